What follows belongs to an exercise in optimizing a design on an open flow for small area; a production flow would make more cautious choices.
RTL that was checked went through simulation tests only; none was proved equivalent to the original.
The runs stand in the order in which they began. Some may have run side by side, so a run need not build on the results above it, and the first need not be the original design.
Not every run is shown, and edits may drop behaviour that the tests do not exercise.
For runs 1 to 7 and 15, only the layout was checked, not whether the RTL still works.
No activity file was given, so power comes from the tool's default toggle rates.

===== run.sh =====
#!/bin/bash
# synth_recipe.tcl (not shown) runs the flow's synth.tcl, then flattens the netlist and writes it again
# the make line also repeats each setting of config.mk as NAME=value (left out here)
make -C /OpenROAD-flow-scripts/flow DESIGN_CONFIG=/design/flow/config.mk WORK_HOME=/design/flow/orfs CLKGATE_MAP_FILE= SYNTH_SCRIPT=/design/flow/synth_recipe.tcl finish

===== config.mk =====
export PLATFORM = sky130hd
export DESIGN_NAME = timerWrapper
export DESIGN_NICKNAME = timerWrapper
export VERILOG_FILES = /design/flow/design.v
export SDC_FILE = /design/flow/constraint.sdc
export NUM_CORES = 4
export LEC_CHECK = 0
export CAP_MARGIN = 20
export CORE_MARGIN = 2
export CORE_UTILIZATION = 40
export SLEW_MARGIN = 20

===== design.v =====
module timerWrapper(PCLK, PENABLE, PSEL, PRESETN, PWRITE, PREADY, PSLVERR,
                    PADDR, PWDATA, PRDATA);
input PCLK, PENABLE, PSEL, PRESETN, PWRITE;
input  [31:0] PWDATA;
input  [7:0] PADDR;
output [31:0] PRDATA;
output PREADY, PSLVERR;
assign PREADY = 1'b1;
assign PSLVERR = 1'b0;
reg [31:0] overflowReg;
reg [31:0] controlReg;
reg [31:0] cnt_q;
reg        cnt_inc;        
reg        cnt_zero;       
reg        overflowReset;  
wire wr     = PSEL & PENABLE & PWRITE;
wire wr_ovf = wr & (PADDR[3:2] == 2'b00);
wire wr_cnt = wr & (PADDR[3:2] == 2'b01);
wire wr_ctl = wr & (PADDR[3:2] == 2'b10);
wire [31:0] wdata = PWDATA & {32{PRESETN}};
wire [31:0] cnt = cnt_zero ? 32'd0 : (cnt_q + {31'd0, cnt_inc});
wire        hit = (cnt == overflowReg);
always @(posedge PCLK) begin
  if (wr_ovf | ~PRESETN) overflowReg <= wdata;
  if (wr_ctl | ~PRESETN) controlReg  <= wdata;
  cnt_q <= wr_cnt ? PWDATA : cnt;
end
always @(posedge PCLK) begin
  if (~PRESETN) begin
    cnt_inc       <= 1'b0;
    cnt_zero      <= 1'b1;
    overflowReset <= 1'b0;
  end else begin
    overflowReset <= wr_ovf;
    if (overflowReset) begin
      cnt_inc  <= 1'b0;
      cnt_zero <= 1'b1;
    end else if (wr_cnt | ~controlReg[0]) begin
      cnt_inc  <= 1'b0;
      cnt_zero <= 1'b0;
    end else begin
      cnt_inc  <= ~hit;
      cnt_zero <= hit;
    end
  end
end
assign PRDATA = PADDR[3] ? controlReg : (PADDR[2] ? cnt_q : overflowReg);
endmodule

===== constraint.sdc =====
create_clock -name core_clock -period 3.0 [get_ports {PCLK}]
set_input_delay 0.6000 -clock core_clock [delete_from_list [all_inputs] [get_ports {PCLK}]]
set_output_delay 0.6000 -clock core_clock [all_outputs]
set_load 0.01 [all_outputs]

==> summary.txt, run 1 <==
The worst vdd rail ir drop is about 0.00036 V. The largest net degree at the start of global routing came out at a little under 70. The row count came out at 42. The number of cells traversed by the worst register-to-register path is 9.

The post-route netlist has 11.6% of its cells at a drive strength greater than 1. Hold is met by roughly 580 ps. The minimum setup slack in the final design came out at between 150 and 200 ps. The number of synthesized flops with an enable pin is 64. Summed over all nets, the half-perimeter wirelength after detailed placement is slightly below 10000 µm. The global-route wire length before repair came out at about 22000 µm.

The average wire length per cell after detail routing is between 15 and 20 µm. The clock-pin slew of the registers on the worst-case setup and hold paths is approximately 60 ps. The max-slew violation count is 0. The worst pin sits at a relative slew slack of a little over a third. The setup slack of the most critical reg-to-reg path came out at around 190 ps. The sequential share of the synthesized area came out at 48.6%. The via count normalized by instance count came out at roughly 5.4. The post-CTS setup buffer count is 0. Along the worst path, the maximum fanout reaches 9.

The total of buffers placed on input and output ports is 70. The sum of routed wire length over all layers is about 13000 µm. For this run, the detailed router's first-pass iteration total came to 5. STA puts the critical path data arrival time at slightly above 3000 ps. The worst setup path is launched from a register. Synthesis handed over a netlist of 534 instances. In the synthesized netlist, the cells that appear most often are nand2_1, o21ai_0, edfxtp_1. The net count after synthesis is roughly 580. A synthesized cell averages between 10 and 15 µm².

The largest total area in the synthesized netlist belongs to edfxtp_1. CTS placed an instance of clkbuf_16 at the clock tree root. Across the run, the number of max-cap violations was 0.

The later pin in the worst-skew pair is clocked with a latency of between 300 and 400 ps. The repair_antennas step left the layout with diodes totalling 0. The most used flip-flop cell after synthesis is edfxtp_1. The worst hold path was traced through 2 stages.

The number of antenna violations at the first check in global routing is 0. TritonCTS built the clock tree. The total overflow left after global routing is 0. The die boundary width is about 120 µm. The run finished with no timing, DRC or antenna violations.

The power per cell area came out at roughly 470 nW/µm². Setup repair after global routing left no endpoint under its margin. The instance count after placement with tap cells included came out at slightly below 800. From bottom edge to top edge, the die measures roughly 120 µm.

The area of the core came out at 13200 µm². The H-tree generated during clock tree synthesis spans 3 levels. No sink is reached through more buffers than the 2 on the longest clock path. The number of warning messages in the yosys log came out at 1. The largest clock skew in the final design came out at ~12 ps.

The number of nets in the finished design is between 600 and 700. For this design the top-level I/O count stands at slightly below 80. Setup violations remaining at the end of the flow were counted as 0. The startpoint-to-endpoint class of the critical path is register to register. The transition time at the pin with the least slew margin came out at 976 ps. The kind of end point of the critical path is a register. The count of endpoints failing hold in the final timing report is 0. The period utilization came out at approximately 94%.

The accumulated negative setup slack is 0 ps. The number of CTS-inserted buffers came out at 9. Counting flops and latches in the post-synthesis netlist gives about 100. The floorplan step defined a die boundary enclosing roughly 14000 µm². The path class of the tightest hold or removal check is register to register.

The clock sink total came out at ~100. Summing every instance area after synthesis gives ~5400 µm². The area growth from synthesis to layout is 24.4%.

The DRC violation total after the first TritonRoute iteration came out at between 200 and 300. The total routing resource utilization after global routing came out at about a fifth. The number of cells in the finished layout apart from fillers is ~790.

The leading cell type by number of instances after synthesis is nand2_1. In the post-synthesis netlist, the biggest area contributors are edfxtp_1, dfxtp_1, mux2i_1. The final critical delay including setup and external delays came out at 2810 ps. Static timing analysis puts the maximum clock frequency at ~360 MHz.

The number of vias after detailed routing came out at approximately 4.3k. Counting flops with an async set or reset pin after synthesis yields a share of 0%. The static leakage came out at 0.00239 µW. The worst-case setup slack after placement came out at about 180 ps. The initial core utilization is between 40 and 50%. The last weighted congestion value of the routability-driven placer is 0.881. The via count of the first global-routing pass is between 4k and 5k.

The count of unique library cells instantiated by Yosys came out at between 50 and 60. The number of buffers added to fix hold violations after cts is 0. The utilization of the core after routing came out at about half. Data on the critical path is required at its endpoint by approximately 3200 ps. The final antenna-violating net count is 0. The final routed DRC violation total is 0. The area share of the largest cell type after synthesis is a little over a third.
sequential cells by signal, summed over array words and instances, names as in the netlist:
| register | flops |
|---|---|
| cnt_inc | 1 |
| cnt_q | 32 |
| controlReg | 32 |
| cnt_zero | 1 |
| overflowReg | 32 |
| overflowReset | 1 |
critical path: stages, from the launching register on:
cell       delay, ps
dfxtp_1          420
and4_1           210
buf_4            190
nand4_2          200
or4_4            570
a21oi_2          190
xnor2_1          170
nand3_1          160
nor4_2           430
a2111oi_2        130
per-layer routing:
metal	global-route usage [%]	routed length (µm)
met3	4.43	570
met4	4.49	136
met1	26.0	6220
met5	0	0
met2	32.0	6350
what timing repair did:
item,CTS,global route
endpoints found under the setup margin,0,2
hold endpoints to repair,0,0
resized for setup,0,3
per-stage QoR:
| stage | power [µW] | cell area, µm² |
|---|---|---|
| after floorplan | 1850 | 5410 |
| after global placement | 2080 | 6440 |
| after detailed placement | 2090 | 6440 |
| after CTS | 3180 | 6710 |
| after global routing | 3280 | 6720 |
| final | 3140 | 6720 |
worst paths after layout:
check	startpoint	end
worst max-delay path	cnt_q[3]	cnt_inc
worst min-delay path	overflowReset	cnt_inc
worst max register to register	cnt_q[3]	cnt_inc
worst min register to register	overflowReset	cnt_inc
power by group:
| part | internal (µW) | switching, µW | total [µW] | leakage (µW) |
|---|---|---|---|---|
| Combinational | 230 | 214 | 444 | 0.00134 |
| Sequential | 1550 | 57.9 | 1610 | 0.000905 |
| Clock | 606 | 477 | 1080 | 0.000137 |
| Total | 2390 | 750 | 3140 | 0.00239 |
layout make-up:
| type | instances | area (µm²) |
|---|---|---|
| Clock inverter | 2 | 10.0 |
| Timing Repair Buffer | 98 | 963 |
| Multi-Input combinational cell | 393 | 2610 |
| Tap cell | 176 | 220 |
| Sequential cell | 99 | 2620 |
| Fill cell | 1211 | 6470 |
| Clock buffer | 14 | 264 |
| Inverter | 7 | 26.3 |
placed cells by master, fill, tap and decap left out, types with 4 or more instances in the layout:
cell,count
o31a_1,4
xnor2_1,17
o31ai_1,8
buf_4,23
mux2i_1,40
nor2_1,15
nand2_1,71
clkdlybuf4s50_1,68
edfxtp_1,64
inv_1,7
nor4_1,9
buf_12,5
dfxtp_1,35
or4_1,4
a21oi_1,6
nand3_1,16
o21ai_0,65
and2_1,32
o21a_1,4
and3_1,4
clkbuf_16,9
nand4_1,16
nor2b_1,7
xor2_1,16
mux2_2,6
cells by family (layout without fill, tap and decap cells):
family	after synthesis	count (layout)	share of synthesized area [%]
DFF	99	99	48.6
AOI/OAI and AO/OA	105	105	11.7
xor gates and xnor gates	33	33	5.35
buffers and inverters	42	121	3.52
muxes	47	47	8.95
other	2	2	0.139
adders and majority gates	2	2	0.463
and+or+nand+nor	204	204	21.3
==> run 2: changes to the inputs <==
--- a/config.mk
+++ b/config.mk
@@ -9,3 +9,4 @@
 export CORE_MARGIN = 2
 export CORE_UTILIZATION = 40
+export CTS_BUF_LIST = sky130_fd_sc_hd__clkbuf_4 sky130_fd_sc_hd__clkbuf_8
 export SLEW_MARGIN = 20
==> run 2 against run 1 <==
  * Combinational power about the same
  * Largest cell class unchanged
  * Utilization shrank 0.69 points
  * Critical path depth decreased by 1
  * Sequential cell count unchanged
  * Wire length is essentially flat
  * Clock skew decreased by 0.86 ps
  * Synthesized cell count is the same
  * Worst hold slack gained 2.9 ps
  * Register-to-register slack about the same
==> summary.txt, run 2 <==
The insertion delay of the later-clocked pin in the worst-skew pair is roughly 390 ps. The required time at the endpoint of the critical path is around 3300 ps. After global routing the overflow that remains totals 0. The path type of the worst min-delay path is register to register.

After synthesis, the most frequently instantiated cells are nand2_1, o21ai_0, edfxtp_1. Setup repair after global routing left no endpoint under its margin. The final antenna-violating net count came out at 0.

In this run, CTS created clock tree buffers numbering 9. The clock root buffer master is clkbuf_8. The instance count after placement with tap cells included came out at between 700 and 800. The total routing resource utilization after global routing is between 10% and 20%. The power per cell area came out at approximately 430 nW/µm². The y dimension of the die came out at between 100 and 150 µm. In this run the worst path has a maximum fanout of 6. For this run, the number of standard cells in the final layout without fillers is around 790. By area the synthesized netlist is led by edfxtp_1, dfxtp_1, mux2i_1. The worst-case setup slack after placement came out at approximately 180 ps. The global-route wire length before repair is roughly 22000 µm. The number of vias after detailed routing is between 4k and 5k.

The library cell used most frequently in the layout, excluding fill and tap cells, is nand2_1. The share of layout cells above drive strength 1 came out at about an eighth. Of the available clock period, the critical path in the final layout requires 93.8%. For the pin with the worst max-slew slack, the measured transition is approximately 960 ps. The die boundary width is around 120 µm.

The layout has about 1.2k filler cells. The final critical delay including setup and external delays came out at between 2000 and 3000 ps. The number of buffers added to fix hold violations after cts came out at 0. The count of pins on the block boundary is 79.

The most common flop cell mapped by yosys is edfxtp_1. The total buffers and inverters traversed by the critical path came out at 0. On the critical path, the stage with the largest delay is an instance of or4_4. The worst relative slew slack came out at a little over a third. The area of the die came out at 14400 µm². The routed design has roughly 13000 µm of wire. For this design the total switching power over the nets is slightly above 700 µW.

The worst setup path is launched from a register. The number of nets in the synthesized netlist is a little under 600. The total half-perimeter wirelength after legalization and detailed placement is between 9000 and 10000 µm. The worst setup path is captured at a register.

From synthesis to final layout, the design area changed by 22.7%. The top cell types in the final layout, fill and taps aside, are nand2_1, clkdlybuf4s50_1, o21ai_0. Once routing completed, OpenROAD measured the worst setup slack at roughly 190 ps. The max-slew violation count came out at 0.

CTS built an H-tree with a depth of 3. Across the VDD grid, the largest voltage drop is 0.000291 V. The setup path with the least slack is of type register to register. The clock-pin slew of the registers on the worst-case setup and hold paths is 90 ps.

The sequential share of the synthesized area is 48.6%. In the routed design, unresolved DRC markers number 0. The largest clock skew in the final design came out at between 10 and 15 ps. The flow ran to the end and the layout has no timing, DRC or antenna violations. The number of buffers on the longest clock path is 2. The share of total power dissipated in combinational logic is 15.4%. The congestion estimate from routability-driven global placement came to about 0.88. The area of the core is between 10000 and 15000 µm². The area share of the largest cell type after synthesis came out at roughly 36%. The initial core utilization came out at between 40 and 50%. The critical path's top delay family is simple AND/OR/NAND/NOR gates. The via count of the first global-routing pass came to between 4k and 5k. The number of warning messages in the yosys log came out at 1. The net switching share of the total power came out at about a quarter. In this run, flip-flops and latches consume 55.8% of the power.

The biggest area contributor in the post-synthesis netlist is edfxtp_1. Summed over all failing endpoints, the final setup total negative slack is 0 ps. Yosys instantiated no cell more often than nand2_1. The static leakage came out at 0.00235 µW.

The first routing iteration left between 200 and 300 violations. During placement, the flow inserted port buffers numbering 70. Across the run, the number of max-cap violations was 0.

The clock group share of total power is 28.7%. Buffers added to address setup during post-CTS repair amount to 0. Walking the worst path, the cells encountered are and3_1, nand4_2, or4_4, a21oi_2, xnor2_1, nand3_1, nor4_2, a2111oi_2. The number of endpoints failing setup at the final stage came out at 0. The largest registers in the layout are cnt_q x32, controlReg x32, overflowReg x32. The upper clock frequency limit is between 300 and 400 MHz.

The number of synthesized flops with an enable pin came out at 64. For this run, asynchronously set or reset flops after synthesis account for 0%. Entering global routing, the biggest net connects 69 pins. The synthesized cell area is between 5000 and 6000 µm². The internal power component is approximately 2200 µW. The count of unique library cells instantiated by Yosys came out at between 50 and 60. The row count is 42. The number of nets in the finished design came out at 655. 0 antenna diodes ended up in the layout. For this run, the slowest stage of the critical path takes 570 ps. In the final routed layout, each cell accounts on average for 16.8 µm. The number of instances in the synthesized netlist is 534. The clock sink total is 99.

Counting flops and latches in the post-synthesis netlist gives ~100. The count of endpoints failing hold in the final timing report came out at 0. TritonCTS built the clock tree.

The average size of a mapped cell is 10.1 µm². The via count normalized by instance count is 5.37. The number of antenna violations at the first check in global routing came out at 0.

At the worst endpoint, the arrival time is between 3000 and 4000 ps. The pre-antenna-repair detailed-routing pass consisted of 5 iterations.
## run 2: path summary, 6_finish.rpt
check	from	to	slack (ps)	cells past startpoint
setup / recovery	cnt_q[6]	cnt_inc	190	8
hold / removal	overflowReset	cnt_inc	580	2
setup reg to reg	cnt_q[6]	cnt_inc	190	8
hold reg to reg	overflowReset	cnt_inc	580	2
## run 2: cell families after synthesis
family	share of synthesized area, %
simple gates	21.3
compound gates	11.7
flops	48.6
mux	8.95
buf+inv	3.52
xor+xnor	5.35
fa+ha+maj	0.463
other cells	0.139
## run 2: area by class of cell
| class | count | area, µm² | area share (%) |
|---|---|---|---|
| well taps | 176 | 220 | 3.32 |
| clock buffers | 14 | 174 | 2.63 |
| multi-input cells | 393 | 2610 | 39.4 |
| clock inverters | 2 | 10.0 | 0.151 |
| flip-flops and latches | 99 | 2620 | 39.6 |
| inverters | 7 | 26.3 | 0.397 |
| repair buffers | 98 | 963 | 14.5 |
## run 2: through the flow
stage               util (%)  cell area [µm²]  hold WS [ps]  power, µW
detailed placement      48.8             6440           571       2090
global route            50.2             6630           600       3000
finish                  50.2             6630           579       2880
floorplan                  -             5410           501       1850
CTS                     50.2             6620           587       2900
global placement        48.8             6440           563       2080
## run 2: worst min-delay path, delay by kind of cell, from the launching register on
kind,cells,cell delay [ps]
flip-flops,1,310
AO/OA/AOI/OAI,1,70
AND/OR/NAND/NOR,1,160
## run 2: repair_timing
action	CTS	global route
setup endpoints to repair	0	2
endpoints found under the hold margin	0	0
resized for setup	0	2
## run 2: power groups by stage
| stage | logic [µW] | clock network (µW) | registers (µW) |
|---|---|---|---|
| final | 444 | 827 | 1610 |
| after global placement | 443 | 0 | 1640 |
| after CTS | 450 | 845 | 1610 |
| after detailed placement | 447 | 0 | 1640 |
| after floorplan | 230 | 0 | 1620 |
| after global routing | 486 | 896 | 1620 |
## run 2: routing by layer
metal | vias up | track usage, % | part of all wire [%]
met5 | - | 0 | 0
met4 | 0 | 5.81 | 1.7
met3 | 17 | 3.87 | 4.7
met2 | 91 | 32.0 | 47
met1 | 2024 | 25.7 | 46
li1 | 2103 | - | -
==> run 3: changes to the inputs <==
--- a/config.mk
+++ b/config.mk
@@ -9,4 +9,7 @@
 export CORE_MARGIN = 2
 export CORE_UTILIZATION = 40
-export CTS_BUF_LIST = sky130_fd_sc_hd__clkbuf_4 sky130_fd_sc_hd__clkbuf_8
+export CTS_BUF_LIST = sky130_fd_sc_hd__clkbuf_8
+export CTS_CLUSTER_DIAMETER = 100
+export CTS_CLUSTER_SIZE = 30
+export GPL_TIMING_DRIVEN = 0
 export SLEW_MARGIN = 20
==> run 3 against run 2 <==
  * Combinational power grew 4%
  * First-iteration DRC count grew 21%
  * Total power grew 1.4%
  * Largest cell class is now multi-input gates
==> summary.txt, run 3 <==
After filler insertion, the fill cell instance count of the layout stands at around 1.2k. Once the floorplan was initialized, standard cells occupied between 40% and 50% of the core. The largest registers in the layout are cnt_q x32, controlReg x32, overflowReg x32. The flow ran to the end and the layout has no timing, DRC or antenna violations. Leaving out fill and tap cells, the most frequent cells in the layout are nand2_1, clkdlybuf4s50_1, o21ai_0. The net count after synthesis is 581. The clock sink total is 99. The post-layout instance area came out at between 6000 and 7000 µm². The startpoint of the worst hold path is overflowReset.

Summing all placed instances gives a cell area of 6380 µm². The total of buffers placed on input and output ports came out at just under 70. The number of synthesized flops with an enable pin came out at 64. The most common flop cell mapped by yosys is edfxtp_1. The synthesized cell area came out at around 5400 µm². The number of buffers added to fix hold violations after cts came out at 0. The most common cell after layout, fill and taps aside is nand2_1. The worst relative slew slack is 57.2%. Relative to the synthesized area, the layout overhead comes to 22.9%.

In this design, the stage delay of the slowest critical-path cell is 560 ps. For this run, the number of Yosys warnings is 1. The data arrival time of the critical path is 3090 ps. The total routing resource utilization after global routing came out at 21.7%. The worst hold path terminates at cnt_inc. After detailed routing, the number of remaining DRC violations is 0. The routed design has about 15000 µm of wire. The via count normalized by instance count came out at roughly 5.5. The die boundary width came out at 120 µm. The accumulated negative setup slack is 0 ps. The sequential share of the synthesized area is ~50%. Of all cell types, the one taking the most synthesized area is edfxtp_1. The die covers ~14000 µm². The clock passes through at most 2 buffers. At the end of routability-driven placement, the weighted congestion stood at 0.893. STA classifies the critical path startpoint as a register. The global-route wire length before repair is 23700 µm. The insertion delay of the later-clocked pin in the worst-skew pair came out at ~400 ps. On the final layout, the worst clock skew is ~8.5 ps. In the post-synthesis netlist, the cell with the most instances is nand2_1. The power per cell area is 440 nW/µm². The share of layout cells above drive strength 1 is around 11%.

The worst hold path belongs to the class register to register. The minimum setup slack in the final design came out at about 180 ps. The final antenna-violating net count is 0.

The number of vias after detailed routing is around 4.4k. The worst vdd rail ir drop came out at ~0.00020 V. Clock-pin slew was measured on the worst setup and hold paths at around 90 ps.

In this run the critical register-to-register path is captured at cnt_inc. The synthesis-stage register bit count came out at 99. The number of cells on the worst hold path came out at 2. After floorplanning, the core was divided into 42 placement rows.

The largest net degree at the start of global routing came out at 20. The number of cells in the finished layout apart from fillers came out at 798. Measured in cells, the most critical reg-to-reg path has a length of 9. The startpoint-to-endpoint class of the critical path is register to register. The max-slew violation count came out at 0. The count of unique library cells instantiated by Yosys is 57. Once placement completed, the tool counted placed cells totaling roughly 780. The count of pins on the block boundary is just under 80. TritonCTS built the clock tree. The area share of the largest cell type after synthesis came out at between 30% and 40%. The count of endpoints failing hold in the final timing report came out at 0. On the critical path the largest part of the delay comes from simple AND/OR/NAND/NOR gates. The static leakage came out at ~0.0024 µW. The iteration count of the initial detailed-routing pass is 5.

The number of endpoints failing setup at the final stage came out at 0. In the finished design, the share of the clock period the worst path needs comes to a little over nine tenths. In the post-synthesis netlist, the biggest area contributors are edfxtp_1, dfxtp_1, mux2i_1. Clock tree synthesis selected as its root buffer the cell clkbuf_8. The number of instances in the synthesized netlist is 534. The y dimension of the die is 120 µm.

Setup repair after global routing left no endpoint under its margin. The H-tree depth is 3. The critical path goes through and3_1, buf_2, nand4_2, or4_4, a21oi_2, xnor2_1, nand3_1, nor4_4, a2111oi_2.

The final critical delay including setup and external delays came out at 2820 ps. The total overflow reported by the global router came out at 0. The average wire length per cell after detail routing is approximately 19 µm. OpenSTA, run right after detailed placement, puts the worst setup slack at -597 ps.

The via count of the first global-routing pass came out at ~4.3k. The upper clock frequency limit came out at ~350 MHz. The number of antenna repair diodes came out at 0. The worst setup path is captured at a register. The setup slack of the most critical reg-to-reg path came out at 180 ps.

By count the netlist is led by nand2_1, o21ai_0, edfxtp_1. The maximum fanout encountered on the critical timing path is 7. The number of antenna violations at the first check in global routing is 0. The largest individual stage delay along the critical path comes from the cell or4_4.

The transition time at the pin with the least slew margin came out at about 640 ps. The number of CTS-inserted buffers came out at 9. The share of async-settable or async-resettable flops after synthesis came out at 0%. The total buffers and inverters traversed by the critical path came out at 1. The area of the core is between 10000 and 15000 µm². The detailed router finished its first iteration with around 310 violations. The number of nets in the finished design came out at about 660.

The number of max-cap violations came out at 0. The startpoint identified for the worst register-to-register timing path is cnt_q[8]. The required time at the endpoint of the critical path came out at approximately 3300 ps. The total half-perimeter wirelength after legalization and detailed placement came out at between 10000 and 15000 µm. The average size of a mapped cell came out at just over 10 µm².
## run 3: cell counts after synthesis
Identical to the previous run, type by type.
## run 3: cell type report
type	instances	area, µm²	area share (%)
clock buffers	9	124	1.87
multi-input cells	393	2640	39.8
plain buffers	35	196	2.96
repair buffers	72	741	11.2
flip-flops and latches	99	2620	39.6
clock inverters	7	61.3	0.924
inverters	7	26.3	0.396
well taps	176	220	3.32
## run 3: worst register-to-register path, delay by kind of cell, from the launching register on
family / cells / cell delay, ps
flip-flops: 1 / 450
XOR/XNOR: 1 / 170
AND/OR/NAND/NOR: 5 / 1560
AO/OA/AOI/OAI: 2 / 300
buffers and inverters: 1 / 210
## run 3: per-stage QoR
stage	utilization (%)	hold WS (ps)	power (µW)
global route	50.3	596	3030
CTS	49.9	549	2940
finish	50.3	558	2920
floorplan	-	501	1850
detailed placement	48.3	532	2090
global placement	47.9	513	2080
## run 3: cells by family (layout without fill, tap and decap cells)
logic type	count (synthesis)	after routing	share of synthesized area (%)
other cells	2	2	0.139
flops	99	99	48.6
simple gates	204	204	21.3
fa+ha+maj	2	2	0.463
mux	47	47	8.95
xor+xnor	33	33	5.35
compound gates	105	105	11.7
buf+inv	42	130	3.52
## run 3: worst max-delay path by stage
stage / endpoint / cells past startpoint / slack, ps / startpoint
final: cnt_inc / 9 / 180 / cnt_q[8]
after floorplan: controlReg[0] / 5 / 410 / PADDR[2]
after detailed placement: PRDATA[24] / 6 / -600 / PADDR[3]
after global placement: controlReg[13] / 5 / -880 / PADDR[3]
after global routing: cnt_inc / 9 / 30 / cnt_q[11]
after CTS: PRDATA[17] / 6 / 3 / PADDR[3]
## run 3: layer usage
layer / GRT usage [%] / vias up / share of wire, % / wire length (µm)
li1: - / 2115 / - / -
met1: 30.0 / 2114 / 47 / 7030
met2: 34.2 / 127 / 47 / 6970
met3: 3.21 / 23 / 4.0 / 602
met4: 8.82 / 0 / 2.3 / 337
met5: 0 / - / 0 / 0
## run 3: power breakdown
group          switching [µW]  internal [µW]  total [µW]
sequential               57.1           1550        1610
clock                     475            376         851
combinational             234            226         460
total                     765           2150        2920
## run 3: timing repair
item	CTS	global route
buffers inserted	0	0
resized for setup	17	11
endpoints found under the setup margin	32	29
==> run 4: changes to the inputs <==
--- a/config.mk
+++ b/config.mk
@@ -9,7 +9,5 @@
 export CORE_MARGIN = 2
 export CORE_UTILIZATION = 40
-export CTS_BUF_LIST = sky130_fd_sc_hd__clkbuf_8
-export CTS_CLUSTER_DIAMETER = 100
-export CTS_CLUSTER_SIZE = 30
+export CTS_BUF_LIST = sky130_fd_sc_hd__clkbuf_4 sky130_fd_sc_hd__clkbuf_8
 export GPL_TIMING_DRIVEN = 0
 export SLEW_MARGIN = 20
==> run 4 against run 3 <==
  * Synthesized cell count stayed put
  * Highest routed layer unchanged
  * Worst hold slack worse by 0.87 ps
  * Register-to-register slack hardly changed
  * Critical endpoint unchanged
==> summary.txt, run 4 <==
The flow ran to the end and the layout has no timing, DRC or antenna violations. The transition time at the pin with the least slew margin came out at around 650 ps. After clock tree synthesis, the repair step resized 17 gates.

The synthesized netlist contains between 50 and 60 unique library cells. The H-tree depth came out at 3. The number of antenna violations at the first check in global routing is 0. Counting flops and latches in the post-synthesis netlist gives 99. The number of nets in the finished design is 664.

Once the floorplan was initialized, standard cells occupied 40.9% of the core. Counting every instance in the synthesized netlist gives 534. Along the worst path, the maximum fanout reaches 7. In this run the remaining antenna-violating nets after routing total 0. The upper clock frequency limit came out at roughly 360 MHz.

In this run, the number of DRC markers left after iteration 0 of detailed routing was 312. The area share of the largest cell type after synthesis came out at a little over a third. The y dimension of the die is approximately 120 µm. The final critical delay including setup and external delays came out at approximately 2800 ps.

The number of vias after detailed routing came out at 4377. The library cell used most frequently in the layout, excluding fill and tap cells, is nand2_1. The area of the core came out at 13200 µm². The period utilization is a little over nine tenths.

TritonCTS built the clock tree. The accumulated negative setup slack is 0 ps. The kind of end point of the critical path is a register. The static leakage came out at 0.00238 µW. The number of buffers added to fix hold violations after cts came out at 0. The post-CTS setup buffer count came out at 0. The share of layout cells above drive strength 1 is 11.4%. The first global-routing pass estimated about 24000 µm of wire. The worst setup path is launched from a register. For the worst setup path, the data arrival time is ~3000 ps.

The overall power consumption is approximately 2900 µW. Data on the critical path is required at its endpoint by approximately 3300 ps. The most common cell in the synthesized netlist is nand2_1. The insertion delay of the later-clocked pin in the worst-skew pair came out at ~400 ps. The worst setup path is of the register to register kind.

The sequential share of the synthesized area is 48.6%. The power per cell area is 441 nW/µm². The worst relative slew slack came out at ~57%. The filler cells instantiated in the layout total around 1.2k. The last weighted congestion value of the routability-driven placer came out at 0.893. In the final layout, the registers with the most flip-flops are cnt_q x32, controlReg x32, overflowReg x32.

The number of endpoints failing setup at the final stage is 0. Summed over all instances, the cell type with the most area after synthesis is edfxtp_1. The number of buffers on the longest clock path is 2. The min-delay analysis places its worst path in the category register to register.

The tree is rooted in a clkbuf_8. The top cell types in the final layout, fill and taps aside, are nand2_1, clkdlybuf4s50_1, o21ai_0. The total of buffers placed on input and output ports came out at slightly below 70. The number of warning messages in the yosys log came out at 1. The sum of routed wire length over all layers came out at approximately 15000 µm. The number of antenna diodes in the final layout is 0. The number of synthesized flops with an enable pin is 64.

By area the synthesized netlist is led by edfxtp_1, dfxtp_1, mux2i_1. The floorplan has 42 rows. The count of endpoints failing hold in the final timing report came to 0. The most used flip-flop cell after synthesis is edfxtp_1. The die boundary width is roughly 120 µm. The number of max-cap violations is 0. The instance count after placement with tap cells included came out at 782. The max-slew violation count is 0. The clock-pin slew of the registers on the worst-case setup and hold paths is around 90 ps. The area of the die is roughly 14000 µm². Of all flip-flops after synthesis, the portion carrying an async set or reset was 0%. The post-layout instance area is ~6600 µm². The largest net degree at the start of global routing came out at 20.

The iteration count of the initial detailed-routing pass is 5. The total overflow reported by the global router is 0. The clock sink total is 99. Buffers inserted during clock tree synthesis total 9. The average size of a mapped cell is ~10 µm². The utilization of the core after routing came out at between 50% and 60%. In the routed design, unresolved DRC markers number 0. Once detailed placement completed, the half-perimeter wirelength came to 11000 µm. The count of cells in the finished layout, fillers not included, comes to about 800. The cell area reported after detailed placement is between 6000 and 7000 µm². Relative to the synthesized area, the layout overhead comes to 22.9%. Pin placement for this block handled about 80 I/O pins. The largest clock skew in the final design is 7.98 ps. After detailed routing, the number of vias per cell comes to between 5 and 6. The via count of the first global-routing pass was around 4.3k. VDD sags by at most approximately 0.00020 V. The net count after synthesis came out at 581. In the synthesized netlist, the cells that appear most often are nand2_1, o21ai_0, edfxtp_1.

Global routing consumed, over all layers together, a little over a fifth of the routing resources. Setup repair after global routing left no endpoint under its margin. The synthesized cell area came out at between 5000 and 6000 µm². Dividing the detail-routed wire length by the instance count gives about 19 µm.
-- run 4: logic make-up after synthesis --
logic type | after synthesis | synth area share (%)
compound gates | 105 | 11.7
xor+xnor | 33 | 5.35
fa+ha+maj | 2 | 0.463
buf+inv | 42 | 3.52
flops | 99 | 48.6
mux | 47 | 8.95
other cells | 2 | 0.139
simple gates | 204 | 21.3
-- run 4: cell type report --
| class | count | area, µm² | area share, % |
|---|---|---|---|
| multi-input combinational | 393 | 2640 | 39.8 |
| sequential | 99 | 2620 | 39.5 |
| timing repair buffer | 72 | 741 | 11.2 |
| tap | 176 | 220 | 3.32 |
| buffer | 35 | 196 | 2.96 |
| clock buffer | 10 | 131 | 1.98 |
| clock inverter | 6 | 57.6 | 0.867 |
| inverter | 7 | 26.3 | 0.396 |
-- run 4: report_power, final --
group | switching, µW | internal, µW | total, µW
sequential | 57.0 | 1550 | 1610
clock | 474 | 389 | 863
combinational | 233 | 226 | 459
-- run 4: metrics by stage --
step                      hold slack (ps)  setup slack (ps)
after floorplan                       501               412
after global placement                513              -877
after detailed placement              532              -597
after CTS                             549              3.36
after global routing                  596              26.2
final                                 558               191
-- run 4: final timing paths --
check / from / endpoint / slack [ps] / cells after the start
max: cnt_q[8] / cnt_inc / 190 / 9
min: overflowReset / cnt_inc / 560 / 2
max reg2reg: cnt_q[8] / cnt_inc / 190 / 9
min reg2reg: overflowReset / cnt_inc / 560 / 2
-- run 4: layer usage --
metal / part of all wire, % / track usage, % / vias to the layer above
met4: 2.3 / 8.82 / 0
met5: 0 / 0 / -
met2: 47 / 34.2 / 122
li1: - / - / 2118
met3: 3.9 / 3.21 / 21
met1: 47 / 30.0 / 2116
-- run 4: worst max-delay path, cell delays in order, from the launching register on --
cell and delay, ps:
dfxtp_1 450, and3_1 200, buf_2 200, nand4_2 210, or4_4 560, a21oi_2 190, xnor2_1 170, nand3_1 210
nor4_4 380, a2111oi_2 110
==> run 5: changes to the inputs <==
--- a/design.v
+++ b/design.v
@@ -1,2 +1,21 @@
+module tm_cnt_bit(input r, input t, input d, input wr, input keep, input ovf,
+                  output y, output e);
+  wire x = r ^ t;               
+  assign y = (wr & d) | (keep & x);
+  assign e = ~(x ^ ovf);
+endmodule
+module tm_rd_bit(input o, input c, input r, input so, input sc, input sr,
+                 output y);
+  assign y = (o & so) | (r & sr) | (c & sc);
+endmodule
+module tm_carry4(input ci, input [3:0] r, output [3:0] t);
+  assign t[0] = ci;
+  assign t[1] = ci & r[0];
+  assign t[2] = ci & r[0] & r[1];
+  assign t[3] = ci & r[0] & r[1] & r[2];
+endmodule
+module tm_and4(input [3:0] a, output y);
+  assign y = &a;
+endmodule
 module timerWrapper(PCLK, PENABLE, PSEL, PRESETN, PWRITE, PREADY, PSLVERR,
                     PADDR, PWDATA, PRDATA);
@@ -15,14 +34,36 @@
 reg        overflowReset;  
 wire wr     = PSEL & PENABLE & PWRITE;
-wire wr_ovf = wr & (PADDR[3:2] == 2'b00);
-wire wr_cnt = wr & (PADDR[3:2] == 2'b01);
-wire wr_ctl = wr & (PADDR[3:2] == 2'b10);
+wire wr_ovf = wr & ~PADDR[3] & ~PADDR[2];
+wire wr_cnt = wr & ~PADDR[3] &  PADDR[2];
+wire wr_ctl = wr &  PADDR[3] & ~PADDR[2];
 wire [31:0] wdata = PWDATA & {32{PRESETN}};
-wire [31:0] cnt = cnt_zero ? 32'd0 : (cnt_q + {31'd0, cnt_inc});
-wire        hit = (cnt == overflowReg);
+wire [7:0] bp;
+wire [7:0] bc;
+wire [31:0] t;
+assign bc[0] = cnt_inc;
+genvar i;
+generate
+  for (i = 0; i < 8; i = i + 1) begin : blk
+    tm_and4   u_p(.a(cnt_q[4*i+3:4*i]), .y(bp[i]));
+    tm_carry4 u_c(.ci(bc[i]), .r(cnt_q[4*i+3:4*i]), .t(t[4*i+3:4*i]));
+    if (i < 7) begin : ch
+      assign bc[i+1] = bc[i] & bp[i];
+    end
+  end
+endgenerate
+wire        keep = ~wr_cnt & ~cnt_zero;
+wire [31:0] cnt_d;
+wire [31:0] eq;
+generate
+  for (i = 0; i < 32; i = i + 1) begin : bits
+    tm_cnt_bit u_b(.r(cnt_q[i]), .t(t[i]), .d(PWDATA[i]), .wr(wr_cnt),
+                   .keep(keep), .ovf(overflowReg[i]), .y(cnt_d[i]), .e(eq[i]));
+  end
+endgenerate
+wire hit = cnt_zero ? ~|overflowReg : &eq;
 always @(posedge PCLK) begin
   if (wr_ovf | ~PRESETN) overflowReg <= wdata;
   if (wr_ctl | ~PRESETN) controlReg  <= wdata;
-  cnt_q <= wr_cnt ? PWDATA : cnt;
+  cnt_q <= cnt_d;
 end
 always @(posedge PCLK) begin
@@ -45,4 +86,12 @@
   end
 end
-assign PRDATA = PADDR[3] ? controlReg : (PADDR[2] ? cnt_q : overflowReg);
+wire sel_ovf = ~PADDR[3] & ~PADDR[2];
+wire sel_cnt = ~PADDR[3] &  PADDR[2];
+wire sel_ctl =  PADDR[3];
+generate
+  for (i = 0; i < 32; i = i + 1) begin : rd
+    tm_rd_bit u_r(.o(overflowReg[i]), .c(controlReg[i]), .r(cnt_q[i]),
+                  .so(sel_ovf), .sc(sel_ctl), .sr(sel_cnt), .y(PRDATA[i]));
+  end
+endgenerate
 endmodule
--- a/config.mk
+++ b/config.mk
@@ -12,2 +12,3 @@
 export GPL_TIMING_DRIVEN = 0
 export SLEW_MARGIN = 20
+export SYNTH_HIERARCHICAL = 1
==> run 5 against run 4 <==
  * Now fails the layout checks on setup timing
  * Sequential power hardly changed
  * Global-route usage fell by 2.0 points
  * Clock power decreased by 7.1%
  * Critical path depth up 3
  * Cell area is 6.3% lower
  * Clock skew is essentially flat
  * Synthesized cell count fell by 28%
  * Sequential cell count unchanged
  * Die area is 11% lower
  * Highest routed layer unchanged
==> summary.txt, run 5 <==
edfxtp_1 takes more of the synthesized area than any other cell. CTS built an H-tree with a depth of 3. The last weighted congestion value of the routability-driven placer is 0.839. The data arrival time of the critical path is 3330 ps. The maximum fanout encountered on the critical timing path came out at 6. The layout filler cell count is 1018.

The path class of the tightest hold or removal check is register to register. By area the synthesized netlist is led by edfxtp_1, dfxtp_1, a222oi_1. The static leakage came out at around 0.0025 µW.

The y dimension of the die is roughly 110 µm. The largest clock skew in the final design came out at between 7 and 8 ps. The minimum setup slack in the final design is -23.0 ps. The sequential share of the synthesized area is 54.9%. The netlist uses 33 different library cells. The number of vias after detailed routing came out at 3569.

The worst vdd rail ir drop came out at 0.000193 V. The clock sink total came out at 99. The count of endpoints failing hold in the final timing report is 0. The post-layout instance area is just over 6000 µm². The total of buffers placed on input and output ports came out at 70.

The area share of the largest cell type after synthesis is ~40%. The via count normalized by instance count is around 5.6. The area of the core came out at between 10000 and 15000 µm². The DRC violation total after the first TritonRoute iteration came out at between 300 and 400. Setup repair after global routing could not meet its margin everywhere.

The most common flop cell mapped by yosys is edfxtp_1. The average wire length per cell after detail routing is just under 20 µm. The number of synthesized flops with an enable pin is between 60 and 70. The row count came out at 39. Power spread over the standard cell area amounts to around 460 nW/µm².

The area of the die is 12800 µm². The number of CTS-inserted buffers is 9. The multi-input logic area is a little over 2000 µm². The leading cell type by number of instances after synthesis is edfxtp_1.

STA classifies the critical path startpoint as a register. Timing would allow up to around 330 MHz. The insertion delay of the later-clocked pin in the worst-skew pair is 360 ps. The transition time at the pin with the least slew margin is 557 ps. The net count after synthesis came out at ~430. In this run, synthesis produced a sequential element count of 99.

Relative to the synthesized area, the layout overhead comes to 30.3%. From left edge to right edge, the die measures about 110 µm. The sum of routed wire length over all layers came out at between 10000 and 15000 µm. The worst relative slew slack is 62.9%.

The number of warning messages in the yosys log is 7. The commonest cells after synthesis are edfxtp_1, and2_1, dfxtp_1. The most numerous cell on the critical path is and3_4. The period utilization came out at 101%. STA classifies the critical path endpoint as a register. The cell area reported after detailed placement came out at just under 6000 µm². The iteration count of the initial detailed-routing pass came out at 19. Clock-pin slew was measured on the worst setup and hold paths at 90 ps. In this run the mean area of a mapped cell was between 10 and 15 µm². TritonCTS built the clock tree. The initial core utilization is between 40% and 50%. The delay of the slowest cell on the worst path came out at approximately 570 ps. The number of antenna diodes in the final layout is 0. In this run the count of I/O pins placed on the die edge is 79. The number of nets in the finished design is 529. The number of instances in the synthesized netlist came out at between 300 and 400. The number of buffers on the longest clock path is 2. The run finished, with violations left. The tool flagged a number of max-cap violations equal to 0.

The required time at the endpoint of the critical path came out at ~3300 ps. The library cells used most frequently in the layout, excluding fill and tap cells, are clkdlybuf4s50_1, edfxtp_1, and2_1. The largest net degree at the start of global routing came out at 24.

The total half-perimeter wirelength after legalization and detailed placement is 8230 µm. Once detail routing completed, the nets flagged for antenna violations numbered 0. The total overflow reported by the global router is 0. The slowest stage of the critical path is the or4_4 cell. Walking the worst path, the cells encountered are and4_4, and3_4, and3_4, and3_4, and2_4, and4_4, xor2_2, xnor2_1, nand4_1, or4_4, nor3_4, a21o_1. Across every metal layer, demand over resource in global routing totals a little under 20%. The number of hold buffers added after CTS was 0.

Of all flip-flops after synthesis, the portion carrying an async set or reset was 0%. Setup violations remaining at the end of the flow were counted as 2. In the final layout, the registers with the most flip-flops are cnt_q x32, controlReg x32, overflowReg x32. Summing all flip-flop and latch instances after layout gives 2640 µm².

The final routed DRC violation total came out at 0. The layout checks failed on setup timing. Subtracting the final worst setup slack from the clock period gives around 3000 ps.

The max-slew violation count came out at 0. The synthesized cell area came out at around 4800 µm². The critical path is of the register to register type. Hold timing on the final database bottoms out at a slack of between 500 and 600 ps. The share of layout cells above drive strength 1 is 17.8%. The tree is rooted in a clkbuf_8. The number of antenna violations at the first check in global routing was 0. The global-route wire length before repair is around 20000 µm. The via count of the first global-routing pass is about 3.7k. Leaving out fill and tap cells, the most frequent cell in the layout is clkdlybuf4s50_1. The total buffers and inverters traversed by the critical path is 0. The kind of cell with the highest combined delay along the critical path is simple AND/OR/NAND/NOR gates.
-- run 5: per-module statistics from Yosys (local to each module, per instance) --
module	cells inside	flops+latches
timerWrapper	187	99
tm_carry4	4	0
tm_cnt_bit	3	0
tm_rd_bit	2	0
tm_and4	1	0
-- run 5: metrics by stage --
stage / setup TNS, ps / setup WS, ps / total power [µW] / std cells / utilization [%]
global placement: -356820 / -3740 / 2060 / 599 / 49.1
floorplan: 0 / 6.93 / 1840 / 386 / -
finish: -35.8 / -23.0 / 2880 / 632 / 54.0
detailed placement: -7270 / -415 / 2090 / 606 / 50.9
global route: -315 / -159 / 2990 / 632 / 54.0
CTS: 0 / 2.95 / 2880 / 628 / 53.3
-- run 5: kinds of logic (layout without fill, tap and decap cells) --
logic type             count (synthesis)  in the layout  synth area share (%)
flip-flops                            99             99                  54.9
AO/OA/AOI/OAI                         68             68                  13.3
other                                  2              2                 0.157
XOR/XNOR                              64             64                  11.7
AND/OR/NAND/NOR                      108            108                  15.5
buffers and inverters                 45            148                  4.33
-- run 5: final cells by class --
class	instances	area share [%]
Tap cell	143	2.88
Inverter	32	1.93
Timing Repair Buffer	87	15.9
Sequential cell	99	42.4
Clock inverter	2	0.181
Multi-Input combinational cell	242	32.6
Clock buffer	14	2.70
Buffer	13	1.39
-- run 5: final timing paths --
path         cells after the start          start  slack, ps        to
max reg2reg                     12       cnt_q[3]        -20  cnt_zero
min                              3  overflowReset        500   cnt_inc
max                             12       cnt_q[3]        -20  cnt_zero
min reg2reg                      3  overflowReset        500   cnt_inc
-- run 5: power by group --
part / switching [µW] / total [µW] / internal [µW] / leakage [µW]
combinational: 210 / 461 / 252 / 0.00154
sequential: 65.5 / 1610 / 1550 / 0.000909
clock: 442 / 802 / 360 / 0.0000920
total: 717 / 2880 / 2160 / 0.00254
-- run 5: repair_timing --
item	in CTS	in global routing
hold endpoints to repair	0	0
buffers inserted	6	3
setup endpoints to repair	34	7
cloned	0	1
resized for setup	17	9
pin swaps	9	9
-- run 5: tightest hold or removal path: stages, from the launching register on --
cell     delay [ps]
dfxtp_1         320
nor2b_1          50
nand2_1          60
nor3_1           40
-- run 5: routing by layer --
layer / track usage, % / routed length, µm
met2: 32.3 / 5950
met5: 0 / 0
met1: 27.1 / 5700
met4: 7.24 / 207
met3: 2.20 / 591
==> run 6: changes to the inputs <==
--- a/design.v
+++ b/design.v
@@ -1,2 +1,25 @@
+module tm_and2(input a, input b, output y);
+  assign y = a & b;
+endmodule
+module tm_and3(input a, input b, input c, output y);
+  assign y = a & b & c;
+endmodule
+module tm_and4(input a, input b, input c, input d, output y);
+  assign y = a & b & c & d;
+endmodule
+module tm_nand4(input a, input b, input c, input d, output y);
+  assign y = ~(a & b & c & d);
+endmodule
+module tm_nor2(input a, input b, output y);
+  assign y = ~(a | b);
+endmodule
+module tm_nand2(input a, input b, output y);
+  assign y = ~(a & b);
+endmodule
+module tm_carry4n(input ci, input [2:0] r, output [3:1] tn);
+  assign tn[1] = ~(ci & r[0]);
+  assign tn[2] = ~(ci & r[0] & r[1]);
+  assign tn[3] = ~(ci & r[0] & r[1] & r[2]);
+endmodule
 module tm_cnt_bit(input r, input t, input d, input wr, input keep, input ovf,
                   output y, output e);
@@ -5,16 +28,13 @@
   assign e = ~(x ^ ovf);
 endmodule
+module tm_cnt_bitn(input r, input tn, input d, input wr, input keep, input ovf,
+                   output y, output e);
+  wire x = ~(r ^ tn);
+  assign y = (wr & d) | (keep & x);
+  assign e = ~(x ^ ovf);
+endmodule
 module tm_rd_bit(input o, input c, input r, input so, input sc, input sr,
                  output y);
   assign y = (o & so) | (r & sr) | (c & sc);
-endmodule
-module tm_carry4(input ci, input [3:0] r, output [3:0] t);
-  assign t[0] = ci;
-  assign t[1] = ci & r[0];
-  assign t[2] = ci & r[0] & r[1];
-  assign t[3] = ci & r[0] & r[1] & r[2];
-endmodule
-module tm_and4(input [3:0] a, output y);
-  assign y = &a;
 endmodule
 module timerWrapper(PCLK, PENABLE, PSEL, PRESETN, PWRITE, PREADY, PSLVERR,
@@ -38,28 +58,61 @@
 wire wr_ctl = wr &  PADDR[3] & ~PADDR[2];
 wire [31:0] wdata = PWDATA & {32{PRESETN}};
-wire [7:0] bp;
+wire [6:0] bp;
 wire [7:0] bc;
-wire [31:0] t;
-assign bc[0] = cnt_inc;
+wire       g03;
 genvar i;
 generate
-  for (i = 0; i < 8; i = i + 1) begin : blk
-    tm_and4   u_p(.a(cnt_q[4*i+3:4*i]), .y(bp[i]));
-    tm_carry4 u_c(.ci(bc[i]), .r(cnt_q[4*i+3:4*i]), .t(t[4*i+3:4*i]));
-    if (i < 7) begin : ch
-      assign bc[i+1] = bc[i] & bp[i];
-    end
+  for (i = 0; i < 7; i = i + 1) begin : prop
+    tm_and4 u_p(.a(cnt_q[4*i]), .b(cnt_q[4*i+1]), .c(cnt_q[4*i+2]),
+                .d(cnt_q[4*i+3]), .y(bp[i]));
   end
 endgenerate
+assign bc[0] = cnt_inc;
+tm_and2 u_bc1(.a(cnt_inc), .b(bp[0]), .y(bc[1]));
+tm_and3 u_bc2(.a(cnt_inc), .b(bp[0]), .c(bp[1]), .y(bc[2]));
+tm_and4 u_bc3(.a(cnt_inc), .b(bp[0]), .c(bp[1]), .d(bp[2]), .y(bc[3]));
+tm_and4 u_g03(.a(bp[0]), .b(bp[1]), .c(bp[2]), .d(bp[3]), .y(g03));
+tm_and2 u_bc4(.a(cnt_inc), .b(g03), .y(bc[4]));
+tm_and3 u_bc5(.a(cnt_inc), .b(g03), .c(bp[4]), .y(bc[5]));
+tm_and4 u_bc6(.a(cnt_inc), .b(g03), .c(bp[4]), .d(bp[5]), .y(bc[6]));
+tm_and4 u_bc7(.a(bc[4]), .b(bp[4]), .c(bp[5]), .d(bp[6]), .y(bc[7]));
 wire        keep = ~wr_cnt & ~cnt_zero;
 wire [31:0] cnt_d;
 wire [31:0] eq;
 generate
-  for (i = 0; i < 32; i = i + 1) begin : bits
-    tm_cnt_bit u_b(.r(cnt_q[i]), .t(t[i]), .d(PWDATA[i]), .wr(wr_cnt),
-                   .keep(keep), .ovf(overflowReg[i]), .y(cnt_d[i]), .e(eq[i]));
+  for (i = 0; i < 8; i = i + 1) begin : blk
+    wire [3:1] tn;
+    tm_carry4n u_c(.ci(bc[i]), .r(cnt_q[4*i+2:4*i]), .tn(tn));
+    tm_cnt_bit u_b0(.r(cnt_q[4*i]), .t(bc[i]), .d(PWDATA[4*i]), .wr(wr_cnt),
+                    .keep(keep), .ovf(overflowReg[4*i]), .y(cnt_d[4*i]),
+                    .e(eq[4*i]));
+    tm_cnt_bitn u_b1(.r(cnt_q[4*i+1]), .tn(tn[1]), .d(PWDATA[4*i+1]), .wr(wr_cnt),
+                     .keep(keep), .ovf(overflowReg[4*i+1]), .y(cnt_d[4*i+1]),
+                     .e(eq[4*i+1]));
+    tm_cnt_bitn u_b2(.r(cnt_q[4*i+2]), .tn(tn[2]), .d(PWDATA[4*i+2]), .wr(wr_cnt),
+                     .keep(keep), .ovf(overflowReg[4*i+2]), .y(cnt_d[4*i+2]),
+                     .e(eq[4*i+2]));
+    tm_cnt_bitn u_b3(.r(cnt_q[4*i+3]), .tn(tn[3]), .d(PWDATA[4*i+3]), .wr(wr_cnt),
+                     .keep(keep), .ovf(overflowReg[4*i+3]), .y(cnt_d[4*i+3]),
+                     .e(eq[4*i+3]));
   end
 endgenerate
-wire hit = cnt_zero ? ~|overflowReg : &eq;
+wire [7:0] eqn1;
+wire [3:0] eq2;
+wire [1:0] eqn3;
+wire       eq_all;
+generate
+  for (i = 0; i < 8; i = i + 1) begin : cmp1
+    tm_nand4 u(.a(eq[4*i]), .b(eq[4*i+1]), .c(eq[4*i+2]), .d(eq[4*i+3]), .y(eqn1[i]));
+  end
+  for (i = 0; i < 4; i = i + 1) begin : cmp2
+    tm_nor2 u(.a(eqn1[2*i]), .b(eqn1[2*i+1]), .y(eq2[i]));
+  end
+  for (i = 0; i < 2; i = i + 1) begin : cmp3
+    tm_nand2 u(.a(eq2[2*i]), .b(eq2[2*i+1]), .y(eqn3[i]));
+  end
+endgenerate
+tm_nor2 u_cmp4(.a(eqn3[0]), .b(eqn3[1]), .y(eq_all));
+wire hit = cnt_zero ? ~|overflowReg : eq_all;
 always @(posedge PCLK) begin
   if (wr_ovf | ~PRESETN) overflowReg <= wdata;
==> flow/run.sh (new file) <==
#!/bin/bash
# Standard ORFS layout (standard.sh), with the port buffers made of the
# smallest buffer cell instead of the one buffer_ports picks by default.
set -euo pipefail
export BUFFER_PORTS_ARGS="-buffer_cell sky130_fd_sc_hd__buf_1"
bash standard.sh finish > standard.log 2>&1
==> standard.sh (new file) <==
#!/bin/bash
# synth_recipe.tcl (not shown) runs the flow's synth.tcl, then flattens the netlist and writes it again
# the make line also repeats each setting of config.mk as NAME=value (left out here)
make -C /OpenROAD-flow-scripts/flow DESIGN_CONFIG=/design/flow/config.mk WORK_HOME=/design/flow/orfs CLKGATE_MAP_FILE= SYNTH_SCRIPT=/design/flow/synth_recipe.tcl "${@:-finish}"
removed: run.sh
==> run 6 against run 5 <==
  * Now clean on timing, DRC and antenna
  * Global-route usage increased by 0.057 points
  * Sequential cell count unchanged
  * Synthesized cell count decreased by 1.6%
  * Sequential power about the same
  * Via count decreased by 2.2%
  * Maximum frequency increased by 6.5%
  * Cell area decreased by 11%
  * Utilization decreased by 5.3 points
==> summary.txt, run 6 <==
The static leakage is slightly below 0.002 µW. The leading cell type by number of instances after synthesis is edfxtp_1. The final antenna-violating net count is 0. Once the floorplan was initialized, standard cells occupied approximately two fifths of the core. At the worst endpoint, the arrival time is between 3000 and 4000 ps. The layout filler cell count is 1056. The synthesized cell area came out at between 4000 and 5000 µm². The number of warning messages in the yosys log came out at 7. The number of antenna violations at the first check in global routing is 0. The transition time at the pin with the least slew margin came out at approximately 700 ps. The setup slack of the most critical reg-to-reg path came out at 160 ps. The number of nets in the finished design is just over 500.

The area of the core is 11400 µm². 79 I/O pins were placed. The period utilization is a little over nine tenths. In the post-synthesis netlist, the biggest area contributors are edfxtp_1, dfxtp_1, xnor2_1. The total overflow reported by the global router came out at 0. In the routed layout, each cell is associated on average with a via count of ~5.6. The number of synthesized flops with an enable pin came out at 64. The fraction of power consumed by sequential logic is approximately three fifths. In the global route stage, overall resource usage came out at between 15 and 20%. The cell type contributing the most total cell area after synthesis is edfxtp_1. The worst register-to-register path begins at cnt_q[6]. TritonCTS built the clock tree. The H-tree depth came out at 3. The max-slew violation count is 0. The library cell used most frequently in the layout, excluding fill and tap cells, is buf_1. The number of vias after detailed routing came out at 3490.

The repair_antennas step left the layout with diodes totalling 0. The number of buffers on the longest clock path is 2. The number of endpoints failing setup at the final stage is 0. The largest net degree at the start of global routing came out at 25. The y dimension of the die is roughly 110 µm. The sequential share of the synthesized area came out at between 50% and 60%. The kind of start point of the critical path is a register. For this run, the number of standard cells in the final layout without fillers is 619.

The number of CTS-inserted buffers is 9. For this run, design rule violations remaining after detail routing come to 0. The flow ran to the end and the layout has no timing, DRC or antenna violations. The via count of the first global-routing pass is ~3.5k.

The clock group share of total power is ~28%. The required time at the endpoint of the critical path is approximately 3300 ps. Net switching is 26.6% of the power.

The instance count after placement with tap cells included is approximately 600. The tree is rooted in a clkbuf_8. The worst setup path is of the register to register kind.

The area of the die is between 10000 and 15000 µm². The worst setup path is captured at a register. The top cell types in the final layout, fill and taps aside, are buf_1, edfxtp_1, xnor2_1. The first global-routing pass estimated 18900 µm of wire.

In this run the power density over the cells is roughly 500 nW/µm². The final critical delay including setup and external delays is ~2800 ps. The count of endpoints failing hold in the final timing report came out at 0. The area share of the largest cell type after synthesis came out at between 40% and 50%.

The share of total power dissipated in combinational logic is ~13%. The startpoint of the worst hold path is overflowReset. The sum of met2 wire segment lengths after detailed routing came out at about 5800 µm. Summed over all layers, the routed wires come to roughly 12000 µm. Setup repair after global routing left no endpoint under its margin. The iteration count of the initial detailed-routing pass is 9. After synthesis, the mean cell area works out to 12.2 µm².

The number of max-cap violations came out at 0. Clock latency on the worst-skew pair, taken at its later pin, is ~370 ps. The detailed router finished its first iteration with 263 violations. The die is around 110 µm wide. The maximum fanout encountered on the critical timing path came out at 5. The number of cells on the worst hold path is 2.

Dividing the detail-routed wire length by the instance count gives between 15 and 20 µm. The worst vdd rail ir drop came out at roughly 0.00037 V. The total met3 wirelength after detailed routing is ~600 µm.

For the final database, setup skew stands at ~8.2 ps. During placement, the flow inserted port buffers numbering 70. The highest metal layer carrying signal wires in the routed design is met4. The sequential cell area came out at 2630 µm².

The share of async-settable or async-resettable flops after synthesis is 0%. The number of instances in the synthesized netlist is 380. The total half-perimeter wirelength after legalization and detailed placement came out at roughly 8400 µm. The endpoint of the worst-slack reg-to-reg timing path is cnt_inc. The overall power consumption is about 2800 µW. The clock-pin slew of the registers on the worst-case setup and hold paths is ~90 ps. For this run, the share of the core covered by cells in the final layout is 48.7%. The most common flop cell mapped by yosys is edfxtp_1.

The share of layout cells above drive strength 1 came out at 9.45%. The row count is 39. The area growth from synthesis to layout is 19.7%. The accumulated negative setup slack is 0 ps. The worst hold path terminates at cnt_zero.

Routability-driven placement finished with a final weighted congestion of 0.854. The clock sink total is slightly below 100. In the final layout, the multi-input gates occupy between 1500 and 2000 µm². The analysis attributes to net switching a power of approximately 740 µW. The detailed router put a total of about 5500 µm of wire on met1. The count of unique library cells instantiated by Yosys came out at 27. The worst hold path belongs to the class register to register. On the final layout, the worst hold slack is 455 ps. The number of cells on the worst reg-to-reg path is 14. The synthesis-stage register bit count came out at 99. The largest registers in the layout are cnt_q x32, controlReg x32, overflowReg x32. Based on the critical path, the design can be clocked at up to between 300 and 400 MHz. The net count after synthesis is roughly 430. The worst relative slew slack is roughly 54%. By count the netlist is led by edfxtp_1, xnor2_1, dfxtp_1. The internal power component is just over 2000 µW.
-- run 6: area by class of cell --
cell class | instances | area share (%)
inverters | 33 | 2.24
repair buffers | 80 | 8.41
flip-flops and latches | 99 | 47.5
well taps | 143 | 3.23
clock buffers | 10 | 2.49
multi-input cells | 243 | 35.0
plain buffers | 5 | 0.475
clock inverters | 6 | 0.723
-- run 6: kinds of logic after synthesis --
family | synth area share, %
AOI/OAI and AO/OA | 13.6
buffers and inverters | 3.25
other | 0.162
xor gates and xnor gates | 12.1
DFF | 56.7
and+or+nand+nor | 14.2
-- run 6: power groups by stage --
| stage | registers [µW] | clock network (µW) | logic [µW] |
|---|---|---|---|
| floorplan | 1630 | 0 | 204 |
| global placement | 1650 | 0 | 320 |
| detailed placement | 1650 | 0 | 359 |
| CTS | 1620 | 805 | 361 |
| global route | 1630 | 848 | 393 |
| finish | 1620 | 788 | 358 |
-- run 6: layer usage --
| metal | track usage, % | vias to the layer above |
|---|---|---|
| li1 | - | 1650 |
| met1 | 27.0 | 1724 |
| met2 | 31.8 | 105 |
| met3 | 4.30 | 11 |
| met4 | 5.84 | 0 |
| met5 | 0 | - |
-- run 6: critical path, cell delays in order, from the launching register on --
cell	delay (ps)
dfxtp_1	410
and4_1	280
and4_4	240
and2_4	180
and4_4	260
nand4_1	160
xnor2_2	210
xnor2_1	140
nand4_1	130
nor2_1	150
nand2_1	70
nor2_1	100
inv_1	40
o32a_1	180
and4b_1	180
-- run 6: how the worst max path moves through the flow --
stage	start	end	slack [ps]	cells past startpoint
3_3_place_gp	PADDR[3]	cnt_q[25]	-2960	4
5_1_grt	cnt_q[5]	cnt_inc	10	14
4_1_cts	cnt_q[4]	cnt_inc	3	14
6_report	cnt_q[6]	cnt_inc	160	14
2_1_floorplan	PWRITE	cnt_q[0]	30	4
3_5_place_dp	cnt_q[0]	cnt_inc	-160	14
-- run 6: modules after synthesis (local to each module, per instance) --
module / flip-flops and latches / cells inside
tm_and2: 0 / 1
tm_cnt_bit: 0 / 3
tm_nand2: 0 / 1
tm_nor2: 0 / 1
tm_and3: 0 / 1
tm_rd_bit: 0 / 2
tm_and4: 0 / 1
tm_carry4n: 0 / 3
tm_cnt_bitn: 0 / 3
tm_nand4: 0 / 1
timerWrapper: 99 / 166
-- run 6: repair_timing --
action	4_1_cts	5_1_grt
hold buffers	0	0
buffers inserted	0	1
resized for setup	7	5
pin swaps	0	1
endpoints found under the setup margin	2	2
-- run 6: stage by stage --
step | cell area, µm² | setup slack [ps]
2_1_floorplan | 4640 | 28.2
3_3_place_gp | 5080 | -2960
3_5_place_dp | 5320 | -158
4_1_cts | 5510 | 3.43
5_1_grt | 5540 | 10.2
6_report | 5540 | 161
==> run 7: changes to the inputs <==
==> run.sh (new file) <==
#!/bin/bash
# synth_recipe.tcl (not shown) runs the flow's synth.tcl, then flattens the netlist and writes it again
# the make line also repeats each setting of config.mk as NAME=value (left out here)
make -C /OpenROAD-flow-scripts/flow DESIGN_CONFIG=/design/flow/config.mk WORK_HOME=/design/flow/orfs CLKGATE_MAP_FILE= SYNTH_SCRIPT=/design/flow/synth_recipe.tcl finish
removed: flow/run.sh
removed: standard.sh
==> run 7 against run 6 <==
  * Largest power group unchanged
  * Largest cell class unchanged
  * Clock power increased by about 20%
  * Combinational power is 27% higher
  * Still clean
  * Highest routed layer unchanged
  * Critical endpoint is now PRDATA[25]
  * Final cell count is 0.48% higher
==> summary.txt, run 7 <==
The flow ran to the end and the layout has no timing, DRC or antenna violations. The filler cells instantiated in the layout total 1018. The transition time at the pin with the least slew margin came out at approximately 630 ps. The total routing resource utilization after global routing came out at ~20%. The average wire length per cell after detail routing came out at 19.6 µm. The number of max-cap violations came out at 0. The final routed DRC violation total came out at 0. The count of endpoints failing hold in the final timing report came to 0. The accumulated negative setup slack came out at 0 ps. The share of async-settable or async-resettable flops after synthesis is 0%. Clock tree synthesis inserted a total of 9 buffers. The total overflow reported by the global router came out at 0. The overall power consumption is 3020 µW. The final layout contains 519 nets. The floorplan step defined a die boundary enclosing ~12000 µm². The number of antenna diodes in the final layout is 0.

The worst hold path begins at overflowReset. In the synthesized netlist the dominant register cell turns out to be edfxtp_1. Hold is met by between 400 and 500 ps. The cell area that synthesis handed to floorplanning was 4630 µm². The required time at the endpoint of the critical path came out at ~2400 ps.

For this run, the slowest stage of the critical path takes 490 ps. For this design the ratio of total power to cell area is between 400 and 500 nW/µm². For the worst setup path, the data arrival time is roughly 2300 ps. The tightest min-delay check is of the register to register type. For the worst-skew pair, the clock arrives at the later sink with an insertion delay of ~370 ps. The startpoint of the lowest-slack register-to-register path is cnt_q[0]. The pre-antenna-repair detailed-routing pass consisted of 6 iterations. The DRC violation total after the first TritonRoute iteration came out at between 300 and 400. The count of unique library cells instantiated by Yosys came out at 27. Of all nets on the critical path, the largest fanout is 24. The largest clock skew in the final design came out at about 17 ps. The number of endpoints failing setup at the final stage is 0. The last weighted congestion value of the routability-driven placer came out at 0.780. In the routed layout, each cell is associated on average with a via count of approximately 5.7.

The count of pins on the block boundary came out at between 70 and 80. The number of synthesized flops with an enable pin is between 60 and 70. The number of instances in the synthesized netlist is between 300 and 400. The number of antenna violations at the first check in global routing came out at 0.

The tree is rooted in a clkbuf_8. The net count after synthesis is 425. The first global-routing pass estimated 19000 µm of wire.

The number of cells traversed by the worst register-to-register path is 14. The number of cells in the finished layout apart from fillers is roughly 620. The most critical setup path has its endpoint at PRDATA[25]. Summing all multi-input logic gate instances after layout gives around 1900 µm². The y dimension of the die is around 110 µm. The sequential share of the synthesized area came out at 56.7%. The via count of the first global-routing pass is about 3.5k. The setup slack of the most critical reg-to-reg path is ~190 ps. The static leakage is 0.00219 µW. The total of buffers placed on input and output ports is 70. The slowest stage of the critical path belongs to the cell clkdlybuf4s50_1. The top cell types in the final layout, fill and taps aside, are clkdlybuf4s50_1, edfxtp_1, xnor2_1. The critical path goes through buf_8, buf_16, nor2_4, buf_16, a222oi_1, inv_1, clkdlybuf4s50_1. The core region is around 11000 µm². Row generation in the floorplan step produced 39 rows. The startpoint-to-endpoint class of the critical path is input pin to output pin.

The die boundary width came out at between 100 and 150 µm. The initial core utilization came out at roughly two fifths. TritonCTS built the clock tree.

After synthesis, the most frequently instantiated cells are edfxtp_1, xnor2_1, dfxtp_1. The max-slew violation count came out at 0. The kind of start point of the critical path is an input pin. The instance count after placement with tap cells included came out at approximately 600. The worst relative slew slack came out at just under 60%. Static timing analysis puts the maximum clock frequency at 348 MHz. STA classifies the critical path endpoint as an output pin. The number of warning messages in the yosys log is 7. Summed over its instances, the top area cell type makes up approximately two fifths of the synthesized netlist area. The clock passes through at most 2 buffers. The total half-perimeter wirelength after legalization and detailed placement came out at ~8600 µm.

The clock sink total is around 100. In this design, the critical path's most frequently occurring cell is buf_16. The H-tree depth is 3. edfxtp_1 is the most common cell in the netlist. In this run the mean area of a mapped cell was ~12 µm². Clock-pin slew was measured on the worst setup and hold paths at approximately 90 ps. The largest net degree at the start of global routing is 25. The worst vdd rail ir drop came out at between 0.0002 and 0.00025 V. The origin of the worst setup path is PADDR[3]. After layout, the minimum clock period comes to 2870 ps.

The post-route netlist has 12.1% of its cells at a drive strength greater than 1. The number of vias after detailed routing is 3555. The endpoint of the worst-slack reg-to-reg timing path is cnt_inc. In the final layout, the registers with the most flip-flops are cnt_q x32, controlReg x32, overflowReg x32. Summing all flip-flop and latch instances after layout gives roughly 2600 µm². The signed area change from the synthesized netlist to the final layout came out at 31.6%. The largest total area in the synthesized netlist belongs to edfxtp_1. The synthesis-stage register bit count came out at ~100.

The most common cell after layout, fill and taps aside is clkdlybuf4s50_1. In this run the remaining antenna-violating nets after routing total 0. The routed design has roughly 12000 µm of wire. The utilization of the core after routing is between 50 and 60%. In the finished design, the share of the clock period the worst path needs comes to 95.8%.

Sorting the synthesized cells by area gives the leading types as edfxtp_1, dfxtp_1, xnor2_1.
-- run 7: cell count changes in the layout (fill, tap and decap cells not counted), moves of 2 or more --
cell	change
and4_4	+2
dfxtp_1	-7
dfxtp_4	+2
dfxtp_2	+5
buf_1	-69
clkdlybuf4s50_1	+68
bufinv_16	+2
-- run 7: how the worst min path moves through the flow --
stage,endpoint,slack [ps],cells past startpoint
floorplan,cnt_zero,410,2
global placement,cnt_zero,440,2
detailed placement,cnt_zero,430,2
CTS,cnt_zero,460,2
global route,cnt_zero,480,2
finish,cnt_zero,450,2
-- run 7: timing repair --
action | in CTS | in global routing
hold buffers | 0 | 0
setup buffers | 1 | 1
setup endpoints to repair | 30 | 15
pin swaps | 0 | 2
gates resized for setup | 6 | 22
-- run 7: per-layer routing --
metal | GRT usage [%] | vias up | wire [µm]
li1 | - | 1661 | -
met1 | 28.2 | 1747 | 5370
met2 | 31.0 | 136 | 5820
met3 | 3.38 | 11 | 910
met4 | 5.51 | 0 | 103
met5 | 0 | - | 0
-- run 7: area by class of cell --
class	instances	share of cell area, %
flip-flops and latches	99	43.4
multi-input cells	243	31.9
repair buffers	83	15.7
well taps	143	2.94
clock buffers	10	2.16
inverters	33	2.04
clock inverters	6	1.48
plain buffers	5	0.432
-- run 7: report_power, final --
part	switching, µW	leakage [µW]	internal, µW
Sequential	72.4	0.000910	1550
Clock	464	0.0000982	479
Combinational	203	0.00119	249
-- run 7: per-module statistics from Yosys (local to each module, per instance), a selection --
module / flops+latches / cells inside / times used / cell area, µm²
tm_and2: 0 / 1 / 2 / 6.26
tm_and4: 0 / 1 / 11 / 8.76
tm_and3: 0 / 1 / 2 / 6.26
tm_carry4n: 0 / 3 / 8 / 15.0
tm_nand2: 0 / 1 / 2 / 3.75
tm_nand4: 0 / 1 / 8 / 6.26
tm_cnt_bit: 0 / 3 / 8 / 26.3
timerWrapper: 99 / 166 / 1 / 3030
tm_rd_bit: 0 / 2 / 32 / 13.8
-- run 7: per-stage QoR --
stage	setup WS [ps]	cell area (µm²)
floorplan	28.2	4640
global placement	-3700	5520
detailed placement	-234	5790
CTS	16.5	6030
global route	-9.68	6090
finish	127	6090
-- run 7: kinds of logic after synthesis --
logic type / Yosys count / synth area share, %
xor gates and xnor gates: 64 / 12.1
DFF: 99 / 56.7
and+or+nand+nor: 109 / 14.2
buffers and inverters: 38 / 3.25
other: 2 / 0.162
AOI/OAI and AO/OA: 68 / 13.6
-- run 7: worst max-delay path: cells and delay by family --
kind / cells / cell delay [ps]
buf+inv: 5 / 1130
compound gates: 1 / 410
simple gates: 1 / 110
==> run 8: changes to the inputs <==
==> design.v (replaced) <==
module tm_nand2(input a, input b, output y);
  assign y = ~(a & b);
endmodule
module tm_nand3(input a, input b, input c, output y);
  assign y = ~(a & b & c);
endmodule
module tm_nand4(input a, input b, input c, input d, output y);
  assign y = ~(a & b & c & d);
endmodule
module tm_nor2(input a, input b, output y);
  assign y = ~(a | b);
endmodule
module tm_nor4(input a, input b, input c, input d, output y);
  assign y = ~(a | b | c | d);
endmodule
module tm_and4(input a, input b, input c, input d, output y);
  assign y = a & b & c & d;
endmodule
module tm_or2(input a, input b, output y);
  assign y = a | b;
endmodule
module tm_carry4(input cin, input [2:0] rn, output [3:1] t);
  assign t[1] = ~(cin | rn[0]);
  assign t[2] = ~(cin | rn[0] | rn[1]);
  assign t[3] = ~(cin | rn[0] | rn[1] | rn[2]);
endmodule
module tm_cnt_bit(input rn, input t, input d, input wr, input keep, input ovfn,
                  output yn, output e);
  wire x = ~(rn ^ t);           
  assign yn = ~((wr & d) | (keep & x));
  assign e = x ^ ovfn;
endmodule
module tm_cnt_bitn(input rn, input tn, input d, input wr, input keep, input ovfn,
                   output yn, output e);
  wire x = rn ^ tn;
  assign yn = ~((wr & d) | (keep & x));
  assign e = x ^ ovfn;
endmodule
module tm_rd_bit(input on, input cn, input rn, input so, input sc, input sr,
                 output y);
  assign y = ~((on & so) | (rn & sr) | (cn & sc));
endmodule
module timerWrapper(PCLK, PENABLE, PSEL, PRESETN, PWRITE, PREADY, PSLVERR,
                    PADDR, PWDATA, PRDATA);
input PCLK, PENABLE, PSEL, PRESETN, PWRITE;
input  [31:0] PWDATA;
input  [7:0] PADDR;
output [31:0] PRDATA;
output PREADY, PSLVERR;
assign PREADY = 1'b1;
assign PSLVERR = 1'b0;
reg [31:0] ovf_n;          
reg [31:0] ctrl_n;         
reg [31:0] cnt_n;          
reg        cnt_inc;        
reg        cnt_zero;       
reg        overflowReset;  
wire wr     = PSEL & PENABLE & PWRITE;
wire wr_ovf = wr & ~PADDR[3] & ~PADDR[2];
wire wr_cnt = wr & ~PADDR[3] &  PADDR[2];
wire wr_ctl = wr &  PADDR[3] & ~PADDR[2];
wire [31:0] wdata_n;
genvar i;
generate
  for (i = 0; i < 32; i = i + 1) begin : wd
    tm_nand2 u(.a(PWDATA[i]), .b(PRESETN), .y(wdata_n[i]));
  end
endgenerate
wire [6:0] bp;
wire [7:0] bcn;
wire       g03, g46n;
generate
  for (i = 0; i < 7; i = i + 1) begin : prop
    tm_nor4 u_p(.a(cnt_n[4*i]), .b(cnt_n[4*i+1]), .c(cnt_n[4*i+2]),
                .d(cnt_n[4*i+3]), .y(bp[i]));
  end
endgenerate
assign bcn[0] = ~cnt_inc;
tm_nand2 u_bc1(.a(cnt_inc), .b(bp[0]), .y(bcn[1]));
tm_nand3 u_bc2(.a(cnt_inc), .b(bp[0]), .c(bp[1]), .y(bcn[2]));
tm_nand4 u_bc3(.a(cnt_inc), .b(bp[0]), .c(bp[1]), .d(bp[2]), .y(bcn[3]));
tm_and4  u_g03(.a(bp[0]), .b(bp[1]), .c(bp[2]), .d(bp[3]), .y(g03));
tm_nand2 u_bc4(.a(cnt_inc), .b(g03), .y(bcn[4]));
tm_nand3 u_bc5(.a(cnt_inc), .b(g03), .c(bp[4]), .y(bcn[5]));
tm_nand4 u_bc6(.a(cnt_inc), .b(g03), .c(bp[4]), .d(bp[5]), .y(bcn[6]));
tm_nand3 u_g46(.a(bp[4]), .b(bp[5]), .c(bp[6]), .y(g46n));
tm_or2   u_bc7(.a(bcn[4]), .b(g46n), .y(bcn[7]));
wire        keep = ~wr_cnt & ~cnt_zero;
wire [31:0] cnt_d_n;
wire [31:0] eq;
generate
  for (i = 0; i < 8; i = i + 1) begin : blk
    wire [3:1] t;
    tm_carry4 u_c(.cin(bcn[i]), .rn(cnt_n[4*i+2:4*i]), .t(t));
    tm_cnt_bitn u_b0(.rn(cnt_n[4*i]), .tn(bcn[i]), .d(PWDATA[4*i]), .wr(wr_cnt),
                     .keep(keep), .ovfn(ovf_n[4*i]), .yn(cnt_d_n[4*i]),
                     .e(eq[4*i]));
    tm_cnt_bit u_b1(.rn(cnt_n[4*i+1]), .t(t[1]), .d(PWDATA[4*i+1]), .wr(wr_cnt),
                    .keep(keep), .ovfn(ovf_n[4*i+1]), .yn(cnt_d_n[4*i+1]),
                    .e(eq[4*i+1]));
    tm_cnt_bit u_b2(.rn(cnt_n[4*i+2]), .t(t[2]), .d(PWDATA[4*i+2]), .wr(wr_cnt),
                    .keep(keep), .ovfn(ovf_n[4*i+2]), .yn(cnt_d_n[4*i+2]),
                    .e(eq[4*i+2]));
    tm_cnt_bit u_b3(.rn(cnt_n[4*i+3]), .t(t[3]), .d(PWDATA[4*i+3]), .wr(wr_cnt),
                    .keep(keep), .ovfn(ovf_n[4*i+3]), .yn(cnt_d_n[4*i+3]),
                    .e(eq[4*i+3]));
  end
endgenerate
wire [7:0] eqn1;
wire [3:0] eq2;
wire [1:0] eqn3;
wire       eq_all;
generate
  for (i = 0; i < 8; i = i + 1) begin : cmp1
    tm_nand4 u(.a(eq[4*i]), .b(eq[4*i+1]), .c(eq[4*i+2]), .d(eq[4*i+3]), .y(eqn1[i]));
  end
  for (i = 0; i < 4; i = i + 1) begin : cmp2
    tm_nor2 u(.a(eqn1[2*i]), .b(eqn1[2*i+1]), .y(eq2[i]));
  end
  for (i = 0; i < 2; i = i + 1) begin : cmp3
    tm_nand2 u(.a(eq2[2*i]), .b(eq2[2*i+1]), .y(eqn3[i]));
  end
endgenerate
tm_nor2 u_cmp4(.a(eqn3[0]), .b(eqn3[1]), .y(eq_all));
wire hit = cnt_zero ? &ovf_n : eq_all;
always @(posedge PCLK) begin
  if (wr_ovf | ~PRESETN) ovf_n  <= wdata_n;
  if (wr_ctl | ~PRESETN) ctrl_n <= wdata_n;
  cnt_n <= cnt_d_n;
end
always @(posedge PCLK) begin
  if (~PRESETN) begin
    cnt_inc       <= 1'b0;
    cnt_zero      <= 1'b1;
    overflowReset <= 1'b0;
  end else begin
    overflowReset <= wr_ovf;
    if (overflowReset) begin
      cnt_inc  <= 1'b0;
      cnt_zero <= 1'b1;
    end else if (wr_cnt | ctrl_n[0]) begin
      cnt_inc  <= 1'b0;
      cnt_zero <= 1'b0;
    end else begin
      cnt_inc  <= ~hit;
      cnt_zero <= hit;
    end
  end
end
wire sel_ovf = ~PADDR[3] & ~PADDR[2];
wire sel_cnt = ~PADDR[3] &  PADDR[2];
wire sel_ctl =  PADDR[3];
generate
  for (i = 0; i < 32; i = i + 1) begin : rd
    tm_rd_bit u_r(.on(ovf_n[i]), .cn(ctrl_n[i]), .rn(cnt_n[i]),
                  .so(sel_ovf), .sc(sel_ctl), .sr(sel_cnt), .y(PRDATA[i]));
  end
endgenerate
endmodule
==> run 8 against run 7 <==
  * Area after synthesis decreased by 4.0%
  * Critical path depth decreased by 2
  * Sequential cell count unchanged
  * Synthesized cell count decreased by 8.7%
  * Maximum frequency decreased by 1.5%
  * Critical path type unchanged
  * Critical endpoint is now PRDATA[0]
  * Largest cell class unchanged
  * Highest routed layer unchanged
==> summary.txt, run 8 <==
The worst setup path is of the input pin to output pin kind. The smallest clock period supported by the final layout is computed as around 2900 ps. The average size of a mapped cell is 12.8 µm².

The library cell used most frequently in the layout, excluding fill and tap cells, is clkdlybuf4s50_1. edfxtp_1 is the most common cell in the netlist. The number of antenna diodes in the final layout is 0. The iteration count of the initial detailed-routing pass is 8. The data arrival time of the critical path came out at approximately 2300 ps. Along the worst path, the maximum fanout reaches 23. The largest net degree at the start of global routing is 24. Following the worst setup path forward leads to its endpoint at PRDATA[0]. Power spread over the standard cell area amounts to 503 nW/µm². The final critical path takes up 97.2% of the cycle. For this run, the share of the core covered by cells in the final layout is 54.5%. The minimum setup slack in the final design came out at around 83 ps.

The setup slack of the most critical reg-to-reg path is 160 ps. The via count of the first global-routing pass came out at 3543. After clock tree synthesis, the clock-pin slew on the worst setup and hold paths is approximately 90 ps.

The net count after synthesis is around 390. In the final layout, the registers with the most flip-flops are cnt_n x32, ctrl_n x32, ovf_n x32. Summed over all layers, the global routing overflow is 0. After synthesis the netlist holds a flip-flop and latch count of 99.

The library cells used most frequently in the layout, excluding fill and tap cells, are clkdlybuf4s50_1, edfxtp_1, xor2_1. The global-route wire length before repair came out at between 15000 and 20000 µm. The share of async-settable or async-resettable flops after synthesis came out at 0%. In the routed layout, each cell is associated on average with a via count of between 5 and 6. The number of synthesized flops with an enable pin came out at 64. From bottom edge to top edge, the die measures roughly 110 µm.

The cell area reported after detailed placement is roughly 5600 µm². The area of the die is ~12000 µm². The synthesized cell area came out at 4440 µm². The transition time at the pin with the least slew margin is just under 600 ps.

After detailed routing, the average wire length per cell comes to 19.6 µm. The worst-case setup slack after placement came out at -270 ps. The largest clock skew in the final design is 14.7 ps.

The filler cells instantiated in the layout total approximately 960. The initial core utilization is 41.0%. The number of instances in the synthesized netlist is about 350. The worst relative slew slack came out at between 60% and 70%. The number of endpoints failing setup at the final stage is 0. The number of cells traversed by the worst register-to-register path is 13. Sorting the synthesized cells by area gives the leading types as edfxtp_1, dfxtp_1, xor2_1. The insertion delay of the later-clocked pin in the worst-skew pair is ~360 ps. The area share of the largest cell type after synthesis came out at a little over two fifths. In this run the deepest clock path goes through 2 buffers. The required time at the endpoint of the critical path is roughly 2400 ps. The number of vias after detailed routing came out at approximately 3.4k. The largest total area in the synthesized netlist belongs to edfxtp_1.

The worst setup path is captured at an output pin. The sequential cell area came out at ~2600 µm². The number of warning messages in the yosys log came out at 7. Detailed placement finished with a half-perimeter wire length of between 8000 and 9000 µm. The upper clock frequency limit is around 340 MHz. Routability-driven placement finished with a final weighted congestion of 0.763. The static leakage is around 0.0020 µW. The share of layout cells above drive strength 1 came out at 15.8%.

In this run the critical register-to-register path is captured at cnt_inc. The clock tree from TritonCTS is built. The root buffer cell chosen for the clock tree is clkbuf_8. The area of the core is ~11000 µm². The count of endpoints failing hold in the final timing report is 0. The row count is 38. The detail route stage leaves a number of antenna-violating nets equal to 0. The final routed DRC violation total is 0. The startpoint identified for the worst register-to-register timing path is cnt_n[5]. Measured along the x axis, the die boundary spans ~110 µm. The commonest cells after synthesis are edfxtp_1, xor2_1, nand2_1. The net count of the finished layout is slightly below 500. For this run, the leading register cell type out of synthesis is edfxtp_1. The clock sink total came out at ~100. The total of buffers placed on input and output ports came out at 70.

The H-tree depth came out at 3. The signed area change from the synthesized netlist to the final layout is 33.0%. The max-slew violation count came out at 0. After clock tree synthesis, the flow added hold-fix buffers numbering 0. The DRC violation total after the first TritonRoute iteration is 243. The flow ran to the end and the layout has no timing, DRC or antenna violations. The worst setup path is launched from an input pin.

The sum of routed wire length over all layers came out at around 12000 µm. In this run the count of I/O pins placed on the die edge is 79. The count of unique library cells instantiated by Yosys came out at 26. The number of CTS-inserted buffers is 9. The most critical setup path has its startpoint at PADDR[3]. The post-layout instance area came out at just under 6000 µm². The sequential share of the synthesized area is around three fifths. In this run the worst hold path is classified as register to register. The worst vdd rail ir drop came out at around 0.00034 V. The multi-input logic area is 1900 µm². The number of cells in the finished layout apart from fillers came out at 589. The number of max-cap violations is 0. The instance count after placement with tap cells included is 569.

The number of antenna violations at the first check in global routing is 0. The total routing resource utilization after global routing came out at approximately a fifth.
## run 8: cell count changes after synthesis, moves of 8 or more
| cell | previous run | this run |
|---|---|---|
| nand2_1 | 12 | 38 |
| a22o_1 | 32 | 0 |
| nor4_2 | 0 | 15 |
| and2_1 | 34 | 0 |
| nor3_1 | 1 | 9 |
| nor2_1 | 9 | 18 |
| inv_1 | 33 | 2 |
| xnor2_1 | 56 | 24 |
| xor2_1 | 8 | 40 |
| and4_1 | 11 | 1 |
| a22oi_1 | 0 | 32 |
## run 8: final cells by class
type / instances / area share, %
Sequential cell: 99 / 44.6
Multi-Input combinational cell: 244 / 32.2
Timing Repair Buffer: 86 / 16.2
Tap cell: 140 / 2.97
Clock buffer: 12 / 2.80
Clock inverter: 4 / 0.953
Buffer: 2 / 0.254
Inverter: 2 / 0.127
## run 8: power by group
| part | switching, µW | internal, µW | total [µW] | leakage, µW |
|---|---|---|---|---|
| clock network | 459 | 461 | 919 | 0.000113 |
| registers | 75.9 | 1550 | 1630 | 0.000917 |
| logic | 198 | 225 | 423 | 0.000995 |
| total | 732 | 2240 | 2970 | 0.00203 |
## run 8: logic make-up (layout without fill, tap and decap cells)
| family | after synthesis | after routing | synth area share (%) |
|---|---|---|---|
| AO/OA/AOI/OAI | 68 | 68 | 13.4 |
| XOR/XNOR | 64 | 64 | 12.6 |
| buffers and inverters | 4 | 106 | 0.507 |
| flip-flops | 99 | 99 | 59.0 |
| other | 2 | 2 | 0.169 |
| AND/OR/NAND/NOR | 110 | 110 | 14.3 |
## run 8: metal layers
metal,global-route usage [%],wire length [µm],vias to the layer above
met4,4.34,100,0
li1,-,-,1606
met1,26.7,5110,1659
met2,34.0,5630,118
met5,0,0,-
met3,3.79,687,10
## run 8: modules after synthesis, one instance, submodules excluded, a selection
module        area (µm²)  times used  flip-flops and latches
timerWrapper        2820           1                      99
tm_carry4           21.3           8                       0
tm_cnt_bit          25.0          24                       0
tm_cnt_bitn         25.0           8                       0
tm_nand4            6.26          10                       0
tm_nor2             3.75           5                       0
tm_nor4             12.5           7                       0
tm_or2              6.26           1                       0
tm_rd_bit           10.0          32                       0
## run 8: timing repair
item                       in CTS  in global routing
cloned                          0                  0
buffers inserted                2                  2
hold endpoints to repair        0                  0
pin swaps                       2                  8
setup endpoints to repair      34                 25
resized for setup               6                 13
## run 8: how the worst min path moves through the flow
stage,from,to,cells past startpoint
floorplan,overflowReset,cnt_zero,2
global placement,overflowReset,cnt_zero,2
detailed placement,overflowReset,cnt_zero,2
CTS,overflowReset,cnt_zero,2
global route,overflowReset,cnt_zero,2
finish,overflowReset,cnt_zero,2
## run 8: per-stage QoR
| stage | power, µW | hold slack (ps) | TNS, ps |
|---|---|---|---|
| floorplan | 1800 | 407 | 0 |
| global placement | 2040 | 422 | -356520 |
| detailed placement | 2080 | 427 | -6670 |
| CTS | 2980 | 446 | 0 |
| global route | 3090 | 469 | -71.6 |
| finish | 2970 | 442 | 0 |
## run 8: critical path: stages
cell and delay [ps]:
buf_4 280, nor2_4 140, buf_16 200, a222oi_1 460, clkdlybuf4s50_1 630
==> run 9: changes to the inputs <==
==> flow/run.sh (new file) <==
#!/bin/bash
# The standard layout (standard.sh), with three changes after the standard
# synthesis: port buffers use the smallest buffer cell, repair may not use the
# largest buffers, and clock tree synthesis adds no dummy loads.
set -euo pipefail
HERE=$(pwd)
bash standard.sh synth > synth.log 2>&1
export BUFFER_PORTS_ARGS="-buffer_cell sky130_fd_sc_hd__buf_1"
for s in FLOORPLAN GLOBAL_PLACE RESIZE REPAIR_TIMING_POST_PLACE CTS GLOBAL_ROUTE DETAIL_PLACE; do
  export PRE_${s}_TCL="$HERE/flow/dontuse.tcl"
done
export CTS_ARGS="-sink_clustering_enable -repair_clock_nets -dont_use_dummy_load -buf_list sky130_fd_sc_hd__clkbuf_8"
bash standard.sh finish > layout.log 2>&1
==> flow/dontuse.tcl (new file) <==
# Keep repair from picking the largest buffer cells; trees of smaller ones do.
catch {
  set_dont_use {sky130_fd_sc_hd__buf_16 sky130_fd_sc_hd__buf_12 sky130_fd_sc_hd__buf_8 sky130_fd_sc_hd__buf_6 sky130_fd_sc_hd__bufbuf_16 sky130_fd_sc_hd__bufbuf_8}
}
==> standard.sh (new file) <==
#!/bin/bash
# synth_recipe.tcl (not shown) runs the flow's synth.tcl, then flattens the netlist and writes it again
# the make line also repeats each setting of config.mk as NAME=value (left out here)
make -C /OpenROAD-flow-scripts/flow DESIGN_CONFIG=/design/flow/config.mk WORK_HOME=/design/flow/orfs CLKGATE_MAP_FILE= SYNTH_SCRIPT=/design/flow/synth_recipe.tcl "${@:-finish}"
removed: run.sh
==> run 9 against run 8 <==
  * Maximum frequency is 2.0% higher
  * Non-clock buffer count is 1 lower
  * Clock skew rose by 9.7 ps
  * Sequential power about the same
  * Combinational power decreased by 26%
  * Total power down 12%
  * Sequential cell count did not move
  * Final cell count decreased by 1.4%
==> summary.txt, run 9 <==
The first detailed-routing pass ran for 6 iterations. The multiplexer area fraction after synthesis is 0%. The biggest area contributor in the post-synthesis netlist is edfxtp_1. After detailed placement, the design holds a cell count of 567. On the final layout, the worst clock skew is 24.4 ps. The synthesis-stage register bit count came out at 99. The layout filler cell count is 1048. The number of antenna diodes in the final layout is 0. The kind of end point of the critical path is an output pin. TritonCTS built the clock tree. The largest registers in the layout are cnt_n x32, ctrl_n x32, ovf_n x32.

Counting both buffers and inverters, the worst setup path holds a total of 4. At the pin with the least slew margin, the transition time is approximately 730 ps. The final critical delay including setup and external delays came out at 2860 ps. The internal portion of the total power is about 1900 µW. The last weighted congestion value of the routability-driven placer came out at 0.840.

The most common cell in the synthesized netlist is edfxtp_1. The count of endpoints failing hold in the final timing report came out at 0. The period utilization is a little over nine tenths. Clock-pin slew was measured on the worst setup and hold paths at around 70 ps.

The share of async-settable or async-resettable flops after synthesis is 0%. Setup repair after global routing left no endpoint under its margin. In this run the worst hold path is classified as register to register. The net switching power came out at about 670 µW. The average size of a mapped cell is ~13 µm². The insertion delay of the later-clocked pin in the worst-skew pair is roughly 360 ps. The signed area change from the synthesized netlist to the final layout came out at 17.7%. The max-slew violation count is 0. The worst relative slew slack came out at 51.0%. The most used flip-flop cell after synthesis is edfxtp_1. The total overflow left after global routing is 0. The area of the die came out at between 10000 and 15000 µm². The flow ran to the end and the layout has no timing, DRC or antenna violations. In this run the worst path has a maximum fanout of 24. The overall power consumption is 2600 µW.

The final antenna-violating net count came out at 0. The synthesized-area fraction occupied by xor and xnor cells is 12.6%. Leaving out fill and tap cells, the most frequent cell in the layout is buf_1. At the placement stage, the worst setup path has a slack of -185 ps.

Summing every instance area after synthesis gives roughly 4400 µm². The initialized floorplan defines 38 standard-cell rows. The floorplan step defined a core boundary enclosing 10800 µm². The number of instances in the synthesized netlist came out at 347. The clock network is responsible for about 26% of the overall power.

In this run the horizontal extent of the chip is ~110 µm. The simple-gate portion of the synthesized area is 14.3%. Sequential elements use 59.0% of the synthesized area. The initial utilization of the core area, before any placement, comes to between 40% and 50%. The net count after synthesis came out at between 300 and 400.

The total routing resource utilization after global routing came out at 20.4%. By startpoint and endpoint, the worst setup path is classified as input pin to output pin. The minimum setup slack in the final design is roughly 140 ps. The data arrival time of the critical path came out at between 2000 and 2500 ps. The number of max-cap violations is 0. The share of layout cells above drive strength 1 came out at a little over an eighth. The delay of the slowest cell on the worst path is approximately 460 ps.

The worst vdd rail ir drop is between 0.0003 and 0.0004 V. For this block, the routed nets add up to about 12000 µm of wire. The count of pins on the block boundary is 79. The worst setup path is launched from an input pin.

The number of antenna violations at the first check in global routing came to 0. The number of endpoints failing setup at the final stage came out at 0. The root buffer cell chosen for the clock tree is clkbuf_8.

The number of buffers on the longest clock path is 2. Buffers placed on the I/O ports in this run total 70. The arithmetic-cell share of the synthesized area counting full adders, half adders and majority gates is 0%. The accumulated negative setup slack is 0 ps. The signal on the critical path passes through clkbuf_4, buf_4, nor2_4, buf_4, a222oi_1, buf_1.

The number of buffers added to fix hold violations after cts came out at 0. The library cells used most frequently in the layout, excluding fill and tap cells, are buf_1, edfxtp_1, xor2_1. The finished layout holds around 580 standard cells, fillers aside. For this run, the share of the core covered by cells in the final layout is 48.2%. The power per cell area came out at about 500 nW/µm².

The synthesized netlist contains 26 unique library cells. The static leakage is 0.00174 µW. The combinational share of power came out at between 10% and 20%. STA puts the critical path data required time at roughly 2400 ps. The cell that appears most often on the critical path is buf_4. In the routed layout, each cell is associated on average with a via count of 5.84.

Counting every sink on the clock net gives approximately 100. The area share of the largest cell type after synthesis is a little over two fifths. The combinational family with the most area after synthesis is simple AND/OR/NAND/NOR gates.

The via count of the first global-routing pass came out at 3418. The largest net degree at the start of global routing is 27. The number of synthesized flops with an enable pin came out at 64. The y dimension of the die is around 110 µm. In this run switching power makes up between 20% and 30% of total power. The first global-routing pass estimated around 18000 µm of wire. During synthesis, Yosys emitted a total of 7 warnings. The fraction of power consumed by sequential logic is 62.4%. Ranked by total cell area, the synthesized netlist is headed by edfxtp_1, dfxtp_1, xor2_1.

The number of CTS-inserted buffers is 9. The number of nets in the finished design is 488. The total half-perimeter wirelength after legalization and detailed placement is approximately 8000 µm. The DRC violation total after the first TritonRoute iteration is 319. By count the netlist is led by edfxtp_1, xor2_1, nand2_1. The upper clock frequency limit is roughly 350 MHz. In the final routed layout, each cell accounts on average for between 20 and 25 µm. The H-tree depth came out at 3. The largest individual stage delay along the critical path comes from the cell a222oi_1.

The compound-cell area share of the yosys netlist came out at a little over an eighth. The critical path's top delay family is buffers and inverters. The number of vias after detailed routing came out at about 3.4k. The final routed DRC violation total came out at 0.
## run 9: logic make-up after synthesis
| group | after synthesis |
|---|---|
| flops | 99 |
| buf+inv | 4 |
| xor+xnor | 64 |
| simple gates | 110 |
| compound gates | 68 |
| other cells | 2 |
## run 9: final timing paths
kind,from,endpoint,slack [ps],depth (start not counted)
setup / recovery,PADDR[3],PRDATA[2],140,6
hold / removal,overflowReset,cnt_zero,440,2
setup reg to reg,cnt_n[0],cnt_inc,220,13
hold reg to reg,overflowReset,cnt_zero,440,2
## run 9: power groups by stage
stage	registers, µW	logic, µW	clock network (µW)
after floorplan	1630	172	0
after global placement	1650	293	0
after detailed placement	1650	309	0
after CTS	1620	313	682
after global routing	1640	342	729
final	1630	313	665
## run 9: worst min-delay path: cells and delay by family, from the launching register on
kind | cells | cell delay [ps]
simple gates | 1 | 50
compound gates | 1 | 50
flops | 1 | 310
## run 9: metrics by stage
| stage | cell area (µm²) | hold WS, ps |
|---|---|---|
| 2_1_floorplan | 4450 | 407 |
| 3_3_place_gp | 4880 | 419 |
| 3_5_place_dp | 5010 | 423 |
| 4_1_cts | 5180 | 437 |
| 5_1_grt | 5230 | 444 |
| 6_report | 5230 | 440 |
## run 9: per-module statistics from Yosys, one instance, submodules excluded, a selection
| module | cells inside | flip-flops and latches | copies in the design |
|---|---|---|---|
| tm_cnt_bitn | 3 | 0 | 8 |
| tm_or2 | 1 | 0 | 1 |
| timerWrapper | 132 | 99 | 1 |
| tm_nor4 | 1 | 0 | 7 |
| tm_and4 | 1 | 0 | 1 |
| tm_nor2 | 1 | 0 | 5 |
| tm_cnt_bit | 3 | 0 | 24 |
## run 9: area by class of cell
cell class	count	area [µm²]	share of cell area, %
repair buffers	85	373	7.13
well taps	140	175	3.35
plain buffers	2	15.0	0.287
flip-flops and latches	99	2630	50.3
inverters	2	7.51	0.144
multi-input cells	244	1900	36.4
clock buffers	9	124	2.37
## run 9: what timing repair did
item,in CTS,in global routing
gates cloned,1,0
pin swaps,4,8
gates resized for setup,4,11
endpoints found under the setup margin,6,10
buffers inserted,3,1
## run 9: per-layer routing
| metal | vias up | wire (µm) | global-route usage, % |
|---|---|---|---|
| met3 | 9 | 747 | 3.79 |
| met4 | 0 | 112 | 5.52 |
| met5 | - | 0 | 0 |
| met2 | 116 | 5720 | 35.0 |
| li1 | 1588 | - | - |
| met1 | 1678 | 5100 | 26.6 |
==> run 10: changes to the inputs <==
--- a/flow/run.sh
+++ b/flow/run.sh
@@ -10,4 +10,5 @@
   export PRE_${s}_TCL="$HERE/flow/dontuse.tcl"
 done
-export CTS_ARGS="-sink_clustering_enable -repair_clock_nets -dont_use_dummy_load -buf_list sky130_fd_sc_hd__clkbuf_8"
+export CTS_ARGS="-sink_clustering_enable -repair_clock_nets -dont_use_dummy_load -sink_clustering_size 24 -buf_list sky130_fd_sc_hd__clkbuf_8"
+export RECOVER_POWER=100
 bash standard.sh finish > layout.log 2>&1
--- a/config.mk
+++ b/config.mk
@@ -8,5 +8,5 @@
 export CAP_MARGIN = 20
 export CORE_MARGIN = 2
-export CORE_UTILIZATION = 40
+export CORE_UTILIZATION = 60
 export CTS_BUF_LIST = sky130_fd_sc_hd__clkbuf_4 sky130_fd_sc_hd__clkbuf_8
 export GPL_TIMING_DRIVEN = 0
==> run 10 against run 9 <==
  * Critical path type unchanged
  * Still clean
  * Cell area is 2.0% lower
  * Sequential cell count did not move
  * Non-clock buffer count down 1
  * Global-route usage is 7.0 points higher
  * Total power decreased by 0.53%
  * Final cell count fell by 7.2%
  * Via count grew 2.2%
  * Worst hold slack got worse by 11 ps
  * Clock skew is 8.5 ps higher
==> summary.txt, run 10 <==
The average wire length per cell after detail routing came out at a little over 20 µm. Internal power comes to 1930 µW. The worst hold margin is ~430 ps. The startpoint of the worst hold path is overflowReset.

The fraction of power consumed by sequential logic came out at 62.8%. The required time at the endpoint of the critical path came out at between 2000 and 2500 ps. The signed area change from the synthesized netlist to the final layout came out at 15.4%.

The upper clock frequency limit came out at 344 MHz. The number of cells traversed by the worst register-to-register path came out at 13. STA puts the critical path data arrival time at between 2000 and 2500 ps. The end point of the worst hold path is cnt_zero.

The floorplan has 31 rows. The count of endpoints failing hold in the final timing report came out at 0. The total overflow reported by the global router is 0. The count of unique library cells instantiated by Yosys is 26. The period utilization is 96.9%. By startpoint and endpoint, the worst setup path is classified as input pin to output pin. In this run the mean area of a mapped cell was approximately 13 µm². The sum of routed wire length over all layers is 11000 µm. Entering global routing, the biggest net connects 23 pins. The setup slack of the most critical reg-to-reg path is between 100 and 150 ps. The number of instances in the synthesized netlist came out at 347. The net count of the finished layout is 487.

The max-slew violation count is 0. The first global-routing pass estimated between 15000 and 20000 µm of wire. The biggest area contributor in the post-synthesis netlist is edfxtp_1. The final critical delay including setup and external delays came out at around 2900 ps. The total routing resource utilization after global routing is a little over a quarter. The via count of the first global-routing pass came out at about 3.6k. The kind of end point of the critical path is an output pin.

Measured along the y axis, the die boundary spans 90.0 µm. The largest clock skew in the final design is between 30 and 40 ps. The worst-path cell with the longest stage delay is a222oi_1.

The number of buffers on the longest clock path came out at 2. The net count after synthesis is between 300 and 400. Counting both buffers and inverters, the worst setup path holds a total of 4. The endpoint of the worst-slack reg-to-reg timing path is cnt_inc. Leaving out fill and tap cells, the most frequent cell in the layout is buf_1. The H-tree depth came out at 3. The total stage count of the critical path is 6. The number of cells on the worst hold path is 2. TritonCTS built the clock tree.

The number of endpoints failing setup at the final stage came out at 0. The most common flop cell mapped by yosys is edfxtp_1. The count of pins on the block boundary came out at 79. The clock root buffer master is clkbuf_8. Yosys attributes the largest share of cell area to edfxtp_1, dfxtp_1, xor2_1.

The tightest min-delay check is of the register to register type. By count the netlist is led by edfxtp_1, xor2_1, nand2_1. The area of the die came out at roughly 8100 µm². The worst relative slew slack is 28.0%. IR analysis of the VDD net gives a maximum drop of approximately 0.00028 V. The largest registers in the layout are cnt_n x32, ctrl_n x32, ovf_n x32. Dividing total power by cell area gives a power density of approximately 500 nW/µm². The synthesis-stage register bit count came out at just under 100. In this run the remaining antenna-violating nets after routing total 0. The clock-pin slew of the registers on the worst-case setup and hold paths is around 80 ps. After routing the design area is 5120 µm². For this run, asynchronously set or reset flops after synthesis account for 0%. For the pin with the worst max-slew slack, the measured transition is 1070 ps.

The die boundary width came out at around 90 µm. The share of total power dissipated in the clock network is 25.6%. Of the synthesized area, sequential elements account for just under 60%. For this design the static power due to leakage is approximately 0.0017 µW. The total of buffers placed on input and output ports is 70.

During synthesis, Yosys emitted a total of 7 warnings. The DRC violation total after the first TritonRoute iteration came out at roughly 330. Of all nets on the critical path, the largest fanout is 21.

Summing all placed instances gives a cell area of 4960 µm². The net switching power is 657 µW. The last weighted congestion value of the routability-driven placer came out at 0.791. The count of cells in the finished layout, fillers not included, comes to around 540. The most common cell in the synthesized netlist is edfxtp_1.

Of the post-synthesis cell area, the dominant cell type holds between 40% and 50%. The worst setup path is launched from an input pin. The via count normalized by instance count came out at 6.43. In this run switching power makes up about 25% of total power. The library cells used most frequently in the layout, excluding fill and tap cells, are buf_1, edfxtp_1, xor2_1. In this run the critical register-to-register path is launched from cnt_n[1]. The number of synthesized flops with an enable pin came out at 64. The critical path's top delay family is buffers and inverters. The iteration count of the initial detailed-routing pass is 9.

Setup repair after global routing left no endpoint under its margin. The insertion delay of the later-clocked pin in the worst-skew pair came out at about 370 ps. TritonCTS created 9 clock buffers. The number of antenna violations at the first check in global routing is 0.

The clock sink total is slightly below 100. The delay of the slowest cell on the worst path is roughly 420 ps. Traced cell by cell, the critical path runs through buf_2, clkbuf_8, nor2_4, buf_4, a222oi_1, buf_1. After detailed routing, the number of remaining DRC violations is 0. The combinational share of power came out at roughly 12%. In this run, placement finished with an instance count of 526. The number of max-cap violations came out at 0. The flow ran to the end and the layout has no timing, DRC or antenna violations. The area of the core is 7210 µm². The initial utilization of the core area, before any placement, comes to about three fifths. The synthesized cell area is between 4000 and 5000 µm². The share of layout cells above drive strength 1 came out at about 12%. The routed layout has between 3k and 4k vias.

The number of antenna repair diodes is 0. Once detailed placement completed, the half-perimeter wirelength came to 7470 µm.
[run 10: cell types whose count changed in the layout (fill, tap and decap cells not counted), sizes merged]
| cell | delta |
|---|---|
| buf | -6 |
| clkbuf | +6 |
| clkdlybuf4s15 | -1 |
[run 10: cell families (layout without fill, tap and decap cells)]
logic type	Yosys count	in the layout	synth area share, %
compound gates	68	68	13.4
buf+inv	4	97	0.507
xor+xnor	64	64	12.6
other cells	2	2	0.169
flops	99	99	59.0
simple gates	110	110	14.3
[run 10: final cells by class]
class | count | area [µm²]
timing repair buffer | 84 | 352
buffer | 2 | 15.0
multi-input combinational | 244 | 1880
clock buffer | 9 | 124
inverter | 2 | 7.51
fill | 574 | 2090
tap | 99 | 124
sequential | 99 | 2630
[run 10: repair_timing]
item,4_1_cts,5_1_grt
hold buffers,0,0
endpoints found under the setup margin,2,10
pin swaps,1,6
gates resized for setup,4,8
setup buffers,1,3
cloned,0,0
[run 10: modules after synthesis, one instance, submodules excluded, a selection]
module / cells / area [µm²] / flip-flops and latches
tm_nand2: 1 / 3.75 / 0
timerWrapper: 132 / 2820 / 99
tm_nand3: 1 / 5.00 / 0
tm_and4: 1 / 8.76 / 0
tm_nor2: 1 / 3.75 / 0
tm_cnt_bitn: 3 / 25.0 / 0
[run 10: layer usage]
layer  share of wire [%]  track usage (%)
met1                  41             35.5
met2                  51             47.9
met3                 6.3             3.35
met4                 1.8             9.49
met5                   0                0
[run 10: worst register-to-register path: stages (launching register included)]
cell and delay, ps:
dfxtp_2 380, nor4_4 380, and4_4 310, nand2_2 100, or2_4 290, nor3_1 220, xnor2_1 190, xor2_1 170
nand4_1 130, nor2_1 140, nand2_1 70, nor2_1 100, a32oi_1 80, and3_2 200
[run 10: power groups by stage]
stage,clock (µW),sequential (µW),combinational [µW]
floorplan,0,1630,172
global placement,0,1650,282
detailed placement,0,1650,301
CTS,663,1620,302
global route,713,1640,328
finish,663,1630,299
[run 10: worst max path at each step]
stage / from / endpoint / slack [ps]
2_1_floorplan: PWRITE / cnt_n[0] / 100
3_3_place_gp: PADDR[3] / cnt_n[20] / -2570
3_5_place_dp: cnt_n[1] / cnt_inc / -180
4_1_cts: cnt_n[2] / cnt_inc / 10
5_1_grt: cnt_n[1] / cnt_zero / 7
6_report: PADDR[3] / PRDATA[15] / 90
[run 10: metrics by stage]
stage / util [%] / setup WS (ps) / TNS, ps / power (µW)
final: 71.0 / 92.2 / 0 / 2590
after global routing: 71.0 / 7.20 / 0 / 2680
after CTS: 70.8 / 13.8 / 0 / 2590
after detailed placement: 68.7 / -176 / -319 / 1950
after global placement: 67.0 / -2570 / -251660 / 1940
after floorplan: - / 95.2 / 0 / 1800
==> run 11: changes to the inputs <==
--- a/flow/run.sh
+++ b/flow/run.sh
@@ -10,5 +10,5 @@
   export PRE_${s}_TCL="$HERE/flow/dontuse.tcl"
 done
-export CTS_ARGS="-sink_clustering_enable -repair_clock_nets -dont_use_dummy_load -sink_clustering_size 24 -buf_list sky130_fd_sc_hd__clkbuf_8"
+export CTS_ARGS="-sink_clustering_enable -repair_clock_nets -dont_use_dummy_load -buf_list sky130_fd_sc_hd__clkbuf_8"
 export RECOVER_POWER=100
 bash standard.sh finish > layout.log 2>&1
--- a/config.mk
+++ b/config.mk
@@ -8,5 +8,5 @@
 export CAP_MARGIN = 20
 export CORE_MARGIN = 2
-export CORE_UTILIZATION = 60
+export CORE_UTILIZATION = 50
 export CTS_BUF_LIST = sky130_fd_sc_hd__clkbuf_4 sky130_fd_sc_hd__clkbuf_8
 export GPL_TIMING_DRIVEN = 0
==> run 11 against run 10 <==
  * Clock-buffer cell count is the same
  * Clock skew shrank 9.1 ps
  * Non-clock buffer count shrank 1
  * Cell area is essentially flat
  * Synthesized cell count is the same
  * Maximum frequency grew 3.1%
  * Clock power is essentially flat
  * Sequential share of layout area is essentially flat
  * Critical endpoint is now PRDATA[25]
  * Largest power group unchanged
==> summary.txt, run 11 <==
The flow ran to the end and the layout has no timing, DRC or antenna violations. The H-tree depth came out at 3. The synthesis-stage register bit count is between 90 and 100. The static leakage is roughly 0.0017 µW. For this configuration, the core starts out at a cell density of around 50%. The final routed DRC violation total came out at 0.

The via count of the first global-routing pass is about 3.5k. The synthesized netlist devotes 14.3% of its cell area to simple gates. For this block, the initial DRC count from the detailed router was between 200 and 300. The number of buffers on the longest clock path is 2. The total overflow left after global routing is 0. The maximum fanout encountered on the critical timing path is 20. The arithmetic-cell share of the synthesized area counting full adders, half adders and majority gates is 0%.

The number of endpoints failing setup at the final stage came out at 0. Among cell families on the critical path, the largest total delay comes from buffers and inverters. The final critical delay including setup and external delays is around 2800 ps. The instance count after placement with tap cells included is roughly 540. Synthesis handed over a netlist of roughly 350 instances. During synthesis, Yosys emitted a total of 7 warnings. The startpoint-to-endpoint class of the critical path is input pin to output pin. Across the run, the number of max-cap violations was 0.

Leaving out fill and tap cells, the most frequent cells in the layout are buf_1, edfxtp_1, xor2_1. Entering global routing, the biggest net connects 22 pins. The y dimension of the die came out at ~98 µm. Summing the sequential cell areas from Yosys gives 59.0% of the chip area. The number of antenna repair diodes is 0. The area of the core came out at between 8000 and 9000 µm².

The count of pins on the block boundary is about 80. The count of endpoints failing hold in the final timing report came out at 0. The net count after synthesis came out at slightly below 400. The average wire length per cell after detail routing is between 20 and 25 µm. For this run, the top clock speed supported by timing is ~350 MHz.

Traced cell by cell, the critical path runs through clkbuf_4, clkbuf_8, nor2_4, buf_4, a222oi_1, buf_1. The multiplexer area fraction after synthesis came out at 0%. The average size of a mapped cell came out at 12.8 µm². The congestion estimate from routability-driven global placement came to slightly below 0.8. The kind of start point of the critical path is an input pin. The number of nets in the finished design came out at 486. The global-route wire length before repair is ~18000 µm.

The delay of the slowest cell on the worst path is around 430 ps. The synthesized design spends more area on one cell type than any other, namely edfxtp_1. STA classifies the critical path endpoint as an output pin. For this design, the CTS-stage hold fixing added 0 buffers. The final antenna-violating net count is 0. In this run the power density over the cells is roughly 500 nW/µm². The worst relative slew slack is between 15 and 20%.

The root buffer cell chosen for the clock tree is clkbuf_8. The via count normalized by instance count came out at 6.24. The area of the die came out at just under 10000 µm². After synthesis, the share of flip-flops with an asynchronous set or reset is 0%. The synthesized-area fraction occupied by xor and xnor cells came out at 12.6%. The worst path uses 94.0% of the clock period. The max-slew violation count came out at 0. The number of synthesized flops with an enable pin is 64.

Leaving out fill and tap cells, the most frequent cell in the layout is buf_1. The number of antenna violations at the first check in global routing is 0. The total half-perimeter wirelength after legalization and detailed placement came out at a little under 8000 µm. Together, buffers and inverters on the worst path number 4. The total routing resource utilization after global routing is 24.1%. Leaving out filler cells and counting taps, the final layout contains ~550. The data arrival time of the critical path is 2220 ps. The multi-input logic area is 1870 µm². The insertion delay of the later-clocked pin in the worst-skew pair is 350 ps.

The count of unique library cells instantiated by Yosys is 26. The largest individual stage delay along the critical path comes from the cell a222oi_1. The post-route netlist has 11.6% of its cells at a drive strength greater than 1. The clock sink total came out at just under 100. The row count came out at 34. Relative to the synthesized area, the layout overhead comes to 15.4%. The pre-antenna-repair detailed-routing pass consisted of 8 iterations. The minimum setup slack in the final design is approximately 180 ps. TritonCTS created 9 clock buffers. The clock-pin slew of the registers on the worst-case setup and hold paths came out at around 90 ps. Wires add up to 11300 µm. The number of vias after detailed routing is approximately 3.4k. The most used flip-flop cell after synthesis is edfxtp_1.

The required time at the endpoint of the critical path is about 2400 ps. The synthesized cell area came out at between 4000 and 5000 µm². The combinational family with the most area after synthesis is simple AND/OR/NAND/NOR gates. TritonCTS built the clock tree. In the final layout, the registers with the most flip-flops are cnt_n x32, ctrl_n x32, ovf_n x32. The worst-case setup slack after placement came out at -165 ps.

Measured along the x axis, the die boundary spans 98.3 µm. In the final layout, flip-flops and latches occupy 2630 µm². Sorting the synthesized cells by how often they occur yields edfxtp_1, xor2_1, nand2_1.

The compound-cell area share of the yosys netlist is a little over an eighth. By area the synthesized netlist is led by edfxtp_1, dfxtp_1, xor2_1. The largest clock skew in the final design came out at between 20 and 25 ps.

The layout has 815 filler cells. In the post-synthesis netlist, the cell with the most instances is edfxtp_1. After synthesis, the largest area contributor takes up 43.3% of total cell area. The transition time at the pin with the least slew margin came out at approximately 1200 ps. The path type of the worst min-delay path is register to register. The worst vdd rail ir drop came out at 0.000269 V.

The total of buffers placed on input and output ports is 70.
-- run 11: changes by cell type in the layout (fill, tap and decap cells not counted), sizes merged --
cell    before  now
buf         79   77
clkbuf      16   17
-- run 11: kinds of logic after synthesis --
group,Yosys count
AND/OR/NAND/NOR,110
flip-flops,99
AO/OA/AOI/OAI,68
XOR/XNOR,64
buffers and inverters,4
other,2
-- run 11: power by group --
part           switching [µW]  internal [µW]
Clock                     393            270
Sequential               76.0           1550
Combinational             189            113
Total                     658           1930
-- run 11: repair_timing --
item	CTS	global route
setup endpoints to repair	2	15
gates cloned	0	0
gates resized for setup	4	7
pin swaps	1	8
setup buffers	1	2
-- run 11: final timing paths --
path	startpoint	end	slack [ps]	cells past startpoint
max reg2reg	cnt_n[2]	cnt_inc	180	13
max	PADDR[3]	PRDATA[25]	180	6
min	overflowReset	cnt_zero	460	2
min reg2reg	overflowReset	cnt_zero	460	2
-- run 11: tightest hold or removal path: stages (launching register included) --
cell     delay [ps]
dfxtp_1         330
nor2b_1          60
o31ai_2          50
-- run 11: layout make-up --
class,count,share of cell area (%)
timing repair buffer,83,6.76
buffer,2,0.293
inverter,2,0.146
clock buffer,9,2.42
sequential,99,51.2
multi-input combinational,244,36.5
tap,108,2.64
-- run 11: metrics by stage --
stage	area (µm²)	util [%]	hold WS (ps)	setup TNS, ps	total power, µW
6_report	5130	59.1	459	0	2590
5_1_grt	5130	59.1	454	-14.1	2700
3_3_place_gp	4840	55.8	430	-266310	1940
3_5_place_dp	4970	57.3	431	-283	1960
4_1_cts	5120	59.0	448	0	2610
2_1_floorplan	4450	-	407	0	1800
-- run 11: layer usage --
metal | vias up | part of all wire [%] | GRT usage, % | routed length, µm
met2 | 116 | 50 | 41.5 | 5640
li1 | 1585 | - | - | -
met4 | 0 | 1.5 | 6.53 | 167
met3 | 14 | 5.7 | 3.29 | 641
met5 | - | 0 | 0 | 0
met1 | 1698 | 43 | 32.2 | 4860
-- run 11: Yosys stat by module, one instance, submodules excluded, a selection --
module | cells | area, µm² | flops+latches | times used
timerWrapper | 132 | 2820 | 99 | 1
tm_and4 | 1 | 8.76 | 0 | 1
tm_carry4 | 3 | 21.3 | 0 | 8
tm_cnt_bit | 3 | 25.0 | 0 | 24
tm_cnt_bitn | 3 | 25.0 | 0 | 8
tm_nand2 | 1 | 3.75 | 0 | 36
tm_nand3 | 1 | 5.00 | 0 | 3
tm_nand4 | 1 | 6.26 | 0 | 10
tm_nor2 | 1 | 3.75 | 0 | 5
tm_or2 | 1 | 6.26 | 0 | 1
tm_rd_bit | 1 | 10.0 | 0 | 32
==> run 12: changes to the inputs <==
--- a/flow/run.sh
+++ b/flow/run.sh
@@ -10,5 +10,5 @@
   export PRE_${s}_TCL="$HERE/flow/dontuse.tcl"
 done
-export CTS_ARGS="-sink_clustering_enable -repair_clock_nets -dont_use_dummy_load -buf_list sky130_fd_sc_hd__clkbuf_8"
+export CTS_ARGS="-sink_clustering_enable -repair_clock_nets -dont_use_dummy_load -sink_clustering_size 10 -buf_list {sky130_fd_sc_hd__clkbuf_4 sky130_fd_sc_hd__clkbuf_8}"
 export RECOVER_POWER=100
 bash standard.sh finish > layout.log 2>&1
==> run 12 against run 11 <==
  * Still clean on timing, DRC and antenna
  * Utilization did not move
  * Register-to-register slack is essentially flat
  * Sequential power is essentially flat
  * First-iteration DRC count did not move
  * Maximum frequency is the same
  * Via count is the same
  * Total power unchanged
  * Worst setup slack unchanged
  * Critical endpoint unchanged
==> summary.txt, run 12 <==
The multi-input logic area came out at between 1500 and 2000 µm². The sequential cell area came out at ~2600 µm². The count of endpoints failing hold in the final timing report is 0. The number of warning messages in the yosys log came out at 7. The share of async-settable or async-resettable flops after synthesis came out at 0%.

The routed layout has approximately 3.4k vias. The number of antenna repair diodes is 0. The row count is 34. For the worst-skew pair, the clock arrives at the later sink with an insertion delay of approximately 350 ps. The routed design uses 641 µm of met3 wire. In this run, CTS created clock tree buffers numbering 9. After layout, the worst path uses between 90% and 100% of the clock period. The initial core utilization came out at between 50% and 60%.

The synthesis-stage register bit count is 99. Once detail routing completed, the nets flagged for antenna violations numbered 0. The synthesized cell area came out at between 4000 and 5000 µm². Clock tree synthesis selected as its root buffer the cell clkbuf_8. The number of endpoints failing setup at the final stage came out at 0. The number of cells in the finished layout apart from fillers is ~550. The die boundary width came out at 98.3 µm. Entering global routing, the biggest net connects 22 pins. The floorplan step defined a die boundary enclosing ~9700 µm². After clock tree synthesis, the clock-pin slew on the worst setup and hold paths is about 90 ps.

The count of unique library cells instantiated by Yosys came out at 26. The total half-perimeter wirelength after legalization and detailed placement came out at 7930 µm. The final critical delay including setup and external delays is around 2800 ps.

The upper clock frequency limit is 355 MHz. Measured along the y axis, the die boundary spans approximately 98 µm. The highest signal layer in the routed design is met4. Wire segments on met2 add up to around 5600 µm in the final route. Leaving out fill and tap cells, the most frequent cell in the layout is buf_1. The maximum fanout encountered on the critical timing path came out at 20.

Summing all placed instances gives a cell area of just under 5000 µm². The number of nets in the finished design came out at ~490. The post-layout instance area is 5130 µm².

Across the routed clock network, the largest skew measured is around 24 ps. The largest registers in the layout are cnt_n x32, ctrl_n x32, ovf_n x32. The average size of a mapped cell is between 10 and 15 µm². The number of synthesized flops with an enable pin is between 60 and 70. The required time at the endpoint of the critical path is about 2400 ps. After the first detailed-routing iteration, the DRC count stood at about 290. The area share of the largest cell type after synthesis is between 40% and 50%. The area of the core is ~8700 µm². The number of buffers added to fix hold violations after cts came out at 0. The final routed DRC violation total is 0. The global-route wire length before repair is between 15000 and 20000 µm. The most used flip-flop cell after synthesis is edfxtp_1. Fill cells in the final layout number between 800 and 900. The accumulated negative setup slack is 0 ps. The iteration count of the initial detailed-routing pass is 8. By count the netlist is led by edfxtp_1, xor2_1, nand2_1. The run finished with no timing, DRC or antenna violations.

In the final routing, the length of wire on met1 measures approximately 4900 µm. The number of max-cap violations is 0. The library cells used most frequently in the layout, excluding fill and tap cells, are buf_1, edfxtp_1, xor2_1.

The worst vdd rail ir drop is ~0.00027 V. The clock sink total came out at 99. The data arrival time of the critical path came out at ~2200 ps. The total overflow left after global routing is 0. The path class of the tightest hold or removal check is register to register.

The setup path with the least slack is of type input pin to output pin. The worst hold margin came out at 459 ps. In the post-synthesis netlist, the cell with the most instances is edfxtp_1. The power per cell area came out at between 500 and 600 nW/µm². The total routing resource utilization after global routing came out at about 24%. The number of antenna violations at the first check in global routing is 0. The sequential share of the synthesized area is between 50% and 60%. The post-route netlist has roughly 12% of its cells at a drive strength greater than 1.

The count of pins on the block boundary came out at between 70 and 80. The cell type contributing the most total cell area after synthesis is edfxtp_1. The last weighted congestion value of the routability-driven placer is 0.793. The signed area change from the synthesized netlist to the final layout came out at 15.4%. The average wire length per cell after detail routing is slightly above 20 µm. By area the synthesized netlist is led by edfxtp_1, dfxtp_1, xor2_1. The worst setup path is captured at an output pin.

The via count of the first global-routing pass is between 3k and 4k. Port buffering added 70 buffers. TritonCTS built the clock tree. The max-slew violation count came out at 0. The clock passes through at most 2 buffers. In this run, placement finished with an instance count of between 500 and 600. The sum of routed wire length over all layers is 11300 µm. The worst relative slew slack is about 17%. The H-tree depth came out at 3. After detailed routing, the number of vias per cell comes to roughly 6.2. The net count after synthesis came out at roughly 400. In this run the static leakage power is between 0.0015 and 0.002 µW. The worst setup path is launched from an input pin.

For the pin with the worst max-slew slack, the measured transition is between 1000 and 1500 ps. The number of instances in the synthesized netlist came out at 347.
[run 12: cell counts after synthesis]
Identical to the previous run, type by type.
[run 12: worst max-delay path, stage by stage]
cell	delay, ps
clkbuf_4	270
clkbuf_8	310
nor2_4	130
buf_4	260
a222oi_1	430
buf_1	200
[run 12: logic make-up (layout without fill, tap and decap cells)]
logic type | after synthesis | in the layout | synth area share [%]
compound gates | 68 | 68 | 13.4
flops | 99 | 99 | 59.0
simple gates | 110 | 110 | 14.3
other cells | 2 | 2 | 0.169
buf+inv | 4 | 96 | 0.507
xor+xnor | 64 | 64 | 12.6
[run 12: through the flow]
stage | power, µW | utilization, % | setup slack [ps]
3_3_place_gp | 1940 | 55.8 | -2750
5_1_grt | 2700 | 59.1 | -14.1
4_1_cts | 2610 | 59.0 | 6.67
6_report | 2590 | 59.1 | 179
3_5_place_dp | 1960 | 57.3 | -165
2_1_floorplan | 1800 | - | 95.2
[run 12: per-module statistics from Yosys, one instance, submodules excluded]
module	flip-flops and latches	times used	cell area (µm²)
tm_and4	0	1	8.76
tm_nor2	0	5	3.75
tm_nand2	0	36	3.75
tm_or2	0	1	6.26
tm_nand4	0	10	6.26
timerWrapper	99	1	2820
tm_carry4	0	8	21.3
tm_cnt_bit	0	24	25.0
tm_nor4	0	7	12.5
tm_cnt_bitn	0	8	25.0
tm_nand3	0	3	5.00
tm_rd_bit	0	32	10.0
[run 12: final cells by class]
class                      instances  area share (%)
buffer                             2           0.293
tap                              108            2.64
inverter                           2           0.146
multi-input combinational        244            36.5
clock buffer                       9            2.42
sequential                        99            51.2
timing repair buffer              83            6.76
[run 12: routing by layer]
metal | vias to the layer above | track usage (%)
met5 | - | 0
met4 | 0 | 6.53
met3 | 14 | 3.29
met2 | 116 | 41.5
met1 | 1698 | 32.2
li1 | 1585 | -
[run 12: where the power goes]
part | switching [µW] | total [µW] | internal (µW)
clock network | 393 | 663 | 270
logic | 189 | 302 | 113
registers | 76.0 | 1630 | 1550
[run 12: worst paths after layout]
path / start / endpoint / slack, ps / cells after the start
min reg2reg: overflowReset / cnt_zero / 460 / 2
max reg2reg: cnt_n[2] / cnt_inc / 180 / 13
min: overflowReset / cnt_zero / 460 / 2
max: PADDR[3] / PRDATA[25] / 180 / 6
[run 12: repair_timing]
| action | 4_1_cts | 5_1_grt |
|---|---|---|
| resized for setup | 4 | 7 |
| setup endpoints to repair | 2 | 15 |
| pin swaps | 1 | 8 |
| setup buffers | 1 | 2 |
==> run 13: changes to the inputs <==
--- a/config.mk
+++ b/config.mk
@@ -6,9 +6,8 @@
 export NUM_CORES = 4
 export LEC_CHECK = 0
-export CAP_MARGIN = 20
+export CAP_MARGIN = 5
 export CORE_MARGIN = 2
 export CORE_UTILIZATION = 50
-export CTS_BUF_LIST = sky130_fd_sc_hd__clkbuf_4 sky130_fd_sc_hd__clkbuf_8
 export GPL_TIMING_DRIVEN = 0
-export SLEW_MARGIN = 20
+export SLEW_MARGIN = 5
 export SYNTH_HIERARCHICAL = 1
==> run 13 against run 12 <==
  * Still clean
  * First-iteration DRC count fell by 10%
  * Sequential cell count did not move
  * Synthesized cell count did not move
  * Combinational power decreased by 1%
  * Non-clock buffer count decreased by 6
  * Clock skew shrank 4.5 ps
  * Sequential share of layout area rose by 0.18 points
  * Final cell count shrank 1.1%
  * Utilization is 0.20 points lower
  * Global-route usage about the same
  * Critical endpoint unchanged
  * Highest routed layer unchanged
==> summary.txt, run 13 <==
The final critical delay including setup and external delays came out at around 2800 ps. The count of endpoints failing hold in the final timing report came to 0. Counting flops and latches in the post-synthesis netlist gives ~100.

The y dimension of the die came out at 98.3 µm. The last weighted congestion value of the routability-driven placer is just under 0.8. The average size of a mapped cell is about 13 µm². The max-slew violation count came out at 0. The worst setup path is launched from an input pin.

The run finished with no timing, DRC or antenna violations. The area of the die came out at 9650 µm². The number of buffers added to fix hold violations after cts is 0.

For this design, the slowest cell found on the critical path is nor2_4. The library cells used most frequently in the layout, excluding fill and tap cells, are buf_1, edfxtp_1, xor2_1. The signed area change from the synthesized netlist to the final layout is 15.0%.

The routed design has ~11000 µm of wire. The most common cell in the synthesized netlist is edfxtp_1. The DRC violation total after the first TritonRoute iteration came out at roughly 260. Entering global routing, the biggest net connects 38 pins.

The synthesized cell area is 4440 µm². The total of buffers placed on input and output ports is 70. The kind of end point of the critical path is an output pin.

By area the synthesized netlist is led by edfxtp_1, dfxtp_1, xor2_1. The insertion delay of the later-clocked pin in the worst-skew pair is 350 ps. The via count normalized by instance count came out at about 6.3.

The clock tree from TritonCTS is built. The static leakage is 0.00168 µW. The signal on the critical path passes through buf_4, nor2_4, a222oi_1, buf_1. The first TritonRoute pass finished after 8 iterations. The data arrival time of the critical path came out at roughly 2200 ps. For this run the aggregate overflow at the end of global routing stands at 0. The number of endpoints failing setup at the final stage came out at 0. The number of nets in the finished design came out at 480. For this run, the number of Yosys warnings is 7. The layout filler cell count is between 800 and 900. Once placement finished, the instance area stood at between 4000 and 5000 µm². The worst-case setup slack after placement came out at -197 ps. The delay of the slowest cell on the worst path is slightly below 800 ps. The number of buffers on the longest clock path came out at 2. During I/O placement, the number of pins put on the boundary was 79.

The number of max-cap violations came out at 0. The share of layout cells above drive strength 1 is 11.1%. The number of synthesized flops with an enable pin came out at 64. Timing would allow up to 358 MHz. The min-delay analysis places its worst path in the category register to register.

The worst pin sits at a relative slew slack of 12.2%. The worst hold margin is about 460 ps. The sequential share of the synthesized area came out at 59.0%. For the pin with the worst max-slew slack, the measured transition is 1310 ps. The number of vias after detailed routing came out at about 3.4k.

The clock-pin slew of the registers on the worst-case setup and hold paths came out at 90 ps. The largest registers in the layout are cnt_n x32, ctrl_n x32, ovf_n x32. The most used flip-flop cell after synthesis is edfxtp_1. The final routed DRC violation total is 0. The count of unique library cells instantiated by Yosys came out at 26.

The number of cells on the worst hold path came out at 2. The die boundary width came out at a little under 100 µm. The H-tree depth is 3. STA puts the critical path data required time at between 2000 and 2500 ps. The total routing resource utilization after global routing came out at roughly a quarter. The worst vdd rail ir drop is 0.000271 V. The maximum fanout encountered on the critical timing path is 37. The number of instances in the synthesized netlist came out at 347. The number of cells traversed by the worst register-to-register path is 13. The clock root buffer master is clkbuf_8. The clock sink total came out at slightly below 100. The number of CTS-inserted buffers came out at 9. The power per cell area is approximately 500 nW/µm².

The first global-routing pass estimated between 15000 and 20000 µm of wire. The initial core utilization is between 50 and 60%. The via count of the first global-routing pass is approximately 3.5k. Leaving out fill and tap cells, the most frequent cell in the layout is buf_1.

The largest clock skew in the final design came out at about 19 ps. The final antenna-violating net count came out at 0. The number of antenna violations at the first check in global routing is 0. The average wire length per cell after detail routing came out at approximately 21 µm. The finished cells cover roughly 5100 µm². The net count after synthesis came out at 392. The row count came out at 34. The cell type contributing the most total cell area after synthesis is edfxtp_1. The minimum setup slack in the final design came out at 203 ps. The share of async-settable or async-resettable flops after synthesis is 0%.

The area share of the largest cell type after synthesis is 43.3%. The total half-perimeter wirelength after legalization and detailed placement is 7350 µm. Counting instances in the post-synthesis netlist gives the leading cell types as edfxtp_1, xor2_1, nand2_1.

The number of antenna repair diodes came out at 0. The period utilization came out at between 90 and 100%. The critical path in this run is classified as input pin to output pin. The area of the core is 8680 µm².
-- run 13: kinds of logic (layout without fill, tap and decap cells) --
logic type | after synthesis | after routing | synth area share, %
other cells | 2 | 2 | 0.169
xor+xnor | 64 | 64 | 12.6
compound gates | 68 | 68 | 13.4
flops | 99 | 99 | 59.0
simple gates | 110 | 110 | 14.3
buf+inv | 4 | 90 | 0.507
-- run 13: worst max-delay path: cells and delay by family --
kind	cells	cell delay (ps)
and+or+nand+nor	1	790
buffers and inverters	2	470
AOI/OAI and AO/OA	1	310
-- run 13: where the power goes --
part           total (µW)  switching, µW  internal, µW  leakage (µW)
registers            1630           77.1          1550      0.000919
clock network         661            391           270     0.0000647
logic                 298            189           109      0.000698
-- run 13: layout make-up --
| cell class | instances | area [µm²] | area share, % |
|---|---|---|---|
| Tap cell | 108 | 135 | 2.65 |
| Sequential cell | 99 | 2630 | 51.4 |
| Multi-Input combinational cell | 244 | 1900 | 37.2 |
| Clock buffer | 9 | 124 | 2.42 |
| Inverter | 2 | 7.51 | 0.147 |
| Timing Repair Buffer | 77 | 303 | 5.93 |
| Buffer | 2 | 15.0 | 0.294 |
-- run 13: per-module statistics from Yosys, one instance, submodules excluded --
| module | cells | area (µm²) | flip-flops and latches |
|---|---|---|---|
| tm_nor4 | 1 | 12.5 | 0 |
| tm_rd_bit | 1 | 10.0 | 0 |
| tm_nand2 | 1 | 3.75 | 0 |
| tm_nand4 | 1 | 6.26 | 0 |
| tm_nand3 | 1 | 5.00 | 0 |
| timerWrapper | 132 | 2820 | 99 |
| tm_cnt_bitn | 3 | 25.0 | 0 |
| tm_and4 | 1 | 8.76 | 0 |
| tm_or2 | 1 | 6.26 | 0 |
| tm_nor2 | 1 | 3.75 | 0 |
| tm_cnt_bit | 3 | 25.0 | 0 |
| tm_carry4 | 3 | 21.3 | 0 |
-- run 13: final timing paths --
check,startpoint,to,slack [ps]
worst max register to register,cnt_n[6],cnt_inc,250
worst min-delay path,overflowReset,cnt_zero,460
worst min register to register,overflowReset,cnt_zero,460
worst max-delay path,PADDR[3],PRDATA[25],200
-- run 13: metal layers --
metal	vias up	global-route usage, %	routed length (µm)
met3	8	3.01	769
met1	1686	32.4	4710
li1	1583	-	-
met5	-	0	0
met4	0	6.85	93
met2	127	41.3	5730
-- run 13: through the flow --
stage                     total power, µW  setup TNS, ps  utilization (%)  cells
after floorplan                      1800              0                -    347
after global placement               1940        -266310             55.8    525
after detailed placement             1960           -353             56.8    529
after CTS                            2610              0             58.5    539
after global routing                 2700        -0.0571             58.9    541
final                                2590              0             58.9    541
-- run 13: timing repair --
item / 4_1_cts / 5_1_grt
endpoints found under the setup margin: 4 / 2
pin swaps: 1 / 7
resized for setup: 5 / 7
setup buffers: 1 / 2
==> run 14: changes to the inputs <==
--- a/design.v
+++ b/design.v
@@ -11,7 +11,4 @@
   assign y = ~(a | b);
 endmodule
-module tm_nor4(input a, input b, input c, input d, output y);
-  assign y = ~(a | b | c | d);
-endmodule
 module tm_and4(input a, input b, input c, input d, output y);
   assign y = a & b & c & d;
@@ -20,8 +17,9 @@
   assign y = a | b;
 endmodule
-module tm_carry4(input cin, input [2:0] rn, output [3:1] t);
+module tm_blk(input cin, input [3:0] rn, output [3:1] t, output bp);
   assign t[1] = ~(cin | rn[0]);
   assign t[2] = ~(cin | rn[0] | rn[1]);
   assign t[3] = ~(cin | rn[0] | rn[1] | rn[2]);
+  assign bp = ~(rn[0] | rn[1] | rn[2] | rn[3]);
 endmodule
 module tm_cnt_bit(input rn, input t, input d, input wr, input keep, input ovfn,
@@ -70,10 +68,5 @@
 wire [7:0] bcn;
 wire       g03, g46n;
-generate
-  for (i = 0; i < 7; i = i + 1) begin : prop
-    tm_nor4 u_p(.a(cnt_n[4*i]), .b(cnt_n[4*i+1]), .c(cnt_n[4*i+2]),
-                .d(cnt_n[4*i+3]), .y(bp[i]));
-  end
-endgenerate
+wire       bp7;   
 assign bcn[0] = ~cnt_inc;
 tm_nand2 u_bc1(.a(cnt_inc), .b(bp[0]), .y(bcn[1]));
@@ -92,5 +85,9 @@
   for (i = 0; i < 8; i = i + 1) begin : blk
     wire [3:1] t;
-    tm_carry4 u_c(.cin(bcn[i]), .rn(cnt_n[4*i+2:4*i]), .t(t));
+    if (i < 7) begin : b
+      tm_blk u_c(.cin(bcn[i]), .rn(cnt_n[4*i+3:4*i]), .t(t), .bp(bp[i]));
+    end else begin : b
+      tm_blk u_c(.cin(bcn[i]), .rn(cnt_n[4*i+3:4*i]), .t(t), .bp(bp7));
+    end
     tm_cnt_bitn u_b0(.rn(cnt_n[4*i]), .tn(bcn[i]), .d(PWDATA[4*i]), .wr(wr_cnt),
                      .keep(keep), .ovfn(ovf_n[4*i]), .yn(cnt_d_n[4*i]),
==> run 14 against run 13 <==
  * Still clean
  * Clock power decreased by 0.9%
  * Area after synthesis decreased by 2.1%
  * Global-route usage decreased by 0.90 points
  * Synthesized cell count unchanged
  * Largest cell class unchanged
  * Largest power group unchanged
  * Highest routed layer unchanged
==> summary.txt, run 14 <==
The cell area reported after detailed placement is between 4000 and 5000 µm². The number of endpoints failing setup at the final stage came out at 0. The area of the core is around 8600 µm².

The setup slack of the most critical reg-to-reg path came out at between 150 and 200 ps. The run finished with no timing, DRC or antenna violations. The via count of the first global-routing pass is approximately 3.4k. The power per cell area came out at between 500 and 600 nW/µm².

The delay of the slowest cell on the worst path is between 800 and 900 ps. The total half-perimeter wirelength after legalization and detailed placement came out at 7020 µm. STA classifies the critical path startpoint as an input pin.

In the final layout, the share of cells above drive strength 1 is 9.17%. The iteration count of the initial detailed-routing pass is 10. The worst-case setup slack after placement came out at -407 ps. Leaving out fill and tap cells, the most frequent cell in the layout is buf_1. The number of buffers on the longest clock path came out at 2. The signal on the critical path passes through clkbuf_1, nor2b_4, a222oi_1, buf_1.

The number of instances in the synthesized netlist came out at between 300 and 400. The max-slew violation count is 0. Clock-pin slew was measured on the worst setup and hold paths at 90 ps. The average wire length per cell after detail routing came out at slightly above 20 µm.

For this configuration, the core starts out at a cell density of approximately 50%. The final critical delay including setup and external delays is approximately 2900 ps. The worst-case IR drop observed on VDD is about 0.00024 V. The clock sink total came out at ~100. The signed area change from the synthesized netlist to the final layout came out at 16.3%. The net count after synthesis came out at slightly below 400. The required time at the endpoint of the critical path is between 2000 and 2500 ps.

The last weighted congestion value of the routability-driven placer came out at a little over 0.8. 79 I/O pins were placed. After filler insertion, the fill cell instance count of the layout stands at approximately 800. The count of endpoints failing hold in the final timing report is 0. Adding up every negative setup slack in the final design gives 0 ps.

The minimum setup slack in the final design is ~120 ps. The static leakage is roughly 0.0017 µW. The data arrival time of the critical path is about 2300 ps. The tightest min-delay check is of the input pin to register type.

The cell area that synthesis handed to floorplanning was 4350 µm². The worst pin sits at a relative slew slack of between 8 and 9%. The H-tree depth is 3.

The die is between 90 and 100 µm tall. The worst hold margin is ~470 ps. The number of max-cap violations is 0. Broken down by cell family, the worst path's largest delay share belongs to simple AND/OR/NAND/NOR gates. After detailed routing, the number of vias per cell comes to around 6.2. The largest net degree at the start of global routing came out at 38.

The total routing resource utilization after global routing is 23.2%. The critical path contains buffers and inverters numbering 2 combined. The startpoint-to-endpoint class of the critical path is input pin to output pin. The highest-utilization routing layer at the global route stage is met2. The area of the die is between 9000 and 10000 µm². The routing usage on met3 came out at under 10%.

The final antenna-violating net count came out at 0. The period utilization is between 90% and 100%. The number of antenna violations at the first check in global routing is 0.

STA classifies the critical path endpoint as an output pin. Clock tree synthesis selected as its root buffer the cell clkbuf_8. Clock tree synthesis inserted a total of 9 buffers. The post-layout instance area is 5060 µm².

The number of nets in the finished design came out at 483. In the layout the commonest cells are buf_1, edfxtp_1, xor2_1. The upper clock frequency limit is between 300 and 400 MHz. The number of antenna repair diodes is 0. In the routed design, unresolved DRC markers number 0. The insertion delay of the later-clocked pin in the worst-skew pair is between 300 and 400 ps. The number of warning messages in the yosys log is 7. The number of vias after detailed routing is 3354. The met2 demand-to-capacity share in global routing came out at between 30 and 40%. The maximum fanout encountered on the critical timing path came out at 32.

The die boundary width is slightly below 100 µm. The slowest stage of the critical path belongs to the cell nor2b_4. For met1 alone, demand over resource in global routing was 30.8%.

Global routing finished with a remaining overflow of 0. The DRC violation total after the first TritonRoute iteration is 230. After detailed routing, the total wire length is about 11000 µm. Clock skew on the completed layout was measured at 25.2 ps. The overall power consumption came out at approximately 2600 µW. The global-route wire length before repair came out at roughly 17000 µm. A synthesized cell averages between 10 and 15 µm².

The row count is 34. The total of buffers placed on input and output ports came out at 70. The clock tree from TritonCTS is built. The largest registers in the layout are cnt_n x32, ctrl_n x32, ovf_n x32. The transition time at the pin with the least slew margin is around 1400 ps.
==> run 14: path summary, 6_finish.rpt <==
check	endpoint	depth (start not counted)	from
setup / recovery	PRDATA[27]	4	PADDR[2]
hold / removal	cnt_n[16]	2	PWDATA[16]
hold reg to reg	cnt_zero	2	overflowReset
setup reg to reg	cnt_inc	13	cnt_n[3]
==> run 14: report_power, final <==
part	switching (µW)	leakage [µW]	total, µW	internal, µW
Sequential	73.6	0.000919	1620	1550
Clock	385	0.0000647	655	270
Combinational	189	0.000709	298	109
==> run 14: repair_timing <==
action,CTS,global route
endpoints found under the setup margin,2,27
gates resized for setup,8,11
pin swaps,1,6
setup buffers,1,4
hold buffers,0,0
gates cloned,0,1
==> run 14: final cells by class <==
cell class              instances  area (µm²)  area share [%]
inverters                       2        7.51           0.148
clock buffers                   9         124            2.45
flip-flops and latches         99        2630            51.9
multi-input cells             245        1840            36.3
repair buffers                 79         315            6.23
plain buffers                   2        15.0           0.297
well taps                     108         135            2.67
==> run 14: per-stage QoR <==
stage	utilization (%)	cells
after floorplan	-	347
after global placement	55.3	525
after detailed placement	56.2	529
after CTS	58.3	539
after global routing	58.9	544
final	58.9	544
==> run 14: per-layer routing <==
| layer | share of wire (%) | vias up | wire (µm) |
|---|---|---|---|
| li1 | - | 1582 | - |
| met1 | 42 | 1641 | 4660 |
| met2 | 50 | 119 | 5480 |
| met3 | 6.4 | 12 | 700 |
| met4 | 1.3 | 0 | 148 |
| met5 | 0 | - | 0 |
==> run 15: changes to the inputs <==
--- a/design.v
+++ b/design.v
@@ -13,7 +13,4 @@
 module tm_and4(input a, input b, input c, input d, output y);
   assign y = a & b & c & d;
-endmodule
-module tm_or2(input a, input b, output y);
-  assign y = a | b;
 endmodule
 module tm_blk(input cin, input [3:0] rn, output [3:1] t, output bp);
@@ -67,5 +64,5 @@
 wire [6:0] bp;
 wire [7:0] bcn;
-wire       g03, g46n;
+wire       g03, h47;
 wire       bp7;   
 assign bcn[0] = ~cnt_inc;
@@ -77,6 +74,6 @@
 tm_nand3 u_bc5(.a(cnt_inc), .b(g03), .c(bp[4]), .y(bcn[5]));
 tm_nand4 u_bc6(.a(cnt_inc), .b(g03), .c(bp[4]), .d(bp[5]), .y(bcn[6]));
-tm_nand3 u_g46(.a(bp[4]), .b(bp[5]), .c(bp[6]), .y(g46n));
-tm_or2   u_bc7(.a(bcn[4]), .b(g46n), .y(bcn[7]));
+tm_and4  u_h47(.a(cnt_inc), .b(bp[4]), .c(bp[5]), .d(bp[6]), .y(h47));
+tm_nand2 u_bc7(.a(g03), .b(h47), .y(bcn[7]));
 wire        keep = ~wr_cnt & ~cnt_zero;
 wire [31:0] cnt_d_n;
==> flow/run.sh (replaced) <==
#!/bin/bash
# The standard layout (standard.sh) after the standard synthesis, with
# these changes: port buffers use the smallest buffer cell, the tie cells'
# output buffers too; repair may not use the largest buffers; clock tree
# synthesis adds no dummy loads; power recovery downsizes non-critical gates
# after global routing.
set -euo pipefail
HERE=$(pwd)
bash standard.sh synth > synth.log 2>&1
export BUFFER_PORTS_ARGS="-buffer_cell sky130_fd_sc_hd__buf_1"
for s in FLOORPLAN RESIZE REPAIR_TIMING_POST_PLACE CTS GLOBAL_ROUTE DETAIL_PLACE; do
  export PRE_${s}_TCL="$HERE/flow/dontuse.tcl"
done
export PRE_GLOBAL_PLACE_TCL="$HERE/flow/tiebuf.tcl"
export CTS_ARGS="-sink_clustering_enable -repair_clock_nets -dont_use_dummy_load -buf_list sky130_fd_sc_hd__clkbuf_8"
export RECOVER_POWER=100
bash standard.sh finish > layout.log 2>&1
==> flow/tiebuf.tcl (new file) <==
# Synthesis puts a buf_4 between each tie cell and its output port (PREADY,
# PSLVERR); the smallest buffer drives that port as well.
source [file dirname [info script]]/dontuse.tcl
set block [ord::get_db_block]
foreach inst [$block getInsts] {
  if {[[$inst getMaster] getName] ne "sky130_fd_sc_hd__buf_4"} { continue }
  set net [[$inst findITerm A] getNet]
  if {$net eq "NULL"} { continue }
  foreach it [$net getITerms] {
    if {[[[$it getInst] getMaster] getName] eq "sky130_fd_sc_hd__conb_1"} {
      replace_cell [$inst getName] sky130_fd_sc_hd__buf_1
      break
    }
  }
}
==> run 15 against run 14 <==
  * Now fails the layout checks on capacitance limit, slew limit
  * Via count decreased by 0.48%
  * Register-to-register slack better by 30 ps
  * Final cell count down 0.92%
  * Utilization down 0.70 points
  * Cell area down 1.2%
  * Maximum frequency shrank 1.0%
  * Largest cell class unchanged
  * Highest routed layer unchanged
==> summary.txt, run 15 <==
The number of CTS-inserted buffers came out at 9. The number of antenna repair diodes came out at 0. The insertion delay of the later-clocked pin in the worst-skew pair came out at around 360 ps. At the pin with the least slew margin, the transition time is 1580 ps.

The worst hold margin is 462 ps. Across every metal layer, demand over resource in global routing totals between 20% and 30%. The root buffer cell chosen for the clock tree is clkbuf_8. The sequential cell area came out at approximately 2600 µm². The library cell used most frequently in the layout, excluding fill and tap cells, is buf_1.

The share of layout cells above drive strength 1 came out at under 10%. The number of nets in the synthesized netlist is slightly below 400. After floorplanning, the core was divided into 34 placement rows.

The total of buffers placed on input and output ports came out at 70. The total buffers and inverters traversed by the critical path came out at 2. The kind of end point of the critical path is an output pin. The signal on the critical path passes through clkbuf_4, nor2_4, a222oi_1, buf_1. The sum of met2 wire segment lengths after detailed routing is between 5000 and 6000 µm. 79 I/O pins were placed. The number of antenna violations at the first check in global routing came out at 0. The data arrival time of the critical path came out at 2310 ps.

The area of the die came out at roughly 9500 µm². The iteration count of the initial detailed-routing pass is 8. Setup repair after global routing left no endpoint under its margin. The post-CTS setup buffer count is 0.

The combinational share of power came out at 11.4%. Routability-driven placement finished with a final weighted congestion of between 0.7 and 0.8. The delay of the slowest cell on the worst path is just over 800 ps. The largest clock skew in the final design came out at between 20 and 30 ps. The accumulated negative setup slack is 0 ps. The clock-pin slew of the registers on the worst-case setup and hold paths is around 100 ps.

The count of endpoints failing hold in the final timing report came out at 0. After detailed routing, the total wire length is between 10000 and 15000 µm. The power per cell area is slightly above 500 nW/µm². Summing over every cut layer, the via total after detailed routing is between 3k and 4k.

The period utilization came out at between 90% and 100%. Subtracting the final worst setup slack from the clock period gives approximately 2900 ps. The largest registers in the layout are cnt_n x32, ctrl_n x32, ovf_n x32.

The net switching share of the total power is about 25%. The clock sink total is 99. In this run the layout check failures are capacitance limit, slew limit. The number of nets in the finished design is 478. The utilization of the core after routing is about three fifths. The net switching power came out at ~650 µW. The via count normalized by instance count is 6.19. The longest clock path from root to sink contains 2 buffers.

In the synthesized netlist, the number of instances is 347. The kind of start point of the critical path is an input pin. The initial core utilization came out at between 50 and 60%. The fraction of power consumed by sequential logic is ~63%. The highest signal layer in the routed design is met4.

The run finished, with violations left. The maximum fanout encountered on the critical timing path came out at 37. Based on the critical path, the design can be clocked at up to approximately 340 MHz. Summing every instance area after synthesis gives ~4300 µm². The y dimension of the die is 97.3 µm. The total area inside the core boundary comes to between 8000 and 9000 µm². Entering global routing, the biggest net connects 38 pins. By startpoint and endpoint, the worst setup path is classified as input pin to output pin.

The layout filler cell count is ~770. The final antenna-violating net count is 0. The static leakage is around 0.0016 µW. After detailed routing, the wire length on met1 is ~4800 µm.

For this block, the initial DRC count from the detailed router was 243. The max-slew violation count was 44. The average size of a mapped cell came out at between 10 and 15 µm². The global-route wire length before repair is 16900 µm.

The number of max-cap violations came out at 2. The die boundary width is ~100 µm. The average wire length per cell after detail routing is roughly 20 µm.

The signed area change from the synthesized netlist to the final layout is 14.9%. The final routed DRC violation total is 0. In the final layout, the multi-input gates occupy about 1800 µm². The required time at the endpoint of the critical path is between 2000 and 2500 ps. In the layout the commonest cells are buf_1, edfxtp_1, xor2_1. Setup violations remaining at the end of the flow were counted as 0. The path type of the worst min-delay path is input pin to register.

The worst vdd rail ir drop came out at between 0.0002 and 0.00025 V. The total half-perimeter wirelength after legalization and detailed placement is about 7000 µm. The H-tree generated during clock tree synthesis spans 3 levels.

Of the total power, the clock network draws between 20% and 30%. The number of warning messages in the yosys log came out at 7. The total overflow reported by the global router is 0. Among all stages on the critical path, the largest delay is contributed by nor2_4.

The internal power component is roughly 1900 µW. The worst relative slew slack is -6.43%. Grouping stages by cell kind, the critical path spends the most delay in simple AND/OR/NAND/NOR gates. TritonCTS built the clock tree.

The total met3 wirelength after detailed routing came out at 566 µm. The via count of the first global-routing pass came out at about 3.3k.
run 15: worst paths after layout:
| kind | startpoint | end | depth (start not counted) | slack (ps) |
|---|---|---|---|---|
| min reg2reg | overflowReset | cnt_zero | 2 | 470 |
| max | PADDR[3] | PRDATA[27] | 4 | 90 |
| min | PWDATA[19] | cnt_n[19] | 2 | 460 |
| max reg2reg | cnt_n[2] | cnt_inc | 12 | 190 |
run 15: power by group through the flow:
stage               registers (µW)  clock network [µW]  logic, µW
floorplan                     1630                   0        171
CTS                           1620                 679        298
detailed placement            1650                   0        296
finish                        1620                 658        293
global placement              1650                   0        285
global route                  1630                 733        320
run 15: layout make-up:
cell class,count,area share (%)
clock buffer,9,2.48
multi-input combinational,244,36.0
timing repair buffer,75,6.01
buffer,2,0.150
inverter,2,0.150
tap,108,2.70
sequential,99,52.5
run 15: metal layers:
metal	up-vias	track usage (%)
li1	1567	-
met4	0	6.52
met3	13	3.31
met5	-	0
met2	116	38.2
met1	1642	30.9
run 15: per-stage QoR:
stage               std cells  area (µm²)  worst slack (ps)  total power, µW
floorplan                 347        4350              95.2             1800
global placement          525        4740             -2640             1940
detailed placement        530        4830              -224             1950
CTS                       539        4980              10.5             2600
global route              539        5000              21.5             2690
finish                    539        5000              93.7             2570
run 15: what timing repair did:
action,CTS,global route
resized for setup,3,10
hold buffers,0,0
pin swaps,0,1
setup endpoints to repair,2,14
==> run 16: changes to the inputs <==
--- a/design.v
+++ b/design.v
@@ -10,4 +10,10 @@
 module tm_nor2(input a, input b, output y);
   assign y = ~(a | b);
+endmodule
+module tm_andn(input a, input b, output y);
+  assign y = a & ~b;
+endmodule
+module tm_wr_cnt(input sel, input en, input wr, input a3, input a2, output y);
+  assign y = sel & en & wr & ~a3 & a2;
 endmodule
 module tm_and4(input a, input b, input c, input d, output y);
@@ -76,5 +82,12 @@
 tm_and4  u_h47(.a(cnt_inc), .b(bp[4]), .c(bp[5]), .d(bp[6]), .y(h47));
 tm_nand2 u_bc7(.a(g03), .b(h47), .y(bcn[7]));
-wire        keep = ~wr_cnt & ~cnt_zero;
+wire [1:0] wr_cnt_h, keep_h;
+generate
+  for (i = 0; i < 2; i = i + 1) begin : half
+    tm_wr_cnt u_w(.sel(PSEL), .en(PENABLE), .wr(PWRITE), .a3(PADDR[3]), .a2(PADDR[2]),
+                  .y(wr_cnt_h[i]));
+    tm_nor2 u_k(.a(wr_cnt_h[i]), .b(cnt_zero), .y(keep_h[i]));
+  end
+endgenerate
 wire [31:0] cnt_d_n;
 wire [31:0] eq;
@@ -87,15 +100,15 @@
       tm_blk u_c(.cin(bcn[i]), .rn(cnt_n[4*i+3:4*i]), .t(t), .bp(bp7));
     end
-    tm_cnt_bitn u_b0(.rn(cnt_n[4*i]), .tn(bcn[i]), .d(PWDATA[4*i]), .wr(wr_cnt),
-                     .keep(keep), .ovfn(ovf_n[4*i]), .yn(cnt_d_n[4*i]),
+    tm_cnt_bitn u_b0(.rn(cnt_n[4*i]), .tn(bcn[i]), .d(PWDATA[4*i]), .wr(wr_cnt_h[i/4]),
+                     .keep(keep_h[i/4]), .ovfn(ovf_n[4*i]), .yn(cnt_d_n[4*i]),
                      .e(eq[4*i]));
-    tm_cnt_bit u_b1(.rn(cnt_n[4*i+1]), .t(t[1]), .d(PWDATA[4*i+1]), .wr(wr_cnt),
-                    .keep(keep), .ovfn(ovf_n[4*i+1]), .yn(cnt_d_n[4*i+1]),
+    tm_cnt_bit u_b1(.rn(cnt_n[4*i+1]), .t(t[1]), .d(PWDATA[4*i+1]), .wr(wr_cnt_h[i/4]),
+                    .keep(keep_h[i/4]), .ovfn(ovf_n[4*i+1]), .yn(cnt_d_n[4*i+1]),
                     .e(eq[4*i+1]));
-    tm_cnt_bit u_b2(.rn(cnt_n[4*i+2]), .t(t[2]), .d(PWDATA[4*i+2]), .wr(wr_cnt),
-                    .keep(keep), .ovfn(ovf_n[4*i+2]), .yn(cnt_d_n[4*i+2]),
+    tm_cnt_bit u_b2(.rn(cnt_n[4*i+2]), .t(t[2]), .d(PWDATA[4*i+2]), .wr(wr_cnt_h[i/4]),
+                    .keep(keep_h[i/4]), .ovfn(ovf_n[4*i+2]), .yn(cnt_d_n[4*i+2]),
                     .e(eq[4*i+2]));
-    tm_cnt_bit u_b3(.rn(cnt_n[4*i+3]), .t(t[3]), .d(PWDATA[4*i+3]), .wr(wr_cnt),
-                    .keep(keep), .ovfn(ovf_n[4*i+3]), .yn(cnt_d_n[4*i+3]),
+    tm_cnt_bit u_b3(.rn(cnt_n[4*i+3]), .t(t[3]), .d(PWDATA[4*i+3]), .wr(wr_cnt_h[i/4]),
+                    .keep(keep_h[i/4]), .ovfn(ovf_n[4*i+3]), .yn(cnt_d_n[4*i+3]),
                     .e(eq[4*i+3]));
   end
@@ -142,11 +155,13 @@
   end
 end
-wire sel_ovf = ~PADDR[3] & ~PADDR[2];
-wire sel_cnt = ~PADDR[3] &  PADDR[2];
-wire sel_ctl =  PADDR[3];
+wire [1:0] sel_ovf, sel_cnt;
 generate
+  for (i = 0; i < 2; i = i + 1) begin : sel
+    tm_nor2 u_o(.a(PADDR[3]), .b(PADDR[2]), .y(sel_ovf[i]));
+    tm_andn u_c(.a(PADDR[2]), .b(PADDR[3]), .y(sel_cnt[i]));
+  end
   for (i = 0; i < 32; i = i + 1) begin : rd
     tm_rd_bit u_r(.on(ovf_n[i]), .cn(ctrl_n[i]), .rn(cnt_n[i]),
-                  .so(sel_ovf), .sc(sel_ctl), .sr(sel_cnt), .y(PRDATA[i]));
+                  .so(sel_ovf[i/16]), .sc(PADDR[3]), .sr(sel_cnt[i/16]), .y(PRDATA[i]));
   end
 endgenerate
--- a/flow/run.sh
+++ b/flow/run.sh
@@ -3,6 +3,5 @@
 # these changes: port buffers use the smallest buffer cell, the tie cells'
 # output buffers too; repair may not use the largest buffers; clock tree
-# synthesis adds no dummy loads; power recovery downsizes non-critical gates
-# after global routing.
+# synthesis adds no dummy loads.
 set -euo pipefail
 HERE=$(pwd)
@@ -14,4 +13,3 @@
 export PRE_GLOBAL_PLACE_TCL="$HERE/flow/tiebuf.tcl"
 export CTS_ARGS="-sink_clustering_enable -repair_clock_nets -dont_use_dummy_load -buf_list sky130_fd_sc_hd__clkbuf_8"
-export RECOVER_POWER=100
 bash standard.sh finish > layout.log 2>&1
--- a/config.mk
+++ b/config.mk
@@ -6,8 +6,8 @@
 export NUM_CORES = 4
 export LEC_CHECK = 0
-export CAP_MARGIN = 5
+export CAP_MARGIN = 10
 export CORE_MARGIN = 2
 export CORE_UTILIZATION = 50
 export GPL_TIMING_DRIVEN = 0
-export SLEW_MARGIN = 5
+export SLEW_MARGIN = 10
 export SYNTH_HIERARCHICAL = 1
==> run 16 against run 15 <==
  * Now clean on timing, DRC and antenna
  * Critical path depth is 1 higher
  * Utilization grew 0.37 points
  * Synthesized cell count grew 1.7%
  * Global-route usage is 0.32 points higher
  * Clock-buffer cell count unchanged
  * Clock skew shrank 1.1 ps
  * Largest cell class unchanged
  * Sequential cell count unchanged
  * First-iteration DRC count grew 14%
  * Maximum frequency is essentially flat
  * Worst setup slack got worse by 1.3 ps
==> summary.txt, run 16 <==
The accumulated negative setup slack is 0 ps. The total buffers and inverters traversed by the critical path is 3. The max-slew violation count was 0. At the later pin of the worst-skew pair, clock insertion delay measures between 300 and 400 ps. The upper clock frequency limit is 344 MHz. Max-cap violations in this run came to 0. The worst register-to-register path ends at cnt_inc. For this run, the number of Yosys warnings is 7. The net count after synthesis came out at 398.

Tracing the worst setup path back leads to its startpoint at PADDR[3]. The area of the core came out at approximately 8600 µm². Routability-driven placement finished with a final weighted congestion of a little over 0.8. STA classifies the critical path endpoint as an output pin.

Counting every sink on the clock net gives about 100. The most common cell after layout, fill and taps aside is buf_1. In this run the worst setup path terminates at PRDATA[7].

The via count of the first global-routing pass was 3387. The DRC violation total after the first TritonRoute iteration came out at around 280. The number of buffers added to fix hold violations after cts came out at 0.

The utilization of the core after routing came out at 58.5%. The critical path is of the input pin to output pin type. The total of buffers placed on input and output ports is 70.

The largest registers in the layout are cnt_n x32, ctrl_n x32, ovf_n x32. The y dimension of the die came out at a little under 100 µm. Setup repair after global routing left no endpoint under its margin. The number of antenna repair diodes came out at 0. The startpoint identified for the worst register-to-register timing path is cnt_n[3]. The largest clock skew in the final design is 28.2 ps.

The post-layout instance area came out at 5050 µm². The clock tree from TritonCTS is built. The total routing resource utilization after global routing is roughly 23%. The total overflow reported by the global router is 0. The number of buffers on the longest clock path came out at 2. The via count normalized by instance count is between 6 and 7. The number of nets in the finished design is roughly 490. The setup slack of the most critical reg-to-reg path came out at about 150 ps.

Before antenna repair, the detailed router went through 5 iterations. In this run the mean area of a mapped cell was between 10 and 15 µm². The worst-path cell with the longest stage delay is a222oi_1. The total stage count of the critical path is 5. The maximum fanout encountered on the critical timing path is 25. The die boundary width is around 100 µm. Traced cell by cell, the critical path runs through buf_2, buf_4, nor2_2, a222oi_1, buf_1. The top cell types in the final layout, fill and taps aside, are buf_1, edfxtp_1, nand2_1. The die covers 9580 µm². The worst vdd rail ir drop is about 0.00025 V.

The count of endpoints failing hold in the final timing report came out at 0. STA classifies the critical path startpoint as an input pin. The row count came out at 34.

The total half-perimeter wirelength after legalization and detailed placement is between 7000 and 8000 µm. Summing over every cut layer, the via total after detailed routing is roughly 3.4k. The root buffer cell chosen for the clock tree is clkbuf_8. The share of layout cells above drive strength 1 is between 8 and 9%. Dividing the detail-routed wire length by the instance count gives between 20 and 25 µm.

The cell area reported after detailed placement is roughly 4800 µm². The initial utilization of the core area, before any placement, comes to about 50%. The number of antenna violations at the first check in global routing came out at 0.

The instance count after placement with tap cells included is roughly 540. The number of endpoints failing setup at the final stage is 0. The data arrival time of the critical path came out at ~2300 ps. The final antenna-violating net count is 0. The worst hold path belongs to the class register to register. The delay of the slowest cell on the worst path came out at about 480 ps. The period utilization is 96.9%. The clock-pin slew of the registers on the worst-case setup and hold paths came out at 80 ps. The number of CTS-inserted buffers is 9. The synthesized cell area is ~4400 µm².

The number of instances in the synthesized netlist came out at 353. The worst relative slew slack came out at between 40% and 50%. The run finished with no timing, DRC or antenna violations.

The global-route wire length before repair came out at roughly 17000 µm. The power per cell area came out at roughly 510 nW/µm². The number of cells in the finished layout apart from fillers came out at between 500 and 600. The final routed DRC violation total came out at 0. The critical path's top delay family is buffers and inverters. The H-tree depth came out at 3. The sum of routed wire length over all layers is roughly 11000 µm. The number of cells traversed by the worst register-to-register path is 12.

For the pin with the worst max-slew slack, the measured transition is 824 ps. The count of pins on the block boundary is 79. The largest net degree at the start of global routing came out at 37. The required time at the endpoint of the critical path is 2400 ps. Relative to the synthesized area, the layout overhead comes to 14.7%. The static leakage is roughly 0.0017 µW. The final critical delay including setup and external delays came out at just under 3000 ps.
[run 16: cell types whose count changed in the layout (fill, tap and decap cells not counted), sizes merged, moves of 2 or more]
cell,previous run,this run
buf,75,80
clkbuf,11,9
nand2,39,42
and4bb,0,3
[run 16: how the worst min path moves through the flow]
| stage | startpoint | to | slack [ps] | depth (start not counted) |
|---|---|---|---|---|
| after floorplan | overflowReset | cnt_zero | 410 | 2 |
| after global placement | overflowReset | cnt_zero | 430 | 2 |
| after detailed placement | overflowReset | cnt_zero | 430 | 2 |
| after CTS | overflowReset | cnt_zero | 450 | 2 |
| after global routing | PWDATA[29] | cnt_n[29] | 460 | 2 |
| final | overflowReset | cnt_zero | 440 | 2 |
[run 16: metal layers]
metal  part of all wire (%)  global-route usage [%]  vias to the layer above
li1                       -                       -                     1603
met1                     43                    30.2                     1650
met2                     50                    39.1                       98
met3                    5.7                    3.08                       12
met4                    1.4                    8.55                        0
met5                      0                       0                        -
[run 16: worst register-to-register path: cells and delay by family, from the launching register on]
family / cells / cell delay, ps
simple gates: 9 / 1920
xor+xnor: 2 / 390
flops: 1 / 360
compound gates: 1 / 90
[run 16: metrics by stage]
step / hold slack (ps) / power, µW / setup WS [ps]
final: 444 / 2590 / 92.4
after global placement: 426 / 1940 / -1710
after detailed placement: 430 / 1950 / -236
after global routing: 461 / 2690 / 3.64
after floorplan: 407 / 1800 / 355
after CTS: 449 / 2600 / 47.6
[run 16: cell type report]
cell class                      instances  area [µm²]
Fill cell                             776        3580
Sequential cell                        99        2620
Multi-Input combinational cell        250        1850
Timing Repair Buffer                   78         312
Tap cell                              108         135
Clock buffer                            9         124
Buffer                                  2        7.51
Inverter                                2        7.51
[run 16: repair_timing]
| item | in CTS | in global routing |
|---|---|---|
| resized for setup | 5 | 7 |
| setup buffers | 0 | 3 |
| pin swaps | 0 | 3 |
| setup endpoints to repair | 20 | 2 |
[run 16: power breakdown]
part,switching [µW],internal [µW]
Sequential,72.8,1550
Combinational,188,111
Clock,401,270
Total,661,1930
==> run 17: changes to the inputs <==
--- a/flow/run.sh
+++ b/flow/run.sh
@@ -3,5 +3,6 @@
 # these changes: port buffers use the smallest buffer cell, the tie cells'
 # output buffers too; repair may not use the largest buffers; clock tree
-# synthesis adds no dummy loads.
+# synthesis adds no dummy loads; power recovery downsizes non-critical gates
+# after global routing.
 set -euo pipefail
 HERE=$(pwd)
@@ -13,3 +14,4 @@
 export PRE_GLOBAL_PLACE_TCL="$HERE/flow/tiebuf.tcl"
 export CTS_ARGS="-sink_clustering_enable -repair_clock_nets -dont_use_dummy_load -buf_list sky130_fd_sc_hd__clkbuf_8"
+export RECOVER_POWER=100
 bash standard.sh finish > layout.log 2>&1
==> run 17 against run 16 <==
  * Wire length decreased by 0.84%
  * Die area unchanged
  * Via count increased by 0.18%
  * Cell area decreased by 0.22%
  * Area after synthesis unchanged
  * Final cell count unchanged
  * Critical path type unchanged
  * Critical endpoint unchanged
==> summary.txt, run 17 <==
The run finished with no timing, DRC or antenna violations. The first routing iteration left 280 violations. The first detailed-routing pass ran for 7 iterations. The worst hold path was traced through 2 stages. No sink is reached through more buffers than the 2 on the longest clock path. The endpoint of the worst-slack reg-to-reg timing path is cnt_inc. The tightest min-delay check is of the register to register type. The number of max-cap violations is 0. The startpoint identified for the worst hold timing path is overflowReset. The average size of a mapped cell came out at ~12 µm². The setup check on the worst reg-to-reg path leaves a slack of between 150 and 200 ps. The number of warning messages in the yosys log is 7. The final antenna-violating net count came out at 0. The final route contains 3369 vias. The final layout contains routed wiring with a total length of 11000 µm. The region available for standard cell placement spans roughly 8600 µm².

The count of endpoints failing hold in the final timing report is 0. After global routing the overflow that remains totals 0. The worst vdd rail ir drop is ~0.00025 V.

The max-slew violation count came out at 0. The final routed DRC violation total came out at 0. In the final layout, the registers with the most flip-flops are cnt_n x32, ctrl_n x32, ovf_n x32.

The number of CTS-inserted buffers is 9. The instance count after placement with tap cells included came out at between 500 and 600. The number of cells traversed by the worst register-to-register path came out at 12. The clock-pin slew of the registers on the worst-case setup and hold paths came out at about 80 ps. Leaving out fill and tap cells, the most frequent cell in the layout is buf_1. TritonCTS built the clock tree. The worst hold margin is about 440 ps. The row count came out at 34. The number of antenna violations at the first check in global routing came out at 0. The critical path's top delay family is buffers and inverters.

The path with the worst hold slack has its endpoint at cnt_zero. The signal on the critical path passes through buf_2, buf_4, nor2_2, a222oi_1, buf_1. The share of layout cells above drive strength 1 came out at slightly below 7%. The floorplan step defined a die boundary enclosing about 9600 µm². The first global-routing pass estimated 17300 µm of wire. The kind of start point of the critical path is an input pin. The repair_antennas step left the layout with diodes totalling 0. The largest single stage delay on the critical path is 660 ps.

The final critical delay including setup and external delays came out at roughly 2900 ps. The number of buffers and inverters on the critical path is 3. In the layout the commonest cells are buf_1, edfxtp_1, nand2_1. The H-tree generated during clock tree synthesis spans 3 levels. For this configuration, the core starts out at a cell density of 51.0%. The average wire length per cell after detail routing is ~20 µm.

The clock root buffer master is clkbuf_8. The startpoint-to-endpoint class of the critical path is input pin to output pin. The data arrival time of the critical path came out at roughly 2300 ps. Counting every net in the synthesized netlist gives between 300 and 400.

The worst register-to-register path begins at cnt_n[3]. The total routing resource utilization after global routing is between 20% and 30%. The largest net degree at the start of global routing is 37. The total of buffers placed on input and output ports came out at 70.

The total half-perimeter wirelength after legalization and detailed placement came out at around 7500 µm. The signed area change from the synthesized netlist to the final layout is 14.4%. The period utilization is 95.8%. The static leakage came out at between 0.0015 and 0.002 µW. The worst setup path is captured at an output pin.

The number of instances in the synthesized netlist came out at 353. The synthesized cell area came out at ~4400 µm². The largest clock skew in the final design is 29.4 ps. Setup repair after global routing left no endpoint under its margin. The slowest stage of the critical path is the nor2_2 cell. Along the worst path, the maximum fanout reaches 25. In this run the horizontal extent of the chip is between 90 and 100 µm. In the final design database the tool counted 487 nets. For this run, the top clock speed supported by timing is between 300 and 400 MHz.

The via count of the first global-routing pass is 3387. The finished layout holds approximately 550 standard cells, fillers aside. The via count normalized by instance count came out at slightly above 6.

The worst relative slew slack is between 40 and 50%. The y dimension of the die is 97.9 µm. The power per cell area is roughly 500 nW/µm². The number of endpoints failing setup at the final stage is 0. The insertion delay of the later-clocked pin in the worst-skew pair is approximately 360 ps. The last weighted congestion value of the routability-driven placer came out at around 0.8. The tree built by TritonCTS fans out to 99 sinks.

During I/O placement, the number of pins put on the boundary was between 70 and 80. The transition time at the pin with the least slew margin is 853 ps. Data on the critical path is required at its endpoint by about 2400 ps.
[run 17: area by class of cell]
type	instances	area, µm²
fill	779	3590
timing repair buffer	78	303
sequential	99	2620
clock buffer	9	124
buffer	2	7.51
multi-input combinational	250	1840
inverter	2	7.51
tap	108	135
[run 17: worst max path at each step]
stage,depth (start not counted),start,slack [ps],endpoint
4_1_cts,12,cnt_n[4],50,cnt_inc
2_1_floorplan,2,PWRITE,350,ovf_n[0]
3_3_place_gp,2,PADDR[3],-1710,ovf_n[3]
3_5_place_dp,5,PADDR[3],-240,PRDATA[14]
6_report,5,PADDR[3],130,PRDATA[7]
5_1_grt,5,PADDR[3],3,PRDATA[7]
[run 17: report_power, final]
part | switching, µW | internal [µW] | total [µW]
combinational | 187 | 109 | 296
sequential | 72.9 | 1550 | 1620
clock | 397 | 270 | 667
[run 17: tightest hold or removal path: stages (launching register included)]
cell and delay [ps]:
dfxtp_1 320, nor2b_1 50, o31ai_2 50
[run 17: routing by layer]
layer / track usage (%) / share of wire (%) / vias to the layer above / wire length (µm)
met1: 30.2 / 43 / 1655 / 4690
met4: 8.55 / 1.3 / 0 / 140
li1: - / - / 1607 / -
met3: 3.08 / 5.5 / 12 / 603
met2: 39.1 / 50 / 95 / 5530
met5: 0 / 0 / - / 0
[run 17: what timing repair did]
| item | CTS | global route |
|---|---|---|
| endpoints found under the setup margin | 20 | 2 |
| hold buffers | 0 | 0 |
| gates resized for setup | 5 | 7 |
| pin swaps | 0 | 3 |
| buffers inserted | 0 | 3 |
| endpoints found under the hold margin | 0 | 0 |
[run 17: through the flow]
| stage | power, µW | worst slack, ps | setup TNS (ps) | cell area, µm² | utilization [%] |
|---|---|---|---|---|---|
| floorplan | 1800 | 355 | 0 | 4410 | - |
| global placement | 1940 | -1710 | -170340 | 4800 | 55.6 |
| detailed placement | 1950 | -236 | -6980 | 4850 | 56.2 |
| CTS | 2600 | 47.6 | 0 | 5000 | 57.9 |
| global route | 2690 | 2.95 | 0 | 5040 | 58.4 |
| finish | 2590 | 126 | 0 | 5040 | 58.4 |
==> run 18: changes to the inputs <==
--- a/design.v
+++ b/design.v
@@ -10,10 +10,4 @@
 module tm_nor2(input a, input b, output y);
   assign y = ~(a | b);
-endmodule
-module tm_andn(input a, input b, output y);
-  assign y = a & ~b;
-endmodule
-module tm_wr_cnt(input sel, input en, input wr, input a3, input a2, output y);
-  assign y = sel & en & wr & ~a3 & a2;
 endmodule
 module tm_and4(input a, input b, input c, input d, output y);
@@ -82,9 +76,10 @@
 tm_and4  u_h47(.a(cnt_inc), .b(bp[4]), .c(bp[5]), .d(bp[6]), .y(h47));
 tm_nand2 u_bc7(.a(g03), .b(h47), .y(bcn[7]));
+wire wa_n = ~(PSEL & PENABLE & PWRITE & ~PADDR[3]);
+wire a2_n = ~PADDR[2];
 wire [1:0] wr_cnt_h, keep_h;
 generate
   for (i = 0; i < 2; i = i + 1) begin : half
-    tm_wr_cnt u_w(.sel(PSEL), .en(PENABLE), .wr(PWRITE), .a3(PADDR[3]), .a2(PADDR[2]),
-                  .y(wr_cnt_h[i]));
+    tm_nor2 u_w(.a(wa_n), .b(a2_n), .y(wr_cnt_h[i]));
     tm_nor2 u_k(.a(wr_cnt_h[i]), .b(cnt_zero), .y(keep_h[i]));
   end
@@ -159,5 +154,5 @@
   for (i = 0; i < 2; i = i + 1) begin : sel
     tm_nor2 u_o(.a(PADDR[3]), .b(PADDR[2]), .y(sel_ovf[i]));
-    tm_andn u_c(.a(PADDR[2]), .b(PADDR[3]), .y(sel_cnt[i]));
+    tm_nor2 u_c(.a(PADDR[3]), .b(a2_n), .y(sel_cnt[i]));
   end
   for (i = 0; i < 32; i = i + 1) begin : rd
==> run 18 against run 17 <==
  * Still clean on timing, DRC and antenna
  * Worst hold slack improved by 21 ps
  * Sequential share of layout area rose by 0.38 points
  * Non-clock buffer count fell by 3
  * Worst setup slack got worse by 30 ps
  * Total power fell by 0.30%
  * First-iteration DRC count did not move
==> summary.txt, run 18 <==
The clock-pin slew of the registers on the worst-case setup and hold paths is approximately 70 ps. Traced cell by cell, the critical path runs through clkbuf_4, or2_2, nor2_1, nor2_1, clkbuf_4, a22oi_1. The final antenna-violating net count is 0. The max-slew violation count is 0.

The worst setup path is launched from an input pin. The share of layout cells above drive strength 1 came out at approximately 7.3%. The area of the core is roughly 8600 µm². The insertion delay of the later-clocked pin in the worst-skew pair is ~350 ps.

The accumulated negative setup slack is 0 ps. The largest net degree at the start of global routing came out at 39. The utilization of the core after routing came out at 58.3%. The die boundary width came out at between 90 and 100 µm.

The final routed DRC violation total is 0. The worst-case setup slack after placement came out at -480 ps. The clock tree from TritonCTS is built.

Hold timing on the final database bottoms out at a slack of 466 ps. The delay of the slowest cell on the worst path came out at between 900 and 1000 ps. The setup slack of the most critical reg-to-reg path came out at roughly 130 ps. After technology mapping, the gate count stands at 354. The tightest min-delay check is of the register to register type. The global-route wire length before repair is around 17000 µm. The worst vdd rail ir drop is between 0.0002 and 0.0003 V. The number of buffers on the longest clock path came out at 2. The required time at the endpoint of the critical path is 3260 ps. The largest registers in the layout are cnt_n x32, ctrl_n x32, ovf_n x32. The number of warning messages in the yosys log came out at 7.

The cell sitting at the root of the clock tree is a clkbuf_8. The final critical delay including setup and external delays is between 2000 and 3000 ps. The via count of the first global-routing pass came to roughly 3.3k. The clock sink total is ~100. During I/O placement, the number of pins put on the boundary was between 70 and 80.

Based on the critical path, the design can be clocked at up to 344 MHz. The net count after synthesis is 399. The count of endpoints failing hold in the final timing report is 0. The row count is 34. The number of vias after detailed routing came out at roughly 3.4k. The flow ran to the end and the layout has no timing, DRC or antenna violations.

Setup slack closes at roughly 96 ps. The maximum fanout encountered on the critical timing path came out at 38. The via count normalized by instance count is around 6.2.

Across the run, the number of max-cap violations was 0. Summing every instance area after synthesis gives roughly 4400 µm². After detailed routing, the average wire length per cell comes to roughly 20 µm.

The total overflow reported by the global router came out at 0. In this run, post-CTS hold repair placed 0 buffers. The floorplan step defined a die boundary enclosing roughly 9500 µm².

The number of antenna repair diodes came out at 0. The initial core utilization is 50.9%. The DRC violation total after the first TritonRoute iteration is 280. The most common cell after layout, fill and taps aside is buf_1. The startpoint-to-endpoint class of the critical path is input pin to register. The static leakage is approximately 0.0016 µW. At the end of the flow, the number of nets in the layout was between 400 and 500. The period utilization came out at a little under 100%.

The average size of a mapped cell is approximately 12 µm². The last weighted congestion value of the routability-driven placer is around 0.82. STA puts the critical path data arrival time at 3160 ps. The total routing resource utilization after global routing came out at between 20 and 25%. The signed area change from the synthesized netlist to the final layout is 14.4%. The total of buffers placed on input and output ports came out at 70. The y dimension of the die is just under 100 µm. In this run, CTS created clock tree buffers numbering 9.

The worst relative slew slack is between 10% and 20%. In the layout the commonest cells are buf_1, edfxtp_1, xor2_1. The slowest stage of the critical path is the nor2_1 cell.

The number of antenna violations at the first check in global routing is 0. Setup repair after global routing could not meet its margin everywhere. Setup violations remaining at the end of the flow were counted as 0. The worst setup path is captured at a register. The sum of routed wire length over all layers came out at roughly 11000 µm. The iteration count of the initial detailed-routing pass is 6.

The transition time at the pin with the least slew margin is roughly 1300 ps. The total half-perimeter wirelength after legalization and detailed placement is 7200 µm. The H-tree was split into 3 levels. Clock skew on the completed layout was measured at between 20 and 25 ps. The power per cell area is approximately 520 nW/µm².
-- run 18: final timing paths --
kind | startpoint | cells after the start | endpoint
setup / recovery | PADDR[3] | 6 | cnt_n[25]
hold / removal | overflowReset | 2 | cnt_zero
setup reg to reg | cnt_n[2] | 13 | cnt_zero
hold reg to reg | overflowReset | 2 | cnt_zero
-- run 18: metal layers --
layer	global-route usage [%]	routed length, µm	share of wire [%]	vias to the layer above
met5	0	0	0	-
met2	34.7	5040	46	126
li1	-	-	-	1589
met1	34.7	5190	47	1688
met3	3.09	737	6.7	8
met4	6.94	76	0.69	0
-- run 18: final cells by class --
type | instances | area [µm²]
repair buffers | 75 | 297
fillers | 766 | 3590
plain buffers | 2 | 7.51
inverters | 2 | 7.51
clock buffers | 9 | 124
multi-input cells | 251 | 1810
well taps | 108 | 135
flip-flops and latches | 99 | 2620
-- run 18: critical path: cells and delay by family --
kind	cells	cell delay [ps]
buffers and inverters	2	660
AO/OA/AOI/OAI	1	160
AND/OR/NAND/NOR	3	1720
-- run 18: where the power goes --
group | total (µW) | switching (µW) | leakage (µW) | internal [µW]
clock network | 662 | 392 | 0.0000647 | 270
registers | 1620 | 73.3 | 0.000920 | 1550
logic | 294 | 187 | 0.000653 | 106
total | 2580 | 652 | 0.00164 | 1930
-- run 18: metrics by stage --
step | cell area, µm² | power, µW | instances
finish | 5010 | 2580 | 546
global route | 5010 | 2680 | 546
CTS | 4980 | 2590 | 543
detailed placement | 4810 | 1940 | 534
global placement | 4770 | 1940 | 532
floorplan | 4380 | 1800 | 354
-- run 18: timing repair --
action | 4_1_cts | 5_1_grt
setup buffers | 0 | 2
pin swaps | 0 | 4
resized for setup | 11 | 5
endpoints found under the setup margin | 66 | 6
==> run 19: changes to the inputs <==
--- a/flow/run.sh
+++ b/flow/run.sh
@@ -13,5 +13,5 @@
 done
 export PRE_GLOBAL_PLACE_TCL="$HERE/flow/tiebuf.tcl"
-export CTS_ARGS="-sink_clustering_enable -repair_clock_nets -dont_use_dummy_load -buf_list sky130_fd_sc_hd__clkbuf_8"
+export CTS_ARGS="-sink_clustering_enable -repair_clock_nets -dont_use_dummy_load -sink_clustering_size 8 -root_buf sky130_fd_sc_hd__clkbuf_8 -buf_list sky130_fd_sc_hd__clkbuf_4"
 export RECOVER_POWER=100
 bash standard.sh finish > layout.log 2>&1
==> run 19 against run 18 <==
  * Still clean on timing, DRC and antenna
  * Worst hold slack did not move
  * Wire length did not move
  * Register-to-register slack barely moved
  * Via count did not move
  * Non-clock buffer count stayed put
  * Final cell count stayed put
  * Highest routed layer unchanged
==> summary.txt, run 19 <==
The transition time at the pin with the least slew margin is roughly 1300 ps. The data arrival time of the critical path is roughly 3200 ps. The clock-pin slew of the registers on the worst-case setup and hold paths came out at 70 ps. For this design, the CTS-stage hold fixing added 0 buffers. The area of the core is 8590 µm².

The number of antenna violations at the first check in global routing came out at 0. The clock tree from TritonCTS is built. The combinational share of power came out at 11.4%.

The critical path is of the input pin to register type. Of the total power, the share spent switching nets is approximately 25%. The fraction of power consumed by sequential logic is between 60 and 70%.

The startpoint identified for the worst hold timing path is overflowReset. The startpoint identified for the worst register-to-register timing path is cnt_n[2]. The completed layout was analyzed and its total power is around 2600 µW. The H-tree was split into 3 levels. The initial utilization of the core area, before any placement, comes to between 50% and 60%. The final routed DRC violation total is 0. In this run the count of I/O pins placed on the die edge is 79. The cell area reported after detailed placement came out at 4810 µm². The total routing resource utilization after global routing came out at a little under a quarter. Detailed placement finished with a half-perimeter wire length of around 7000 µm. The power per cell area is 515 nW/µm². The worst hold margin came out at 466 ps.

The DRC violation total after the first TritonRoute iteration came out at 280. Clock tree synthesis found a total of between 90 and 100 sinks. Global routing finished with a remaining overflow of 0. The y dimension of the die is between 90 and 100 µm. The worst relative slew slack came out at between 10% and 20%. On the critical path the largest part of the delay comes from simple AND/OR/NAND/NOR gates.

The net switching power is roughly 650 µW. The number of buffers and inverters on the critical path is 2. The area of the die is about 9500 µm². The analysis attributes to cell leakage a power of between 0.0015 and 0.002 µW. Leaving out fill and tap cells, the most frequent cells in the layout are buf_1, edfxtp_1, xor2_1.

The total stage count of the critical path is 6. The upper clock frequency limit is 344 MHz. Tracing the worst setup path back leads to its startpoint at PADDR[3]. The worst setup path is launched from an input pin.

The synthesized cell area came out at about 4400 µm². At the end of the flow the core is filled with cells to between 50% and 60%. The worst vdd rail ir drop is 0.000300 V. The count of endpoints failing hold in the final timing report came out at 0. The signed area change from the synthesized netlist to the final layout is 14.4%. The clock arrives with between 20 and 25 ps of skew. The number of CTS-inserted buffers is 9. The number of max-cap violations came out at 0. The last weighted congestion value of the routability-driven placer is about 0.82. Summing over every cut layer, the via total after detailed routing is around 3.4k. The insertion delay of the later-clocked pin in the worst-skew pair is between 300 and 400 ps. The number of instances in the synthesized netlist came out at ~350. The maximum fanout encountered on the critical timing path is 38.

STA classifies the critical path endpoint as a register. Entering global routing, the biggest net connects 39 pins. The internal power component came out at 1930 µW. The number of buffers on the longest clock path came out at 2. The clock root buffer master is clkbuf_8. On the worst path, the slowest cell contributes a delay of ~970 ps. The flow ran to the end and the layout has no timing, DRC or antenna violations. Data on the critical path is required at its endpoint by 3260 ps.

The clock group share of total power came out at between 20% and 30%. The net count after synthesis came out at between 300 and 400. The layout filler cell count came out at 766. The iteration count of the initial detailed-routing pass came out at 6.

The period utilization is a little over nine tenths. Walking the worst path, the cells encountered are clkbuf_4, or2_2, nor2_1, nor2_1, clkbuf_4, a22oi_1. Counting cells, the worst reg-to-reg path comes to 13. The via count of the first global-routing pass is roughly 3.3k. The average instance in the mapped netlist occupies 12.4 µm².

The row count came out at 34. Dividing the detail-routed via count by the number of cells gives 6.25. Setup repair after global routing could not meet its margin everywhere.

The path type of the worst min-delay path is register to register. The share of layout cells above drive strength 1 came out at approximately 7.3%. The total of buffers placed on input and output ports is 70. The library cell used most frequently in the layout, excluding fill and tap cells, is buf_1.

In the final layout, the registers with the most flip-flops are cnt_n x32, ctrl_n x32, ovf_n x32. The max-slew violation count came out at 0. The slowest stage of the critical path belongs to the cell nor2_1. The number of antenna diodes in the final layout is 0. For this run, the number of Yosys warnings is 7.

The final antenna-violating net count came out at 0. For this block, the routed nets add up to between 10000 and 15000 µm of wire. The post-layout instance area is 5010 µm².

The average wire length per cell after detail routing is between 20 and 25 µm. The number of cells on the worst hold path is 2. The global-route wire length before repair is approximately 17000 µm. At the end of the flow, the number of nets in the layout was 485.

The die is between 90 and 100 µm wide. The final critical delay including setup and external delays came out at 2900 ps. Setup violations remaining at the end of the flow were counted as 0.
## run 19: power by group through the flow
| stage | Combinational, µW | Sequential, µW | Clock (µW) |
|---|---|---|---|
| finish | 294 | 1620 | 662 |
| global route | 324 | 1630 | 722 |
| CTS | 296 | 1620 | 678 |
| detailed placement | 293 | 1650 | 0 |
| global placement | 284 | 1650 | 0 |
| floorplan | 172 | 1630 | 0 |
## run 19: layout make-up
cell class	instances	area [µm²]	area share, %
plain buffers	2	7.51	0.150
inverters	2	7.51	0.150
flip-flops and latches	99	2620	52.4
well taps	108	135	2.70
clock buffers	9	124	2.47
multi-input cells	251	1810	36.2
repair buffers	75	297	5.92
## run 19: repair_timing
item | in CTS | in global routing
pin swaps | 0 | 4
setup buffers | 0 | 2
resized for setup | 11 | 5
endpoints found under the setup margin | 66 | 6
cloned | 0 | 0
## run 19: path summary, 6_finish.rpt
check | end | slack [ps]
max | cnt_n[25] | 100
min | cnt_zero | 470
max reg2reg | cnt_zero | 130
min reg2reg | cnt_zero | 470
## run 19: tightest hold or removal path: cells and delay by family, from the launching register on
kind | cells | cell delay (ps)
simple gates | 1 | 60
flops | 1 | 320
compound gates | 1 | 50
## run 19: layer usage
layer | global-route usage [%] | up-vias | wire, µm
li1 | - | 1589 | -
met1 | 34.7 | 1688 | 5190
met2 | 34.7 | 126 | 5040
met3 | 3.09 | 8 | 737
met4 | 6.94 | 0 | 76
met5 | 0 | - | 0
## run 19: through the flow
stage	cells	setup WS (ps)	TNS [ps]
after floorplan	354	112	0
after global placement	532	-2120	-194110
after detailed placement	534	-480	-19260
after CTS	543	17.1	0
after global routing	546	-85.9	-392
final	546	95.7	0
==> run 20: changes to the inputs <==
--- a/flow/run.sh
+++ b/flow/run.sh
@@ -13,5 +13,5 @@
 done
 export PRE_GLOBAL_PLACE_TCL="$HERE/flow/tiebuf.tcl"
-export CTS_ARGS="-sink_clustering_enable -repair_clock_nets -dont_use_dummy_load -sink_clustering_size 8 -root_buf sky130_fd_sc_hd__clkbuf_8 -buf_list sky130_fd_sc_hd__clkbuf_4"
+export CTS_ARGS="-sink_clustering_enable -repair_clock_nets -dont_use_dummy_load -sink_clustering_size 18 -sink_clustering_max_diameter 80 -buf_list sky130_fd_sc_hd__clkbuf_8"
 export RECOVER_POWER=100
 bash standard.sh finish > layout.log 2>&1
==> run 20 against run 19 <==
  * Still clean
  * Global-route usage did not move
  * Final cell count unchanged
  * Register-to-register slack barely moved
  * Die area did not move
  * Utilization unchanged
  * Sequential power hardly changed
  * Synthesized cell count unchanged
  * Cell area unchanged
  * Sequential share of layout area stayed put
  * Total power stayed put
  * Critical path type unchanged
  * Largest power group unchanged
  * Highest routed layer unchanged
==> summary.txt, run 20 <==
The H-tree depth came out at 3. The static leakage is ~0.0016 µW. The number of antenna repair diodes came out at 0.

The signal on the critical path passes through clkbuf_4, or2_2, nor2_1, nor2_1, clkbuf_4, a22oi_1. The average size of a mapped cell came out at 12.4 µm². The global-route wire length before repair is between 15000 and 20000 µm. The period utilization came out at slightly below 100%.

Before antenna repair, the detailed router went through 6 iterations. With fillers left out, the area of the finished cells amounts to approximately 5000 µm². The slowest stage of the critical path is the nor2_1 cell. The y dimension of the die came out at 97.6 µm.

The required time at the endpoint of the critical path is 3260 ps. The final route contains between 3k and 4k vias. The die boundary width is a little under 100 µm. Setup repair after global routing could not meet its margin everywhere. Compared with the post-synthesis result, the final layout area differs by 14.4%. After global routing the overflow that remains totals 0. The worst-case setup slack after placement came out at -480 ps.

In the post-route analysis, the smallest setup slack over all paths is approximately 96 ps. The max-slew violation count came to 0. The clock root buffer master is clkbuf_8. The total half-perimeter wirelength after legalization and detailed placement came out at roughly 7000 µm. Once the floorplan was initialized, standard cells occupied around half of the core. The via count of the first global-routing pass is approximately 3.3k.

The number of CTS-inserted buffers came out at 9. In the final layout, the registers with the most flip-flops are cnt_n x32, ctrl_n x32, ovf_n x32. The total routing resource utilization after global routing is between 20 and 25%. The path type of the worst min-delay path is register to register. The upper clock frequency limit came out at 344 MHz. The cell area reported after detailed placement came out at between 4000 and 5000 µm². The number of max-cap violations came out at 0. The worst setup path is launched from an input pin.

a little under 80 I/O pins were placed. The clock group share of total power came out at ~26%. The row count came out at 34. In this run the remaining antenna-violating nets after routing total 0. The final critical delay including setup and external delays is between 2000 and 3000 ps. Yosys printed 7 warnings. At the worst endpoint, the arrival time is between 3000 and 4000 ps. The floorplan step defined a die boundary enclosing about 9500 µm². The last weighted congestion value of the routability-driven placer is between 0.8 and 0.9. The via count normalized by instance count came out at approximately 6.2.

The number of buffers on the longest clock path came out at 2. The number of nets in the finished design came out at 485. The sum of routed wire length over all layers is roughly 11000 µm. The worst relative slew slack is a little over an eighth.

The startpoint-to-endpoint class of the critical path is input pin to register. The area of the core came out at 8590 µm². The insertion delay of the later-clocked pin in the worst-skew pair came out at around 350 ps. The top cell types in the final layout, fill and taps aside, are buf_1, edfxtp_1, xor2_1.

The net switching power came out at 652 µW. Setup violations remaining at the end of the flow were counted as 0. TritonCTS built the clock tree. Counting the fill cells in the layout gives ~770. The net switching share of the total power came out at between 20% and 30%. The power per cell area came out at roughly 500 nW/µm². The final routed DRC violation total came out at 0. The library cell used most frequently in the layout, excluding fill and tap cells, is buf_1. In this run the cell area of the synthesized design comes to between 4000 and 5000 µm².

The DRC violation total after the first TritonRoute iteration is 280. The kind of end point of the critical path is a register. The total of buffers placed on input and output ports is 70. The flow ran to the end and the layout has no timing, DRC or antenna violations.

Clock-pin slew was measured on the worst setup and hold paths at approximately 70 ps. The combinational share of power came out at 11.4%. The clock sink total came out at between 90 and 100.

The number of antenna violations at the first check in global routing is 0. The largest net degree at the start of global routing is 39. The number of nets handed over by synthesis was between 300 and 400. The fraction of power consumed by sequential logic is 63.0%.

In the final routed layout, each cell accounts on average for 20.2 µm. The count of endpoints failing hold in the final timing report came out at 0. The worst vdd rail ir drop is between 0.0002 and 0.0003 V. The number of instances in the synthesized netlist is 354.

The maximum fanout encountered on the critical timing path came out at 38. For this run, the slowest stage of the critical path takes between 900 and 1000 ps. For the final database, setup skew stands at around 22 ps.

The internal power component came out at approximately 1900 µW. The transition time at the pin with the least slew margin is ~1300 ps. The overall power consumption is 2580 µW.

The share of layout cells above drive strength 1 is under 10%. At the end of the flow the core is filled with cells to between 50% and 60%.
-- run 20: through the flow --
step	hold slack, ps	TNS [ps]	instances
after floorplan	411	0	354
after global placement	428	-194110	532
after detailed placement	430	-19260	534
after CTS	454	0	543
after global routing	469	-392	546
final	466	0	546
-- run 20: critical path: cells and delay by family --
family / cells / cell delay (ps)
and+or+nand+nor: 3 / 1720
AOI/OAI and AO/OA: 1 / 160
buffers and inverters: 2 / 660
-- run 20: per-layer routing --
| layer | global-route usage, % | part of all wire [%] | up-vias |
|---|---|---|---|
| met4 | 6.94 | 0.69 | 0 |
| li1 | - | - | 1589 |
| met3 | 3.09 | 6.7 | 8 |
| met1 | 34.7 | 47 | 1688 |
| met2 | 34.7 | 46 | 126 |
| met5 | 0 | 0 | - |
-- run 20: path summary, 6_finish.rpt --
path	depth (start not counted)	slack (ps)	from	to
max	6	100	PADDR[3]	cnt_n[25]
min	2	470	overflowReset	cnt_zero
max reg2reg	13	130	cnt_n[2]	cnt_zero
min reg2reg	2	470	overflowReset	cnt_zero
-- run 20: final cells by class --
class	count	area, µm²	area share (%)
well taps	108	135	2.70
repair buffers	75	297	5.92
clock buffers	9	124	2.47
plain buffers	2	7.51	0.150
inverters	2	7.51	0.150
multi-input cells	251	1810	36.2
flip-flops and latches	99	2620	52.4
-- run 20: power groups by stage --
stage	clock (µW)	combinational [µW]	sequential (µW)
after detailed placement	0	293	1650
after global routing	722	324	1630
final	662	294	1620
after global placement	0	284	1650
after CTS	678	296	1620
after floorplan	0	172	1630
-- run 20: timing repair --
item                                    CTS  global route
endpoints found under the setup margin   66             6
pin swaps                                 0             4
cloned                                    0             0
resized for setup                        11             5
setup buffers                             0             2
hold buffers                              0             0

static timing again, ports no longer ideal:
The flow's constraints put no driver on any port. The routed layouts listed below were extracted and timed again, unchanged, in two steps. Step 1: set_driving_cell puts a clkbuf_16 on PCLK and a buf_2 on each other input, an assumption about the parent block. Step 2 times the ports against the registers' clock, not the clock port: input delays grow and output delays shrink by t, the midpoint of the rising clock arrivals with the driver on. Slacks: ideal ports / drivers / drivers and shift; pairs: ideal ports / drivers.
| run | t (ns) | setup WS [ns] | hold slack, ns |
|---|---|---|---|
| run 1 | 0.388 | 0.188 / 0.188 / 0.188 | 0.577 / 0.577 / 0.577 |
| run 2 | 0.418 | 0.187 / 0.187 / 0.187 | 0.579 / 0.579 / 0.579 |
| run 3 | 0.429 | 0.178 / 0.176 / 0.176 | 0.558 / 0.558 / 0.558 |
| run 4 | 0.427 | 0.191 / 0.178 / 0.178 | 0.558 / 0.558 / 0.558 |
| run 5 | 0.393 | -0.023 / -0.023 / -0.023 | 0.503 / 0.503 / 0.503 |
| run 6 | 0.402 | 0.161 / 0.161 / 0.161 | 0.455 / 0.454 / 0.455 |
| run 7 | 0.395 | 0.127 / 0.074 / 0.074 | 0.454 / 0.454 / 0.454 |
| run 8 | 0.379 | 0.083 / 0.055 / 0.055 | 0.442 / 0.442 / 0.442 |
| run 9 | 0.385 | 0.141 / 0.116 / 0.116 | 0.440 / 0.440 / 0.440 |
| run 10 | 0.382 | 0.092 / 0.068 / -0.219 | 0.429 / 0.429 / 0.429 |
| run 11 | 0.378 | 0.179 / 0.155 / -0.178 | 0.459 / 0.449 / 0.459 |
| run 12 | 0.378 | 0.179 / 0.155 / -0.178 | 0.459 / 0.449 / 0.459 |
| run 13 | 0.376 | 0.203 / 0.180 / -0.009 | 0.455 / 0.455 / 0.455 |
| run 14 | 0.371 | 0.124 / 0.100 / -0.161 | 0.465 / 0.461 / 0.467 |
| run 15 | 0.373 | 0.094 / 0.073 / -0.166 | 0.462 / 0.456 / 0.467 |
| run 16 | 0.385 | 0.092 / 0.069 / 0.069 | 0.444 / 0.444 / 0.444 |
| run 17 | 0.382 | 0.126 / 0.106 / -0.096 | 0.445 / 0.445 / 0.445 |
| run 18 | 0.374 | 0.096 / 0.108 / -0.267 | 0.466 / 0.457 / 0.466 |
| run 19 | 0.374 | 0.096 / 0.108 / -0.267 | 0.466 / 0.457 / 0.466 |
| run 20 | 0.374 | 0.096 / 0.108 / -0.267 | 0.466 / 0.457 / 0.466 |
